This is an optimization exercise on Yosys and OpenROAD, whose aim is small area, not a production implementation.
RTL that was checked went through simulation tests only; none was proved equivalent to the original.
The runs stand in the order in which they began. Some may have run side by side, so a run need not build on the results above it, and the first need not be the original design.
The series may have gaps, and a smaller design here may also do less where the tests do not look.
Function not checked in run 3: the RTL went through the layout flow alone.
No driver is modelled on the clock port, so clocking that relies on it looks cheaper here than on a real chip.
Power and IR drop assume default switching activity.

**run.sh**
```bash
#!/bin/bash
# synth_recipe.tcl (not shown) runs the flow's synth.tcl, then flattens the netlist and writes it again
# the make line also repeats each setting of config.mk as NAME=value (left out here)
make -C /OpenROAD-flow-scripts/flow DESIGN_CONFIG=/design/flow/config.mk WORK_HOME=/design/flow/orfs CLKGATE_MAP_FILE= SYNTH_SCRIPT=/design/flow/synth_recipe.tcl finish
```
**config.mk**
```make
export PLATFORM = sky130hd
export DESIGN_NAME = AHB_master
export DESIGN_NICKNAME = AHB_master
export VERILOG_FILES = /design/flow/design.v
export SDC_FILE = /design/flow/constraint.sdc
export NUM_CORES = 4
export LEC_CHECK = 0
export CAP_MARGIN = 20
export CORE_MARGIN = 2
export CORE_UTILIZATION = 40
export SLEW_MARGIN = 20
```
**constraint.sdc**
```tcl
create_clock -name core_clock -period 4.0 [get_ports {HCLK}]
set_input_delay 0.8000 -clock core_clock [delete_from_list [all_inputs] [get_ports {HCLK}]]
set_output_delay 0.8000 -clock core_clock [all_outputs]
set_load 0.01 [all_outputs]
```
**design.v**
```verilog
module AHB_master(
	input wire HCLK,  
	input wire HRESET_n,  
	input wire d_EN,  
	input wire d_busy,  
	input wire d_write,  
	input wire [31:0] d_wdata,  
	input wire [2:0] d_burst,  
	input wire [31:0] d_addr,  
	input wire [2:0] d_size,  
	input wire d_burst_stop,  
	input wire HREADY,  
	input wire HRESP,  
	input wire [31:0] HRDATA,  
	output reg [31:0] HADDR,  
	output reg [2:0] HBURST,  
	output reg [2:0] HSIZE,  
	output reg [1:0] HTRANS,  
	output reg [31:0] HWDATA,  
	output reg HWRITE  
);
	parameter [1:0] IDLE = 0;  
	parameter [1:0] BUSY = 1;  
	parameter [1:0] SINGLE = 2;  
	parameter [1:0] BURST = 3;  
	reg [1:0] cs; 
	reg [31:0] pending_data;  
	reg [4:0] burst_count;  
	reg [4:0] required_count;  
	reg [31:0] burst_inc;  
	reg [4:0] new_required_count;
	reg [31:0] new_burst_inc; 
	always@(posedge HCLK or negedge HRESET_n) begin
		if(!HRESET_n) begin
			cs <= IDLE;
			HTRANS <= 2'b0;
			HWRITE <= 1'b0; 
			HADDR <= 32'b0;
			HSIZE <= 1'b0;
			HWDATA <= 32'b0;
			HBURST <= 3'b0;
			pending_data <= 32'b0;
			burst_count <= 0;
			burst_inc <= 0;
			required_count <= 0;
		end
		else begin
			case(cs)
				IDLE: begin 
					HWRITE <= d_write; 
					HADDR <= d_addr;
					HBURST <= d_burst;
					HSIZE <= d_size;
					pending_data <= d_wdata;
					required_count <= new_required_count;
					burst_inc <= new_burst_inc;
					if(d_EN && (HREADY || (HRESP == 1'b0) )) begin
						HTRANS <= 2'b10;
						if(|d_burst) begin 
							if(d_busy) begin
								cs <= BUSY;
								HTRANS <= 2'b01;
								burst_count <= 0;
							end
							else begin
								cs <= BURST; 
								burst_count <= 1'b1;
							end
						end
						else begin
							cs <= SINGLE;
							burst_count <= 0;
						end
					end
					else begin
						HTRANS <= 2'b00;
						burst_count <= 0;
					end
				end
				SINGLE: begin
					if(HREADY) begin
						if(HWRITE) begin
							HWDATA <= pending_data;
						end
						HWRITE <= d_write; 
						HADDR <= d_addr;
						HBURST <= d_burst;
						HSIZE <= d_size;
						pending_data <= d_wdata;
						required_count <= new_required_count;
						burst_inc <= new_burst_inc;
						if(d_EN) begin
							HTRANS <= 2'b10;
							if(|d_burst) begin 
								if(d_busy) begin
									cs <= BUSY;
									HTRANS <= 2'b01;
									burst_count <= 1'b0;
								end
								else begin
									cs <= BURST ;
									burst_count <= 1'b1;
								end
							end
							else begin
								cs <= SINGLE;
								burst_count <= 1'b0;
							end
						end
						else begin
							cs <= IDLE;
							HTRANS <= 2'b0;
							burst_count <= 1'b0;
							pending_data <= 32'b0;
						end
					end
					else if(HRESP == 1'b1) begin
						cs <= IDLE;
						HWRITE <= d_write; 
						HADDR <= d_addr;
						HBURST <= d_burst;
						HSIZE <= d_size;
						pending_data <= d_wdata;
						required_count <= new_required_count;
						burst_inc <= new_burst_inc;
						HTRANS <= 2'b0;
						burst_count <= 0;
					end
				end		
				BURST: begin
					if(HREADY) begin
						if(HWRITE) begin
							HWDATA <= pending_data;
						end
						if( (burst_count == required_count && (HBURST != 3'b1)) || (d_burst_stop && HBURST == 3'b1)) begin
							HWRITE <= d_write; 
							HADDR <= d_addr;
							HBURST <= d_burst;
							HSIZE <= d_size;
							pending_data <= d_wdata;
							required_count <= new_required_count;
							burst_inc <= new_burst_inc;
							if(d_EN) begin
								if(|d_burst) begin 					
									if(d_busy) begin
										cs <= BUSY;
										HTRANS <= 2'b01;
										burst_count <= 0;
									end
									else begin
										cs <= BURST;
										HTRANS <= 2'b10;
										burst_count <= 1'b1;
									end	
								end
								else begin
									cs <= SINGLE;
									HTRANS <= 2'b10;
									burst_count <= 0;
								end
							end
							else begin
								cs <= IDLE;
								HTRANS <= 2'b0;
								burst_count <= 0;
							end		
						end
						else begin
							pending_data <= d_wdata;
							if(d_busy) begin
								HTRANS <= 2'b01;
								HADDR <= HADDR + burst_inc; 
								cs <= BUSY;
							end
							else begin
								burst_count <= burst_count + 5'b1;
								HTRANS <= 2'b11;
								HADDR <= HADDR + burst_inc; 
							end
						end
					end
					else if(HRESP == 1'b1) begin
						cs <= IDLE;
						HWRITE <= d_write; 
						HADDR <= d_addr;
						HBURST <= d_burst;
						HSIZE <= d_size;
						pending_data <= d_wdata;
						required_count <= new_required_count;
						burst_inc <= new_burst_inc;
						HTRANS <= 2'b0;
						burst_count <= 0;
					end
				end
				BUSY: begin
					if((HRESP == 1'b1) && !HREADY) begin
						cs <= IDLE;
						HWRITE <= d_write; 
						HADDR <= d_addr;
						HBURST <= d_burst;
						HSIZE <= d_size;
						pending_data <= d_wdata;
						required_count <= new_required_count;
						burst_inc <= new_burst_inc;
						HTRANS <= 2'b0;
						burst_count <= 0;
					end
					else if(!d_busy) begin
						if((HBURST == 3'b1) && d_burst_stop && !HREADY) begin
							HWRITE <= d_write; 
							HADDR <= d_addr;
							HBURST <= d_burst;
							HSIZE <= d_size;
							pending_data <= d_wdata;
							required_count <= new_required_count;
							burst_inc <= new_burst_inc;
							if(d_EN) begin
								if(|d_burst) begin 
									cs <= BURST;
									HTRANS <= 2'b10;
									burst_count <= 1;
								end
								else begin
									cs <= SINGLE;
									HTRANS <= 2'b10;
									burst_count <= 0;
								end
							end
							else begin
								cs <= IDLE;
								HTRANS <= 2'b0;
								burst_count <= 0;
							end
						end
						else if(burst_count == 0) begin
							cs <= BURST; 
							HTRANS <= 2'b10; 
							burst_count <= 1;
						end
						else begin
							cs <= BURST;
							HTRANS <= 2'b11; 
							burst_count <= burst_count + 1;
						end
					end
				end
			endcase
		end
	end
	always@(*) begin
		new_burst_inc = 0;
		new_required_count = 0;
		case(d_burst) 
			3'b011: begin
				new_required_count = 5'd4;
			end
			3'b101: begin
				new_required_count = 5'd8;
			end
			3'b111: begin
				new_required_count = 5'd16;
			end
			default : begin  
				new_required_count = 0;
			end 
		endcase
		case(d_size)
			3'b000: begin
				new_burst_inc = 32'h1;
			end
			3'b001: begin
				new_burst_inc = 32'h2;
			end
			3'b010: begin
				new_burst_inc = 32'h4;
			end
			3'b011: begin
				new_burst_inc = 32'h8;
			end
			3'b100: begin
				new_burst_inc = 32'h10;
			end
			3'b101: begin
				new_burst_inc = 32'h20;
			end
			3'b110: begin
				new_burst_inc = 32'h40;
			end
			3'b111: begin
				new_burst_inc = 32'h80;
			end
		endcase
	end
endmodule
```
==> results of run 1 <==
## layer usage
metal,GRT usage [%],routed length [um],vias to the layer above
met5,0,0,-
met4,6.37,298,0
met3,4.68,1500,21
met2,35.8,10600,263
met1,35.0,10600,3474
li1,-,-,3323
## cells by family after synthesis
| kind of cell | share of synthesized area, % |
|---|---|
| AND/OR/NAND/NOR | 18.2 |
| AO/OA/AOI/OAI | 24.4 |
| flip-flops | 41.7 |
| buffers and inverters | 4.29 |
| multiplexers | 7.60 |
| XOR/XNOR | 1.78 |
| adder cells (fa/ha/maj) | 1.97 |
## power by group through the flow
stage / logic, mW / clock network, mW / registers [mW]
detailed placement: 3.56 / 0 / 2.41
floorplan: 2.02 / 0 / 2.38
global route: 3.89 / 1.65 / 2.50
global placement: 3.54 / 0 / 2.40
finish: 3.58 / 1.56 / 2.40
CTS: 3.58 / 1.59 / 2.40
## worst max-delay path by stage
stage,to,slack (ns),cells after the start
after floorplan,HBURST[0],1.67,8
after global placement,HSIZE[2],0.72,7
after detailed placement,HWRITE,0.72,7
after CTS,HADDR[31],1.13,7
after global routing,HADDR[31],0.81,7
final,HADDR[31],1.08,7
## cell usage in the layout (no fill, tap or decap), types with 6 or more instances in the layout
master | Yosys | routed
and2_1 | 6 | 6
a211oi_1 | 16 | 16
mux2i_1 | 11 | 11
nor3_1 | 9 | 9
a31oi_1 | 9 | 9
mux2_2 | 40 | 40
inv_1 | 20 | 20
nand2_1 | 132 | 132
buf_4 | 1 | 25
xnor2_1 | 8 | 8
a21oi_1 | 52 | 52
nor2_1 | 41 | 41
xor2_1 | 7 | 7
o21ai_0 | 34 | 34
nand3_1 | 48 | 48
a21o_1 | 10 | 10
clkbuf_16 | 0 | 17
a22oi_1 | 16 | 16
and3_1 | 12 | 12
dfrtp_1 | 123 | 123
o21ai_1 | 7 | 7
o22ai_1 | 13 | 13
o41ai_1 | 6 | 6
o21a_1 | 8 | 8
ha_1 | 10 | 10
o211ai_1 | 12 | 12
o31ai_1 | 11 | 11
clkdlybuf4s50_1 | 0 | 149
## flip-flops by register name, summed over array words and instances, names as in the netlist
signal	cells
pending_data	32
required_count	3
HWRITE	1
burst_count	5
HBURST	3
burst_inc	8
cs	2
HTRANS	2
HSIZE	3
HADDR	32
HWDATA	32
## stage by stage
stage                     instances  worst slack, ns
after floorplan                 820             1.67
after global placement         1171            0.725
after detailed placement       1171            0.723
after CTS                      1203             1.13
after global routing           1203            0.812
final                          1203             1.08
## worst reg2reg max path, cell delays in order (launching register included)
cell       delay (ns)
dfrtp_1          0.44
ha_1             0.30
a21o_1           0.12
nand4_1          0.22
a21oi_1          0.55
o21ai_0          0.37
nor4_1           0.61
a2111oi_2        0.15
## area by class of cell
type	count	area share, %
multi-input cells	621	41.0
repair buffers	175	17.5
inverters	23	0.887
flip-flops and latches	123	31.6
well taps	229	2.94
clock inverters	15	1.70
clock buffers	17	4.37
==> out/qor.yml, run 1 <==
synth_seq_cells: 123
startpoint: "HADDR[1]"
cts_sinks: 123
grt_pass1_wl_um: 36700
dp_hpwl_um: 16000
vdd_drop_max_v: 0.000382
antenna_found_initial: 0
grt_pass1_vias: 6571
fillCellCount: 1694
drc_errors: 0
register_area_mm2: 0.00308
crit_path_max_incr_delay_ns: 0.61
drt_iter0_markers: 559
cp.required_ns: 4.27
clockPowerShare_pct: 20.7
htreeDepth: 4
p_int_mw: 4.47
gp_congestion: 0.868
synth_cell_types: 82
setup_viol: 0
die_area_mm2: 0.0195
syn_to_final_growth_pct: 31.9
fin_worst_skew_ns: 0.00990
power_mw: 7.55
min_period_ns: 2.92
switching_share_pct: 40.8
holdWs_ns: 0.416
status: "complete, no violations"
fmax_mhz: 343
hold_buffers: 0
p_seq_share_pct: 31.8
synth-seq-area-share_pct: 41.7
cts_buffers: 17
synth_area_leaders: "dfrtp_1 42%, nand2_1 6.7%, mux2_2 6.1%, a21oi_1 3.5%, nand3_1 3.3%"
multi_input_area_mm2: 0.00399
cp_cell_sequence: "ha_1 -> a21o_1 -> nand4_1 -> a21oi_1 -> o21ai_0 -> nor4_1 -> a2111oi_2"
drtPass1Iterations: 5
leakage_nw: 4.13
synth_top_area_share_pct: 41.7
clk_pin_slew_ns: 0.06
p_sw_mw: 3.08
grtUsageTotal_pct: 23.8
arrival_ns: 3.19
path_max_fanout: 6
path_class: "register to register"
routedWlPerCell_um: 19.1
num-nets-final: 1082
worst-r2r-setup-slack_ns: 1.08
syn-num-nets: 941
postLayoutCellArea_mm2: 0.00973
die_h_um: 140
clock-root-buffer: "clkbuf_16"
routed-via-count: 7081
relSlewSlack_pct: 36.9
drtAntennaViolNets: 0
design.core.area_mm2: 0.0180
synth_top_area_cell: "dfrtp_1"
io_pins: 183
yosys-top-cells-count: "132 x nand2_1, 123 x dfrtp_1, 52 x a21oi_1, 48 x nand3_1, 41 x nor2_1"
start_util_pct: 40.9
drive_above_1_share_pct: 11.6
cp.buffers_inverters: 0
final_core_util_pct: 54.0
r2r_cells: 7
power_frac_comb_pct: 47.5
synthesis.area_mm2: 0.00738
clk_latency_ns: 0.43
wirelength_um: 23000
cp_slowest_cell: "nor4_1"
final_hold_viol_count: 0
n_antenna_cell: 0
grt_max_degree: 73
async_reset_ff_share_pct: 100
start_kind: "register"
via_per_inst: 5.89
r2r_start: "HADDR[1]"
post_cts_buffers: 0
post_cts_resized: 0
yosys.cell_count.top_type: "nand2_1"
die_w_um: 140
grt_remaining_overflow: 0
port_buffers: 150
tightest_slew_ns: 0.939
synth_edf_count: 0
cap_violations: 0
timing.rr.end: "HADDR[31]"
clock_path_buffers: 2
yosys_warnings: 1
period_share_pct: 72.9
placed_area_mm2: 0.00914
slew_violations: 0
num_rows: 49
synth_ff_type: "dfrtp_1"
fin_tns_setup_ns: 0
crit_family: "compound AO/OA/AOI/OAI gates"
hold_class: "input port to asynchronous set/reset pin"
power-per-cell-area_mw_per_mm2: 775
cts_tree: "done"
synth_area_per_cell_um2: 9.00
netlist_instances: 820
rsz0062_at_grt: "no"
crit_path_end_kind: "register"
==> inputs of run 2 (changes only) <==
==> design.v (replaced) <==
module AHB_master(
	input wire HCLK,
	input wire HRESET_n,
	input wire d_EN,
	input wire d_busy,
	input wire d_write,
	input wire [31:0] d_wdata,
	input wire [2:0] d_burst,
	input wire [31:0] d_addr,
	input wire [2:0] d_size,
	input wire d_burst_stop,
	input wire HREADY,
	input wire HRESP,
	input wire [31:0] HRDATA,
	output reg [31:0] HADDR,
	output reg [2:0] HBURST,
	output reg [2:0] HSIZE,
	output reg [1:0] HTRANS,
	output reg [31:0] HWDATA,
	output reg HWRITE
);
	reg [31:0] pending_data;  
	reg [4:0] burst_count;    
	wire st_idle = (HTRANS == 2'b00);
	wire st_busy = (HTRANS == 2'b01);
	wire act     = HTRANS[1];
	wire hb_zero = (HBURST == 3'b000);
	wire hb_incr = (HBURST == 3'b001);
	wire st_burst = act & ~hb_zero;
	wire err = HRESP & ~HREADY;
	reg cnt_hit;
	always @(*) begin
		case (HBURST)
			3'b011: cnt_hit = (burst_count == 5'd4);
			3'b101: cnt_hit = (burst_count == 5'd8);
			3'b111: cnt_hit = (burst_count == 5'd16);
			default: cnt_hit = (burst_count == 5'd0);
		endcase
	end
	wire endc = hb_incr ? d_burst_stop : cnt_hit;
	wire busy_stop = ~d_busy & hb_incr & d_burst_stop & ~HREADY;
	wire load = st_idle
	          | (act & ~hb_zero & ((HREADY & endc) | err))
	          | (act & hb_zero & (HREADY | HRESP))
	          | (st_busy & (err | busy_stop));
	wire step = st_burst & HREADY & ~endc;
	wire bstep = st_busy & ~err & ~d_busy & ~busy_stop;
	wire go = d_EN & ~err;
	wire [1:0] new_trans = go ? (((|d_burst) & d_busy) ? 2'b01 : 2'b10) : 2'b00;
	always @(posedge HCLK or negedge HRESET_n) begin
		if (!HRESET_n) begin
			HTRANS <= 2'b0;
			HWRITE <= 1'b0;
			HADDR <= 32'b0;
			HSIZE <= 3'b0;
			HBURST <= 3'b0;
			HWDATA <= 32'b0;
		end else begin
			if (act & HREADY & HWRITE)
				HWDATA <= pending_data;
			if (load) begin
				HWRITE <= d_write;
				HADDR <= d_addr;
				HBURST <= d_burst;
				HSIZE <= d_size;
				HTRANS <= new_trans;
			end else if (step) begin
				HADDR <= HADDR + (32'd1 << HSIZE);
				HTRANS <= d_busy ? 2'b01 : 2'b11;
			end else if (bstep) begin
				HTRANS <= (burst_count == 5'd0) ? 2'b10 : 2'b11;
			end
		end
	end
	always @(posedge HCLK) begin
		if (load | step)
			pending_data <= d_wdata;
		if (load)
			burst_count <= {4'b0, ~d_busy};
		else if ((step & ~d_busy) | bstep)
			burst_count <= burst_count + 5'd1;
	end
endmodule
==> run 2 against run 1 <==
Largest cell class is now sequential cells; utilization increased by 2.2 points; global-route usage decreased by 4.9 points; setup slack got worse by 0.17 ns; count of clock-buffer cells in the layout decreased by 7; maximum frequency decreased by 5.5%; sequential power decreased by 13%; die area decreased by 29%.
==> out/qor.yml, run 2 <==
cp.buffers_inverters: 0  # unchanged
num_rows: 41  # was 49
crit_path_end_kind: "register"  # unchanged
worst_path_most_repeated_cell: "nand2b_1"
cp_num_cells: 8  # was 7
routedWlPerCell_um: 16.6  # was 19.1 um
crit_family: "simple AND/OR/NAND/NOR gates"  # was compound AO/OA/AOI/OAI gates
min_period_ns: 3.08  # was 2.92 ns
gp_congestion: 0.767  # was 0.868
final_cell_mix: "149 x clkdlybuf4s50_1, 73 x dfrtp_1, 55 x nand2_1, 34 x mux2_2, 33 x edfxtp_1"  # was 149 x clkdlybuf4s50_1, 132 x nand2_1, 123 x dfrtp_1, 52 x a21oi_1, 48 x nand3_1
hold_buffers: 0  # unchanged
final_hold_viol_count: 0  # unchanged
dp_hpwl_um: 8790  # was 16,000 um
synth_edf_count: 33  # was 0
register_area_mm2: 0.00290  # was 0.00308 mm2
via_per_inst: 5.19  # was 5.89
rsz0062_at_grt: "no"  # unchanged
fin_worst_skew_ns: 0.00687  # was 0.00990 ns
drc_errors: 0  # unchanged
synth_top_area_cell: "dfrtp_1"  # unchanged
start_util_pct: 40.8  # was 40.9%
synth_area_per_cell_um2: 11.4  # was 9.00 um2
clock-root-buffer: "clkbuf_16"  # unchanged
hold_class: "register to register"  # was input port to asynchronous set/reset pin
antenna_found_initial: 0  # unchanged
cts_buffers: 9  # was 17
period_share_pct: 77.1  # was 72.9%
final_core_util_pct: 56.2  # was 54.0%
die_h_um: 117  # was 140 um
power_mw: 5.55  # was 7.55 mW
yosys_warnings: 1  # unchanged
cp_cell_sequence: "or3b_2 -> fa_1 -> nand2b_1 -> a21oi_1 -> a21oi_2 -> nand2b_1 -> o211ai_1 -> o311ai_1"  # was ha_1 -> a21o_1 -> nand4_1 -> a21oi_1 -> o21ai_0 -> nor4_1 -> a2111oi_2
n_antenna_cell: 0  # unchanged
r2r_cells: 8  # was 7
fin_tns_setup_ns: 0  # unchanged
drive_above_1_share_pct: 12.5  # was 11.6%
fillCellCount: 1131  # was 1,694
crit_path_max_incr_delay_ns: 0.53  # was 0.61 ns
status: "complete, no violations"  # unchanged
num-nets-final: 718  # was 1,082
post_cts_resized: 0  # unchanged
fmax_mhz: 324  # was 343 MHz
syn_to_final_growth_pct: 37.6  # was 31.9%
reg_top3: "HADDR: 32 flops, HWDATA: 32 flops, pending_data: 32 flops"  # unchanged
async_reset_ff_share_pct: 66.4  # was 100%
synth_ff_type: "dfrtp_1"  # unchanged
worst-r2r-setup-slack_ns: 0.92  # was 1.08 ns
synth_top_area_share_pct: 35.5  # was 41.7%
grt_pass1_wl_um: 21000  # was 36,700 um
netlist_instances: 450  # was 820
setup_viol: 0  # unchanged
clock_path_buffers: 2  # unchanged
final_common_cell: "clkdlybuf4s50_1"  # unchanged
synthesis.area_mm2: 0.00515  # was 0.00738 mm2
holdWs_ns: 0.477  # was 0.416 ns
synth_seq_cells: 110  # was 123
clk_latency_ns: 0.35  # was 0.43 ns
power-per-cell-area_mw_per_mm2: 783  # was 775 mW/mm2
synth_area_leaders: "dfrtp_1 35%, edfxtp_1 19%, mux2_2 7.4%, nand2_1 4.0%, a21oi_1 2.7%"  # was dfrtp_1 42%, nand2_1 6.7%, mux2_2 6.1%, a21oi_1 3.5%, nand3_1 3.3%
multi_input_area_mm2: 0.00209  # was 0.00399 mm2
r2r_start: "HSIZE[0]"  # was HADDR[1]
leakage_nw: 2.83  # was 4.13 nW
timing.rr.end: "HADDR[10]"  # was HADDR[31]
relSlewSlack_pct: 35.7  # was 36.9%
slew_violations: 0  # unchanged
tightest_slew_ns: 0.964  # was 0.939 ns
arrival_ns: 3.31  # was 3.19 ns
die_w_um: 117  # was 140 um
grt_max_degree: 74  # was 73
path_max_fanout: 11  # was 6
wirelength_um: 12800  # was 23,000 um
synth_cell_types: 61  # was 82
drt_iter0_markers: 248  # was 559
path_class: "register to register"  # unchanged
htreeDepth: 3  # was 4
yosys.cell_count.top_type: "dfrtp_1"  # was nand2_1
design.core.area_mm2: 0.0126  # was 0.0180 mm2
startpoint: "HSIZE[0]"  # was HADDR[1]
yosys-top-cells-count: "73 x dfrtp_1, 55 x nand2_1, 34 x mux2_2, 33 x edfxtp_1, 28 x a21oi_1"  # was 132 x nand2_1, 123 x dfrtp_1, 52 x a21oi_1, 48 x nand3_1, 41 x nor2_1
cp-endpoint: "HADDR[10]"  # was HADDR[31]
synth-seq-area-share_pct: 56.3  # was 41.7%
drtAntennaViolNets: 0  # unchanged
cp_slowest_cell: "dfrtp_1"  # was nor4_1
placed_area_mm2: 0.00680  # was 0.00914 mm2
port_buffers: 150  # unchanged
cap_violations: 0  # unchanged
io_pins: 183  # unchanged
cts_sinks: 110  # was 123
drtPass1Iterations: 6  # was 5
vdd_drop_max_v: 0.000295  # was 0.000382 V
grtUsageTotal_pct: 18.9  # was 23.8%
die_area_mm2: 0.0138  # was 0.0195 mm2
cts_tree: "done"  # unchanged
postLayoutCellArea_mm2: 0.00709  # was 0.00973 mm2
routed-via-count: 4016  # was 7,081
clk_pin_slew_ns: 0.08  # was 0.06 ns
grt_pass1_vias: 3949  # was 6,571
syn-num-nets: 571  # was 941
start_kind: "register"  # unchanged
cp.required_ns: 4.23  # was 4.27 ns
post_cts_buffers: 0  # unchanged
grt_remaining_overflow: 0  # unchanged
==> run 2: changes by cell type in the layout (fill, tap and decap cells not counted), moves of 16 or more <==
cell      change
dfrtp_1      -50
a22oi_1      -16
buf_4        -17
edfxtp_1     +33
nand3_1      -37
a21oi_1      -25
o21ai_0      -27
nand2_1      -77
==> run 2: how the worst min path moves through the flow <==
stage          slack [ns]  cells past startpoint              from          to
6_report             0.48                      1   pending_data[7]   HWDATA[7]
5_1_grt              0.50                      1  pending_data[17]  HWDATA[17]
4_1_cts              0.48                      1  pending_data[25]  HWDATA[25]
3_5_place_dp         0.46                      1   pending_data[7]   HWDATA[7]
3_3_place_gp         0.46                      1   pending_data[7]   HWDATA[7]
2_1_floorplan        0.46                      1   pending_data[7]   HWDATA[7]
==> run 2: metal layers <==
| layer | wire length [um] | GRT usage, % |
|---|---|---|
| met1 | 6050 | 25.7 |
| met2 | 5900 | 30.0 |
| met3 | 780 | 5.72 |
| met4 | 98 | 4.14 |
| met5 | 0 | 0 |
==> run 2: logic make-up (layout without fill, tap and decap cells) <==
logic type / after synthesis / after routing / share of synthesized area, %
AND/OR/NAND/NOR: 147 / 147 / 14.9
flip-flops: 110 / 110 / 56.3
AO/OA/AOI/OAI: 90 / 90 / 11.2
multiplexers: 44 / 44 / 9.38
buffers and inverters: 35 / 187 / 3.30
XOR/XNOR: 13 / 13 / 2.21
adder cells (fa/ha/maj): 11 / 11 / 2.82
==> run 2: area by class of cell <==
type                       count  area share [%]
clock inverter                 6           0.777
clock buffer                  10            3.23
tap                          172            3.04
sequential                   110            40.9
inverter                      14           0.741
timing repair buffer         157            21.9
multi-input combinational    305            29.4
==> run 2: metrics by stage <==
step	instances	setup slack, ns
final	774	0.916
after global routing	774	0.710
after CTS	774	0.724
after detailed placement	758	0.592
after global placement	758	0.626
after floorplan	450	1.22
==> run 2: worst register-to-register path, stage by stage (launching register included) <==
cell and delay (ns):
dfrtp_1 0.53, or3b_2 0.51, fa_1 0.43, nand2b_1 0.17, a21oi_1 0.35, a21oi_2 0.27, nand2b_1 0.35, o211ai_1 0.24
o311ai_1 0.11
==> run 2: power by group <==
| group | internal (mW) | switching, mW | total, mW |
|---|---|---|---|
| combinational | 1.33 | 1.27 | 2.60 |
| clock | 0.437 | 0.432 | 0.868 |
| sequential | 1.69 | 0.398 | 2.09 |
| total | 3.46 | 2.10 | 5.55 |
==> inputs of run 3 (changes only) <==
--- a/design.v
+++ b/design.v
@@ -48,4 +48,15 @@
 	wire go = d_EN & ~err;
 	wire [1:0] new_trans = go ? (((|d_burst) & d_busy) ? 2'b01 : 2'b10) : 2'b00;
+	wire [31:0] tog;
+	assign tog[0] = step & (HSIZE == 3'd0);
+	genvar k;
+	generate
+		for (k = 1; k < 32; k = k + 1) begin : g_inc
+			if (k < 8)
+				assign tog[k] = (step & (HSIZE == k)) | (tog[k-1] & HADDR[k-1]);
+			else
+				assign tog[k] = tog[k-1] & HADDR[k-1];
+		end
+	endgenerate
 	always @(posedge HCLK or negedge HRESET_n) begin
 		if (!HRESET_n) begin
@@ -65,8 +76,10 @@
 				HSIZE <= d_size;
 				HTRANS <= new_trans;
-			end else if (step) begin
-				HADDR <= HADDR + (32'd1 << HSIZE);
+			end else begin
+				HADDR <= HADDR ^ tog;
+			end
+			if (step) begin
 				HTRANS <= d_busy ? 2'b01 : 2'b11;
-			end else if (bstep) begin
+			end else if (~load & bstep) begin
 				HTRANS <= (burst_count == 5'd0) ? 2'b10 : 2'b11;
 			end
==> flow/run.sh (new file) <==
#!/bin/bash
set -o pipefail
export BUFFER_PORTS_ARGS="-buffer_cell sky130_fd_sc_hd__buf_1"
export CTS_ARGS="-sink_clustering_enable -repair_clock_nets -buf_list sky130_fd_sc_hd__clkbuf_8 -dont_use_dummy_load"
bash standard.sh > standard.log 2>&1
==> standard.sh (new file) <==
#!/bin/bash
# synth_recipe.tcl (not shown) runs the flow's synth.tcl, then flattens the netlist and writes it again
# the make line also repeats each setting of config.mk as NAME=value (left out here)
make -C /OpenROAD-flow-scripts/flow DESIGN_CONFIG=/design/flow/config.mk WORK_HOME=/design/flow/orfs CLKGATE_MAP_FILE= SYNTH_SCRIPT=/design/flow/synth_recipe.tcl "${@:-finish}"
--- a/config.mk
+++ b/config.mk
@@ -9,3 +9,4 @@
 export CORE_MARGIN = 2
 export CORE_UTILIZATION = 40
+export CTS_BUF_LIST = sky130_fd_sc_hd__clkbuf_8
 export SLEW_MARGIN = 20
removed: run.sh
==> run 3 against run 2 <==
The layout now fails its checks (setup timing); clock skew is 0.029 ns higher; total power is 17% lower; final cell count is 20% lower; hold slack worse by 0.017 ns; global-route usage is 1.9 points lower; die area is 8.9% lower; count of clock-buffer cells in the layout is 1 lower; critical path depth is 39 higher; combinational power is 22% lower; synthesized cell count is 36% lower; setup slack worse by 5.1 ns; sequential share of layout area is 5.8 points higher; critical endpoint is now HADDR[31].
==> out/qor.yml, run 3 <==
status: "complete, but fails checks"  # was complete, no violations
antenna_found_initial: 0  # unchanged
hold_path_depth: 1  # unchanged
grt_pass1_vias: 3320  # was 3,949
hold_class: "register to register"  # unchanged
syn-num-nets: 433  # was 571
routed-via-count: 3030  # was 4,016
cts_buffers: 9  # unchanged
slew_violations: 0  # unchanged
grt_pass1_wl_um: 16700  # was 21,000 um
worst_path_most_repeated_cell: "ha_4"  # was nand2b_1
clock-root-buffer: "clkbuf_8"  # was clkbuf_16
drtPass1Iterations: 4  # was 6
start_kind: "register"  # unchanged
drt_iter0_markers: 101  # was 248
routedWlPerCell_um: 16.2  # was 16.6 um
cap_violations: 0  # unchanged
rsz0062_at_grt: "yes"  # was no
synth_top_area_share_pct: 39.0  # was 35.5%
hold_buffers: 0  # unchanged
tightest_slew_ns: 0.941  # was 0.964 ns
holdWs_ns: 0.460  # was 0.477 ns
crit_path_max_incr_delay_ns: 0.41  # was 0.53 ns
htreeDepth: 3  # unchanged
die_h_um: 112  # was 117 um
relSlewSlack_pct: 37.3  # was 35.7%
num_rows: 39  # was 41
placed_area_mm2: 0.00602  # was 0.00680 mm2
synthesis.area_mm2: 0.00468  # was 0.00515 mm2
fin_ws_ns: -4.17  # was 0.916 ns
cp.required_ns: 4.26  # was 4.23 ns
period_share_pct: 204  # was 77.1%
synth_area_per_cell_um2: 16.1  # was 11.4 um2
cts_sinks: 110  # unchanged
drtAntennaViolNets: 0  # unchanged
power-per-cell-area_mw_per_mm2: 740  # was 783 mW/mm2
drive_above_1_share_pct: 30.7  # was 12.5%
fin_worst_skew_ns: 0.0363  # was 0.00687 ns
cp.buffers_inverters: 1  # was 0
num-nets-final: 618  # was 718
io_pins: 183  # unchanged
min_period_ns: 8.17  # was 3.08 ns
crit_family: "adder cells"  # was simple AND/OR/NAND/NOR gates
syn_to_final_growth_pct: 32.5  # was 37.6%
async_reset_ff_share_pct: 66.4  # unchanged
grt_remaining_overflow: 0  # unchanged
final_common_cell: "buf_1"  # was clkdlybuf4s50_1
netlist_instances: 290  # was 450
reg_top3: "HADDR: 32 flops, HWDATA: 32 flops, pending_data: 32 flops"  # unchanged
synth_top_area_cell: "dfrtp_1"  # unchanged
gp_congestion: 0.804  # was 0.767
final_cell_mix: "149 x buf_1, 73 x dfrtp_1, 34 x buf_4, 33 x edfxtp_1, 32 x mux2_2"  # was 149 x clkdlybuf4s50_1, 73 x dfrtp_1, 55 x nand2_1, 34 x mux2_2, 33 x edfxtp_1
postLayoutCellArea_mm2: 0.00620  # was 0.00709 mm2
synth_cell_types: 49  # was 61
yosys-top-cells-count: "73 x dfrtp_1, 40 x mux2_1, 33 x edfxtp_1, 33 x ha_1, 32 x mux2_2"  # was 73 x dfrtp_1, 55 x nand2_1, 34 x mux2_2, 33 x edfxtp_1, 28 x a21oi_1
r2r_cells: 47  # was 8
final_hold_viol_count: 0  # unchanged
synth_seq_cells: 110  # unchanged
synth-seq-area-share_pct: 61.9  # was 56.3%
setup_viol: 26  # was 0
dp_hpwl_um: 7280  # was 8790 um
yosys_warnings: 1  # unchanged
design.core.area_mm2: 0.0114  # was 0.0126 mm2
die_w_um: 112  # was 117 um
crit_path_end_kind: "register"  # unchanged
synth_area_leaders: "dfrtp_1 39%, edfxtp_1 21%, mux2_1 9.6%, ha_1 8.8%, mux2_2 7.7%"  # was dfrtp_1 35%, edfxtp_1 19%, mux2_2 7.4%, nand2_1 4.0%, a21oi_1 2.7%
cp_slowest_cell: "edfxtp_1"  # was dfrtp_1
vdd_drop_max_v: 0.000413  # was 0.000295 V
via_per_inst: 4.92  # was 5.19
path_class: "register to register"  # unchanged
clock_path_buffers: 2  # unchanged
yosys.cell_count.top_type: "dfrtp_1"  # unchanged
clk_pin_slew_ns: 0.11  # was 0.08 ns
grt_max_degree: 74  # unchanged
drc_errors: 0  # unchanged
clk_latency_ns: 0.39  # was 0.35 ns
n_antenna_cell: 0  # unchanged
die_area_mm2: 0.0126  # was 0.0138 mm2
start_util_pct: 41.0  # was 40.8%
cp_num_cells: 47  # was 8
fin_tns_setup_ns: -59.68  # was 0 ns
cts_tree: "done"  # unchanged
arrival_ns: 8.42  # was 3.31 ns
leakage_nw: 2.52  # was 2.83 nW
path_max_fanout: 3  # was 11
violatedChecks: "setup timing"
grtUsageTotal_pct: 17.0  # was 18.9%
wirelength_um: 10000  # was 12,800 um
fmax_mhz: 122  # was 324 MHz
synth_ff_type: "dfrtp_1"  # unchanged
port_buffers: 150  # unchanged
synth_edf_count: 33  # unchanged
[run 3: stage by stage]
| stage | setup WS (ns) | util (%) | power (mW) | instances |
|---|---|---|---|---|
| 6_report | -4.17 | 54.3 | 4.59 | 616 |
| 2_1_floorplan | -4.22 | - | 3.31 | 290 |
| 3_3_place_gp | -4.38 | 52.8 | 4.02 | 605 |
| 3_5_place_dp | -4.51 | 52.8 | 4.09 | 605 |
| 4_1_cts | -4.18 | 54.2 | 4.67 | 615 |
| 5_1_grt | -4.47 | 54.3 | 4.94 | 616 |
[run 3: logic make-up after synthesis]
| family | Yosys count | share of synthesized area (%) |
|---|---|---|
| and+or+nand+nor | 27 | 4.12 |
| xor gates and xnor gates | 1 | 0.187 |
| muxes | 76 | 18.2 |
| AOI/OAI and AO/OA | 28 | 4.81 |
| adders and majority gates | 33 | 8.83 |
| DFF | 110 | 61.9 |
| buffers and inverters | 15 | 1.93 |
[run 3: power breakdown]
part | internal [mW] | leakage [nW] | switching [mW]
combinational | 1.04 | 1.23 | 0.983
clock | 0.203 | 0.0647 | 0.332
sequential | 1.70 | 1.22 | 0.332
total | 2.94 | 2.52 | 1.65
[run 3: metal layers]
layer	wire, um	up-vias	track usage (%)
li1	-	1450	-
met1	4330	1483	21.3
met2	4960	89	28.4
met3	597	8	6.32
met4	104	0	3.98
met5	0	-	0
[run 3: path summary, 6_finish.rpt]
path | start | endpoint | slack (ns)
min in group asynchronous | HRESET_n | HWDATA[27] | 0.57
setup reg to reg | burst_count[0] | HADDR[31] | -4.17
hold reg to reg | pending_data[27] | HWDATA[27] | 0.46
max in group asynchronous | HRESET_n | HADDR[15] | 2.81
setup / recovery | burst_count[0] | HADDR[31] | -4.17
hold / removal | pending_data[27] | HWDATA[27] | 0.46
[run 3: what timing repair did]
| item | in CTS | in global routing |
|---|---|---|
| resized for setup | 6 | 0 |
| endpoints found under the setup margin | 26 | 27 |
| setup buffers | 1 | 1 |
[run 3: layout make-up]
type / instances / area (um2)
Fill cell: 993 / 5220
Inverter: 6 / 22.5
Timing Repair Buffer: 183 / 815
Sequential cell: 110 / 2900
Multi-Input combinational cell: 165 / 2160
Clock buffer: 9 / 124
Tap cell: 143 / 179
==> inputs of run 4 (changes only) <==
--- a/design.v
+++ b/design.v
@@ -48,11 +48,43 @@
 	wire go = d_EN & ~err;
 	wire [1:0] new_trans = go ? (((|d_burst) & d_busy) ? 2'b01 : 2'b10) : 2'b00;
-	wire [31:0] tog;
-	assign tog[0] = step & (HSIZE == 3'd0);
+	wire [7:0] sz;    
+	wire [8:0] ones;  
 	genvar k;
 	generate
-		for (k = 1; k < 32; k = k + 1) begin : g_inc
+		for (k = 0; k < 8; k = k + 1) begin : g_sz
+			assign sz[k] = (HSIZE == k);
+		end
+	endgenerate
+	assign ones[0] = sz[0];
+	generate
+		for (k = 1; k < 9; k = k + 1) begin : g_ones
 			if (k < 8)
-				assign tog[k] = (step & (HSIZE == k)) | (tog[k-1] & HADDR[k-1]);
+				assign ones[k] = sz[k] | (ones[k-1] & HADDR[k-1]);
+			else
+				assign ones[k] = ones[k-1] & HADDR[k-1];
+		end
+	endgenerate
+	wire [7:0] blk;  
+	wire [7:0] cin;  
+	generate
+		for (k = 0; k < 8; k = k + 1) begin : g_blk
+			assign blk[k] = &HADDR[4*k+3:4*k];
+		end
+	endgenerate
+	assign cin[0] = sz[0];
+	assign cin[1] = ones[4];
+	assign cin[2] = ones[8];
+	generate
+		for (k = 3; k < 8; k = k + 1) begin : g_cin
+			assign cin[k] = cin[k-1] & blk[k-1];
+		end
+	endgenerate
+	wire [31:0] tog;
+	generate
+		for (k = 0; k < 32; k = k + 1) begin : g_tog
+			if (k % 4 == 0)
+				assign tog[k] = step & cin[k/4];
+			else if (k < 8)
+				assign tog[k] = (step & sz[k]) | (tog[k-1] & HADDR[k-1]);
 			else
 				assign tog[k] = tog[k-1] & HADDR[k-1];
==> run.sh (new file) <==
#!/bin/bash
# synth_recipe.tcl (not shown) runs the flow's synth.tcl, then flattens the netlist and writes it again
# the make line also repeats each setting of config.mk as NAME=value (left out here)
make -C /OpenROAD-flow-scripts/flow DESIGN_CONFIG=/design/flow/config.mk WORK_HOME=/design/flow/orfs CLKGATE_MAP_FILE= SYNTH_SCRIPT=/design/flow/synth_recipe.tcl finish
removed: flow/run.sh
removed: standard.sh
==> run 4 against run 3 <==
Now clean on timing, DRC and antenna; register-to-register slack better by 5.2 ns; clock skew fell by 0.027 ns; sequential share of layout area down 2.9 points; global-route usage up 0.31 points; synthesized area is 1.3% higher; critical path depth fell by 37; clock power is 22% higher; count of clock-buffer cells in the layout unchanged; utilization up 3.3 points; final cell count up 12%; hold slack improved by 0.021 ns; die area rose by 1.3%; largest power group is now combinational logic.
==> out/qor.yml, run 4 <==
syn_to_final_growth_pct: 39.4  # was 32.5%
min_period_ns: 3.19  # was 8.17 ns
synth_seq_cells: 110  # unchanged
grt_pass1_wl_um: 17500  # was 16,700 um
cp.required_ns: 4.26  # about the same
worst_path_most_repeated_cell: "ha_1"  # was ha_4
cts_tree: "done"  # unchanged
setup_viol: 0  # was 26
crit_path_end_kind: "register"  # unchanged
clock-root-buffer: "clkbuf_8"  # unchanged
status: "complete, no violations"  # was complete, but fails checks
die_h_um: 113  # was 112 um
wirelength_um: 10900  # was 10000 um
post_cts_buffers: 0  # was 1
relSlewSlack_pct: 36.8  # was 37.3%
synth_cell_types: 46  # was 49
io_pins: 183  # unchanged
async_reset_ff_share_pct: 66.4  # unchanged
synth_top_area_share_pct: 38.5  # was 39.0%
gp_congestion: 0.766  # was 0.804
grt_remaining_overflow: 0  # unchanged
cts_sinks: 110  # unchanged
netlist_instances: 392  # was 290
grt_max_degree: 74  # unchanged
post_cts_resized: 0  # was 6
reg_top3: "HADDR: 32 flops, HWDATA: 32 flops, pending_data: 32 flops"  # unchanged
synth_area_per_cell_um2: 12.1  # was 16.1 um2
cap_violations: 0  # unchanged
cp_cell_sequence: "clkdlybuf4s50_1 -> nand2_1 -> nand4b_2 -> or4_1 -> nor3_2 -> ha_1 -> ha_1 -> ha_1 -> xnor2_1 -> o21ai_0"
design.core.area_mm2: 0.0115  # was 0.0114 mm2
yosys-top-cells-count: "99 x nand2_1, 73 x dfrtp_1, 34 x mux2_2, 33 x edfxtp_1, 26 x ha_1"  # was 73 x dfrtp_1, 40 x mux2_1, 33 x edfxtp_1, 33 x ha_1, 32 x mux2_2
grtUsageTotal_pct: 17.4  # was 17.0%
power_mw: 4.87  # was 4.59 mW
dp_cells: 676  # was 605
final_cell_mix: "149 x clkdlybuf4s50_1, 99 x nand2_1, 73 x dfrtp_1, 34 x mux2_2, 33 x edfxtp_1"  # was 149 x buf_1, 73 x dfrtp_1, 34 x buf_4, 33 x edfxtp_1, 32 x mux2_2
cts_buffers: 9  # unchanged
hold_buffers: 0  # unchanged
path_max_fanout: 8  # was 3
startpoint: "HREADY"  # was burst_count[0]
synth-seq-area-share_pct: 61.1  # was 61.9%
antenna_found_initial: 0  # unchanged
leakage_nw: 2.82  # was 2.52 nW
fin_tns_setup_ns: 0  # was -59.68 ns
dp_hpwl_um: 7620  # was 7280 um
num-nets-final: 680  # was 618
drt_iter0_markers: 180  # was 101
port_buffers: 150  # unchanged
drc_errors: 0  # unchanged
fillCellCount: 1017  # was 993
clock_path_buffers: 2  # unchanged
synth_ff_type: "dfrtp_1"  # unchanged
arrival_ns: 3.45  # was 8.42 ns
min-delay-start: "pending_data[4]"  # was pending_data[27]
yosys.cell_count.top_type: "nand2_1"  # was dfrtp_1
num_rows: 39  # unchanged
slew_violations: 0  # unchanged
die_area_mm2: 0.0127  # was 0.0126 mm2
synthesis.area_mm2: 0.00474  # was 0.00468 mm2
syn-num-nets: 528  # was 433
routedWlPerCell_um: 15.8  # was 16.2 um
drtPass1Iterations: 4  # unchanged
final_hold_viol_count: 0  # unchanged
stdcell_count: 692  # was 616
fin_worst_skew_ns: 0.00974  # was 0.0363 ns
via_per_inst: 5.03  # was 4.92
synth_top_area_cell: "dfrtp_1"  # unchanged
power-per-cell-area_mw_per_mm2: 736  # was 740 mW/mm2
synth_area_leaders: "dfrtp_1 39%, edfxtp_1 21%, mux2_2 8.1%, nand2_1 7.8%, ha_1 6.9%"  # was dfrtp_1 39%, edfxtp_1 21%, mux2_1 9.6%, ha_1 8.8%, mux2_2 7.7%
clk_latency_ns: 0.38  # was 0.39 ns
die_w_um: 113  # was 112 um
clk_pin_slew_ns: 0.11  # about the same
crit_path_max_incr_delay_ns: 0.68  # was 0.41 ns
htreeDepth: 3  # unchanged
rsz0062_at_grt: "no"  # was yes
path_class: "input port to register"  # was register to register
start_kind: "input port"  # was register
yosys_warnings: 1  # unchanged
vdd_drop_max_v: 0.000345  # was 0.000413 V
hold_class: "register to register"  # unchanged
routed-via-count: 3480  # was 3,030
r2r_start: "burst_count[0]"  # unchanged
n_antenna_cell: 0  # unchanged
final_common_cell: "clkdlybuf4s50_1"  # was buf_1
grt_pass1_vias: 3545  # was 3,320
fmax_mhz: 313  # was 122 MHz
drtAntennaViolNets: 0  # unchanged
period_share_pct: 79.8  # was 204%
synth_edf_count: 33  # unchanged
cp_slowest_cell: "or4_1"  # was edfxtp_1
drive_above_1_share_pct: 11.7  # was 30.7%
start_util_pct: 41.3  # was 41.0%
tightest_slew_ns: 0.948  # was 0.941 ns
-- run 4: changes by cell type after synthesis, moves of 7 or more --
cell,before,now
ha_1,33,26
nand4_1,1,8
nand2_1,4,99
mux2_1,40,0
nor2_1,3,10
o21ai_0,3,14
-- run 4: logic make-up after synthesis --
logic type,Yosys count,synth area share (%)
flops,110,61.1
fa+ha+maj,26,6.86
xor+xnor,6,1.11
mux,38,8.92
compound gates,38,5.31
buf+inv,26,2.51
simple gates,148,14.2
-- run 4: final timing paths --
path                                    to  slack (ns)  cells after the start
worst min register to register   HWDATA[4]        0.48                      1
worst max-delay path             HADDR[31]        0.81                     10
min in group asynchronous       HWDATA[22]        0.57                      1
worst min-delay path             HWDATA[4]        0.48                      1
max in group asynchronous        HADDR[17]        2.84                      1
worst max register to register    HADDR[7]        0.99                     15
-- run 4: metal layers --
layer | routed length [um] | up-vias | part of all wire (%) | track usage [%]
met5 | 0 | - | 0 | 0
met4 | 221 | 0 | 2.0 | 6.91
met3 | 820 | 15 | 7.5 | 4.18
met2 | 4900 | 121 | 45 | 26.4
met1 | 4960 | 1675 | 45 | 24.1
li1 | - | 1669 | - | -
-- run 4: critical path, delay by kind of cell --
family,cells,cell delay [ns]
buf+inv,1,0.61
xor+xnor,1,0.11
compound gates,1,0.09
simple gates,4,1.39
fa+ha+maj,3,0.45
-- run 4: metrics by stage --
stage | hold slack [ns] | util (%) | setup WS, ns | cell area (um2)
after global placement | 0.457 | 56.0 | 0.403 | 6420
after CTS | 0.489 | 57.6 | 0.774 | 6610
after detailed placement | 0.464 | 56.0 | 0.350 | 6420
after floorplan | 0.455 | - | 0.657 | 4740
after global routing | 0.501 | 57.6 | 0.603 | 6610
final | 0.482 | 57.6 | 0.807 | 6610
-- run 4: cell type report --
| class | instances | area [um2] | area share, % |
|---|---|---|---|
| flip-flops and latches | 110 | 2900 | 43.9 |
| clock buffers | 9 | 124 | 1.87 |
| multi-input cells | 256 | 1740 | 26.4 |
| clock inverters | 7 | 63.8 | 0.966 |
| well taps | 143 | 179 | 2.71 |
| repair buffers | 157 | 1560 | 23.7 |
| inverters | 10 | 37.5 | 0.568 |
-- run 4: report_power, final --
part	internal, mW	switching [mW]	total (mW)
clock	0.241	0.411	0.652
combinational	1.19	0.988	2.18
sequential	1.68	0.357	2.04
==> inputs of run 5 (changes only) <==
==> flow/run.sh (new file) <==
#!/bin/bash
set -o pipefail
export BUFFER_PORTS_ARGS="-buffer_cell sky130_fd_sc_hd__buf_1"
export CTS_ARGS="-sink_clustering_enable -repair_clock_nets -buf_list sky130_fd_sc_hd__clkbuf_8 -dont_use_dummy_load"
bash standard.sh > standard.log 2>&1
==> standard.sh (new file) <==
#!/bin/bash
# synth_recipe.tcl (not shown) runs the flow's synth.tcl, then flattens the netlist and writes it again
# the make line also repeats each setting of config.mk as NAME=value (left out here)
make -C /OpenROAD-flow-scripts/flow DESIGN_CONFIG=/design/flow/config.mk WORK_HOME=/design/flow/orfs CLKGATE_MAP_FILE= SYNTH_SCRIPT=/design/flow/synth_recipe.tcl "${@:-finish}"
removed: run.sh
==> run 5 against run 4 <==
Maximum frequency increased by 0.11%; highest routed layer unchanged; clock skew rose by 0.0075 ns; first-iteration DRC count up 18%; clock power is 19% lower; utilization decreased by 8.9 points; flip-flop and latch count did not move; final cell count shrank 1.2%.
==> out/qor.yml, run 5 <==
final_cell_mix: "149 x buf_1, 99 x nand2_1, 73 x dfrtp_1, 34 x mux2_2, 33 x edfxtp_1"  # was 149 x clkdlybuf4s50_1, 99 x nand2_1, 73 x dfrtp_1, 34 x mux2_2, 33 x edfxtp_1
netlist_instances: 392  # unchanged
fillCellCount: 1060  # was 1,017
num-nets-final: 679  # was 680
slew_violations: 0  # unchanged
status: "complete, no violations"  # unchanged
synth_seq_cells: 110  # unchanged
hold_path_depth: 1  # unchanged
reg_top3: "HADDR: 32 flops, HWDATA: 32 flops, pending_data: 32 flops"  # unchanged
clk_latency_ns: 0.37  # was 0.38 ns
power-per-cell-area_mw_per_mm2: 749  # was 736 mW/mm2
final_core_util_pct: 48.8  # was 57.6%
drc_errors: 0  # unchanged
cp-endpoint: "HADDR[3]"  # was HADDR[31]
drt_iter0_markers: 212  # was 180
vdd_drop_max_v: 0.000374  # was 0.000345 V
via_per_inst: 5.03  # about the same
post_cts_buffers: 0  # unchanged
clock-root-buffer: "clkbuf_8"  # unchanged
cts_tree: "done"  # unchanged
synth_cell_types: 46  # unchanged
crit_path_end_kind: "register"  # unchanged
tightest_slew_ns: 0.959  # was 0.948 ns
leakage_nw: 2.38  # was 2.82 nW
period_share_pct: 79.7  # was 79.8%
fin_worst_skew_ns: 0.0173  # was 0.00974 ns
routedWlPerCell_um: 14.9  # was 15.8 um
routed-via-count: 3442  # was 3,480
drtAntennaViolNets: 0  # unchanged
clk_pin_slew_ns: 0.08  # was 0.11 ns
synth_edf_count: 33  # unchanged
worst-r2r-setup-slack_ns: 0.81  # was 0.99 ns
path_class: "register to register"  # was input port to register
fmax_mhz: 314  # was 313 MHz
die_area_mm2: 0.0127  # unchanged
start_util_pct: 41.3  # unchanged
min_period_ns: 3.19  # about the same
setup_viol: 0  # unchanged
final_common_cell: "buf_1"  # was clkdlybuf4s50_1
io_pins: 183  # unchanged
holdWs_ns: 0.480  # was 0.482 ns
n_antenna_cell: 0  # unchanged
p_sw_mw: 1.65  # was 1.76 mW
r2r_start: "burst_count[0]"  # unchanged
wirelength_um: 10200  # was 10,900 um
p_int_mw: 2.54  # was 3.11 mW
grt_max_degree: 74  # unchanged
syn-num-nets: 528  # unchanged
path_max_fanout: 15  # was 8
grtUsageTotal_pct: 16.3  # was 17.4%
grt_pass1_vias: 3411  # was 3,545
start_kind: "register"  # was input port
grt_remaining_overflow: 0  # unchanged
grt_pass1_wl_um: 16400  # was 17,500 um
async_reset_ff_share_pct: 66.4  # unchanged
p_seq_share_pct: 48.4  # was 41.9%
dp_hpwl_um: 7290  # was 7620 um
synth-seq-area-share_pct: 61.1  # unchanged
power_mw: 4.19  # was 4.87 mW
yosys-top-cells-count: "99 x nand2_1, 73 x dfrtp_1, 34 x mux2_2, 33 x edfxtp_1, 26 x ha_1"  # unchanged
synth_top_area_share_pct: 38.5  # unchanged
syn_to_final_growth_pct: 18.0  # was 39.4%
yosys_warnings: 1  # unchanged
switching_share_pct: 39.4  # was 36.1%
port_buffers: 150  # unchanged
synth_area_leaders: "dfrtp_1 39%, edfxtp_1 21%, mux2_2 8.1%, nand2_1 7.8%, ha_1 6.9%"  # unchanged
clock_path_buffers: 2  # unchanged
antenna_found_initial: 0  # unchanged
rsz0062_at_grt: "no"  # unchanged
power_frac_comb_pct: 39.0  # was 44.7%
clockPowerShare_pct: 12.6  # was 13.4%
timing.rr.end: "HADDR[3]"  # was HADDR[7]
cap_violations: 0  # unchanged
design.core.area_mm2: 0.0115  # unchanged
cts_buffers: 9  # unchanged
cp.required_ns: 4.30  # was 4.26 ns
htreeDepth: 3  # unchanged
r2r_cells: 17  # was 15
postLayoutCellArea_mm2: 0.00559  # was 0.00661 mm2
cts_sinks: 110  # unchanged
placed_area_mm2: 0.00547  # was 0.00642 mm2
drtPass1Iterations: 4  # unchanged
hold_buffers: 0  # unchanged
die_w_um: 113  # unchanged
gp_congestion: 0.803  # was 0.766
fin_tns_setup_ns: 0  # unchanged
die_h_um: 113  # unchanged
startpoint: "burst_count[0]"  # was HREADY
synth_area_per_cell_um2: 12.1  # unchanged
num_rows: 39  # unchanged
post_cts_resized: 0  # unchanged
arrival_ns: 3.49  # was 3.45 ns
yosys.cell_count.top_type: "nand2_1"  # unchanged
drive_above_1_share_pct: 10.4  # was 11.7%
relSlewSlack_pct: 36.1  # was 36.8%
synthesis.area_mm2: 0.00474  # unchanged
synth_top_area_cell: "dfrtp_1"  # unchanged
synth_ff_type: "dfrtp_1"  # unchanged
hold_class: "register to register"  # unchanged
final_hold_viol_count: 0  # unchanged
[run 5: power groups by stage]
stage          sequential (mW)  clock [mW]  combinational (mW)
3_3_place_gp              2.03           0                1.64
3_5_place_dp              2.05           0                1.67
6_report                  2.03       0.526                1.64
4_1_cts                   2.03       0.552                1.68
5_1_grt                   2.09       0.599                1.85
2_1_floorplan             2.16           0               0.949
[run 5: logic make-up (layout without fill, tap and decap cells)]
| family | after synthesis | after routing | synth area share (%) |
|---|---|---|---|
| buf+inv | 26 | 175 | 2.51 |
| simple gates | 148 | 148 | 14.2 |
| flops | 110 | 110 | 61.1 |
| fa+ha+maj | 26 | 26 | 6.86 |
| compound gates | 38 | 38 | 5.31 |
| xor+xnor | 6 | 6 | 1.11 |
| mux | 38 | 38 | 8.92 |
[run 5: area by class of cell]
| cell class | instances | area (um2) | area share [%] |
|---|---|---|---|
| timing repair buffer | 156 | 612 | 10.9 |
| multi-input combinational | 256 | 1740 | 31.1 |
| inverter | 10 | 37.5 | 0.671 |
| tap | 143 | 179 | 3.20 |
| sequential | 110 | 2900 | 51.8 |
| clock buffer | 9 | 124 | 2.22 |
[run 5: worst min-delay path by stage]
stage	slack [ns]	to	from
after floorplan	0.46	HWDATA[0]	pending_data[0]
after global placement	0.46	HWDATA[13]	pending_data[13]
after detailed placement	0.46	HWDATA[0]	pending_data[0]
after CTS	0.48	HWDATA[0]	pending_data[0]
after global routing	0.50	HWDATA[5]	pending_data[5]
final	0.48	HWDATA[0]	pending_data[0]
[run 5: critical path, cell delays in order, from the launching register on]
cell	delay [ns]
edfxtp_1	0.43
inv_1	0.10
ha_1	0.21
nor4b_1	0.40
o22ai_1	0.21
nand4b_2	0.17
buf_4	0.23
nor4_1	0.07
ha_1	0.19
inv_1	0.05
o41ai_1	0.07
ha_1	0.19
o21bai_1	0.15
ha_1	0.22
nor2_1	0.10
o21ai_0	0.09
o32a_1	0.18
nand3_1	0.09
[run 5: per-stage QoR]
| step | setup WS [ns] | std cells |
|---|---|---|
| 6_report | 0.811 | 684 |
| 5_1_grt | 0.564 | 684 |
| 4_1_cts | 0.768 | 684 |
| 3_5_place_dp | 0.702 | 675 |
| 3_3_place_gp | 0.796 | 675 |
| 2_1_floorplan | 0.657 | 392 |
[run 5: layer usage]
layer	vias to the layer above	wire [um]	GRT usage, %
li1	1666	-	-
met1	1633	4690	21.5
met2	129	4460	24.9
met3	14	852	4.87
met4	0	200	7.07
met5	-	0	0
==> inputs of run 6 (changes only) <==
==> flow/run.sh (replaced) <==
#!/bin/bash
set -o pipefail
export BUFFER_PORTS_ARGS="-buffer_cell sky130_fd_sc_hd__buf_1"
export CTS_ARGS="-sink_clustering_enable -repair_clock_nets -dont_use_dummy_load -buf_list sky130_fd_sc_hd__clkbuf_8 -sink_clustering_size 30"
bash standard.sh > standard.log 2>&1
==> run 6 against run 5 <==
Die area stayed put; total power stayed put; sequential power about the same; global-route usage stayed put; design area unchanged; routed wire length stayed put; critical path depth stayed put.
==> out/qor.yml, run 6 <==
synth_top_family_by_area: "simple AND/OR/NAND/NOR gates"  # unchanged
drtAntennaViolNets: 0  # unchanged
path_max_fanout: 15  # unchanged
syn_to_final_growth_pct: 18.0  # unchanged
synth_mux_area_share_pct: 8.92  # unchanged
cp.buffers_inverters: 3  # unchanged
synth_xor_area_share_pct: 1.11  # unchanged
synthSimpleGateAreaFrac_pct: 14.1  # unchanged
io_pins: 183  # unchanged
worst_path_most_repeated_cell: "ha_1"  # unchanged
synth_compound_area_share_pct: 5.31  # unchanged
syn-num-nets: 528  # unchanged
fin_worst_skew_ns: 0.0173  # unchanged
clockPowerShare_pct: 12.6  # about the same
num_rows: 39  # unchanged
yosys.cell_count.top_type: "nand2_1"  # unchanged
routed-via-count: 3442  # unchanged
synth_seq_cells: 110  # unchanged
dp_hpwl_um: 7290  # unchanged
reg_top3: "HADDR: 32 flops, HWDATA: 32 flops, pending_data: 32 flops"  # unchanged
grt_max_degree: 74  # unchanged
die_w_um: 113  # unchanged
routedWlPerCell_um: 14.9  # unchanged
fillCellCount: 1060  # unchanged
power_frac_comb_pct: 39.0  # about the same
synth_ff_type: "dfrtp_1"  # unchanged
grtUsageTotal_pct: 16.3  # unchanged
vdd_drop_max_v: 0.000374  # unchanged
drt_iter0_markers: 212  # unchanged
final_cell_mix: "149 x buf_1, 99 x nand2_1, 73 x dfrtp_1, 34 x mux2_2, 33 x edfxtp_1"  # unchanged
hold_path_depth: 1  # unchanged
synth_edf_count: 33  # unchanged
leakage_nw: 2.38  # unchanged
fin_ws_ns: 0.811  # unchanged
synthesis.area_mm2: 0.00474  # unchanged
cts_sinks: 110  # unchanged
drive_above_1_share_pct: 10.4  # unchanged
cts_tree: "done"  # unchanged
cp.required_ns: 4.30  # about the same
yosys_warnings: 1  # unchanged
rsz0062_at_grt: "no"  # unchanged
cap_violations: 0  # unchanged
holdWs_ns: 0.480  # unchanged
crit_path_end_kind: "register"  # unchanged
cp_slowest_cell: "edfxtp_1"  # unchanged
synthAdderAreaFrac_pct: 6.86  # unchanged
min_period_ns: 3.19  # unchanged
design.core.area_mm2: 0.0115  # unchanged
post_cts_resized: 0  # unchanged
final_common_cell: "buf_1"  # unchanged
hold_buffers: 0  # unchanged
start_kind: "register"  # unchanged
port_buffers: 150  # unchanged
r2r_start: "burst_count[0]"  # unchanged
synth_area_leaders: "dfrtp_1 39%, edfxtp_1 21%, mux2_2 8.1%, nand2_1 7.8%, ha_1 6.9%"  # unchanged
hold_class: "register to register"  # unchanged
timing.rr.end: "HADDR[3]"  # unchanged
relSlewSlack_pct: 36.1  # unchanged
drtPass1Iterations: 4  # unchanged
die_area_mm2: 0.0127  # unchanged
p_int_mw: 2.54  # unchanged
cp_cell_sequence: "inv_1 -> ha_1 -> nor4b_1 -> o22ai_1 -> nand4b_2 -> buf_4 -> nor4_1 -> ha_1 -> inv_1 -> o41ai_1 -> ha_1 -> o21bai_1 -> ha_1 -> nor2_1 -> o21ai_0 -> o32a_1 -> nand3_1"  # unchanged
worst-r2r-setup-slack_ns: 0.81  # about the same
antenna_found_initial: 0  # unchanged
fmax_mhz: 314  # unchanged
grt_pass1_wl_um: 16400  # unchanged
min-delay-start: "pending_data[0]"  # unchanged
synth_top_area_share_pct: 38.5  # unchanged
wirelength_um: 10200  # unchanged
crit_path_max_incr_delay_ns: 0.43  # about the same
clock_path_buffers: 2  # unchanged
grt_remaining_overflow: 0  # unchanged
num-nets-final: 679  # unchanged
p_seq_share_pct: 48.4  # about the same
async_reset_ff_share_pct: 66.4  # unchanged
yosys-top-cells-count: "99 x nand2_1, 73 x dfrtp_1, 34 x mux2_2, 33 x edfxtp_1, 26 x ha_1"  # unchanged
setup_viol: 0  # unchanged
arrival_ns: 3.49  # about the same
slew_violations: 0  # unchanged
start_util_pct: 41.3  # unchanged
fin_tns_setup_ns: 0  # unchanged
tightest_slew_ns: 0.959  # unchanged
synth_top_area_cell: "dfrtp_1"  # unchanged
power-per-cell-area_mw_per_mm2: 749  # unchanged
clk_latency_ns: 0.37  # about the same
htreeDepth: 3  # unchanged
gp_congestion: 0.803  # unchanged
p_sw_mw: 1.65  # unchanged
holdPathEnd: "HWDATA[0]"  # unchanged
synth_cell_types: 46  # unchanged
clock-root-buffer: "clkbuf_8"  # unchanged
status: "complete, no violations"  # unchanged
synth_area_per_cell_um2: 12.1  # unchanged
final_core_util_pct: 48.8  # unchanged
period_share_pct: 79.7  # unchanged
cts_buffers: 9  # unchanged
synth-seq-area-share_pct: 61.1  # unchanged
netlist_instances: 392  # unchanged
clk_pin_slew_ns: 0.08  # about the same
path_class: "register to register"  # unchanged
switching_share_pct: 39.4  # unchanged
die_h_um: 113  # unchanged
r2r_cells: 17  # unchanged
post_cts_buffers: 0  # unchanged
n_antenna_cell: 0  # unchanged
grt_pass1_vias: 3411  # unchanged
pre_cts_ws_ns: 0.702  # unchanged
via_per_inst: 5.03  # unchanged
final_hold_viol_count: 0  # unchanged
crit_family: "simple AND/OR/NAND/NOR gates"  # unchanged
drc_errors: 0  # unchanged
power_mw: 4.19  # unchanged
## run 6: per-stage QoR
step	instances	area [um2]
after global placement	675	5470
after detailed placement	675	5470
after CTS	684	5590
after floorplan	392	4740
after global routing	684	5590
final	684	5590
## run 6: how the worst max path moves through the flow
stage,slack (ns),start,cells past startpoint,endpoint
finish,0.81,burst_count[0],17,HADDR[3]
global route,0.56,burst_count[0],17,HADDR[3]
CTS,0.77,burst_count[0],17,HADDR[3]
detailed placement,0.70,d_burst_stop,16,HADDR[3]
global placement,0.80,d_burst_stop,16,HADDR[3]
floorplan,0.66,HTRANS[1],5,HADDR[3]
## run 6: final cells by class
type                       count  area (um2)  share of cell area (%)
sequential                   110        2900                    51.8
multi-input combinational    256        1740                    31.1
timing repair buffer         156         612                    10.9
tap                          143         179                    3.20
clock buffer                   9         124                    2.22
inverter                      10        37.5                   0.671
## run 6: worst register-to-register path, cell delays in order (launching register included)
cell      delay (ns)
edfxtp_1        0.43
inv_1           0.10
ha_1            0.21
nor4b_1         0.40
o22ai_1         0.21
nand4b_2        0.17
buf_4           0.23
nor4_1          0.08
ha_1            0.19
inv_1           0.05
o41ai_1         0.07
ha_1            0.19
o21bai_1        0.15
ha_1            0.22
nor2_1          0.10
o21ai_0         0.09
o32a_1          0.18
nand3_1         0.09
## run 6: per-layer routing
layer | vias up | wire, um | share of wire (%) | GRT usage (%)
met3 | 14 | 852 | 8.4 | 4.87
met1 | 1633 | 4690 | 46 | 21.5
met4 | 0 | 200 | 2.0 | 7.07
met2 | 129 | 4460 | 44 | 24.9
met5 | - | 0 | 0 | 0
li1 | 1666 | - | - | -
## run 6: logic make-up (layout without fill, tap and decap cells)
logic type | count (synthesis) | after routing
AO/OA/AOI/OAI | 38 | 38
XOR/XNOR | 6 | 6
adder cells (fa/ha/maj) | 26 | 26
buffers and inverters | 26 | 175
flip-flops | 110 | 110
multiplexers | 38 | 38
AND/OR/NAND/NOR | 148 | 148
## run 6: power by group through the flow
stage | clock network [mW] | registers (mW) | logic [mW]
6_report | 0.526 | 2.03 | 1.64
5_1_grt | 0.599 | 2.09 | 1.85
4_1_cts | 0.552 | 2.03 | 1.68
3_5_place_dp | 0 | 2.05 | 1.67
3_3_place_gp | 0 | 2.03 | 1.64
2_1_floorplan | 0 | 2.16 | 0.949
==> inputs of run 7 (changes only) <==
==> flow/run.sh (replaced) <==
#!/bin/bash
set -o pipefail
export BUFFER_PORTS_ARGS="-buffer_cell sky130_fd_sc_hd__buf_1"
export CTS_ARGS="-sink_clustering_enable -repair_clock_nets -dont_use_dummy_load -buf_list sky130_fd_sc_hd__clkbuf_16 -sink_clustering_size 40"
bash standard.sh > standard.log 2>&1
==> run 7 against run 6 <==
Synthesized cell count did not move; utilization is 0.88 points higher; flip-flop and latch count unchanged; sequential share of layout area down 0.92 points; maximum frequency is 0.20% lower; highest routed layer unchanged.
==> out/qor.yml, run 7 <==
status: "complete, no violations"  # unchanged
fin_tns_setup_ns: 0  # unchanged
fin_ws_ns: 0.805  # was 0.811 ns
synth_top_area_cell: "dfrtp_1"  # unchanged
synth_area_leaders: "dfrtp_1 39%, edfxtp_1 21%, mux2_2 8.1%, nand2_1 7.8%, ha_1 6.9%"  # unchanged
cp.required_ns: 4.27  # was 4.30 ns
rsz0062_at_grt: "no"  # unchanged
power-per-cell-area_mw_per_mm2: 775  # was 749 mW/mm2
netlist_instances: 392  # unchanged
crit_family: "simple AND/OR/NAND/NOR gates"  # unchanged
design.core.area_mm2: 0.0115  # unchanged
cp_cell_sequence: "inv_1 -> ha_1 -> nor4b_1 -> o22ai_1 -> nand4b_2 -> buf_4 -> nor4_1 -> ha_1 -> inv_1 -> o41ai_1 -> ha_1 -> o21bai_1 -> ha_1 -> nor2_1 -> o21ai_0 -> o32a_1 -> nand3_1"  # unchanged
hold_buffers: 0  # unchanged
io_pins: 183  # unchanged
synth_ff_type: "dfrtp_1"  # unchanged
top_usage_layer: "met2"  # unchanged
syn_to_final_growth_pct: 20.1  # was 18.0%
routedWlPerCell_um: 14.9  # about the same
grt_pass1_wl_um: 16400  # about the same
fin_worst_skew_ns: 0.0107  # was 0.0173 ns
synth_top_area_share_pct: 38.5  # unchanged
worst_path_most_repeated_cell: "ha_1"  # unchanged
start_kind: "register"  # unchanged
gp_congestion: 0.803  # unchanged
synth_edf_count: 33  # unchanged
vdd_drop_max_v: 0.000432  # was 0.000374 V
synthSimpleGateAreaFrac_pct: 14.1  # unchanged
dp_cells: 675  # unchanged
grt_max_degree: 74  # unchanged
use_met1_pct: 21.4  # was 21.5%
die_h_um: 113  # unchanged
grtUsageTotal_pct: 16.3  # about the same
synthesis.area_mm2: 0.00474  # unchanged
p_sw_mw: 1.67  # was 1.65 mW
final_hold_viol_count: 0  # unchanged
clk_latency_ns: 0.34  # was 0.37 ns
holdWs_ns: 0.477  # was 0.480 ns
fmax_mhz: 313  # was 314 MHz
synthAdderAreaFrac_pct: 6.86  # unchanged
synth_mux_area_share_pct: 8.92  # unchanged
synth_top_family_by_area: "simple AND/OR/NAND/NOR gates"  # unchanged
met2_usage_pct: 25.3  # was 24.9%
cts_tree: "done"  # unchanged
grt_pass1_vias: 3417  # was 3,411
syn-num-nets: 528  # unchanged
grt_remaining_overflow: 0  # unchanged
arrival_ns: 3.47  # was 3.49 ns
yosys_warnings: 1  # unchanged
start_util_pct: 41.3  # unchanged
switching_share_pct: 37.9  # was 39.4%
clk_pin_slew_ns: 0.06  # was 0.08 ns
synth_cell_types: 46  # unchanged
tightest_slew_ns: 0.960  # was 0.959 ns
final_common_cell: "buf_1"  # unchanged
antenna_found_initial: 0  # unchanged
clock_path_buffers: 2  # unchanged
drtPass1Iterations: 4  # unchanged
period_share_pct: 79.9  # was 79.7%
leakage_nw: 2.43  # was 2.38 nW
die_area_mm2: 0.0127  # unchanged
cp.buffers_inverters: 3  # unchanged
slew_violations: 0  # unchanged
synth-seq-area-share_pct: 61.1  # unchanged
path_max_fanout: 15  # unchanged
crit_path_end_kind: "register"  # unchanged
cp_slowest_cell: "edfxtp_1"  # unchanged
clockPowerShare_pct: 16.8  # was 12.6%
cts_buffers: 9  # unchanged
p_seq_share_pct: 46.0  # was 48.4%
post_cts_buffers: 0  # unchanged
num_rows: 39  # unchanged
hold_class: "register to register"  # unchanged
drtAntennaViolNets: 0  # unchanged
crit_path_max_incr_delay_ns: 0.42  # was 0.43 ns
power_frac_comb_pct: 37.2  # was 39.0%
num-nets-final: 679  # unchanged
drive_above_1_share_pct: 10.4  # unchanged
clock-root-buffer: "clkbuf_16"  # was clkbuf_8
synth_xor_area_share_pct: 1.11  # unchanged
n_antenna_cell: 0  # unchanged
routed-via-count: 3442  # unchanged
die_w_um: 113  # unchanged
synth_seq_cells: 110  # unchanged
dp_hpwl_um: 7290  # unchanged
cap_violations: 0  # unchanged
min_period_ns: 3.20  # was 3.19 ns
drc_errors: 0  # unchanged
p_int_mw: 2.74  # was 2.54 mW
cts_sinks: 110  # unchanged
drt_iter0_markers: 199  # was 212
path_class: "register to register"  # unchanged
grtUsageMet3_pct: 4.61  # was 4.87%
synth_compound_area_share_pct: 5.31  # unchanged
final_cell_mix: "149 x buf_1, 99 x nand2_1, 73 x dfrtp_1, 34 x mux2_2, 33 x edfxtp_1"  # unchanged
async_reset_ff_share_pct: 66.4  # unchanged
pre_cts_ws_ns: 0.702  # unchanged
synth_area_per_cell_um2: 12.1  # unchanged
port_buffers: 150  # unchanged
post_cts_resized: 0  # unchanged
relSlewSlack_pct: 36.0  # was 36.1%
yosys-top-cells-count: "99 x nand2_1, 73 x dfrtp_1, 34 x mux2_2, 33 x edfxtp_1, 26 x ha_1"  # unchanged
stdcell_count: 684  # unchanged
via_per_inst: 5.03  # unchanged
reg_top3: "HADDR: 32 flops, HWDATA: 32 flops, pending_data: 32 flops"  # unchanged
wirelength_um: 10200  # about the same
yosys.cell_count.top_type: "nand2_1"  # unchanged
htreeDepth: 3  # unchanged
setup_viol: 0  # unchanged
[run 7: cell counts after synthesis]
No cell type changed its count.
[run 7: worst reg2reg max path, cell delays in order (launching register included)]
cell and delay [ns]:
edfxtp_1 0.42, inv_1 0.10, ha_1 0.21, nor4b_1 0.41
o22ai_1 0.21, nand4b_2 0.17, buf_4 0.23, nor4_1 0.07
ha_1 0.18, inv_1 0.05, o41ai_1 0.07, ha_1 0.19
o21bai_1 0.15, ha_1 0.22, nor2_1 0.10, o21ai_0 0.09
o32a_1 0.18, nand3_1 0.09
[run 7: per-stage QoR]
step / power, mW / util [%] / instance area, um2
CTS: 4.48 / 49.6 / 5690
floorplan: 3.11 / - / 4740
finish: 4.41 / 49.6 / 5690
detailed placement: 3.72 / 47.7 / 5470
global placement: 3.67 / 47.7 / 5470
global route: 4.76 / 49.6 / 5690
[run 7: power groups by stage]
stage	registers [mW]	logic (mW)	clock network [mW]
finish	2.03	1.64	0.741
global placement	2.03	1.64	0
floorplan	2.16	0.949	0
CTS	2.03	1.68	0.772
global route	2.10	1.85	0.815
detailed placement	2.05	1.67	0
[run 7: path summary, 6_finish.rpt]
check / from / endpoint / slack [ns] / cells past startpoint
hold reg to reg: pending_data[0] / HWDATA[0] / 0.48 / 1
max in group asynchronous: HRESET_n / HADDR[18] / 2.75 / 1
min in group asynchronous: HRESET_n / HWDATA[14] / 0.60 / 1
setup reg to reg: burst_count[0] / HADDR[3] / 0.80 / 17
setup / recovery: burst_count[0] / HADDR[3] / 0.80 / 17
hold / removal: pending_data[0] / HWDATA[0] / 0.48 / 1
[run 7: cell families after synthesis]
group                      Yosys count
and+or+nand+nor                    148
adders and majority gates           26
muxes                               38
DFF                                110
xor gates and xnor gates             6
AOI/OAI and AO/OA                   38
buffers and inverters               26
[run 7: routing by layer]
metal,vias to the layer above,routed length [um]
li1,1670,-
met5,-,0
met1,1623,4670
met4,0,220
met2,133,4490
met3,16,819
[run 7: layout make-up]
cell class                 count  area [um2]
fill                        1048        5770
sequential                   110        2900
multi-input combinational    256        1740
timing repair buffer         156         612
clock buffer                   9         225
tap                          143         179
inverter                      10        37.5
==> inputs of run 8 (changes only) <==
==> flow/run.sh (replaced) <==
#!/bin/bash
set -o pipefail
export BUFFER_PORTS_ARGS="-buffer_cell sky130_fd_sc_hd__buf_1"
export CTS_ARGS="-sink_clustering_enable -repair_clock_nets -buf_list sky130_fd_sc_hd__clkbuf_8 -dont_use_dummy_load"
bash standard.sh > standard.log 2>&1
--- a/config.mk
+++ b/config.mk
@@ -10,3 +10,4 @@
 export CORE_UTILIZATION = 40
 export CTS_BUF_LIST = sky130_fd_sc_hd__clkbuf_8
+export GPL_TIMING_DRIVEN = 0
 export SLEW_MARGIN = 20
==> run 8 against run 7 <==
Register-to-register slack got worse by 0.31 ns; count of clock-buffer cells in the layout stayed put; die area stayed put; hold slack got worse by 0.071 ns; highest routed layer unchanged.
==> out/qor.yml, run 8 <==
start_kind: "register"  # unchanged
design.core.area_mm2: 0.0115  # unchanged
p_seq_share_pct: 46.9  # was 46.0%
synth_xor_area_share_pct: 1.11  # unchanged
drt_iter0_markers: 146  # was 199
cts_buffers: 9  # unchanged
holdWs_ns: 0.405  # was 0.477 ns
worst_path_most_repeated_cell: "ha_1"  # unchanged
async_reset_ff_share_pct: 66.4  # unchanged
synth_cell_types: 46  # unchanged
p_int_mw: 2.59  # was 2.74 mW
min_period_ns: 3.51  # was 3.20 ns
stdcell_count: 697  # was 684
io_pins: 183  # unchanged
antenna_found_initial: 0  # unchanged
slew_violations: 0  # unchanged
leakage_nw: 2.43  # about the same
drtPass1Iterations: 4  # unchanged
num_rows: 39  # unchanged
synth-seq-area-share_pct: 61.1  # unchanged
port_buffers: 150  # unchanged
r2r_cells: 17  # unchanged
vdd_drop_max_v: 0.000448  # was 0.000432 V
status: "complete, no violations"  # unchanged
synth_seq_cells: 110  # unchanged
synthesis.area_mm2: 0.00474  # unchanged
path_max_fanout: 10  # was 15
worst-r2r-setup-slack_ns: 0.49  # was 0.80 ns
post_cts_buffers: 0  # unchanged
synth_top_area_share_pct: 38.5  # unchanged
yosys.cell_count.top_type: "nand2_1"  # unchanged
syn_to_final_growth_pct: 20.1  # about the same
relSlewSlack_pct: 55.7  # was 36.0%
cts_sinks: 110  # unchanged
final_hold_viol_count: 0  # unchanged
synth_ff_type: "dfrtp_1"  # unchanged
hold_class: "input port to asynchronous set/reset pin"  # was register to register
synthSimpleGateAreaFrac_pct: 14.1  # unchanged
drtAntennaViolNets: 0  # unchanged
dp_hpwl_um: 8150  # was 7290 um
synth_compound_area_share_pct: 5.31  # unchanged
hold_buffers: 0  # unchanged
switching_share_pct: 39.6  # was 37.9%
synth_edf_count: 33  # unchanged
fin_worst_skew_ns: 0.0188  # was 0.0107 ns
clk_latency_ns: 0.38  # was 0.34 ns
routed-via-count: 3479  # was 3,442
post_cts_resized: 0  # unchanged
power-per-cell-area_mw_per_mm2: 754  # was 775 mW/mm2
synth_mux_area_share_pct: 8.92  # unchanged
die_h_um: 113  # unchanged
p_sw_mw: 1.70  # was 1.67 mW
power_frac_comb_pct: 40.6  # was 37.2%
yosys_warnings: 1  # unchanged
routedWlPerCell_um: 15.4  # was 14.9 um
timing.rr.end: "HADDR[3]"  # unchanged
via_per_inst: 4.99  # was 5.03
grt_max_degree: 29  # was 74
clk_pin_slew_ns: 0.10  # was 0.06 ns
die_area_mm2: 0.0127  # unchanged
clock-root-buffer: "clkbuf_8"  # was clkbuf_16
fin_tns_setup_ns: 0  # unchanged
cts_tree: "done"  # unchanged
reg_top3: "HADDR: 32 flops, HWDATA: 32 flops, pending_data: 32 flops"  # unchanged
syn-num-nets: 528  # unchanged
synthAdderAreaFrac_pct: 6.86  # unchanged
clock_path_buffers: 2  # unchanged
grtUsageTotal_pct: 17.7  # was 16.3%
start_util_pct: 41.3  # unchanged
netlist_instances: 392  # unchanged
grt_remaining_overflow: 0  # unchanged
cap_violations: 0  # unchanged
path_class: "register to register"  # unchanged
synth_area_leaders: "dfrtp_1 39%, edfxtp_1 21%, mux2_2 8.1%, nand2_1 7.8%, ha_1 6.9%"  # unchanged
grt_pass1_vias: 3610  # was 3,417
crit_path_max_incr_delay_ns: 0.45  # was 0.42 ns
clockPowerShare_pct: 12.5  # was 16.8%
wirelength_um: 10700  # was 10,200 um
grt_pass1_wl_um: 17600  # was 16,400 um
period_share_pct: 87.6  # was 79.9%
crit_path_end_kind: "register"  # unchanged
gp_congestion: 0.771  # was 0.803
drive_above_1_share_pct: 11.0  # was 10.4%
htreeDepth: 3  # unchanged
num-nets-final: 692  # was 679
fmax_mhz: 285  # was 313 MHz
rsz0062_at_grt: "no"  # unchanged
cp.required_ns: 4.32  # was 4.27 ns
dp_cells: 688  # was 675
drc_errors: 0  # unchanged
final_common_cell: "buf_1"  # unchanged
n_antenna_cell: 0  # unchanged
setup_viol: 0  # unchanged
die_w_um: 113  # unchanged
cp_slowest_cell: "clkbuf_1"  # was edfxtp_1
r2r_start: "burst_count[0]"  # unchanged
synth_top_area_cell: "dfrtp_1"  # unchanged
arrival_ns: 3.82  # was 3.47 ns
tightest_slew_ns: 0.664  # was 0.960 ns
final_cell_mix: "151 x buf_1, 99 x nand2_1, 73 x dfrtp_1, 34 x mux2_2, 33 x edfxtp_1"  # was 149 x buf_1, 99 x nand2_1, 73 x dfrtp_1, 34 x mux2_2, 33 x edfxtp_1
synth_area_per_cell_um2: 12.1  # unchanged
cp_cell_sequence: "inv_1 -> ha_1 -> nor4b_1 -> o22ai_1 -> nand4b_2 -> clkbuf_1 -> nor4_1 -> ha_1 -> inv_1 -> o41ai_1 -> ha_1 -> o21bai_1 -> ha_1 -> nor2_1 -> o21ai_0 -> o32a_1 -> nand3_1"  # was inv_1 -> ha_1 -> nor4b_1 -> o22ai_1 -> nand4b_2 -> buf_4 -> nor4_1 -> ha_1 -> inv_1 -> o41ai_1 -> ha_1 -> o21bai_1 -> ha_1 -> nor2_1 -> o21ai_0 -> o32a_1 -> nand3_1
yosys-top-cells-count: "99 x nand2_1, 73 x dfrtp_1, 34 x mux2_2, 33 x edfxtp_1, 26 x ha_1"  # unchanged
synth_top_family_by_area: "simple AND/OR/NAND/NOR gates"  # unchanged
[run 8: cell counts after synthesis]
No cell type changed its count.
[run 8: critical path, delay by kind of cell, from the launching register on]
| family | cells | cell delay (ns) |
|---|---|---|
| fa+ha+maj | 4 | 0.82 |
| flops | 1 | 0.43 |
| compound gates | 5 | 0.70 |
| buf+inv | 3 | 0.61 |
| simple gates | 5 | 0.88 |
[run 8: worst max-delay path by stage]
stage | cells past startpoint | from | endpoint
global placement | 5 | HTRANS[1] | HADDR[3]
global route | 17 | burst_count[0] | HADDR[3]
finish | 17 | burst_count[0] | HADDR[3]
floorplan | 5 | HTRANS[1] | HADDR[3]
CTS | 17 | burst_count[0] | HADDR[3]
detailed placement | 16 | d_burst_stop | HADDR[3]
[run 8: per-stage QoR]
stage / power [mW] / area (um2) / setup slack, ns / util [%]
6_report: 4.29 / 5690 / 0.495 / 49.6
5_1_grt: 4.66 / 5690 / 0.109 / 49.6
4_1_cts: 4.37 / 5690 / 0.486 / 49.6
2_1_floorplan: 3.11 / 4740 / 0.657 / -
3_3_place_gp: 3.73 / 5480 / -1.00 / 47.8
3_5_place_dp: 3.82 / 5570 / 0.385 / 48.6
[run 8: layer usage]
metal,global-route usage (%),vias up,wire length [um]
met1,21.7,1641,4690
met2,29.5,127,5080
met5,0,-,0
met4,5.20,0,136
met3,6.64,10,846
li1,-,1701,-
[run 8: area by class of cell]
| type | count | area, um2 |
|---|---|---|
| Buffer | 16 | 81.3 |
| Sequential cell | 110 | 2900 |
| Fill cell | 1080 | 5780 |
| Clock buffer | 9 | 124 |
| Tap cell | 143 | 179 |
| Timing Repair Buffer | 153 | 632 |
| Inverter | 10 | 37.5 |
| Multi-Input combinational cell | 256 | 1740 |
[run 8: kinds of logic (layout without fill, tap and decap cells)]
family / after synthesis / after routing
buf+inv: 26 / 188
flops: 110 / 110
xor+xnor: 6 / 6
mux: 38 / 38
fa+ha+maj: 26 / 26
simple gates: 148 / 148
compound gates: 38 / 38
[run 8: power by group through the flow]
stage | clock (mW) | combinational, mW | sequential, mW
after CTS | 0.565 | 1.79 | 2.02
final | 0.538 | 1.74 | 2.01
after global routing | 0.607 | 1.97 | 2.08
after floorplan | 0 | 0.949 | 2.16
after detailed placement | 0 | 1.79 | 2.04
after global placement | 0 | 1.71 | 2.02
==> inputs of run 9 (changes only) <==
--- a/config.mk
+++ b/config.mk
@@ -8,6 +8,5 @@
 export CAP_MARGIN = 20
 export CORE_MARGIN = 2
-export CORE_UTILIZATION = 40
+export CORE_UTILIZATION = 65
 export CTS_BUF_LIST = sky130_fd_sc_hd__clkbuf_8
-export GPL_TIMING_DRIVEN = 0
 export SLEW_MARGIN = 20
==> run 9 against run 8 <==
Critical path type unchanged; count of clock-buffer cells in the layout unchanged; critical path depth unchanged; maximum frequency rose by 9.3%; sequential share of layout area is 1.4 points higher; combinational power decreased by 6%; synthesized cell count is the same; clock skew up 0.012 ns; largest power group unchanged; highest routed layer unchanged; final cell count decreased by 8.0%.
==> out/qor.yml, run 9 <==
status: "complete, no violations"  # unchanged
grt_pass1_wl_um: 14700  # was 17,600 um
synth_cell_types: 46  # unchanged
syn-num-nets: 528  # unchanged
final_core_util_pct: 77.7  # was 49.6%
clockPowerShare_pct: 12.4  # was 12.5%
num_rows: 31  # was 39
fin_tns_setup_ns: 0  # unchanged
postLayoutCellArea_mm2: 0.00554  # was 0.00569 mm2
reg_top3: "HADDR: 32 flops, HWDATA: 32 flops, pending_data: 32 flops"  # unchanged
post_cts_resized: 0  # unchanged
cp-endpoint: "HADDR[3]"  # unchanged
clk_latency_ns: 0.37  # was 0.38 ns
placed_area_mm2: 0.00542  # was 0.00557 mm2
netlist_instances: 392  # unchanged
post_cts_buffers: 0  # unchanged
cap_violations: 0  # unchanged
hold_class: "register to register"  # was input port to asynchronous set/reset pin
die_h_um: 89.4  # was 113 um
synth_edf_count: 33  # unchanged
dp_hpwl_um: 6790  # was 8150 um
routed-via-count: 3426  # was 3,479
die_w_um: 89.4  # was 113 um
rsz0062_at_grt: "no"  # unchanged
final_hold_viol_count: 0  # unchanged
stdcell_count: 641  # was 697
routedWlPerCell_um: 14.5  # was 15.4 um
fin_ws_ns: 0.794  # was 0.495 ns
grt_max_degree: 74  # was 29
tightest_slew_ns: 0.902  # was 0.664 ns
final_cell_mix: "149 x buf_1, 99 x nand2_1, 73 x dfrtp_1, 34 x mux2_2, 33 x edfxtp_1"  # was 151 x buf_1, 99 x nand2_1, 73 x dfrtp_1, 34 x mux2_2, 33 x edfxtp_1
async_reset_ff_share_pct: 66.4  # unchanged
design.core.area_mm2: 0.00714  # was 0.0115 mm2
wirelength_um: 9320  # was 10,700 um
start_kind: "register"  # unchanged
antenna_found_initial: 0  # unchanged
period_share_pct: 80.2  # was 87.6%
pre_cts_ws_ns: 0.704  # was 0.385 ns
p_seq_share_pct: 48.6  # was 46.9%
clk_pin_slew_ns: 0.11  # was 0.10 ns
relSlewSlack_pct: 39.8  # was 55.7%
synth_area_leaders: "dfrtp_1 39%, edfxtp_1 21%, mux2_2 8.1%, nand2_1 7.8%, ha_1 6.9%"  # unchanged
min-delay-start: "pending_data[28]"
synth-seq-area-share_pct: 61.1  # unchanged
switching_share_pct: 39.1  # was 39.6%
fillCellCount: 527  # was 1,080
grt_pass1_vias: 3237  # was 3,610
holdWs_ns: 0.460  # was 0.405 ns
io_pins: 183  # unchanged
die_area_mm2: 0.00799  # was 0.0127 mm2
power_mw: 4.18  # was 4.29 mW
power-per-cell-area_mw_per_mm2: 755  # was 754 mW/mm2
drive_above_1_share_pct: 10.3  # was 11.0%
synth_top_area_cell: "dfrtp_1"  # unchanged
arrival_ns: 3.49  # was 3.82 ns
yosys_warnings: 1  # unchanged
path_class: "register to register"  # unchanged
r2r_cells: 17  # unchanged
synth_ff_type: "dfrtp_1"  # unchanged
worst-r2r-setup-slack_ns: 0.79  # was 0.49 ns
dp_cells: 632  # was 688
yosys.cell_count.top_type: "nand2_1"  # unchanged
grtUsageTotal_pct: 23.9  # was 17.7%
power_frac_comb_pct: 39.0  # was 40.6%
slew_violations: 0  # unchanged
setup_viol: 0  # unchanged
drc_errors: 0  # unchanged
via_per_inst: 5.34  # was 4.99
path_max_fanout: 10  # unchanged
syn_to_final_growth_pct: 16.9  # was 20.1%
start_util_pct: 66.4  # was 41.3%
vdd_drop_max_v: 0.000438  # was 0.000448 V
cts_buffers: 9  # unchanged
clock-root-buffer: "clkbuf_8"  # unchanged
p_int_mw: 2.55  # was 2.59 mW
min_period_ns: 3.21  # was 3.51 ns
synth_area_per_cell_um2: 12.1  # unchanged
startpoint: "burst_count[0]"  # unchanged
leakage_nw: 2.39  # was 2.43 nW
fmax_mhz: 312  # was 285 MHz
hold_buffers: 0  # unchanged
cts_tree: "done"  # unchanged
synth_seq_cells: 110  # unchanged
port_buffers: 150  # unchanged
fin_worst_skew_ns: 0.0307  # was 0.0188 ns
clock_path_buffers: 2  # unchanged
drtAntennaViolNets: 0  # unchanged
drtPass1Iterations: 4  # unchanged
htreeDepth: 3  # unchanged
cp.required_ns: 4.29  # was 4.32 ns
p_sw_mw: 1.64  # was 1.70 mW
drt_iter0_markers: 178  # was 146
yosys-top-cells-count: "99 x nand2_1, 73 x dfrtp_1, 34 x mux2_2, 33 x edfxtp_1, 26 x ha_1"  # unchanged
synthesis.area_mm2: 0.00474  # unchanged
timing.rr.end: "HADDR[3]"  # unchanged
r2r_start: "burst_count[0]"  # unchanged
n_antenna_cell: 0  # unchanged
gp_congestion: 0.841  # was 0.771
crit_path_end_kind: "register"  # unchanged
num-nets-final: 680  # was 692
final_common_cell: "buf_1"  # unchanged
cts_sinks: 110  # unchanged
grt_remaining_overflow: 0  # unchanged
synth_top_area_share_pct: 38.5  # unchanged
## run 9: cell counts after synthesis
No cell type changed its count.
## run 9: cell families after synthesis
logic type	Yosys count	synth area share, %
compound gates	38	5.31
mux	38	8.92
buf+inv	26	2.51
fa+ha+maj	26	6.86
flops	110	61.1
simple gates	148	14.2
xor+xnor	6	1.11
## run 9: layout make-up
| type | count | area (um2) | share of cell area (%) |
|---|---|---|---|
| tap | 99 | 124 | 2.23 |
| multi-input combinational | 256 | 1740 | 31.4 |
| sequential | 110 | 2900 | 52.3 |
| clock buffer | 9 | 124 | 2.23 |
| inverter | 10 | 37.5 | 0.677 |
| timing repair buffer | 157 | 619 | 11.2 |
## run 9: worst min-delay path by stage
stage,end,slack [ns],cells past startpoint
after global routing,HWDATA[28],0.48,1
after floorplan,HWDATA[0],0.46,1
after CTS,HWDATA[28],0.47,1
after global placement,HWDATA[19],0.46,1
after detailed placement,HWDATA[6],0.46,1
final,HWDATA[28],0.46,1
## run 9: power by group through the flow
stage	registers, mW	logic (mW)	clock network (mW)
2_1_floorplan	2.16	0.949	0
3_3_place_gp	2.02	1.60	0
5_1_grt	2.10	1.85	0.570
6_report	2.03	1.63	0.520
4_1_cts	2.03	1.66	0.528
3_5_place_dp	2.05	1.65	0
## run 9: worst max-delay path: stages, from the launching register on
cell and delay (ns):
edfxtp_1 0.43, inv_1 0.10, ha_1 0.20, nor4b_1 0.42
o22ai_1 0.20, nand4b_2 0.23, buf_4 0.21, nor4_1 0.06
ha_1 0.18, inv_1 0.05, o41ai_1 0.06, ha_1 0.19
o21bai_1 0.15, ha_1 0.21, nor2_1 0.08, o21ai_0 0.09
o32a_1 0.19, nand3_1 0.08
## run 9: routing by layer
layer / routed length, um / vias up / track usage (%)
met4: 85 / 0 / 7.73
met2: 4410 / 126 / 38.1
met3: 763 / 8 / 5.82
li1: - / 1670 / -
met5: 0 / - / 0
met1: 4060 / 1622 / 32.7
==> inputs of run 10 (changes only) <==
--- a/config.mk
+++ b/config.mk
@@ -6,7 +6,7 @@
 export NUM_CORES = 4
 export LEC_CHECK = 0
-export CAP_MARGIN = 20
+export CAP_MARGIN = 0
 export CORE_MARGIN = 2
-export CORE_UTILIZATION = 65
+export CORE_UTILIZATION = 40
 export CTS_BUF_LIST = sky130_fd_sc_hd__clkbuf_8
-export SLEW_MARGIN = 20
+export SLEW_MARGIN = 0
==> run 10 against run 9 <==
Design area is 0.88% higher; setup slack better by 0.019 ns; via count is 0.50% higher; sequential share of layout area is 0.46 points lower; total power is 0.14% higher; register-to-register slack better by 0.02 ns.
==> out/qor.yml, run 10 <==
status: "complete, no violations"  # unchanged
min-delay-start: "pending_data[0]"  # was pending_data[28]
reg_top3: "HADDR: 32 flops, HWDATA: 32 flops, pending_data: 32 flops"  # unchanged
final_core_util_pct: 48.8  # was 77.7%
postLayoutCellArea_mm2: 0.00559  # was 0.00554 mm2
syn_to_final_growth_pct: 18.0  # was 16.9%
cts_buffers: 9  # unchanged
hold_buffers: 0  # unchanged
final_hold_viol_count: 0  # unchanged
syn-num-nets: 528  # unchanged
grt_remaining_overflow: 0  # unchanged
grt_pass1_vias: 3411  # was 3,237
pre_cts_ws_ns: 0.702  # was 0.704 ns
tightest_slew_ns: 1.04  # was 0.902 ns
fin_ws_ns: 0.813  # was 0.794 ns
path_class: "register to register"  # unchanged
dp_hpwl_um: 7290  # was 6790 um
die_h_um: 113  # was 89.4 um
highest_layer: "met4"  # unchanged
period_share_pct: 79.7  # was 80.2%
antenna_found_initial: 0  # unchanged
clk_latency_ns: 0.37  # about the same
final_common_cell: "buf_1"  # unchanged
final_cell_mix: "149 x buf_1, 99 x nand2_1, 73 x dfrtp_1, 34 x mux2_2, 33 x edfxtp_1"  # unchanged
num_rows: 39  # was 31
r2r_cells: 17  # unchanged
min_period_ns: 3.19  # was 3.21 ns
relSlewSlack_pct: 30.7  # was 39.8%
cts_sinks: 110  # unchanged
num-nets-final: 679  # was 680
drtAntennaViolNets: 0  # unchanged
synth-seq-area-share_pct: 61.1  # unchanged
yosys.cell_count.top_type: "nand2_1"  # unchanged
fin_worst_skew_ns: 0.0173  # was 0.0307 ns
timing.rr.end: "HADDR[3]"  # unchanged
synthesis.area_mm2: 0.00474  # unchanged
yosys_warnings: 1  # unchanged
synth_seq_cells: 110  # unchanged
synth_edf_count: 33  # unchanged
crit_path_end_kind: "register"  # unchanged
post_cts_buffers: 0  # unchanged
cp.required_ns: 4.30  # was 4.29 ns
die_area_mm2: 0.0127  # was 0.00799 mm2
gp_congestion: 0.803  # was 0.841
wl_met2_um: 4460  # was 4410 um
async_reset_ff_share_pct: 66.4  # unchanged
yosys-top-cells-count: "99 x nand2_1, 73 x dfrtp_1, 34 x mux2_2, 33 x edfxtp_1, 26 x ha_1"  # unchanged
slew_violations: 0  # unchanged
met3_length_um: 854  # was 763 um
port_buffers: 150  # unchanged
drtPass1Iterations: 4  # unchanged
start_kind: "register"  # unchanged
fmax_mhz: 314  # was 312 MHz
io_pins: 183  # unchanged
wirelength_um: 10200  # was 9320 um
leakage_nw: 2.38  # was 2.39 nW
start_util_pct: 41.3  # was 66.4%
rsz0062_at_grt: "no"  # unchanged
drt_iter0_markers: 210  # was 178
grt_max_degree: 74  # unchanged
worst-r2r-setup-slack_ns: 0.81  # was 0.79 ns
setup_viol: 0  # unchanged
grt_pass1_wl_um: 16400  # was 14,700 um
synth_ff_type: "dfrtp_1"  # unchanged
cts_tree: "done"  # unchanged
cap_violations: 0  # unchanged
clk_pin_slew_ns: 0.08  # was 0.11 ns
synth_cell_types: 46  # unchanged
clock_path_buffers: 2  # unchanged
die_w_um: 113  # was 89.4 um
grtUsageTotal_pct: 16.3  # was 23.9%
r2r_start: "burst_count[0]"  # unchanged
path_max_fanout: 15  # was 10
routed-via-count: 3443  # was 3,426
post_cts_resized: 0  # unchanged
routedWlPerCell_um: 14.9  # was 14.5 um
hold_path_depth: 1  # unchanged
synth_top_area_cell: "dfrtp_1"  # unchanged
htreeDepth: 3  # unchanged
drc_errors: 0  # unchanged
power-per-cell-area_mw_per_mm2: 749  # was 755 mW/mm2
via_per_inst: 5.03  # was 5.34
drive_above_1_share_pct: 10.4  # was 10.3%
fin_tns_setup_ns: 0  # unchanged
n_antenna_cell: 0  # unchanged
holdPathEnd: "HWDATA[0]"  # was HWDATA[28]
wl_met1_um: 4680  # was 4060 um
vdd_drop_max_v: 0.000374  # was 0.000438 V
synth_area_per_cell_um2: 12.1  # unchanged
netlist_instances: 392  # unchanged
clock-root-buffer: "clkbuf_8"  # unchanged
synth_area_leaders: "dfrtp_1 39%, edfxtp_1 21%, mux2_2 8.1%, nand2_1 7.8%, ha_1 6.9%"  # unchanged
holdWs_ns: 0.480  # was 0.460 ns
design.core.area_mm2: 0.0115  # was 0.00714 mm2
placed_area_mm2: 0.00547  # was 0.00542 mm2
hold_class: "register to register"  # unchanged
synth_top_area_share_pct: 38.5  # unchanged
arrival_ns: 3.49  # about the same
## run 10: cell count changes in the layout (fill, tap and decap cells not counted), sizes merged
| cell | change |
|---|---|
| clkbuf | +1 |
| buf | -2 |
## run 10: worst max-delay path by stage
stage              startpoint       end  slack (ns)  cells after the start
3_5_place_dp     d_burst_stop  HADDR[3]        0.70                     16
4_1_cts        burst_count[0]  HADDR[3]        0.77                     17
2_1_floorplan       HTRANS[1]  HADDR[3]        0.66                      5
3_3_place_gp     d_burst_stop  HADDR[3]        0.80                     16
5_1_grt        burst_count[0]  HADDR[3]        0.56                     17
6_report       burst_count[0]  HADDR[3]        0.81                     17
## run 10: critical path, stage by stage, from the launching register on
cell and delay [ns]:
edfxtp_1 0.43, inv_1 0.10, ha_1 0.21, nor4b_1 0.40, o22ai_1 0.21, nand4b_2 0.17, buf_4 0.23, nor4_1 0.07
ha_1 0.19, inv_1 0.05, o41ai_1 0.07, ha_1 0.19, o21bai_1 0.15, ha_1 0.22, nor2_1 0.10, o21ai_0 0.09
o32a_1 0.18, nand3_1 0.09
## run 10: cell type report
cell class	count	area, um2
sequential	110	2900
multi-input combinational	256	1740
clock buffer	9	124
tap	143	179
timing repair buffer	156	612
inverter	10	37.5
fill	1060	5880
## run 10: power by group
group | leakage [nW] | switching (mW) | internal [mW]
Clock | 0.0647 | 0.324 | 0.203
Sequential | 1.24 | 0.345 | 1.68
Combinational | 1.08 | 0.980 | 0.656
## run 10: through the flow
stage | instances | power [mW]
floorplan | 392 | 3.11
global placement | 675 | 3.67
detailed placement | 675 | 3.72
CTS | 684 | 4.25
global route | 684 | 4.54
finish | 684 | 4.19
## run 10: logic make-up after synthesis
group / after synthesis / share of synthesized area (%)
flops: 110 / 61.1
buf+inv: 26 / 2.51
simple gates: 148 / 14.2
fa+ha+maj: 26 / 6.86
compound gates: 38 / 5.31
mux: 38 / 8.92
xor+xnor: 6 / 1.11
## run 10: layer usage
metal  vias to the layer above  track usage [%]
met1                      1633             21.5
met2                       129             24.9
met5                         -                0
met3                        14             4.87
met4                         0             7.07
li1                       1667                -
==> inputs of run 11 (changes only) <==
==> flow/run.sh (replaced) <==
#!/bin/bash
# The standard layout with three changes: abc maps the logic with an
# area-oriented script (flow/area.abc), ports get the smallest buffer, and
# CTS uses clkbuf_8 without dummy loads.
set -o pipefail
here=$(pwd)
export AREA_ABC_SCRIPT=$here/flow/area.abc
export BUFFER_PORTS_ARGS="-buffer_cell sky130_fd_sc_hd__buf_1"
export CTS_ARGS="-sink_clustering_enable -repair_clock_nets -buf_list sky130_fd_sc_hd__clkbuf_8 -dont_use_dummy_load"
sed "s#SYNTH_SCRIPT=[^ ]*#SYNTH_SCRIPT=$here/flow/my_synth.tcl#" standard.sh > my_standard.sh
bash my_standard.sh > standard.log 2>&1
==> flow/area.abc (new file) <==
strash
&get -n
&st
&dch
&nf -R 1000
&put
topo
==> flow/my_synth.tcl (new file) <==
proc synth {args} { yosys synth -nofsm -noshare {*}$args }
# synth_recipe.tcl with one change: abc maps with flow/area.abc instead of ORFS's script.
proc abc {args} { set i [lsearch $args -script]; if {$i >= 0} { lset args [expr {$i+1}] $::env(AREA_ABC_SCRIPT) }; yosys abc {*}$args }
source $::env(SCRIPTS_DIR)/synth.tcl
# left out here: clear keep_hierarchy, flatten, clean up, hide names made inside functions, write 1_2_yosys.v
--- a/config.mk
+++ b/config.mk
@@ -6,7 +6,7 @@
 export NUM_CORES = 4
 export LEC_CHECK = 0
-export CAP_MARGIN = 0
+export CAP_MARGIN = 20
 export CORE_MARGIN = 2
 export CORE_UTILIZATION = 40
 export CTS_BUF_LIST = sky130_fd_sc_hd__clkbuf_8
-export SLEW_MARGIN = 0
+export SLEW_MARGIN = 20
==> run 11 against run 10 <==
Still clean on timing, DRC and antenna; sequential power increased by 3%; via count decreased by 7.6%; synthesized cell count decreased by 17%; largest cell class unchanged.
==> out/qor.yml, run 11 <==
tightest_slew_ns: 0.966  # was 1.04 ns
synth_ff_type: "dfrtp_1"  # unchanged
cts_buffers: 9  # unchanged
arrival_ns: 3.71  # was 3.49 ns
cp_slowest_cell: "dfrtp_1"  # was edfxtp_1
n_antenna_cell: 0  # unchanged
post_cts_resized: 0  # unchanged
fillCellCount: 1070  # was 1,060
async_reset_ff_share_pct: 66.4  # unchanged
yosys-top-cells-count: "73 x dfrtp_1, 61 x mux2_1, 33 x edfxtp_1, 26 x ha_1, 26 x nand2_1"  # was 99 x nand2_1, 73 x dfrtp_1, 34 x mux2_2, 33 x edfxtp_1, 26 x ha_1
grtUsageTotal_pct: 16.4  # was 16.3%
slew_violations: 0  # unchanged
grt_remaining_overflow: 0  # unchanged
hold_class: "register to register"  # unchanged
stdcell_count: 628  # was 684
dp_hpwl_um: 6870  # was 7290 um
port_buffers: 150  # unchanged
netlist_instances: 324  # was 392
synth_area_leaders: "dfrtp_1 40%, edfxtp_1 21%, mux2_1 15%, ha_1 7.0%, nand2_1 2.1%"  # was dfrtp_1 39%, edfxtp_1 21%, mux2_2 8.1%, nand2_1 7.8%, ha_1 6.9%
antenna_found_initial: 0  # unchanged
fmax_mhz: 288  # was 314 MHz
final_hold_viol_count: 0  # unchanged
syn-num-nets: 460  # was 528
num-nets-final: 623  # was 679
yosys_warnings: 1  # unchanged
relSlewSlack_pct: 35.6  # was 30.7%
path_class: "register to register"  # unchanged
num_rows: 39  # unchanged
io_pins: 183  # unchanged
synth_top_area_cell: "dfrtp_1"  # unchanged
drive_above_1_share_pct: 3.30  # was 10.4%
clock_path_buffers: 2  # unchanged
clock-root-buffer: "clkbuf_8"  # unchanged
crit_path_end_kind: "register"  # unchanged
clk_latency_ns: 0.37  # about the same
path_max_fanout: 6  # was 15
drc_errors: 0  # unchanged
cap_violations: 0  # unchanged
synth_cell_types: 37  # was 46
yosys.cell_count.top_type: "dfrtp_1"  # was nand2_1
synth-seq-area-share_pct: 62.7  # was 61.1%
fin_tns_setup_ns: 0  # unchanged
post_cts_buffers: 0  # unchanged
cp_cell_sequence: "clkinv_1 -> nor3_1 -> o21ai_0 -> o21ai_0 -> nand2_1 -> o31ai_1 -> nand2_1 -> nand2_1 -> nand2_1 -> nand2_1 -> nand2_1 -> o21ai_0 -> nand2_1 -> nor3_1 -> nand3_1 -> nor4_1 -> ha_1 -> ha_1 -> ha_1 -> mux2_1"  # was inv_1 -> ha_1 -> nor4b_1 -> o22ai_1 -> nand4b_2 -> buf_4 -> nor4_1 -> ha_1 -> inv_1 -> o41ai_1 -> ha_1 -> o21bai_1 -> ha_1 -> nor2_1 -> o21ai_0 -> o32a_1 -> nand3_1
cts_sinks: 110  # unchanged
design.core.area_mm2: 0.0113  # was 0.0115 mm2
clk_pin_slew_ns: 0.10  # was 0.08 ns
cp.buffers_inverters: 1  # was 3
power-per-cell-area_mw_per_mm2: 748  # was 749 mW/mm2
hold_buffers: 0  # unchanged
synth_area_per_cell_um2: 14.3  # was 12.1 um2
rsz0062_at_grt: "no"  # unchanged
worst_path_most_repeated_cell: "nand2_1"  # was ha_1
fin_worst_skew_ns: 0.0232  # was 0.0173 ns
vdd_drop_max_v: 0.000419  # was 0.000374 V
grt_max_degree: 74  # unchanged
crit_path_max_incr_delay_ns: 0.43  # about the same
start_util_pct: 40.8  # was 41.3%
drtAntennaViolNets: 0  # unchanged
die_w_um: 111  # was 113 um
min_period_ns: 3.47  # was 3.19 ns
drt_iter0_markers: 134  # was 210
grt_pass1_vias: 3333  # was 3,411
syn_to_final_growth_pct: 19.7  # was 18.0%
synth_edf_count: 33  # unchanged
final_cell_mix: "149 x buf_1, 73 x dfrtp_1, 61 x mux2_1, 33 x edfxtp_1, 26 x ha_1"  # was 149 x buf_1, 99 x nand2_1, 73 x dfrtp_1, 34 x mux2_2, 33 x edfxtp_1
cp.required_ns: 4.24  # was 4.30 ns
die_h_um: 111  # was 113 um
wirelength_um: 9630  # was 10,200 um
htreeDepth: 3  # unchanged
via_per_inst: 5.07  # was 5.03
reg_top3: "HADDR: 32 flops, HWDATA: 32 flops, pending_data: 32 flops"  # unchanged
dp_cells: 619  # was 675
period_share_pct: 86.7  # was 79.7%
die_area_mm2: 0.0124  # was 0.0127 mm2
final_common_cell: "buf_1"  # unchanged
setup_viol: 0  # unchanged
cts_tree: "done"  # unchanged
status: "complete, no violations"  # unchanged
gp_congestion: 0.823  # was 0.803
synth_top_area_share_pct: 39.6  # was 38.5%
leakage_nw: 2.21  # was 2.38 nW
synthesis.area_mm2: 0.00462  # was 0.00474 mm2
routed-via-count: 3183  # was 3,443
grt_pass1_wl_um: 16200  # was 16,400 um
power_mw: 4.13  # was 4.19 mW
routedWlPerCell_um: 15.3  # was 14.9 um
drtPass1Iterations: 4  # unchanged
start_kind: "register"  # unchanged
crit_family: "simple AND/OR/NAND/NOR gates"  # unchanged
synth_seq_cells: 110  # unchanged
==> run 11: changes by cell type after synthesis, moves of 5 or more <==
cell	before	now
clkbuf_1	5	0
clkinv_1	0	6
inv_1	10	0
mux2_1	0	61
mux2_2	34	0
nand2_1	99	26
==> run 11: area by class of cell <==
cell class	instances	area (um2)	area share (%)
multi-input combinational	207	1700	30.8
inverter	6	22.5	0.407
clock buffer	9	124	2.24
sequential	110	2900	52.4
timing repair buffer	153	602	10.9
tap	143	179	3.24
==> run 11: final timing paths <==
check                                      start  cells past startpoint  slack [ns]         end
worst max-delay path                    HSIZE[1]                     20        0.53   HADDR[30]
worst min-delay path            pending_data[29]                      1        0.45  HWDATA[29]
worst max register to register          HSIZE[1]                     20        0.53   HADDR[30]
worst min register to register  pending_data[29]                      1        0.45  HWDATA[29]
max in group asynchronous               HRESET_n                      1        2.78   HBURST[0]
min in group asynchronous               HRESET_n                      1        0.56  HWDATA[15]
==> run 11: layer usage <==
metal	wire [um]	GRT usage, %	vias up
met1	4150	20.1	1531
met5	0	0	-
li1	-	-	1521
met4	194	6.09	0
met2	4390	25.8	116
met3	891	7.29	15
==> run 11: worst register-to-register path: cells and delay by family (launching register included) <==
| kind | cells | cell delay [ns] |
|---|---|---|
| AOI/OAI and AO/OA | 4 | 0.36 |
| adders and majority gates | 3 | 0.56 |
| buffers and inverters | 1 | 0.16 |
| DFF | 1 | 0.43 |
| muxes | 1 | 0.27 |
| and+or+nand+nor | 11 | 1.56 |
==> run 11: power by group <==
group / internal, mW / switching [mW]
combinational: 0.611 / 0.906
sequential: 1.75 / 0.336
clock: 0.203 / 0.325
==> run 11: per-stage QoR <==
| step | instance area (um2) | hold WS, ns | utilization, % | setup slack (ns) |
|---|---|---|---|---|
| 2_1_floorplan | 4620 | 0.432 | - | 0.840 |
| 3_3_place_gp | 5400 | 0.435 | 47.7 | 0.493 |
| 3_5_place_dp | 5400 | 0.442 | 47.7 | 0.508 |
| 4_1_cts | 5530 | 0.445 | 48.8 | 0.471 |
| 5_1_grt | 5530 | 0.466 | 48.8 | 0.0880 |
| 6_report | 5530 | 0.451 | 48.8 | 0.530 |
==> run 11: logic make-up after synthesis <==
| logic type | count (synthesis) | share of synthesized area, % |
|---|---|---|
| AO/OA/AOI/OAI | 38 | 5.20 |
| XOR/XNOR | 8 | 1.52 |
| adder cells (fa/ha/maj) | 26 | 7.04 |
| buffers and inverters | 7 | 0.650 |
| flip-flops | 110 | 62.7 |
| multiplexers | 62 | 15.1 |
| AND/OR/NAND/NOR | 73 | 7.75 |
==> inputs of run 12 (changes only) <==
==> flow/area.abc (replaced) <==
strash
&get -n
&fraig -x
&put
scorr
dc2
dretime
strash
&get -n
&dch -f
&nf {D}
&put
==> run 12 against run 11 <==
Flip-flop and latch count stayed put; register-to-register slack better by 0.24 ns; die area down 0.23%; design area fell by 0.11%; hold slack lost 0.015 ns; synthesized cell count up 15%; still clean; first-iteration DRC count rose by 16%; critical path depth fell by 4; clock skew grew 0.0061 ns; critical path type unchanged; maximum frequency rose by 7.3%; final cell count up 8.1%; non-clock buffer count increased by 1.
==> out/qor.yml, run 12 <==
status: "complete, no violations"  # unchanged
power_mw: 4.10  # was 4.13 mW
routed-via-count: 3366  # was 3,183
grtUsageTotal_pct: 15.8  # was 16.4%
crit_path_max_incr_delay_ns: 0.42  # was 0.43 ns
dp_hpwl_um: 6900  # was 6870 um
synth_xor_area_share_pct: 1.52  # about the same
htreeDepth: 3  # unchanged
yosys.cell_count.top_type: "nand2_1"  # was dfrtp_1
clock_path_buffers: 2  # unchanged
cp.required_ns: 4.20  # was 4.24 ns
fmax_mhz: 309  # was 288 MHz
stdcell_count: 679  # was 628
synth_area_leaders: "dfrtp_1 40%, edfxtp_1 22%, mux2_1 8.1%, ha_1 7.1%, nand2_1 6.8%"  # was dfrtp_1 40%, edfxtp_1 21%, mux2_1 15%, ha_1 7.0%, nand2_1 2.1%
fin_worst_skew_ns: 0.0293  # was 0.0232 ns
yosys-top-cells-count: "83 x nand2_1, 73 x dfrtp_1, 33 x edfxtp_1, 33 x mux2_1, 26 x ha_1"  # was 73 x dfrtp_1, 61 x mux2_1, 33 x edfxtp_1, 26 x ha_1, 26 x nand2_1
synth_top_family_by_area: "simple AND/OR/NAND/NOR gates"  # was multiplexers
drtAntennaViolNets: 0  # unchanged
hold_class: "register to register"  # unchanged
reg_top3: "HADDR: 32 flops, HWDATA: 32 flops, pending_data: 32 flops"  # unchanged
final_common_cell: "buf_1"  # unchanged
clk_pin_slew_ns: 0.11  # was 0.10 ns
clk_latency_ns: 0.36  # was 0.37 ns
pre_cts_ws_ns: 0.702  # was 0.508 ns
cts_tree: "done"  # unchanged
vdd_drop_max_v: 0.000394  # was 0.000419 V
dp_cells: 670  # was 619
hold_buffers: 0  # unchanged
startpoint: "burst_count[0]"  # was HSIZE[1]
r2r_cells: 16  # was 20
port_buffers: 150  # unchanged
post_cts_buffers: 0  # unchanged
wirelength_um: 9610  # was 9630 um
placed_area_mm2: 0.00540  # about the same
cts_buffers: 9  # unchanged
via_per_inst: 4.96  # was 5.07
io_pins: 183  # unchanged
synth_ff_type: "dfrtp_1"  # unchanged
drc_errors: 0  # unchanged
synth_top_area_share_pct: 39.7  # was 39.6%
drtPass1Iterations: 4  # unchanged
synth_seq_cells: 110  # unchanged
die_w_um: 111  # about the same
drive_above_1_share_pct: 3.36  # was 3.30%
worst-r2r-setup-slack_ns: 0.77  # was 0.53 ns
worst_path_most_repeated_cell: "ha_1"  # was nand2_1
grt_pass1_vias: 3292  # was 3,333
grt_max_degree: 74  # unchanged
cp-endpoint: "HADDR[3]"  # was HADDR[30]
cp_num_cells: 16  # was 20
n_antenna_cell: 0  # unchanged
rsz0062_at_grt: "no"  # unchanged
design.core.area_mm2: 0.0113  # unchanged
syn-num-nets: 510  # was 460
cp_cell_sequence: "clkinv_1 -> ha_1 -> nor4b_1 -> a21oi_1 -> o21ai_0 -> nor2_1 -> buf_4 -> and3_1 -> ha_1 -> a41o_1 -> ha_1 -> o21bai_1 -> ha_1 -> a21oi_1 -> xor2_1 -> a21oi_1"  # was clkinv_1 -> nor3_1 -> o21ai_0 -> o21ai_0 -> nand2_1 -> o31ai_1 -> nand2_1 -> nand2_1 -> nand2_1 -> nand2_1 -> nand2_1 -> o21ai_0 -> nand2_1 -> nor3_1 -> nand3_1 -> nor4_1 -> ha_1 -> ha_1 -> ha_1 -> mux2_1
relSlewSlack_pct: 37.2  # was 35.6%
setup_viol: 0  # unchanged
min_period_ns: 3.23  # was 3.47 ns
routedWlPerCell_um: 14.2  # was 15.3 um
syn_to_final_growth_pct: 19.9  # was 19.7%
path_max_fanout: 6  # unchanged
gp_congestion: 0.798  # was 0.823
power-per-cell-area_mw_per_mm2: 742  # was 748 mW/mm2
num-nets-final: 674  # was 623
synth-seq-area-share_pct: 62.9  # was 62.7%
period_share_pct: 80.8  # was 86.7%
arrival_ns: 3.43  # was 3.71 ns
synthesis.area_mm2: 0.00461  # was 0.00462 mm2
grt_pass1_wl_um: 15900  # was 16,200 um
synthSimpleGateAreaFrac_pct: 12.5  # was 7.75%
synthAdderAreaFrac_pct: 7.06  # was 7.04%
fin_tns_setup_ns: 0  # unchanged
crit_path_end_kind: "register"  # unchanged
antenna_found_initial: 0  # unchanged
fin_ws_ns: 0.766  # was 0.530 ns
path_class: "register to register"  # unchanged
synth_mux_area_share_pct: 8.50  # was 15.1%
final_hold_viol_count: 0  # unchanged
slew_violations: 0  # unchanged
num_rows: 39  # unchanged
r2r_start: "burst_count[0]"  # was HSIZE[1]
grt_remaining_overflow: 0  # unchanged
async_reset_ff_share_pct: 66.4  # unchanged
final_cell_mix: "149 x buf_1, 83 x nand2_1, 73 x dfrtp_1, 33 x mux2_1, 33 x edfxtp_1"  # was 149 x buf_1, 73 x dfrtp_1, 61 x mux2_1, 33 x edfxtp_1, 26 x ha_1
die_area_mm2: 0.0124  # about the same
synth_area_per_cell_um2: 12.3  # was 14.3 um2
synth_cell_types: 36  # was 37
start_util_pct: 40.7  # was 40.8%
start_kind: "register"  # unchanged
drt_iter0_markers: 156  # was 134
cp_slowest_cell: "edfxtp_1"  # was dfrtp_1
tightest_slew_ns: 0.943  # was 0.966 ns
synth_top_area_cell: "dfrtp_1"  # unchanged
synth_edf_count: 33  # unchanged
postLayoutCellArea_mm2: 0.00552  # was 0.00553 mm2
die_h_um: 111  # about the same
cp.buffers_inverters: 2  # was 1
post_cts_resized: 0  # unchanged
synth_compound_area_share_pct: 6.36  # was 5.20%
leakage_nw: 2.36  # was 2.21 nW
clock-root-buffer: "clkbuf_8"  # unchanged
timing.rr.end: "HADDR[3]"  # was HADDR[30]
cts_sinks: 110  # unchanged
cap_violations: 0  # unchanged
netlist_instances: 374  # was 324
yosys_warnings: 1  # unchanged
crit_family: "compound AO/OA/AOI/OAI gates"  # was simple AND/OR/NAND/NOR gates
-- run 12: cells by family (layout without fill, tap and decap cells) --
family / after synthesis / count (layout)
AND/OR/NAND/NOR: 135 / 135
flip-flops: 110 / 110
AO/OA/AOI/OAI: 47 / 47
multiplexers: 35 / 35
adder cells (fa/ha/maj): 26 / 26
buffers and inverters: 13 / 175
XOR/XNOR: 8 / 8
-- run 12: cell type report --
type,count,area [um2]
Fill cell,1087,5800
Sequential cell,110,2900
Multi-Input combinational cell,251,1680
Timing Repair Buffer,154,597
Tap cell,143,179
Clock buffer,9,124
Inverter,12,46.3
-- run 12: report_power, final --
part / switching (mW) / internal [mW]
clock: 0.324 / 0.204
sequential: 0.312 / 1.67
combinational: 1.02 / 0.573
total: 1.65 / 2.44
-- run 12: through the flow --
stage,util [%],hold WS (ns)
6_report,48.8,0.435
5_1_grt,48.8,0.464
4_1_cts,48.8,0.441
3_5_place_dp,47.7,0.441
3_3_place_gp,47.7,0.435
2_1_floorplan,-,0.432
-- run 12: worst min path at each step --
stage / from / end / slack, ns / cells past startpoint
detailed placement: pending_data[20] / HWDATA[20] / 0.44 / 1
CTS: pending_data[2] / HWDATA[2] / 0.44 / 1
global route: pending_data[2] / HWDATA[2] / 0.46 / 1
floorplan: pending_data[0] / HWDATA[0] / 0.43 / 1
finish: pending_data[2] / HWDATA[2] / 0.44 / 1
global placement: pending_data[31] / HWDATA[31] / 0.43 / 1
-- run 12: metal layers --
metal / wire [um] / vias up / global-route usage [%]
met2: 4340 / 125 / 25.2
met4: 68 / 0 / 2.96
li1: - / 1642 / -
met5: 0 / - / 0
met3: 717 / 8 / 5.08
met1: 4480 / 1591 / 21.6
-- run 12: worst reg2reg max path: stages (launching register included) --
cell	delay [ns]
edfxtp_1	0.42
clkinv_1	0.08
ha_1	0.17
nor4b_1	0.39
a21oi_1	0.12
o21ai_0	0.18
nor2_1	0.13
buf_4	0.20
and3_1	0.16
ha_1	0.17
a41o_1	0.20
ha_1	0.17
o21bai_1	0.15
ha_1	0.17
a21oi_1	0.14
xor2_1	0.16
a21oi_1	0.08
==> inputs of run 13 (changes only) <==
==> flow/area.abc (replaced) <==
strash
&get -n
&st
&syn2
&dch -f
&nf -R 1000
&put
topo
==> run 13 against run 12 <==
Flip-flop and latch count did not move; clock power about the same; synthesized area decreased by 0.92%; utilization decreased by 0.20 points; critical path type unchanged; design area is 0.84% lower; combinational power fell by 5%; clock skew is 0.0099 ns lower; still clean on timing, DRC and antenna; via count fell by 8.9%; highest routed layer unchanged; global-route usage is 0.35 points lower; maximum frequency fell by 6.3%.
==> out/qor.yml, run 13 <==
status: "complete, no violations"  # unchanged
path_max_fanout: 12  # was 6
clk_latency_ns: 0.37  # was 0.36 ns
crit_path_end_kind: "register"  # unchanged
crit_path_max_incr_delay_ns: 0.55  # was 0.42 ns
syn-num-nets: 452  # was 510
r2r_start: "HSIZE[1]"  # was burst_count[0]
wirelength_um: 9040  # was 9610 um
synth-seq-area-share_pct: 63.5  # was 62.9%
dp_hpwl_um: 6510  # was 6900 um
start_kind: "register"  # unchanged
switching_share_pct: 37.8  # was 40.3%
rsz0062_at_grt: "no"  # unchanged
post_cts_buffers: 0  # unchanged
period_share_pct: 86.3  # was 80.8%
die_area_mm2: 0.0123  # was 0.0124 mm2
routedWlPerCell_um: 14.6  # was 14.2 um
design.core.area_mm2: 0.0113  # about the same
use_met1_pct: 20.8  # was 21.6%
grt_pass1_vias: 3077  # was 3,292
synth_seq_cells: 110  # unchanged
final_hold_viol_count: 0  # unchanged
synthAdderAreaFrac_pct: 7.13  # was 7.06%
hold_class: "register to register"  # unchanged
crit_family: "simple AND/OR/NAND/NOR gates"  # was compound AO/OA/AOI/OAI gates
synth_area_per_cell_um2: 14.4  # was 12.3 um2
cp_cell_sequence: "a21oi_1 -> nor3_1 -> o21ai_0 -> o21ai_0 -> nand3_1 -> o21ai_0 -> nand2_1 -> nor2_1 -> nand3_1 -> nor4_1 -> and3_1 -> ha_1 -> ha_1 -> ha_1 -> mux2_1"  # was clkinv_1 -> ha_1 -> nor4b_1 -> a21oi_1 -> o21ai_0 -> nor2_1 -> buf_4 -> and3_1 -> ha_1 -> a41o_1 -> ha_1 -> o21bai_1 -> ha_1 -> a21oi_1 -> xor2_1 -> a21oi_1
grtUsageMet3_pct: 4.87  # was 5.08%
met2_usage_pct: 23.4  # was 25.2%
cp_slowest_cell: "dfrtp_1"  # was edfxtp_1
synth_top_family_by_area: "multiplexers"  # was simple AND/OR/NAND/NOR gates
synth_top_area_share_pct: 40.0  # was 39.7%
p_sw_mw: 1.56  # was 1.65 mW
routed-via-count: 3068  # was 3,366
final_cell_mix: "149 x buf_1, 73 x dfrtp_1, 61 x mux2_1, 33 x edfxtp_1, 26 x ha_1"  # was 149 x buf_1, 83 x nand2_1, 73 x dfrtp_1, 33 x mux2_1, 33 x edfxtp_1
cap_violations: 0  # unchanged
cp_num_cells: 15  # was 16
fin_worst_skew_ns: 0.0194  # was 0.0293 ns
synthSimpleGateAreaFrac_pct: 6.11  # was 12.5%
die_h_um: 111  # about the same
async_reset_ff_share_pct: 66.4  # unchanged
drc_errors: 0  # unchanged
clk_pin_slew_ns: 0.10  # was 0.11 ns
worst-r2r-setup-slack_ns: 0.55  # was 0.77 ns
cp.required_ns: 4.25  # was 4.20 ns
synthesis.area_mm2: 0.00456  # was 0.00461 mm2
final_common_cell: "buf_1"  # unchanged
drtPass1Iterations: 4  # unchanged
drive_above_1_share_pct: 3.35  # was 3.36%
path_class: "register to register"  # unchanged
n_antenna_cell: 0  # unchanged
synth_ff_type: "dfrtp_1"  # unchanged
die_w_um: 111  # about the same
timing.rr.end: "HADDR[30]"  # was HADDR[3]
clock_path_buffers: 2  # unchanged
r2r_cells: 15  # was 16
htreeDepth: 3  # unchanged
postLayoutCellArea_mm2: 0.00548  # was 0.00552 mm2
register_area_mm2: 0.00290  # unchanged
grt_pass1_wl_um: 15200  # was 15,900 um
leakage_nw: 2.18  # was 2.36 nW
grt_remaining_overflow: 0  # unchanged
synth_mux_area_share_pct: 15.0  # was 8.50%
syn_to_final_growth_pct: 20.0  # was 19.9%
clock-root-buffer: "clkbuf_8"  # unchanged
arrival_ns: 3.71  # was 3.43 ns
netlist_instances: 316  # was 374
gp_congestion: 0.826  # was 0.798
clockPowerShare_pct: 12.7  # was 12.9%
synth_edf_count: 33  # unchanged
synth_compound_area_share_pct: 5.32  # was 6.36%
start_util_pct: 40.5  # was 40.7%
fmax_mhz: 290  # was 309 MHz
fin_tns_setup_ns: 0  # unchanged
fillCellCount: 1071  # was 1,087
power_frac_comb_pct: 36.4  # was 38.8%
min_period_ns: 3.45  # was 3.23 ns
drtAntennaViolNets: 0  # unchanged
p_seq_share_pct: 50.8  # was 48.3%
num_rows: 39  # unchanged
grtUsageTotal_pct: 15.5  # was 15.8%
placed_area_mm2: 0.00535  # was 0.00540 mm2
top_usage_layer: "met2"  # unchanged
yosys-top-cells-count: "73 x dfrtp_1, 61 x mux2_1, 33 x edfxtp_1, 26 x ha_1, 21 x o21ai_0"  # was 83 x nand2_1, 73 x dfrtp_1, 33 x edfxtp_1, 33 x mux2_1, 26 x ha_1
cts_sinks: 110  # unchanged
via_per_inst: 4.94  # was 4.96
vdd_drop_max_v: 0.000411  # was 0.000394 V
synth_top_area_cell: "dfrtp_1"  # unchanged
drt_iter0_markers: 177  # was 156
multi_input_area_mm2: 0.00164  # was 0.00168 mm2
cts_tree: "done"  # unchanged
setup_viol: 0  # unchanged
power-per-cell-area_mw_per_mm2: 755  # was 742 mW/mm2
hold_buffers: 0  # unchanged
synth_cell_types: 33  # was 36
grt_max_degree: 74  # unchanged
yosys_warnings: 1  # unchanged
cp-endpoint: "HADDR[30]"  # was HADDR[3]
slew_violations: 0  # unchanged
cts_buffers: 9  # unchanged
final_core_util_pct: 48.6  # was 48.8%
antenna_found_initial: 0  # unchanged
tightest_slew_ns: 0.961  # was 0.943 ns
yosys.cell_count.top_type: "dfrtp_1"  # was nand2_1
holdWs_ns: 0.453  # was 0.435 ns
post_cts_resized: 0  # unchanged
synth_area_leaders: "dfrtp_1 40%, edfxtp_1 22%, mux2_1 15%, ha_1 7.1%, o21ai_0 2.3%"  # was dfrtp_1 40%, edfxtp_1 22%, mux2_1 8.1%, ha_1 7.1%, nand2_1 6.8%
startpoint: "HSIZE[1]"  # was burst_count[0]
reg_top3: "HADDR: 32 flops, HWDATA: 32 flops, pending_data: 32 flops"  # unchanged
relSlewSlack_pct: 35.9  # was 37.2%
num-nets-final: 616  # was 674
port_buffers: 150  # unchanged
io_pins: 183  # unchanged
synth_xor_area_share_pct: 1.92  # was 1.52%
cp.buffers_inverters: 0  # was 2
power_mw: 4.14  # was 4.10 mW
p_int_mw: 2.57  # was 2.44 mW
## run 13: changes by cell type in the layout (fill, tap and decap cells not counted), moves of 2 or more
cell | previous run | this run
and4_1 | 3 | 0
mux2_1 | 33 | 61
o2111ai_1 | 2 | 0
a21boi_0 | 4 | 0
a21o_1 | 2 | 0
o21ai_0 | 6 | 21
nand4_1 | 4 | 7
mux2i_1 | 2 | 0
nand2_1 | 83 | 19
a21oi_1 | 20 | 5
nor2_1 | 24 | 11
## run 13: how the worst min path moves through the flow
stage                     startpoint    endpoint  cells after the start
detailed placement   pending_data[5]   HWDATA[5]                      1
global placement     pending_data[1]   HWDATA[1]                      1
finish               pending_data[1]   HWDATA[1]                      1
floorplan            pending_data[0]   HWDATA[0]                      1
CTS                  pending_data[1]   HWDATA[1]                      1
global route        pending_data[26]  HWDATA[26]                      1
## run 13: worst reg2reg max path: cells and delay by family, from the launching register on
kind | cells | cell delay, ns
DFF | 1 | 0.55
muxes | 1 | 0.28
AOI/OAI and AO/OA | 4 | 0.50
adders and majority gates | 3 | 0.52
and+or+nand+nor | 7 | 1.48
## run 13: per-stage QoR
step | cells | worst slack [ns]
3_3_place_gp | 612 | 0.558
2_1_floorplan | 316 | 0.110
6_report | 621 | 0.548
4_1_cts | 621 | 0.538
3_5_place_dp | 612 | 0.515
5_1_grt | 621 | 0.258
## run 13: power groups by stage
stage | Clock [mW] | Combinational (mW) | Sequential (mW)
2_1_floorplan | 0 | 0.785 | 2.25
3_3_place_gp | 0 | 1.52 | 2.10
3_5_place_dp | 0 | 1.55 | 2.13
4_1_cts | 0.555 | 1.55 | 2.11
5_1_grt | 0.595 | 1.70 | 2.18
6_report | 0.525 | 1.51 | 2.10
## run 13: final cells by class
class                      count  area share, %
clock buffer                   9           2.26
timing repair buffer         154           10.9
inverter                      10          0.686
tap                          143           3.27
sequential                   110           52.9
multi-input combinational    195           30.0
## run 13: per-layer routing
layer	vias to the layer above	wire, um	share of wire (%)
li1	1484	-	-
met1	1459	4270	47
met2	113	3920	43
met3	12	693	7.7
met4	0	159	1.8
met5	-	0	0
## run 13: kinds of logic after synthesis
logic type               count (synthesis)
AO/OA/AOI/OAI                           40
XOR/XNOR                                10
adder cells (fa/ha/maj)                 26
buffers and inverters                   11
flip-flops                             110
multiplexers                            61
AND/OR/NAND/NOR                         58
==> inputs of run 14 (changes only) <==
==> flow/area.abc (replaced) <==
strash
&get -n
&st
&syn2
&dch -f
&nf -R 1000
&put
strash
&get -n
&st
&syn2
&dch -f
&nf -R 1000
&put
topo
==> run 14 against run 13 <==
Hold slack is essentially flat; clock skew grew 0.0027 ns; final cell count shrank 0.16%; synthesized area is essentially flat.
==> out/qor.yml, run 14 <==
synth_area_leaders: "dfrtp_1 40%, edfxtp_1 22%, mux2_1 15%, ha_1 7.1%, o21ai_0 1.9%"  # was dfrtp_1 40%, edfxtp_1 22%, mux2_1 15%, ha_1 7.1%, o21ai_0 2.3%
dp_cells: 611  # was 612
hold_buffers: 0  # unchanged
num_rows: 39  # unchanged
final_core_util_pct: 48.6  # about the same
die_h_um: 111  # about the same
start_kind: "register"  # unchanged
switching_share_pct: 36.9  # was 37.8%
clockPowerShare_pct: 14.0  # was 12.7%
yosys-top-cells-count: "73 x dfrtp_1, 62 x mux2_1, 33 x edfxtp_1, 26 x ha_1, 18 x nand2_1"  # was 73 x dfrtp_1, 61 x mux2_1, 33 x edfxtp_1, 26 x ha_1, 21 x o21ai_0
status: "complete, no violations"  # unchanged
postLayoutCellArea_mm2: 0.00547  # was 0.00548 mm2
slew_violations: 0  # unchanged
placed_area_mm2: 0.00535  # about the same
synth_cell_types: 36  # was 33
drtAntennaViolNets: 0  # unchanged
cp.buffers_inverters: 0  # unchanged
clk_latency_ns: 0.38  # was 0.37 ns
arrival_ns: 3.84  # was 3.71 ns
register_area_mm2: 0.00290  # unchanged
syn_to_final_growth_pct: 19.8  # was 20.0%
die_w_um: 111  # about the same
cp_slowest_cell: "a2111oi_0"  # was dfrtp_1
cp_cell_sequence: "o21ai_0 -> a2111oi_0 -> nor2_1 -> o32ai_1 -> nand3_1 -> nor4_1 -> and3_1 -> and3_1 -> ha_1 -> ha_1 -> ha_1 -> mux2_1"  # was a21oi_1 -> nor3_1 -> o21ai_0 -> o21ai_0 -> nand3_1 -> o21ai_0 -> nand2_1 -> nor2_1 -> nand3_1 -> nor4_1 -> and3_1 -> ha_1 -> ha_1 -> ha_1 -> mux2_1
antenna_found_initial: 0  # unchanged
p_sw_mw: 1.40  # was 1.56 mW
dp_hpwl_um: 6700  # was 6510 um
cap_violations: 0  # unchanged
relSlewSlack_pct: 36.3  # was 35.9%
port_buffers: 150  # unchanged
io_pins: 183  # unchanged
synth_seq_cells: 110  # unchanged
power-per-cell-area_mw_per_mm2: 696  # was 755 mW/mm2
drt_iter0_markers: 137  # was 177
num-nets-final: 615  # was 616
final_cell_mix: "149 x buf_1, 73 x dfrtp_1, 62 x mux2_1, 33 x edfxtp_1, 26 x ha_1"  # was 149 x buf_1, 73 x dfrtp_1, 61 x mux2_1, 33 x edfxtp_1, 26 x ha_1
synth_top_area_share_pct: 40.0  # about the same
path_class: "register to register"  # unchanged
power_mw: 3.81  # was 4.14 mW
grt_remaining_overflow: 0  # unchanged
fin_worst_skew_ns: 0.0222  # was 0.0194 ns
multi_input_area_mm2: 0.00164  # about the same
drc_errors: 0  # unchanged
worst_path_most_repeated_cell: "ha_1"
pre_cts_ws_ns: 0.357  # was 0.515 ns
crit_family: "simple AND/OR/NAND/NOR gates"  # unchanged
drtPass1Iterations: 4  # unchanged
power_frac_comb_pct: 34.3  # was 36.4%
hold_class: "register to register"  # unchanged
start_util_pct: 40.5  # about the same
final_common_cell: "buf_1"  # unchanged
min_period_ns: 3.60  # was 3.45 ns
n_antenna_cell: 0  # unchanged
clock-root-buffer: "clkbuf_8"  # unchanged
grtUsageTotal_pct: 16.1  # was 15.5%
grt_pass1_vias: 3270  # was 3,077
fin_ws_ns: 0.399  # was 0.548 ns
leakage_nw: 2.22  # was 2.18 nW
htreeDepth: 3  # unchanged
grt_pass1_wl_um: 15600  # was 15,200 um
reg_top3: "HADDR: 32 flops, HWDATA: 32 flops, pending_data: 32 flops"  # unchanged
fmax_mhz: 278  # was 290 MHz
stdcell_count: 620  # was 621
yosys.cell_count.top_type: "dfrtp_1"  # unchanged
p_int_mw: 2.40  # was 2.57 mW
async_reset_ff_share_pct: 66.4  # unchanged
drive_above_1_share_pct: 3.56  # was 3.35%
synth-seq-area-share_pct: 63.5  # about the same
clock_path_buffers: 2  # unchanged
wirelength_um: 9360  # was 9040 um
cts_sinks: 110  # unchanged
design.core.area_mm2: 0.0113  # unchanged
cp.required_ns: 4.24  # was 4.25 ns
setup_viol: 0  # unchanged
routedWlPerCell_um: 15.1  # was 14.6 um
yosys_warnings: 1  # unchanged
netlist_instances: 314  # was 316
syn-num-nets: 450  # was 452
final_hold_viol_count: 0  # unchanged
vdd_drop_max_v: 0.000351  # was 0.000411 V
gp_congestion: 0.816  # was 0.826
synth_top_area_cell: "dfrtp_1"  # unchanged
cts_tree: "done"  # unchanged
crit_path_end_kind: "register"  # unchanged
routed-via-count: 3079  # was 3,068
tightest_slew_ns: 0.955  # was 0.961 ns
fillCellCount: 1055  # was 1,071
worst-r2r-setup-slack_ns: 0.40  # was 0.55 ns
fin_tns_setup_ns: 0  # unchanged
die_area_mm2: 0.0123  # about the same
synth_area_per_cell_um2: 14.5  # was 14.4 um2
holdWs_ns: 0.453  # about the same
crit_path_max_incr_delay_ns: 0.57  # was 0.55 ns
post_cts_buffers: 0  # unchanged
p_seq_share_pct: 51.7  # was 50.8%
clk_pin_slew_ns: 0.09  # was 0.10 ns
post_cts_resized: 0  # unchanged
synth_ff_type: "dfrtp_1"  # unchanged
synth_edf_count: 33  # unchanged
grt_max_degree: 74  # unchanged
period_share_pct: 90.0  # was 86.3%
rsz0062_at_grt: "no"  # unchanged
via_per_inst: 4.97  # was 4.94
synthesis.area_mm2: 0.00457  # was 0.00456 mm2
path_max_fanout: 9  # was 12
cts_buffers: 9  # unchanged
==> run 14: cell types whose count changed after synthesis, sizes merged, moves of 3 or more <==
cell / change
a21oi: +3
clkinv: -3
nor2: +4
nor3: -3
o21ai: -4
==> run 14: worst paths after layout <==
kind                                        from          to  depth (start not counted)
worst min-delay path            pending_data[12]  HWDATA[12]                          1
min in group asynchronous               HRESET_n   HBURST[2]                          1
max in group asynchronous               HRESET_n   HADDR[27]                          1
worst max-delay path                    HSIZE[1]   HADDR[30]                         12
worst min register to register  pending_data[12]  HWDATA[12]                          1
worst max register to register          HSIZE[1]   HADDR[30]                         12
==> run 14: cell families after synthesis <==
group | count (synthesis) | share of synthesized area [%]
AOI/OAI and AO/OA | 38 | 5.04
xor gates and xnor gates | 10 | 1.92
adders and majority gates | 26 | 7.12
buffers and inverters | 8 | 0.740
DFF | 110 | 63.5
muxes | 63 | 15.5
and+or+nand+nor | 59 | 6.22
==> run 14: cell type report <==
cell class	instances	share of cell area, %
timing repair buffer	155	11.0
tap	143	3.27
inverter	7	0.480
sequential	110	52.9
multi-input combinational	196	30.0
clock buffer	9	2.26
==> run 14: worst register-to-register path, delay by kind of cell, from the launching register on <==
kind | cells | cell delay [ns]
adder cells (fa/ha/maj) | 3 | 0.50
flip-flops | 1 | 0.48
AND/OR/NAND/NOR | 5 | 1.25
AO/OA/AOI/OAI | 3 | 0.98
multiplexers | 1 | 0.28
==> run 14: metal layers <==
metal / global-route usage (%) / wire length (um) / up-vias
met5: 0 / 0 / -
met4: 7.33 / 179 / 0
met3: 5.63 / 748 / 12
met2: 25.8 / 4370 / 103
met1: 19.8 / 4060 / 1486
li1: - / - / 1478
==> run 14: power by group through the flow <==
stage	clock network, mW	logic, mW	registers, mW
after floorplan	0	0.645	2.11
after global placement	0	1.31	1.96
after detailed placement	0	1.34	1.99
after CTS	0.558	1.35	1.98
after global routing	0.600	1.47	2.04
final	0.535	1.31	1.97
==> inputs of run 15 (changes only) <==
--- a/design.v
+++ b/design.v
@@ -21,5 +21,7 @@
 );
 	reg [31:0] pending_data;  
-	reg [4:0] burst_count;    
+	reg [4:0] burst_count;
+	wire [4:0] count_next = {burst_count[3:0],
+		burst_count[4] ^ burst_count[2] ^ (burst_count[3:0] == 4'b0000)};
 	wire st_idle = (HTRANS == 2'b00);
 	wire st_busy = (HTRANS == 2'b01);
@@ -32,7 +34,7 @@
 	always @(*) begin
 		case (HBURST)
-			3'b011: cnt_hit = (burst_count == 5'd4);
-			3'b101: cnt_hit = (burst_count == 5'd8);
-			3'b111: cnt_hit = (burst_count == 5'd16);
+			3'b011: cnt_hit = (burst_count == 5'd9);
+			3'b101: cnt_hit = (burst_count == 5'd22);
+			3'b111: cnt_hit = (burst_count == 5'd28);
 			default: cnt_hit = (burst_count == 5'd0);
 		endcase
@@ -124,5 +126,5 @@
 			burst_count <= {4'b0, ~d_busy};
 		else if ((step & ~d_busy) | bstep)
-			burst_count <= burst_count + 5'd1;
+			burst_count <= count_next;
 	end
 endmodule
==> flow/area.abc (replaced) <==
strash
&get -n
&st
&syn2
&dch -f
&nf -R 1000
&put
topo
==> run 15 against run 14 <==
Still clean on timing, DRC and antenna; first-iteration DRC count rose by 28%; synthesized area fell by 0.66%; utilization rose by 1.3 points; setup slack improved by 0.11 ns; count of clock-buffer cells in the layout did not move; clock power barely moved; combinational power rose by 19%; critical path type unchanged; critical endpoint unchanged; largest cell class unchanged; highest routed layer unchanged.
==> out/qor.yml, run 15 <==
crit_path_end_kind: "register"  # unchanged
yosys-top-cells-count: "73 x dfrtp_1, 62 x mux2_1, 33 x edfxtp_1, 24 x ha_1, 17 x nand2_1"  # was 73 x dfrtp_1, 62 x mux2_1, 33 x edfxtp_1, 26 x ha_1, 18 x nand2_1
cp_slowest_cell: "dfxtp_1"  # was a2111oi_0
synth_area_per_cell_um2: 14.7  # was 14.5 um2
via_per_inst: 5.03  # was 4.97
fin_worst_skew_ns: 0.0310  # was 0.0222 ns
drive_above_1_share_pct: 3.20  # was 3.56%
drt_iter0_markers: 176  # was 137
grtUsageTotal_pct: 16.1  # about the same
cts_buffers: 9  # unchanged
min_period_ns: 3.49  # was 3.60 ns
leakage_nw: 2.19  # was 2.22 nW
synth_top_area_share_pct: 40.3  # was 40.0%
cts_tree: "done"  # unchanged
die_area_mm2: 0.0122  # was 0.0123 mm2
relSlewSlack_pct: 37.1  # was 36.3%
clockPowerShare_pct: 12.7  # was 14.0%
p_sw_mw: 1.59  # was 1.40 mW
synth_cell_types: 35  # was 36
arrival_ns: 3.76  # was 3.84 ns
period_share_pct: 87.3  # was 90.0%
dp_hpwl_um: 6650  # was 6700 um
htreeDepth: 3  # unchanged
port_buffers: 150  # unchanged
rsz0062_at_grt: "no"  # unchanged
io_pins: 183  # unchanged
synth_seq_cells: 110  # unchanged
reg_top3: "HADDR: 32 flops, HWDATA: 32 flops, pending_data: 32 flops"  # unchanged
r2r_cells: 17  # was 12
vdd_drop_max_v: 0.000525  # was 0.000351 V
final_common_cell: "buf_1"  # unchanged
slew_violations: 0  # unchanged
fin_tns_setup_ns: 0  # unchanged
p_seq_share_pct: 50.2  # was 51.7%
post_cts_buffers: 0  # unchanged
async_reset_ff_share_pct: 66.4  # unchanged
cp_cell_sequence: "nor2_1 -> a21oi_1 -> a21oi_1 -> o2111ai_1 -> nand3b_1 -> o211ai_1 -> o311a_1 -> nand2_1 -> nor2_1 -> clkinv_1 -> nor4_1 -> and3_1 -> and3_1 -> ha_1 -> ha_1 -> ha_1 -> mux2_1"  # was o21ai_0 -> a2111oi_0 -> nor2_1 -> o32ai_1 -> nand3_1 -> nor4_1 -> and3_1 -> and3_1 -> ha_1 -> ha_1 -> ha_1 -> mux2_1
final_cell_mix: "149 x buf_1, 73 x dfrtp_1, 62 x mux2_1, 33 x edfxtp_1, 24 x ha_1"  # was 149 x buf_1, 73 x dfrtp_1, 62 x mux2_1, 33 x edfxtp_1, 26 x ha_1
power_mw: 4.19  # was 3.81 mW
num-nets-final: 605  # was 615
grt_pass1_wl_um: 15800  # was 15,600 um
syn-num-nets: 442  # was 450
worst_path_most_repeated_cell: "ha_1"  # unchanged
final_core_util_pct: 49.8  # was 48.6%
timing.rr.end: "HADDR[30]"  # unchanged
path_max_fanout: 5  # was 9
min-delay-start: "pending_data[25]"  # was pending_data[12]
r2r_start: "burst_count[2]"  # was HSIZE[1]
fillCellCount: 1007  # was 1,055
grt_pass1_vias: 3204  # was 3,270
drc_errors: 0  # unchanged
path_class: "register to register"  # unchanged
design.core.area_mm2: 0.0109  # was 0.0113 mm2
clk_pin_slew_ns: 0.11  # was 0.09 ns
cp.required_ns: 4.27  # was 4.24 ns
start_util_pct: 41.5  # was 40.5%
die_w_um: 111  # about the same
routed-via-count: 3065  # was 3,079
pre_cts_ws_ns: 0.388  # was 0.357 ns
antenna_found_initial: 0  # unchanged
cap_violations: 0  # unchanged
worst-r2r-setup-slack_ns: 0.51  # was 0.40 ns
drtAntennaViolNets: 0  # unchanged
netlist_instances: 308  # was 314
synth_area_leaders: "dfrtp_1 40%, edfxtp_1 22%, mux2_1 15%, ha_1 6.6%, dfxtp_1 1.8%"  # was dfrtp_1 40%, edfxtp_1 22%, mux2_1 15%, ha_1 7.1%, o21ai_0 1.9%
hold_buffers: 0  # unchanged
yosys_warnings: 1  # unchanged
synth_top_area_cell: "dfrtp_1"  # unchanged
post_cts_resized: 0  # unchanged
final_hold_viol_count: 0  # unchanged
yosys.cell_count.top_type: "dfrtp_1"  # unchanged
status: "complete, no violations"  # unchanged
clk_latency_ns: 0.38  # about the same
crit_path_max_incr_delay_ns: 0.41  # was 0.57 ns
synth_edf_count: 33  # unchanged
drtPass1Iterations: 6  # was 4
grt_remaining_overflow: 0  # unchanged
cts_sinks: 110  # unchanged
synth-seq-area-share_pct: 63.9  # was 63.5%
synth_ff_type: "dfrtp_1"  # unchanged
n_antenna_cell: 0  # unchanged
clock-root-buffer: "clkbuf_8"  # unchanged
power-per-cell-area_mw_per_mm2: 769  # was 696 mW/mm2
clock_path_buffers: 2  # unchanged
switching_share_pct: 37.8  # was 36.9%
fmax_mhz: 286  # was 278 MHz
start_kind: "register"  # unchanged
power_frac_comb_pct: 37.1  # was 34.3%
fin_ws_ns: 0.509  # was 0.399 ns
die_h_um: 111  # about the same
gp_congestion: 0.759  # was 0.816
p_int_mw: 2.61  # was 2.40 mW
tightest_slew_ns: 0.943  # was 0.955 ns
hold_path_depth: 1  # unchanged
holdPathEnd: "HWDATA[25]"  # was HWDATA[12]
setup_viol: 0  # unchanged
num_rows: 38  # was 39
syn_to_final_growth_pct: 20.1  # was 19.8%
routedWlPerCell_um: 15.3  # was 15.1 um
wirelength_um: 9350  # was 9360 um
grt_max_degree: 74  # unchanged
hold_class: "register to register"  # unchanged
synthesis.area_mm2: 0.00454  # was 0.00457 mm2
==> run 15: cell count changes in the layout (fill, tap and decap cells not counted), sizes merged, moves of 2 or more <==
cell    before  now
nor2        15   11
ha          26   24
o22ai        1    3
o21ai       17   14
a22o         0    4
o211ai       0    2
nand2b       2    4
nand4        7    5
buf        155  153
nand3b       0    3
==> run 15: power by group through the flow <==
stage	combinational, mW	clock [mW]	sequential, mW
after detailed placement	1.60	0	2.13
after global routing	1.76	0.590	2.19
after CTS	1.60	0.554	2.11
final	1.56	0.532	2.10
after global placement	1.56	0	2.10
after floorplan	0.811	0	2.25
==> run 15: metal layers <==
metal  track usage (%)  wire length, um  up-vias  part of all wire [%]
met5                 0                0        -                     0
met4              7.50              214        0                   2.3
met3              5.21              715       15                   7.7
met2              24.7             4310      103                    46
met1              20.9             4110     1489                    44
li1                  -                -     1458                     -
==> run 15: cell type report <==
cell class	count	area, um2	area share, %
sequential	110	2900	53.2
inverter	7	26.3	0.482
tap	140	175	3.21
timing repair buffer	153	602	11.0
clock buffer	9	124	2.27
multi-input combinational	190	1620	29.8
==> run 15: worst max-delay path by stage <==
stage / start / to / slack [ns] / cells after the start
2_1_floorplan: HREADY / pending_data[0] / 0.18 / 6
3_3_place_gp: d_burst_stop / HADDR[30] / 0.41 / 13
3_5_place_dp: d_burst_stop / HADDR[30] / 0.39 / 13
4_1_cts: HBURST[2] / HADDR[30] / 0.48 / 16
5_1_grt: HBURST[2] / HADDR[30] / 0.17 / 16
6_report: burst_count[2] / HADDR[30] / 0.51 / 17
==> run 15: worst max-delay path: cells and delay by family, from the launching register on <==
kind            cells  cell delay, ns
mux                 1            0.28
flops               1            0.41
simple gates        7            1.28
buf+inv             1            0.14
compound gates      5            0.71
fa+ha+maj           3            0.56
==> run 15: metrics by stage <==
stage / instance area [um2] / std cells / hold slack [ns]
2_1_floorplan: 4540 / 308 / 0.432
3_3_place_gp: 5330 / 600 / 0.433
3_5_place_dp: 5330 / 600 / 0.443
4_1_cts: 5450 / 609 / 0.458
5_1_grt: 5450 / 609 / 0.472
6_report: 5450 / 609 / 0.459
==> run 15: cell families after synthesis <==
logic type / count (synthesis) / share of synthesized area [%]
flip-flops: 110 / 63.9
multiplexers: 62 / 15.4
AND/OR/NAND/NOR: 56 / 6.15
AO/OA/AOI/OAI: 39 / 5.49
adder cells (fa/ha/maj): 24 / 6.62
XOR/XNOR: 9 / 1.74
buffers and inverters: 8 / 0.745
==> inputs of run 16 (changes only) <==
--- a/flow/run.sh
+++ b/flow/run.sh
@@ -7,4 +7,6 @@
 export AREA_ABC_SCRIPT=$here/flow/area.abc
 export BUFFER_PORTS_ARGS="-buffer_cell sky130_fd_sc_hd__buf_1"
+export PRE_CTS_TCL=$here/flow/pre_cts.tcl
+export POST_CTS_TCL=$here/flow/post_cts.tcl
 export CTS_ARGS="-sink_clustering_enable -repair_clock_nets -buf_list sky130_fd_sc_hd__clkbuf_8 -dont_use_dummy_load"
 sed "s#SYNTH_SCRIPT=[^ ]*#SYNTH_SCRIPT=$here/flow/my_synth.tcl#" standard.sh > my_standard.sh
==> flow/post_cts.tcl (new file) <==
set_max_fanout 100000 [current_design]
==> flow/pre_cts.tcl (new file) <==
set_max_fanout 40 [current_design]
==> run 16 against run 15 <==
Largest cell class unchanged; critical path type unchanged; global-route usage unchanged; utilization unchanged; synthesized area unchanged; highest routed layer unchanged; routed wire length unchanged; still clean.
==> out/qor.yml, run 16 <==
drtPass1Iterations: 6  # unchanged
netlist_instances: 308  # unchanged
start_util_pct: 41.5  # unchanged
synth_cell_types: 35  # unchanged
cap_violations: 0  # unchanged
fin_worst_skew_ns: 0.0310  # unchanged
die_area_mm2: 0.0122  # unchanged
switching_share_pct: 37.8  # unchanged
worst_path_most_repeated_cell: "ha_1"  # unchanged
syn_to_final_growth_pct: 20.1  # unchanged
holdWs_ns: 0.459  # unchanged
relSlewSlack_pct: 37.1  # unchanged
synth_edf_count: 33  # unchanged
cp_slowest_cell: "dfxtp_1"  # unchanged
setup_viol: 0  # unchanged
reg_top3: "HADDR: 32 flops, HWDATA: 32 flops, pending_data: 32 flops"  # unchanged
crit_path_end_kind: "register"  # unchanged
drive_above_1_share_pct: 3.20  # unchanged
arrival_ns: 3.76  # about the same
final_hold_viol_count: 0  # unchanged
yosys-top-cells-count: "73 x dfrtp_1, 62 x mux2_1, 33 x edfxtp_1, 24 x ha_1, 17 x nand2_1"  # unchanged
stdcell_count: 609  # unchanged
io_pins: 183  # unchanged
r2r_cells: 17  # unchanged
rsz0062_at_grt: "no"  # unchanged
fmax_mhz: 286  # unchanged
gp_congestion: 0.759  # unchanged
cp.required_ns: 4.27  # about the same
tightest_slew_ns: 0.943  # unchanged
vdd_drop_max_v: 0.000525  # unchanged
cts_tree: "done"  # unchanged
routed-via-count: 3065  # unchanged
drt_iter0_markers: 176  # unchanged
design.core.area_mm2: 0.0109  # unchanged
die_h_um: 111  # unchanged
clockPowerShare_pct: 12.7  # about the same
p_sw_mw: 1.59  # unchanged
routedWlPerCell_um: 15.3  # unchanged
cts_sinks: 110  # unchanged
hold_path_depth: 1  # unchanged
min_period_ns: 3.49  # unchanged
power_frac_comb_pct: 37.1  # about the same
start_kind: "register"  # unchanged
port_buffers: 150  # unchanged
via_per_inst: 5.03  # unchanged
grt_pass1_vias: 3204  # unchanged
clk_latency_ns: 0.38  # about the same
crit_path_max_incr_delay_ns: 0.41  # about the same
fin_tns_setup_ns: 0  # unchanged
synth_seq_cells: 110  # unchanged
hold_class: "register to register"  # unchanged
period_share_pct: 87.3  # unchanged
synth-seq-area-share_pct: 63.9  # unchanged
grt_max_degree: 74  # unchanged
num-nets-final: 605  # unchanged
wirelength_um: 9350  # unchanged
clk_pin_slew_ns: 0.11  # about the same
final_common_cell: "buf_1"  # unchanged
dp_hpwl_um: 6650  # unchanged
synth_ff_type: "dfrtp_1"  # unchanged
p_seq_share_pct: 50.2  # about the same
fillCellCount: 1007  # unchanged
yosys.cell_count.top_type: "dfrtp_1"  # unchanged
path_max_fanout: 5  # unchanged
pre_cts_ws_ns: 0.388  # unchanged
drtAntennaViolNets: 0  # unchanged
grtUsageTotal_pct: 16.1  # unchanged
leakage_nw: 2.19  # unchanged
dp_cells: 600  # unchanged
num_rows: 38  # unchanged
cp_cell_sequence: "nor2_1 -> a21oi_1 -> a21oi_1 -> o2111ai_1 -> nand3b_1 -> o211ai_1 -> o311a_1 -> nand2_1 -> nor2_1 -> clkinv_1 -> nor4_1 -> and3_1 -> and3_1 -> ha_1 -> ha_1 -> ha_1 -> mux2_1"  # unchanged
antenna_found_initial: 0  # unchanged
status: "complete, no violations"  # unchanged
final_cell_mix: "149 x buf_1, 73 x dfrtp_1, 62 x mux2_1, 33 x edfxtp_1, 24 x ha_1"  # unchanged
synthesis.area_mm2: 0.00454  # unchanged
synth_area_per_cell_um2: 14.7  # unchanged
power-per-cell-area_mw_per_mm2: 769  # unchanged
async_reset_ff_share_pct: 66.4  # unchanged
synth_area_leaders: "dfrtp_1 40%, edfxtp_1 22%, mux2_1 15%, ha_1 6.6%, dfxtp_1 1.8%"  # unchanged
die_w_um: 111  # unchanged
grt_pass1_wl_um: 15800  # unchanged
yosys_warnings: 1  # unchanged
fin_ws_ns: 0.509  # unchanged
p_int_mw: 2.61  # unchanged
grt_remaining_overflow: 0  # unchanged
n_antenna_cell: 0  # unchanged
synth_top_area_cell: "dfrtp_1"  # unchanged
synth_top_area_share_pct: 40.3  # unchanged
path_class: "register to register"  # unchanged
slew_violations: 0  # unchanged
drc_errors: 0  # unchanged
syn-num-nets: 442  # unchanged
run 16: final timing paths:
path / startpoint / slack [ns] / endpoint
max in group asynchronous: HRESET_n / 2.81 / HADDR[13]
min in group asynchronous: HRESET_n / 0.54 / HWDATA[14]
worst max register to register: burst_count[2] / 0.51 / HADDR[30]
worst max-delay path: burst_count[2] / 0.51 / HADDR[30]
worst min-delay path: pending_data[25] / 0.46 / HWDATA[25]
worst min register to register: pending_data[25] / 0.46 / HWDATA[25]
run 16: kinds of logic (layout without fill, tap and decap cells):
logic type / count (synthesis) / count (layout) / share of synthesized area (%)
buffers and inverters: 8 / 169 / 0.745
flip-flops: 110 / 110 / 63.9
XOR/XNOR: 9 / 9 / 1.74
multiplexers: 62 / 62 / 15.4
adder cells (fa/ha/maj): 24 / 24 / 6.62
AND/OR/NAND/NOR: 56 / 56 / 6.15
AO/OA/AOI/OAI: 39 / 39 / 5.49
run 16: power by group through the flow:
| stage | clock network [mW] | logic (mW) | registers (mW) |
|---|---|---|---|
| after floorplan | 0 | 0.811 | 2.25 |
| final | 0.532 | 1.56 | 2.10 |
| after global routing | 0.590 | 1.76 | 2.19 |
| after global placement | 0 | 1.56 | 2.10 |
| after detailed placement | 0 | 1.60 | 2.13 |
run 16: cell type report:
type	count	area (um2)	share of cell area, %
flip-flops and latches	110	2900	53.2
multi-input cells	190	1620	29.8
repair buffers	153	602	11.0
well taps	140	175	3.21
clock buffers	9	124	2.27
inverters	7	26.3	0.482
run 16: critical path: cells and delay by family (launching register included):
| kind | cells | cell delay, ns |
|---|---|---|
| AOI/OAI and AO/OA | 5 | 0.71 |
| adders and majority gates | 3 | 0.56 |
| buffers and inverters | 1 | 0.14 |
| DFF | 1 | 0.41 |
| muxes | 1 | 0.28 |
| and+or+nand+nor | 7 | 1.28 |
run 16: routing by layer:
metal / routed length, um / track usage [%] / up-vias
met5: 0 / 0 / -
met4: 214 / 7.50 / 0
met3: 715 / 5.21 / 15
met2: 4310 / 24.7 / 103
met1: 4110 / 20.9 / 1489
li1: - / - / 1458
run 16: metrics by stage:
step / cell area, um2 / power [mW] / utilization [%]
floorplan: 4540 / 3.06 / -
global placement: 5330 / 3.66 / 48.7
detailed placement: 5330 / 3.73 / 48.7
global route: 5450 / 4.54 / 49.8
finish: 5450 / 4.19 / 49.8
==> inputs of run 17 (changes only) <==
==> flow/pre_cts.tcl (replaced) <==
set_max_fanout 28 [current_design]
==> run 17 against run 16 <==
Global-route usage unchanged; final cell count unchanged; routed wire length unchanged; setup slack unchanged; via count unchanged; clock power about the same.
==> out/qor.yml, run 17 <==
port_buffers: 150  # unchanged
io_pins: 183  # unchanged
start_util_pct: 41.5  # unchanged
grt_pass1_vias: 3204  # unchanged
cts_sinks: 110  # unchanged
min_period_ns: 3.49  # unchanged
holdPathEnd: "HWDATA[25]"  # unchanged
reg_top3: "HADDR: 32 flops, HWDATA: 32 flops, pending_data: 32 flops"  # unchanged
holdWs_ns: 0.459  # unchanged
drive_above_1_share_pct: 3.20  # unchanged
dp_hpwl_um: 6650  # unchanged
routedWlPerCell_um: 15.3  # unchanged
hold_path_depth: 1  # unchanged
vdd_drop_max_v: 0.000525  # unchanged
die_h_um: 111  # unchanged
timing.rr.end: "HADDR[30]"  # unchanged
fillCellCount: 1007  # unchanged
r2r_cells: 17  # unchanged
crit_path_end_kind: "register"  # unchanged
die_w_um: 111  # unchanged
cp.required_ns: 4.27  # about the same
syn-num-nets: 442  # unchanged
period_share_pct: 87.3  # unchanged
num-nets-final: 605  # unchanged
die_area_mm2: 0.0122  # unchanged
synth_seq_cells: 110  # unchanged
fin_worst_skew_ns: 0.0310  # unchanged
synth-seq-area-share_pct: 63.9  # unchanged
synth_top_area_share_pct: 40.3  # unchanged
yosys_warnings: 1  # unchanged
design.core.area_mm2: 0.0109  # unchanged
synth_cell_types: 35  # unchanged
synth_compound_area_share_pct: 5.49  # unchanged
drtPass1Iterations: 6  # unchanged
power-per-cell-area_mw_per_mm2: 769  # unchanged
tightest_slew_ns: 0.943  # unchanged
async_reset_ff_share_pct: 66.4  # unchanged
slew_violations: 0  # unchanged
leakage_nw: 2.19  # unchanged
cp_cell_sequence: "nor2_1 -> a21oi_1 -> a21oi_1 -> o2111ai_1 -> nand3b_1 -> o211ai_1 -> o311a_1 -> nand2_1 -> nor2_1 -> clkinv_1 -> nor4_1 -> and3_1 -> and3_1 -> ha_1 -> ha_1 -> ha_1 -> mux2_1"  # unchanged
postLayoutCellArea_mm2: 0.00545  # unchanged
yosys-top-cells-count: "73 x dfrtp_1, 62 x mux2_1, 33 x edfxtp_1, 24 x ha_1, 17 x nand2_1"  # unchanged
cap_violations: 0  # unchanged
synth_edf_count: 33  # unchanged
fmax_mhz: 286  # unchanged
cp_slowest_cell: "dfxtp_1"  # unchanged
path_max_fanout: 5  # unchanged
final_hold_viol_count: 0  # unchanged
synthAdderAreaFrac_pct: 6.62  # unchanged
synthSimpleGateAreaFrac_pct: 6.15  # unchanged
placed_area_mm2: 0.00533  # unchanged
worst_path_most_repeated_cell: "ha_1"  # unchanged
synth_area_leaders: "dfrtp_1 40%, edfxtp_1 22%, mux2_1 15%, ha_1 6.6%, dfxtp_1 1.8%"  # unchanged
synth_xor_area_share_pct: 1.74  # unchanged
gp_congestion: 0.759  # unchanged
path_class: "register to register"  # unchanged
worst-r2r-setup-slack_ns: 0.51  # about the same
netlist_instances: 308  # unchanged
synthesis.area_mm2: 0.00454  # unchanged
grt_max_degree: 74  # unchanged
status: "complete, no violations"  # unchanged
yosys.cell_count.top_type: "dfrtp_1"  # unchanged
drt_iter0_markers: 176  # unchanged
arrival_ns: 3.76  # about the same
drtAntennaViolNets: 0  # unchanged
min-delay-start: "pending_data[25]"  # unchanged
synth_ff_type: "dfrtp_1"  # unchanged
fin_ws_ns: 0.509  # unchanged
clk_latency_ns: 0.38  # about the same
crit_path_max_incr_delay_ns: 0.41  # about the same
rsz0062_at_grt: "no"  # unchanged
grt_remaining_overflow: 0  # unchanged
synth_area_per_cell_um2: 14.7  # unchanged
syn_to_final_growth_pct: 20.1  # unchanged
grt_pass1_wl_um: 15800  # unchanged
final_common_cell: "buf_1"  # unchanged
n_antenna_cell: 0  # unchanged
synth_top_family_by_area: "multiplexers"  # unchanged
r2r_start: "burst_count[2]"  # unchanged
fin_tns_setup_ns: 0  # unchanged
via_per_inst: 5.03  # unchanged
setup_viol: 0  # unchanged
relSlewSlack_pct: 37.1  # unchanged
antenna_found_initial: 0  # unchanged
start_kind: "register"  # unchanged
cts_tree: "done"  # unchanged
routed-via-count: 3065  # unchanged
synth_mux_area_share_pct: 15.4  # unchanged
clk_pin_slew_ns: 0.11  # about the same
hold_class: "register to register"  # unchanged
drc_errors: 0  # unchanged
wirelength_um: 9350  # unchanged
synth_top_area_cell: "dfrtp_1"  # unchanged
num_rows: 38  # unchanged
pre_cts_ws_ns: 0.388  # unchanged
crit_family: "simple AND/OR/NAND/NOR gates"  # unchanged
final_cell_mix: "149 x buf_1, 73 x dfrtp_1, 62 x mux2_1, 33 x edfxtp_1, 24 x ha_1"  # unchanged
grtUsageTotal_pct: 16.1  # unchanged
cp.buffers_inverters: 1  # unchanged
-- run 17: per-stage QoR --
stage / std cells / power [mW] / utilization [%]
after detailed placement: 600 / 3.73 / 48.7
after floorplan: 308 / 3.06 / -
after global routing: 609 / 4.54 / 49.8
after global placement: 600 / 3.66 / 48.7
final: 609 / 4.19 / 49.8
-- run 17: worst max path at each step --
| stage | startpoint | end | slack, ns | cells after the start |
|---|---|---|---|---|
| detailed placement | d_burst_stop | HADDR[30] | 0.39 | 13 |
| global placement | d_burst_stop | HADDR[30] | 0.41 | 13 |
| floorplan | HREADY | pending_data[0] | 0.18 | 6 |
| finish | burst_count[2] | HADDR[30] | 0.51 | 17 |
| global route | HBURST[2] | HADDR[30] | 0.17 | 16 |
-- run 17: cell type report --
| class | count | area [um2] | area share, % |
|---|---|---|---|
| multi-input combinational | 190 | 1620 | 29.8 |
| tap | 140 | 175 | 3.21 |
| sequential | 110 | 2900 | 53.2 |
| timing repair buffer | 153 | 602 | 11.0 |
| inverter | 7 | 26.3 | 0.482 |
| clock buffer | 9 | 124 | 2.27 |
-- run 17: logic make-up (layout without fill, tap and decap cells) --
group	Yosys count	after routing
AND/OR/NAND/NOR	56	56
buffers and inverters	8	169
XOR/XNOR	9	9
flip-flops	110	110
AO/OA/AOI/OAI	39	39
adder cells (fa/ha/maj)	24	24
multiplexers	62	62
-- run 17: routing by layer --
metal | wire length (um) | global-route usage (%) | part of all wire [%]
met2 | 4310 | 24.7 | 46
met3 | 715 | 5.21 | 7.7
met5 | 0 | 0 | 0
met1 | 4110 | 20.9 | 44
met4 | 214 | 7.50 | 2.3
-- run 17: power by group --
part | total [mW] | switching (mW) | internal, mW
clock | 0.532 | 0.330 | 0.203
combinational | 1.56 | 0.907 | 0.649
sequential | 2.10 | 0.349 | 1.75
total | 4.19 | 1.59 | 2.61
==> inputs of run 18 (changes only) <==
==> flow/run.sh (replaced) <==
#!/bin/bash
# The standard layout with three changes: abc maps the logic with an
# area-oriented script (flow/area.abc), ports get the smallest buffer, and
# CTS uses clkbuf_8 without dummy loads.
set -o pipefail
here=$(pwd)
export AREA_ABC_SCRIPT=$here/flow/area.abc
export BUFFER_PORTS_ARGS="-buffer_cell sky130_fd_sc_hd__buf_1"
export CTS_ARGS="-repair_clock_nets -buf_list sky130_fd_sc_hd__clkbuf_8 -dont_use_dummy_load"
sed "s#SYNTH_SCRIPT=[^ ]*#SYNTH_SCRIPT=$here/flow/my_synth.tcl#" standard.sh > my_standard.sh
bash my_standard.sh > standard.log 2>&1
==> flow/area.abc (replaced) <==
strash
&get -n
&st
&syn2
&dch -f
&nf -R 1000
&put
strash
&get -n
&st
&syn2
&dch -f
&nf -R 1000
&put
topo
removed: flow/post_cts.tcl
removed: flow/pre_cts.tcl
==> run 18 against run 17 <==
Still clean on timing, DRC and antenna; setup slack improved by 0.19 ns; hold slack got worse by 0.021 ns; first-iteration DRC count fell by 38%; count of clock-buffer cells in the layout did not move; critical endpoint unchanged; sequential share of layout area rose by 0.12 points; non-clock buffer count did not move; sequential power fell by 6%; via count fell by 2.0%; final cell count fell by 0.49%; register-to-register slack improved by 0.19 ns; global-route usage fell by 0.52 points; routed wire length fell by 3.3%.
==> out/qor.yml, run 18 <==
synth_edf_count: 33  # unchanged
port_buffers: 150  # unchanged
clockPowerShare_pct: 13.7  # was 12.7%
period_share_pct: 82.5  # was 87.3%
netlist_instances: 305  # was 308
wirelength_um: 9040  # was 9350 um
grt_max_degree: 74  # unchanged
setup_viol: 0  # unchanged
multi_input_area_mm2: 0.00163  # was 0.00162 mm2
synthesis.area_mm2: 0.00453  # was 0.00454 mm2
stdcell_count: 606  # was 609
crit_path_end_kind: "register"  # unchanged
p_sw_mw: 1.42  # was 1.59 mW
grt_pass1_wl_um: 14300  # was 15,800 um
n_antenna_cell: 0  # unchanged
p_seq_share_pct: 51.4  # was 50.2%
grt_remaining_overflow: 0  # unchanged
drive_above_1_share_pct: 3.43  # was 3.20%
die_h_um: 110  # was 111 um
syn_to_final_growth_pct: 20.1  # about the same
clock_path_buffers: 2
yosys-top-cells-count: "73 x dfrtp_1, 61 x mux2_1, 33 x edfxtp_1, 24 x ha_1, 16 x nand2_1"  # was 73 x dfrtp_1, 62 x mux2_1, 33 x edfxtp_1, 24 x ha_1, 17 x nand2_1
fillCellCount: 1023  # was 1,007
final_hold_viol_count: 0  # unchanged
final_cell_mix: "149 x buf_1, 73 x dfrtp_1, 61 x mux2_1, 33 x edfxtp_1, 24 x ha_1"  # was 149 x buf_1, 73 x dfrtp_1, 62 x mux2_1, 33 x edfxtp_1, 24 x ha_1
register_area_mm2: 0.00290  # unchanged
synth_area_leaders: "dfrtp_1 40%, edfxtp_1 22%, mux2_1 15%, ha_1 6.6%, dfxtp_1 1.8%"  # unchanged
path_class: "register to register"  # unchanged
drtPass1Iterations: 4  # was 6
cts_tree: "done"  # unchanged
dp_hpwl_um: 6440  # was 6650 um
htreeDepth: 3
status: "complete, no violations"  # unchanged
antenna_found_initial: 0  # unchanged
path_max_fanout: 4  # was 5
async_reset_ff_share_pct: 66.4  # unchanged
synth_area_per_cell_um2: 14.8  # was 14.7 um2
fmax_mhz: 303  # was 286 MHz
clk_pin_slew_ns: 0.11  # about the same
cts_buffers: 9
synth_top_area_cell: "dfrtp_1"  # unchanged
final_common_cell: "buf_1"  # unchanged
die_area_mm2: 0.0122  # about the same
reg_top3: "HADDR: 32 flops, HWDATA: 32 flops, pending_data: 32 flops"  # unchanged
post_cts_resized: 0
synth_seq_cells: 110  # unchanged
fin_tns_setup_ns: 0  # unchanged
power_frac_comb_pct: 34.9  # was 37.1%
via_per_inst: 4.96  # was 5.03
arrival_ns: 3.55  # was 3.76 ns
synth-seq-area-share_pct: 64.0  # was 63.9%
rsz0062_at_grt: "no"  # unchanged
routed-via-count: 3005  # was 3,065
num-nets-final: 602  # was 605
grtUsageTotal_pct: 15.6  # was 16.1%
hold_buffers: 0
start_util_pct: 41.4  # was 41.5%
hold_class: "register to register"  # unchanged
slew_violations: 0  # unchanged
clock-root-buffer: "clkbuf_8"
min_period_ns: 3.30  # was 3.49 ns
cp.required_ns: 4.25  # was 4.27 ns
synth_cell_types: 37  # was 35
dp_cells: 597  # was 600
leakage_nw: 2.21  # was 2.19 nW
drt_iter0_markers: 110  # was 176
yosys_warnings: 1  # unchanged
design.core.area_mm2: 0.0109  # unchanged
p_int_mw: 2.40  # was 2.61 mW
synth_ff_type: "dfrtp_1"  # unchanged
power-per-cell-area_mw_per_mm2: 704  # was 769 mW/mm2
drc_errors: 0  # unchanged
start_kind: "register"  # unchanged
yosys.cell_count.top_type: "dfrtp_1"  # unchanged
synth_top_area_share_pct: 40.3  # about the same
die_w_um: 110  # was 111 um
drtAntennaViolNets: 0  # unchanged
grt_pass1_vias: 2954  # was 3,204
clk_latency_ns: 0.38  # about the same
cap_violations: 0  # unchanged
post_cts_buffers: 0
relSlewSlack_pct: 36.6  # was 37.1%
routedWlPerCell_um: 14.9  # was 15.3 um
cts_sinks: 110  # unchanged
syn-num-nets: 439  # was 442
gp_congestion: 0.785  # was 0.759
tightest_slew_ns: 0.951  # was 0.943 ns
num_rows: 38  # unchanged
vdd_drop_max_v: 0.000422  # was 0.000525 V
io_pins: 183  # unchanged
switching_share_pct: 37.2  # was 37.8%
fin_worst_skew_ns: 0.0245  # was 0.0310 ns
run 18: cell types whose count changed in the layout (fill, tap and decap cells not counted), moves of 2 or more:
cell	change
o22ai_1	-2
nand3b_1	-2
o21ai_0	-2
nor2_1	-3
and3_1	+2
a21oi_1	+2
o221ai_1	+2
run 18: layout make-up:
cell class,count,area share [%]
flip-flops and latches,110,53.3
inverters,6,0.414
well taps,140,3.22
repair buffers,153,10.8
clock buffers,9,2.28
multi-input cells,188,29.9
run 18: cell families (layout without fill, tap and decap cells):
group                      Yosys count  in the layout  share of synthesized area, %
DFF                                110            110                          64.0
muxes                               61             61                          15.2
and+or+nand+nor                     55             55                          6.38
AOI/OAI and AO/OA                   39             39                          5.42
adders and majority gates           24             24                          6.63
xor gates and xnor gates             9              9                          1.74
buffers and inverters                7            168                         0.663
run 18: path summary, 6_finish.rpt:
path | start | to | slack, ns | depth (start not counted)
hold / removal | pending_data[6] | HWDATA[6] | 0.44 | 1
max in group asynchronous | HRESET_n | HADDR[3] | 2.80 | 1
min in group asynchronous | HRESET_n | HADDR[27] | 0.57 | 1
setup reg to reg | burst_count[0] | HADDR[30] | 0.70 | 13
hold reg to reg | pending_data[6] | HWDATA[6] | 0.44 | 1
setup / recovery | burst_count[0] | HADDR[30] | 0.70 | 13
run 18: critical path, cell delays in order, from the launching register on:
cell	delay (ns)
edfxtp_1	0.44
nor4b_1	0.17
a31oi_1	0.15
o221ai_1	0.14
o221ai_1	0.10
nand4_1	0.20
nor4_1	0.55
and3_1	0.28
and3_1	0.19
and3_1	0.17
ha_1	0.15
ha_1	0.15
ha_1	0.22
mux2_1	0.27
run 18: metrics by stage:
step	setup slack [ns]	utilization (%)	hold slack (ns)	power [mW]	area, um2
global route	0.389	49.7	0.472	4.16	5440
CTS	0.684	49.7	0.444	3.91	5440
floorplan	0.486	-	0.432	2.79	4530
detailed placement	0.581	48.6	0.443	3.36	5310
finish	0.700	49.7	0.438	3.83	5440
global placement	0.640	48.6	0.434	3.32	5310
run 18: power groups by stage:
stage | logic [mW] | clock network (mW) | registers, mW
global route | 1.52 | 0.603 | 2.04
detailed placement | 1.37 | 0 | 1.99
finish | 1.34 | 0.526 | 1.97
floorplan | 0.677 | 0 | 2.11
global placement | 1.34 | 0 | 1.97
CTS | 1.37 | 0.564 | 1.97
run 18: routing by layer:
layer	vias to the layer above	global-route usage (%)	part of all wire [%]
met3	11	8.70	12
li1	1454	-	-
met4	0	4.73	0.98
met5	-	0	0
met2	121	23.3	44
met1	1419	19.5	43
==> inputs of run 19 (changes only) <==
--- a/flow/run.sh
+++ b/flow/run.sh
@@ -7,5 +7,5 @@
 export AREA_ABC_SCRIPT=$here/flow/area.abc
 export BUFFER_PORTS_ARGS="-buffer_cell sky130_fd_sc_hd__buf_1"
-export CTS_ARGS="-repair_clock_nets -buf_list sky130_fd_sc_hd__clkbuf_8 -dont_use_dummy_load"
+export CTS_ARGS="-sink_clustering_enable -sink_clustering_levels 1 -sink_clustering_size 30 -sink_clustering_max_diameter 300 -repair_clock_nets -buf_list sky130_fd_sc_hd__clkbuf_8 -dont_use_dummy_load"
 sed "s#SYNTH_SCRIPT=[^ ]*#SYNTH_SCRIPT=$here/flow/my_synth.tcl#" standard.sh > my_standard.sh
 bash my_standard.sh > standard.log 2>&1
==> run 19 against run 18 <==
Flip-flop and latch count stayed put; clock power about the same; synthesized cell count is the same; non-clock buffer count unchanged; synthesized area did not move; hold slack unchanged; critical endpoint unchanged; highest routed layer unchanged.
==> out/qor.yml, run 19 <==
holdPathEnd: "HWDATA[6]"  # unchanged
arrival_ns: 3.55  # about the same
fmax_mhz: 303  # unchanged
yosys.cell_count.top_type: "dfrtp_1"  # unchanged
syn-num-nets: 439  # unchanged
cts_tree: "done"  # unchanged
via_per_inst: 4.96  # unchanged
path_max_fanout: 4  # unchanged
period_share_pct: 82.5  # unchanged
yosys_warnings: 1  # unchanged
drc_errors: 0  # unchanged
pre_cts_ws_ns: 0.581  # unchanged
synth_top_area_cell: "dfrtp_1"  # unchanged
synth-seq-area-share_pct: 64.0  # unchanged
reg_top3: "HADDR: 32 flops, HWDATA: 32 flops, pending_data: 32 flops"  # unchanged
fin_tns_setup_ns: 0  # unchanged
placed_area_mm2: 0.00531  # unchanged
hold_class: "register to register"  # unchanged
r2r_cells: 13  # unchanged
dp_hpwl_um: 6440  # unchanged
min-delay-start: "pending_data[6]"  # unchanged
tightest_slew_ns: 0.951  # unchanged
timing.rr.end: "HADDR[30]"  # unchanged
synth_cell_types: 37  # unchanged
synth_seq_cells: 110  # unchanged
synth_edf_count: 33  # unchanged
power-per-cell-area_mw_per_mm2: 704  # unchanged
port_buffers: 150  # unchanged
hold_buffers: 0  # unchanged
syn_to_final_growth_pct: 20.1  # unchanged
p_sw_mw: 1.42  # unchanged
final_cell_mix: "149 x buf_1, 73 x dfrtp_1, 61 x mux2_1, 33 x edfxtp_1, 24 x ha_1"  # unchanged
die_h_um: 110  # unchanged
fin_worst_skew_ns: 0.0245  # unchanged
clk_latency_ns: 0.38  # about the same
synthesis.area_mm2: 0.00453  # unchanged
clockPowerShare_pct: 13.7  # about the same
fin_ws_ns: 0.700  # unchanged
design.core.area_mm2: 0.0109  # unchanged
num-nets-final: 602  # unchanged
io_pins: 183  # unchanged
grt_max_degree: 74  # unchanged
n_antenna_cell: 0  # unchanged
synth_top_area_share_pct: 40.3  # unchanged
clock-root-buffer: "clkbuf_8"  # unchanged
yosys-top-cells-count: "73 x dfrtp_1, 61 x mux2_1, 33 x edfxtp_1, 24 x ha_1, 16 x nand2_1"  # unchanged
drive_above_1_share_pct: 3.43  # unchanged
power_frac_comb_pct: 34.9  # about the same
leakage_nw: 2.21  # unchanged
cts_buffers: 9  # unchanged
relSlewSlack_pct: 36.6  # unchanged
fillCellCount: 1023  # unchanged
start_kind: "register"  # unchanged
final_hold_viol_count: 0  # unchanged
cap_violations: 0  # unchanged
grt_pass1_wl_um: 14300  # unchanged
grtUsageTotal_pct: 15.6  # unchanged
rsz0062_at_grt: "no"  # unchanged
clk_pin_slew_ns: 0.11  # about the same
grt_remaining_overflow: 0  # unchanged
switching_share_pct: 37.2  # unchanged
status: "complete, no violations"  # unchanged
vdd_drop_max_v: 0.000422  # unchanged
final_common_cell: "buf_1"  # unchanged
cp.required_ns: 4.25  # about the same
crit_path_end_kind: "register"  # unchanged
synth_area_leaders: "dfrtp_1 40%, edfxtp_1 22%, mux2_1 15%, ha_1 6.6%, dfxtp_1 1.8%"  # unchanged
worst-r2r-setup-slack_ns: 0.70  # about the same
drtPass1Iterations: 4  # unchanged
post_cts_buffers: 0  # unchanged
min_period_ns: 3.30  # unchanged
start_util_pct: 41.4  # unchanged
hold_path_depth: 1  # unchanged
antenna_found_initial: 0  # unchanged
htreeDepth: 3  # unchanged
num_rows: 38  # unchanged
p_int_mw: 2.40  # unchanged
netlist_instances: 305  # unchanged
p_seq_share_pct: 51.4  # about the same
gp_congestion: 0.785  # unchanged
r2r_start: "burst_count[0]"  # unchanged
async_reset_ff_share_pct: 66.4  # unchanged
path_class: "register to register"  # unchanged
postLayoutCellArea_mm2: 0.00544  # unchanged
clock_path_buffers: 2  # unchanged
synth_ff_type: "dfrtp_1"  # unchanged
routedWlPerCell_um: 14.9  # unchanged
drtAntennaViolNets: 0  # unchanged
drt_iter0_markers: 110  # unchanged
synth_area_per_cell_um2: 14.8  # unchanged
routed-via-count: 3005  # unchanged
die_w_um: 110  # unchanged
final_core_util_pct: 49.7  # unchanged
power_mw: 3.83  # unchanged
wirelength_um: 9040  # unchanged
setup_viol: 0  # unchanged
post_cts_resized: 0  # unchanged
die_area_mm2: 0.0122  # unchanged
slew_violations: 0  # unchanged
grt_pass1_vias: 2954  # unchanged
cts_sinks: 110  # unchanged
-- run 19: cell counts in the layout (fill, tap and decap cells not counted) --
No cell type changed its count.
-- run 19: cell families (layout without fill, tap and decap cells) --
kind of cell	after synthesis	in the layout	share of synthesized area (%)
DFF	110	110	64.0
muxes	61	61	15.2
and+or+nand+nor	55	55	6.38
AOI/OAI and AO/OA	39	39	5.42
adders and majority gates	24	24	6.63
xor gates and xnor gates	9	9	1.74
buffers and inverters	7	168	0.663
-- run 19: critical path: stages, from the launching register on --
cell      delay [ns]
edfxtp_1        0.44
nor4b_1         0.17
a31oi_1         0.15
o221ai_1        0.14
o221ai_1        0.10
nand4_1         0.20
nor4_1          0.55
and3_1          0.28
and3_1          0.19
and3_1          0.17
ha_1            0.15
ha_1            0.15
ha_1            0.22
mux2_1          0.27
-- run 19: layer usage --
metal / vias up / global-route usage, % / routed length, um
met4: 0 / 4.73 / 89
met3: 11 / 8.70 / 1100
met5: - / 0 / 0
met1: 1419 / 19.5 / 3910
li1: 1454 / - / -
met2: 121 / 23.3 / 3940
-- run 19: stage by stage --
stage                     hold WS (ns)  std cells
final                            0.438        606
after global routing             0.472        606
after CTS                        0.444        606
after detailed placement         0.443        597
after global placement           0.434        597
after floorplan                  0.432        305
-- run 19: cell type report --
class / count / area, um2 / share of cell area (%)
sequential: 110 / 2900 / 53.3
tap: 140 / 175 / 3.22
inverter: 6 / 22.5 / 0.414
timing repair buffer: 153 / 589 / 10.8
multi-input combinational: 188 / 1630 / 29.9
clock buffer: 9 / 124 / 2.28
-- run 19: worst max path at each step --
stage,from,to,slack [ns],cells after the start
floorplan,HBURST[2],burst_count[0],0.49,9
global placement,d_burst_stop,HADDR[30],0.64,11
detailed placement,d_burst_stop,HADDR[30],0.58,11
CTS,burst_count[0],HADDR[30],0.68,13
global route,HSIZE[1],HADDR[30],0.39,13
finish,burst_count[0],HADDR[30],0.70,13
-- run 19: power groups by stage --
stage	Sequential (mW)	Clock, mW	Combinational, mW
2_1_floorplan	2.11	0	0.677
3_3_place_gp	1.97	0	1.34
3_5_place_dp	1.99	0	1.37
4_1_cts	1.97	0.564	1.37
5_1_grt	2.04	0.603	1.52
6_report	1.97	0.526	1.34
==> inputs of run 20 (changes only) <==
==> flow/run.sh (replaced) <==
#!/bin/bash
# The standard layout with three changes: abc maps the logic with an
# area-oriented script (flow/area.abc), ports get the smallest buffer, and
# CTS uses clkbuf_8 without dummy loads.
set -o pipefail
here=$(pwd)
export AREA_ABC_SCRIPT=$here/flow/area.abc
export BUFFER_PORTS_ARGS="-buffer_cell sky130_fd_sc_hd__buf_1"
export CTS_ARGS="-sink_clustering_enable -repair_clock_nets -buf_list sky130_fd_sc_hd__clkbuf_8 -dont_use_dummy_load"
sed "s#SYNTH_SCRIPT=[^ ]*#SYNTH_SCRIPT=$here/flow/my_synth.tcl#" standard.sh > my_standard.sh
bash my_standard.sh > standard.log 2>&1
==> run 20 against run 19 <==
Utilization is the same; synthesized cell count is the same; sequential power is essentially flat; setup slack is the same; maximum frequency is the same; global-route usage is the same; hold slack is the same; synthesized area is the same; via count is the same; largest cell class unchanged.
==> out/qor.yml, run 20 <==
yosys-top-cells-count: "73 x dfrtp_1, 61 x mux2_1, 33 x edfxtp_1, 24 x ha_1, 16 x nand2_1"  # unchanged
drt_iter0_markers: 110  # unchanged
routed-via-count: 3005  # unchanged
vdd_drop_max_v: 0.000422  # unchanged
design.core.area_mm2: 0.0109  # unchanged
power-per-cell-area_mw_per_mm2: 704  # unchanged
cts_sinks: 110  # unchanged
n_antenna_cell: 0  # unchanged
synth_ff_type: "dfrtp_1"  # unchanged
drtAntennaViolNets: 0  # unchanged
use_met1_pct: 19.5  # unchanged
path_class: "register to register"  # unchanged
worst-r2r-setup-slack_ns: 0.70  # about the same
final_cell_mix: "149 x buf_1, 73 x dfrtp_1, 61 x mux2_1, 33 x edfxtp_1, 24 x ha_1"  # unchanged
rsz0062_at_grt: "no"  # unchanged
grt_remaining_overflow: 0  # unchanged
final_core_util_pct: 49.7  # unchanged
tightest_slew_ns: 0.951  # unchanged
cp.required_ns: 4.25  # about the same
gp_congestion: 0.785  # unchanged
period_share_pct: 82.5  # unchanged
dp_cells: 597  # unchanged
drive_above_1_share_pct: 3.43  # unchanged
post_cts_resized: 0  # unchanged
via_per_inst: 4.96  # unchanged
num_rows: 38  # unchanged
synth-seq-area-share_pct: 64.0  # unchanged
io_pins: 183  # unchanged
synth_area_leaders: "dfrtp_1 40%, edfxtp_1 22%, mux2_1 15%, ha_1 6.6%, dfxtp_1 1.8%"  # unchanged
syn_to_final_growth_pct: 20.1  # unchanged
cap_violations: 0  # unchanged
synth_area_per_cell_um2: 14.8  # unchanged
synth_edf_count: 33  # unchanged
arrival_ns: 3.55  # about the same
crit_path_max_incr_delay_ns: 0.55  # about the same
die_area_mm2: 0.0122  # unchanged
min-delay-start: "pending_data[6]"  # unchanged
relSlewSlack_pct: 36.6  # unchanged
synth_seq_cells: 110  # unchanged
leakage_nw: 2.21  # unchanged
met2_usage_pct: 23.3  # unchanged
htreeDepth: 3  # unchanged
stdcell_count: 606  # unchanged
holdWs_ns: 0.438  # unchanged
cp_cell_sequence: "nor4b_1 -> a31oi_1 -> o221ai_1 -> o221ai_1 -> nand4_1 -> nor4_1 -> and3_1 -> and3_1 -> and3_1 -> ha_1 -> ha_1 -> ha_1 -> mux2_1"  # unchanged
cp_slowest_cell: "nor4_1"  # unchanged
wirelength_um: 9040  # unchanged
synthesis.area_mm2: 0.00453  # unchanged
path_max_fanout: 4  # unchanged
reg_top3: "HADDR: 32 flops, HWDATA: 32 flops, pending_data: 32 flops"  # unchanged
status: "complete, no violations"  # unchanged
start_kind: "register"  # unchanged
start_util_pct: 41.4  # unchanged
grt_pass1_wl_um: 14300  # unchanged
cp.buffers_inverters: 0  # unchanged
drtPass1Iterations: 4  # unchanged
fmax_mhz: 303  # unchanged
synth_top_area_cell: "dfrtp_1"  # unchanged
power_mw: 3.83  # unchanged
grt_pass1_vias: 2954  # unchanged
synth_top_area_share_pct: 40.3  # unchanged
clock_path_buffers: 2  # unchanged
timing.rr.end: "HADDR[30]"  # unchanged
crit_path_end_kind: "register"  # unchanged
hold_class: "register to register"  # unchanged
yosys_warnings: 1  # unchanged
fin_worst_skew_ns: 0.0245  # unchanged
r2r_start: "burst_count[0]"  # unchanged
grt_max_degree: 74  # unchanged
fin_tns_setup_ns: 0  # unchanged
drc_errors: 0  # unchanged
grtUsageMet3_pct: 8.70  # unchanged
post_cts_buffers: 0  # unchanged
routedWlPerCell_um: 14.9  # unchanged
cts_tree: "done"  # unchanged
async_reset_ff_share_pct: 66.4  # unchanged
netlist_instances: 305  # unchanged
syn-num-nets: 439  # unchanged
crit_family: "simple AND/OR/NAND/NOR gates"  # unchanged
die_w_um: 110  # unchanged
clk_pin_slew_ns: 0.11  # about the same
die_h_um: 110  # unchanged
slew_violations: 0  # unchanged
clock-root-buffer: "clkbuf_8"  # unchanged
final_common_cell: "buf_1"  # unchanged
min_period_ns: 3.30  # unchanged
dp_hpwl_um: 6440  # unchanged
hold_path_depth: 1  # unchanged
setup_viol: 0  # unchanged
clk_latency_ns: 0.38  # about the same
grtUsageTotal_pct: 15.6  # unchanged
antenna_found_initial: 0  # unchanged
cts_buffers: 9  # unchanged
port_buffers: 150  # unchanged
synth_cell_types: 37  # unchanged
holdPathEnd: "HWDATA[6]"  # unchanged
hold_buffers: 0  # unchanged
r2r_cells: 13  # unchanged
final_hold_viol_count: 0  # unchanged
num-nets-final: 602  # unchanged
top_usage_layer: "met2"  # unchanged
yosys.cell_count.top_type: "dfrtp_1"  # unchanged
## run 20: worst max-delay path by stage
| stage | from | end | slack [ns] | cells after the start |
|---|---|---|---|---|
| after global routing | HSIZE[1] | HADDR[30] | 0.39 | 13 |
| after CTS | burst_count[0] | HADDR[30] | 0.68 | 13 |
| after global placement | d_burst_stop | HADDR[30] | 0.64 | 11 |
| after detailed placement | d_burst_stop | HADDR[30] | 0.58 | 11 |
| after floorplan | HBURST[2] | burst_count[0] | 0.49 | 9 |
| final | burst_count[0] | HADDR[30] | 0.70 | 13 |
## run 20: per-layer routing
| layer | up-vias | part of all wire [%] |
|---|---|---|
| li1 | 1454 | - |
| met1 | 1419 | 43 |
| met2 | 121 | 44 |
| met3 | 11 | 12 |
| met4 | 0 | 0.98 |
| met5 | - | 0 |
## run 20: report_power, final
group,internal [mW],switching [mW],leakage (nW),total (mW)
combinational,0.560,0.775,0.911,1.34
clock,0.203,0.323,0.0647,0.526
sequential,1.64,0.325,1.23,1.97
## run 20: cell type report
| class | instances | area [um2] |
|---|---|---|
| clock buffers | 9 | 124 |
| fillers | 1023 | 5500 |
| inverters | 6 | 22.5 |
| multi-input cells | 188 | 1630 |
| flip-flops and latches | 110 | 2900 |
| well taps | 140 | 175 |
| repair buffers | 153 | 589 |
## run 20: cells by family (layout without fill, tap and decap cells)
family / after synthesis / in the layout / synth area share (%)
AO/OA/AOI/OAI: 39 / 39 / 5.42
XOR/XNOR: 9 / 9 / 1.74
adder cells (fa/ha/maj): 24 / 24 / 6.63
buffers and inverters: 7 / 168 / 0.663
flip-flops: 110 / 110 / 64.0
multiplexers: 61 / 61 / 15.2
AND/OR/NAND/NOR: 55 / 55 / 6.38
## run 20: stage by stage
stage          setup WS, ns  instance area (um2)
2_1_floorplan         0.486                 4530
3_3_place_gp          0.640                 5310
3_5_place_dp          0.581                 5310
4_1_cts               0.684                 5440
5_1_grt               0.389                 5440
6_report              0.700                 5440
## run 20: worst reg2reg max path: stages, from the launching register on
cell and delay, ns:
edfxtp_1 0.44, nor4b_1 0.17, a31oi_1 0.15, o221ai_1 0.14
o221ai_1 0.10, nand4_1 0.20, nor4_1 0.55, and3_1 0.28
and3_1 0.19, and3_1 0.17, ha_1 0.15, ha_1 0.15
ha_1 0.22, mux2_1 0.27

## afterwards: timing with drivers on the ports
The flow's constraints put no driver on any port. The routed layouts listed below were extracted and timed again, unchanged, in two steps. Step 1: set_driving_cell puts a clkbuf_16 on HCLK and a buf_2 on each other input, an assumption about the parent block. Step 2, shift: input delay + t, output delay - t, t = (earliest + latest rising clock arrival at the registers) / 2. This alone moves slack from input paths to output paths. a / b / c = no drivers / after step 1 / after step 2; a / b = the first two.
run	t (ns)	slack for setup (ns)	worst setup path after step 2	clock arrival spread, ns	pins driven straight from the clock port
run 1	0.471	1.084 / 1.084 / 0.655	input to register	0.010 / 0.010	1
run 2	0.388	0.916 / 0.916 / 0.605	input to register	0.008 / 0.008	1
run 3	0.400	-4.168 / -4.168 / -4.475	input to register	0.037 / 0.038	1
run 4	0.406	0.807 / 0.798 / 0.392	input to register	0.012 / 0.012	1
run 5	0.388	0.811 / 0.811 / 0.710	input to register	0.017 / 0.018	1
run 6	0.388	0.811 / 0.811 / 0.710	input to register	0.017 / 0.018	1
run 7	0.370	0.805 / 0.805 / 0.712	input to register	0.010 / 0.011	1
run 8	0.400	0.495 / 0.495 / 0.421	input to register	0.025 / 0.024	1
run 9	0.382	0.794 / 0.794 / 0.648	input to register	0.031 / 0.031	1
run 10	0.388	0.813 / 0.813 / 0.712	input to register	0.018 / 0.017	1
run 11	0.396	0.530 / 0.530 / 0.530	register to register	0.026 / 0.026	1
run 12	0.374	0.766 / 0.766 / 0.671	input to register	0.035 / 0.035	1
run 13	0.392	0.548 / 0.548 / 0.522	input to register	0.024 / 0.024	1
run 14	0.395	0.399 / 0.399 / 0.399	register to register	0.023 / 0.023	1
run 15	0.400	0.509 / 0.509 / 0.424	input to register	0.032 / 0.032	1
run 16	0.400	0.509 / 0.509 / 0.424	input to register	0.032 / 0.032	1
run 17	0.400	0.509 / 0.509 / 0.424	input to register	0.032 / 0.032	1
run 18	0.393	0.700 / 0.700 / 0.571	input to register	0.039 / 0.039	1
run 19	0.393	0.700 / 0.700 / 0.571	input to register	0.039 / 0.039	1
run 20	0.393	0.700 / 0.700 / 0.571	input to register	0.039 / 0.039	1
For run 1, which loses most, drivers alone change the setup slack by 0.000 ns; drivers and shift together by -0.429 ns.
